This design comes from an exercise in tuning for small area on the open sky130 flow, not from production work.
The RTL was checked by simulation tests, not by an equivalence proof against the original design.
Order is by start time. A run may have started before the one above it ended, and the first run may already hold edits.
Some runs may be left out. An edit can pass the tests and still lose a function that they never use.

$ cat design/flow/run.sh
#!/bin/bash
# synth_recipe.tcl (not shown) runs the flow's synth.tcl, then flattens the netlist and writes it again
# the make line also repeats each setting of config.mk as NAME=value (left out here)
make -C /OpenROAD-flow-scripts/flow DESIGN_CONFIG=/design/flow/config.mk WORK_HOME=/design/flow/orfs CLKGATE_MAP_FILE= SYNTH_SCRIPT=/design/flow/synth_recipe.tcl finish
$ cat design/flow/config.mk
export PLATFORM = sky130hd
export DESIGN_NAME = my_chip
export DESIGN_NICKNAME = my_chip
export VERILOG_FILES = /design/flow/design.v
export SDC_FILE = /design/flow/constraint.sdc
export NUM_CORES = 4
export LEC_CHECK = 0
export CAP_MARGIN = 20
export CORE_MARGIN = 2
export CORE_UTILIZATION = 40
export SLEW_MARGIN = 20
$ cat design/flow/constraint.sdc
create_clock -name core_clock -period 10.0 [get_ports {clock}]
set_input_delay 2.0000 -clock core_clock [delete_from_list [all_inputs] [get_ports {clock}]]
set_output_delay 2.0000 -clock core_clock [all_outputs]
set_load 0.01 [all_outputs]
$ cat design/flow/design.v
module ChipInterface #(parameter FRE = 25000000, parameter DEBOUNCE = FRE / 100) (
    input logic clock,
    input logic confirm,
    input logic clear,
    input logic algorithm_select_mode,
    input reset,
    input logic enter0, enter1,
    output logic [5:0] led
  );
  logic confirm_sync, clear_sync, enter0_sync, enter1_sync, algorithm_select_mode_sync;
  logic enter0_valid_press, enter1_valid_press, clear_valid_press, confirm_valid_press, algorithm_select_mode_valid_press;
  logic [11:0] password_current, password_next;
  logic [11:0] password_ref;
  logic [5:0] OTP;
  logic change_current, change_next;
  logic [31:0] cnt_current, cnt_next;
  logic [1:0] wrong_password_time_current, wrong_password_time_next;
  logic algorithm_selet_current, algorithm_selet_next;
  logic [2:0] algorithm_mode_current, algorithm_mode_next;
  password_generator password_generator_inst(
    .clock(clock),
    .reset(reset),  
    .algorithm_select(algorithm_mode_current),
    .OTP(OTP), 
    .password(password_ref));
  FF2_Synchronizer confirm_sync_ (
    .clock(clock),
    .button(confirm),
    .sync_button(confirm_sync)
  );
  FF2_Synchronizer clear_sync_ (
    .clock(clock),
    .button(clear),
    .sync_button(clear_sync)
  );
  FF2_Synchronizer enter0_sync_ (
    .clock(clock),
    .button(enter0),
    .sync_button(enter0_sync)
  );
  FF2_Synchronizer enter1_sync_ (
    .clock(clock),
    .button(enter1),
    .sync_button(enter1_sync)
  );
  FF2_Synchronizer algorithm_select_mode_sync_ (
    .clock(clock),
    .button(algorithm_select_mode),
    .sync_button(algorithm_select_mode_sync)
  );
  button_handler #(.COUNT_MAX(DEBOUNCE)) confirm_valid(.clock(clock), .reset(reset), .btn(confirm_sync), .valid_press(confirm_valid_press));
  button_handler #(.COUNT_MAX(DEBOUNCE)) clear_valid(.clock(clock), .reset(reset), .btn(clear_sync), .valid_press(clear_valid_press));
  button_handler #(.COUNT_MAX(DEBOUNCE)) enter0_valid(.clock(clock), .reset(reset), .btn(enter0_sync), .valid_press(enter0_valid_press));
  button_handler #(.COUNT_MAX(DEBOUNCE)) enter1_valid(.clock(clock), .reset(reset), .btn(enter1_sync), .valid_press(enter1_valid_press));
  button_handler #(.COUNT_MAX(DEBOUNCE)) algorithm_select_mode_valid(.clock(clock), .reset(reset), .btn(algorithm_select_mode_sync), .valid_press(algorithm_select_mode_valid_press));
  OTP_generator inst_OTP_generator(.clock(clock), .reset(reset), .change(change_current), .OTP(OTP));
  typedef enum logic [2:0] {IDLE = 3'b000, 
                            TIMEOUT = 3'b001, 
                            INPUT = 3'b010, 
                            VERIFY = 3'b011, 
                            PASS = 3'b100, 
                            FAIL = 3'b101, 
                            LOCK = 3'b110,
                            ALGO_SELECT = 3'b111} state_t;
  state_t current_state, next_state;
  always_ff @(posedge clock or posedge reset) begin 
    if(reset) begin
      current_state <= IDLE;
      password_current <= 0;
      change_current <= 0;
      wrong_password_time_current <= 0;
      algorithm_selet_current <= 0;
      algorithm_mode_current <= 0;
      cnt_current <= 0;
    end
    else begin
      current_state <= next_state;
      password_current <= password_next;
      change_current <= change_next;
      wrong_password_time_current <= wrong_password_time_next;
      algorithm_selet_current <= algorithm_selet_next;
      algorithm_mode_current <= algorithm_mode_next;
      cnt_current <= cnt_next;
    end
  end
  always_comb begin
    case(current_state)
      IDLE: begin
        wrong_password_time_next = wrong_password_time_current;
        algorithm_mode_next = algorithm_mode_current;
        if(cnt_current == 60 * FRE -1) begin
          next_state = TIMEOUT;
          password_next = 0;
          change_next = 1;
          algorithm_selet_next = 0;
          cnt_next = 0;
        end
        else if(algorithm_select_mode_valid_press) begin
            algorithm_selet_next = 1;
            next_state = INPUT;
            change_next = 0;
            password_next = 0;
            cnt_next = 0;
        end
        else if(enter0_valid_press)begin
           cnt_next = 0;
           next_state = INPUT;
           password_next = {password_current[10:0],1'b0};
           change_next = 0;
           algorithm_selet_next = 0;
        end 
        else if(enter1_valid_press)begin
           cnt_next = 0;
           next_state = INPUT;
           password_next = {password_current[10:0],1'b1};
           change_next = 0;
           algorithm_selet_next = 0;
        end 
        else begin
          cnt_next = cnt_current + 1;
          next_state = IDLE;
          password_next = 0;
          change_next = 0;
          algorithm_selet_next = 0;
        end
      end
      TIMEOUT: begin
        next_state = IDLE;
        wrong_password_time_next = wrong_password_time_current;
        cnt_next = cnt_current + 1;
        password_next = 0;
        change_next = 0;
        algorithm_selet_next = 0;
        algorithm_mode_next = algorithm_mode_current;
      end
      INPUT:begin
        wrong_password_time_next = wrong_password_time_current;
        cnt_next = 0;
        change_next = 0;
        algorithm_selet_next = algorithm_selet_current;
        algorithm_mode_next = algorithm_mode_current;
        if(confirm_valid_press) begin
           next_state = VERIFY;
           password_next = password_current;
        end
        else if(clear_valid_press) begin
           next_state = INPUT;
           password_next = 0;
        end
        else if(enter0_valid_press) begin
           next_state = INPUT;
           password_next = {password_current[10:0],1'b0};
        end 
        else if(enter1_valid_press)begin
           next_state = INPUT;
           password_next = {password_current[10:0],1'b1};
        end
        else begin
          next_state = INPUT;
          password_next = password_current;
        end
      end
      VERIFY: begin
        cnt_next = 0;
        password_next = 0;
        change_next = 0;
        algorithm_selet_next = algorithm_selet_current;
        algorithm_mode_next = algorithm_mode_current;
        if(password_current == password_ref) begin
            next_state = PASS;
            wrong_password_time_next = wrong_password_time_current;
        end
        else begin
            next_state = FAIL;
            wrong_password_time_next = wrong_password_time_current + 1;
        end
      end
      PASS: begin
        wrong_password_time_next = wrong_password_time_current;
        password_next = 0;
        algorithm_selet_next = algorithm_selet_current;
        algorithm_mode_next = algorithm_mode_current;
        if(cnt_current == 6 * FRE) begin
          if(algorithm_selet_current == 1) begin
              next_state = ALGO_SELECT;
              change_next = 0;
          end
          else begin
              next_state = IDLE;
              change_next = 1;
          end
          cnt_next = 0;
        end 
        else begin
          cnt_next = cnt_current + 1;
          next_state = PASS;
          change_next = 0;
        end
      end
      ALGO_SELECT : begin
        password_next = 0;
        cnt_next = 0;
        algorithm_selet_next = 0;
        wrong_password_time_next = wrong_password_time_current;
        if(confirm_valid_press) begin
           next_state = IDLE;
           algorithm_mode_next = algorithm_mode_current;
           change_next = 1;
        end
        else if(clear_valid_press) begin
           next_state = ALGO_SELECT;
           algorithm_mode_next = 0;
           change_next = 0;
        end
        else if(enter0_valid_press) begin
           next_state = ALGO_SELECT;
           algorithm_mode_next = {algorithm_mode_current[1:0],1'b0};
           change_next = 0;
        end 
        else if(enter1_valid_press)begin
           next_state = ALGO_SELECT;
           algorithm_mode_next = {algorithm_mode_current[1:0],1'b1};
           change_next = 0;
        end
        else begin
           next_state = ALGO_SELECT;
           algorithm_mode_next = algorithm_mode_current;
           change_next = 0;
        end
      end
      FAIL: begin
        algorithm_mode_next = algorithm_mode_current;
        wrong_password_time_next = wrong_password_time_current;
        password_next = 0;
        algorithm_selet_next = 0;
        if(cnt_current == 6 * FRE) begin
          change_next = 1;
          cnt_next = 0;
          next_state = LOCK;
        end 
        else begin
          cnt_next = cnt_current + 1;
          next_state = FAIL;
          change_next = 0;
        end
      end
      LOCK: begin
         algorithm_mode_next = algorithm_mode_current;
         cnt_next = cnt_current + 1;
         wrong_password_time_next = wrong_password_time_current;
         password_next = 0;
         algorithm_selet_next = 0;
         if(wrong_password_time_current == 1) begin
            if(cnt_current == 15 * FRE) begin
              next_state = IDLE;
              change_next = 1;
              cnt_next = 0;
            end
            else begin
              next_state = LOCK;
              change_next = 0;
            end
         end
         else if (wrong_password_time_current == 2) begin
            if(cnt_current == 30 * FRE) begin
              next_state = IDLE;
              change_next = 1;
              cnt_next = 0;
            end
            else begin
               next_state = LOCK;
              change_next = 0;
            end 
         end
         else begin
            if(cnt_current == 60 * FRE) begin
                 next_state = IDLE;
                 change_next = 1;
                 cnt_next = 0;
            end
            else begin
              next_state = LOCK;
              change_next = 0;
            end
         end
      end
    endcase
  end
  always_ff @(posedge clock or posedge reset) begin
    if(reset) led <= 6'b0;
    else if(current_state == PASS) led <= 6'b111111;
    else if(current_state == ALGO_SELECT) begin
        led <= {4'b0, algorithm_mode_current};
    end
    else if(current_state == FAIL) begin
    if ((cnt_current >= FRE*1 && cnt_current < FRE*2) || 
        (cnt_current >= FRE*3 && cnt_current < FRE*4) || 
        (cnt_current >= FRE*5 && cnt_current < FRE*6))
        led <= 6'b0; 
    else
        led <= 6'b111111; 
    end
    else if(current_state == LOCK) led <= 6'b101010;
    else led <= OTP;
  end
endmodule
module password_generator(
    input logic clock,
    input logic reset,  
    input logic [2:0] algorithm_select,
    input logic [5:0] OTP,
    output logic [11:0] password
);
  always_ff @(posedge clock or posedge reset) begin
      if(reset) begin
          password <= 0;
      end
      else begin
        case(algorithm_select)
            3'd0: password <= OTP * 2 + 1;                    
            3'd1: password <= (OTP << 2) ^ 12'hA3; 
            3'd2: password <= (OTP * 3) + (OTP >> 1);         
            3'd3: password <= ~(OTP * 5) & 12'hFFF;           
            3'd4: password <= (OTP * OTP) % 4096;             
            3'd5: password <= ((OTP << 3) - OTP) ^ 12'h3C3;   
            3'd6: password <= {OTP[2:0], OTP[5:3]} + 12'h55A; 
            3'd7: password <= (OTP * 9) & 12'hFFF;            
        endcase
      end
  end
endmodule
module OTP_generator(
    input logic clock,
    input logic change,
    input reset,
    output logic [5:0] OTP 
);
    logic [5:0] lfsr;
    always_ff @(posedge clock or posedge reset) begin
        if (reset)
            lfsr <= 6'b101101;  
        else if (change)
            lfsr <= {lfsr[4:0], lfsr[5] ^ lfsr[3]};
    end
    assign OTP = lfsr;
endmodule
module button_handler (
    input  logic clock,        
    input  logic reset,
    input  logic btn,         
    output logic valid_press  
);
    parameter COUNT_MAX = 250_000;
    logic btn_pre;
    logic [$clog2(COUNT_MAX):0] count;
    logic armed;
    always_ff @(posedge clock or posedge reset) begin
        if (reset)
            btn_pre <= 0;
        else
            btn_pre <= btn;
    end
    always_ff @(posedge clock or posedge reset) begin
        if (reset) begin
            count <= 0;
            valid_press <= 0;
            armed <= 1;
        end else begin
            valid_press <= 0;  
            if (btn && btn_pre) begin  
                if (armed) begin
                    if (count < COUNT_MAX - 1) begin
                        count <= count + 1;
                    end else begin
                        valid_press <= 1;  
                        armed <= 0;        
                        count <= 0;
                    end
                end
            end else begin
                count <= 0;
                if (!btn) 
                    armed <= 1; 
            end
        end
    end
endmodule
module FF2_Synchronizer(
  input logic clock,
  input logic button,
  output logic sync_button
);
  logic [1:0] button_dff;
  always_ff @(posedge clock) begin
    button_dff[0] <= button;
    button_dff[1] <= button_dff[0];
  end
  assign sync_button = button_dff[1];
endmodule
`default_nettype none
module my_chip (
    input logic [11:0] io_in,  
    output logic [11:0] io_out,  
    input logic clock,
    input logic reset  
);
    ChipInterface #(.FRE(25000)) chipInterface_inst(
        .clock(clock),
        .confirm(io_in[0]),
        .clear(io_in[1]),
        .algorithm_select_mode(io_in[2]),
        .reset(reset),
        .enter0(io_in[3]), 
        .enter1(io_in[4]),
        .led(io_out[5:0])
    );
    assign io_out[11:6] = 6'b0;
endmodule
==> results of run 1 <==
[worst max-delay path, cell delays in order (launching register included)]
cell	delay, ps
dfstp_2	760
inv_1	270
nor2_1	300
fa_1	460
inv_1	120
fa_1	410
inv_1	90
fa_1	400
ha_1	350
a21o_1	200
a21o_1	230
a2111oi_0	400
nor3_1	130
mux2i_1	180
o211ai_1	100
[final cells by class]
type / count / area [sq um] / area share [%]
multi-input combinational: 791 / 5320 / 51.2
sequential: 148 / 3660 / 35.3
clock buffer: 21 / 440 / 4.24
tap: 319 / 399 / 3.84
inverter: 54 / 208 / 2.00
clock inverter: 11 / 204 / 1.96
timing repair buffer: 17 / 158 / 1.52
[worst paths after layout]
check / cells past startpoint / start / to
max: 14 / chipInterface_inst.inst_OTP_generator.lfsr[0] / flop
min: 0 / chipInterface_inst.confirm_sync_.button_dff[0] / chipInterface_inst.confirm_sync_.button_dff[1]
max reg2reg: 14 / chipInterface_inst.inst_OTP_generator.lfsr[0] / flop
min reg2reg: 0 / chipInterface_inst.confirm_sync_.button_dff[0] / chipInterface_inst.confirm_sync_.button_dff[1]
max in group asynchronous: 3 / reset / chipInterface_inst.enter0_valid.valid_press
min in group asynchronous: 2 / reset / chipInterface_inst.confirm_valid.btn_pre
[kinds of logic after synthesis]
logic type / after synthesis
buf+inv: 106
compound gates: 241
fa+ha+maj: 78
xor+xnor: 69
other cells: 1
simple gates: 388
flops: 148
mux: 9
[metrics by stage]
step	setup WS (ps)	cells	hold WS [ps]
floorplan	4320	1045	310
global placement	5470	1329	312
detailed placement	5470	1329	315
CTS	5460	1361	330
global route	5150	1361	331
finish	5480	1361	328
[synthesized netlist by cell type (all sizes together) (8+ instances only)]
library cell | number | share of area (%)
nand2 | 87 | 3.5
inv | 53 | 2.1
and3 | 9 | 0.60
mux2i | 9 | 0.96
nor4 | 14 | 0.93
and2 | 16 | 1.1
dfxtp | 10 | 2.1
o21ai | 83 | 4.4
xor2 | 32 | 3.0
o22ai | 8 | 0.53
nor2 | 106 | 4.2
a21oi | 46 | 2.5
xnor2 | 37 | 3.4
ha | 63 | 8.4
a31oi | 12 | 0.80
nor2b | 17 | 1.1
a22o | 14 | 1.4
nand2b | 17 | 1.1
a21o | 13 | 1.0
dfstp | 9 | 2.5
fa | 15 | 3.2
nor3 | 23 | 1.2
nand3 | 32 | 1.7
clkbuf | 38 | 1.5
or3 | 9 | 0.60
nand4 | 24 | 1.6
buf | 14 | 1.1
dfrtp | 129 | 34
[routing by layer]
metal | global-route usage [%] | wire length (microns) | vias up
met5 | 0 | 0 | -
met4 | 5.41 | 337 | 0
met3 | 3.06 | 742 | 25
met2 | 28.9 | 9880 | 125
met1 | 24.9 | 10100 | 3603
li1 | - | - | 3659
[state kept, by name (all words and copies together) (netlist names), 2 cells and up]
register / count
chipInterface_inst.algorithm_select_mode_valid.count: 9
chipInterface_inst.password_current: 12
chipInterface_inst.wrong_password_time_current: 2
chipInterface_inst.confirm_sync_.button_dff: 2
chipInterface_inst.algorithm_select_mode_sync_.button_dff: 2
chipInterface_inst.led: 6
chipInterface_inst.enter0_valid.count: 9
chipInterface_inst.clear_valid.count: 9
chipInterface_inst.confirm_valid.count: 9
chipInterface_inst.password_generator_inst.password: 12
chipInterface_inst.algorithm_mode_current: 3
chipInterface_inst.inst_OTP_generator.lfsr: 6
chipInterface_inst.enter1_valid.count: 9
chipInterface_inst.cnt_current: 32
chipInterface_inst.current_state: 3
chipInterface_inst.enter1_sync_.button_dff: 2
chipInterface_inst.clear_sync_.button_dff: 2
chipInterface_inst.enter0_sync_.button_dff: 2
==> flow_metrics.env, run 1 <==
export IMPL_cts_tree="yes"
export IMPL_finalClockSkew_ps=18.2
export IMPL_synth_warnings=5
export IMPL_cap_violations=0
export IMPL_synthAdderAreaFrac_pct=11.6
export IMPL_path_clk_slew_ps=60
export IMPL_hold_violations=0
export IMPL_fillers=2324
export IMPL_critPathKind="reg -> reg"
export IMPL_worstSkewPairLatency_ps=440
export IMPL_post_drt_wl_per_cell_microns=15.5
export IMPL_vias=7412
export IMPL_cts_setup_buffers=0
export IMPL_area_growth_syn_to_layout_pct=10.4
export IMPL_setup_tns_ps=0
export IMPL_start_util_pct=40.5
export IMPL_synthMuxAreaShare_pct=0.957
export IMPL_synth_top_family_by_area="simple AND/OR/NAND/NOR gates"
export IMPL_core_area_sq_um=23300
export IMPL_final_area_sq_um=10400
export IMPL_finalMaxSlewViolations=0
export IMPL_drtPass1Iterations=5
export IMPL_ys_seq_area_share_pct=38.9
export IMPL_cts_buffers=17
export IMPL_relSlewSlack_pct=36.6
export IMPL_final_common_cell="dfrtp_1"
export IMPL_crit_arrival_ps=4820
export IMPL_async_reset_ff_share_pct=93.2
export IMPL_synth_compound_area_share_pct=16.6
export IMPL_die_height_microns=157
export IMPL_cts_root_buf="clkbuf_16"
export IMPL_ant_nets=0
export IMPL_place_area_sq_um=9750
export IMPL_synth_edf_count=0
export IMPL_grt_max_degree=76
export IMPL_grtUsageTotal_pct=18.0
export IMPL_htreeDepth=4
export IMPL_cts_hold_fix_buffers=0
export IMPL_syn_area_per_cell_sq_um=9.06
export IMPL_fmaxAchievable_mhz=221
export IMPL_status="finished clean"
export IMPL_synthFlopType="dfrtp_1"
export IMPL_final_cell_mix="dfrtp_1 (129), nor2_1 (106), nand2_1 (87)"
export IMPL_cp_end_kind="flop"
export IMPL_die_w_microns=157
export IMPL_crit_fanout=14
export IMPL_port_buffers=12
export IMPL_gp_congestion=0.850
export IMPL_grt_pass1_vias=7029
export IMPL_cp_start_kind="flop"
export IMPL_ys_seq_elements=148
export IMPL_hp_class="reg -> reg"
export IMPL_dieArea_sq_um=24800
export IMPL_overflow=0
export IMPL_cts_num_sinks=148
export IMPL_period_needed_ps=4520
export IMPL_first_iter_violations=451
export IMPL_hpwl_microns=14700
export IMPL_drc=0
export IMPL_required_ps=10300
export IMPL_syn_area_sq_um=9420
export IMPL_synthDistinctLibCells=75
export IMPL_io_pins=26
export IMPL_rows=56
export IMPL_nets=1121
export IMPL_clock_path_buffers=2
export IMPL_post_route_util_pct=44.7
export IMPL_synth_xor_area_share_pct=6.42
export IMPL_tightest_slew_ps=947
export IMPL_finalWirelength_microns=21100
export IMPL_grt_pass1_wl_microns=35600
export IMPL_rsz0062_at_grt="no"
export IMPL_ff2ff_setup_slack_ps=5480
export IMPL_post_cts_resized=0
export IMPL_diodes=0
export IMPL_vias_per_cell=5.45
export IMPL_finalCritPeriodShare_pct=45.2
export IMPL_synthCells=1040
export IMPL_antenna_found_initial=0
export IMPL_setup_viol_count_final=0
export IMPL_yosys_area_share_simple_pct=20.7
export IMPL_drive_above_1_share_pct=5.28
Power of run 1 is not shown: the default activity estimate is doubtful for this run.
==> run 2: changes to the inputs <==
==> design/flow/design.v (replaced) <==
`default_nettype none
module debounce (
    input  logic clock,
    input  logic reset,
    input  logic btn,
    output logic press
);
  logic s1, s2;
  always_ff @(posedge clock) begin
    s1 <= btn;
    s2 <= s1;
  end
  localparam logic [7:0] Z = 8'hf7;
  logic [7:0] y, x, xn;
  assign x = y ^ Z;
  assign press = (x == 8'h7f);
  assign xn = {x[6:0], ~(x[7] ^ x[5] ^ x[4] ^ x[3]) | press};
  always_ff @(posedge clock or posedge reset) begin
    if (reset) y <= 8'h00;
    else if (s2) y <= xn ^ Z;
    else y <= 8'h00;
  end
endmodule
module ChipInterface (
    input  logic clock,
    input  logic reset,
    input  logic [4:0] btn,
    output logic [5:0] led
);
  logic confirm, clear, asel_p, e0, e1;
  debounce d0 (.clock(clock), .reset(reset), .btn(btn[0]), .press(confirm));
  debounce d1 (.clock(clock), .reset(reset), .btn(btn[1]), .press(clear));
  debounce d2 (.clock(clock), .reset(reset), .btn(btn[2]), .press(asel_p));
  debounce d3 (.clock(clock), .reset(reset), .btn(btn[3]), .press(e0));
  debounce d4 (.clock(clock), .reset(reset), .btn(btn[4]), .press(e1));
  typedef enum logic [2:0] {IDLE = 3'b000, TIMEOUT = 3'b001, INPUT = 3'b010, VERIFY = 3'b011,
                            PASS = 3'b100, FAIL = 3'b101, LOCK = 3'b110, ALGO = 3'b111} state_t;
  state_t st, st_n;
  logic [14:0] p, p_n;
  logic [5:0] s, s_n;
  logic p_end, p_zero, clr;
  assign p_end = (p == 15'h77b9);
  assign p_zero = (p == 15'h0000);
  logic [11:0] pw, pw_n;        
  logic asel, asel_n;           
  logic chg, chg_n;
  logic [1:0] wr, wr_n;
  logic [2:0] alg, alg_n;
  logic [5:0] otp;
  logic [11:0] o, ref_pw;
  assign o = {6'b0, otp};
  always_comb begin
    case (alg)
      3'd0: ref_pw = o * 2 + 1;
      3'd1: ref_pw = (o << 2) ^ 12'hA3;
      3'd2: ref_pw = (o * 3) + (o >> 1);
      3'd3: ref_pw = ~(o * 5);
      3'd4: ref_pw = o * o;
      3'd5: ref_pw = ((o << 3) - o) ^ 12'h3C3;
      3'd6: ref_pw = {6'b0, otp[2:0], otp[5:3]} + 12'h55A;
      default: ref_pw = o * 9;
    endcase
  end
  logic end6, endl, tmo, any_entry;
  assign end6 = s[2] & s[1] & p_zero;            
  assign tmo = s[5] & s[4] & s[3] & s[1] & s[0] & p_end;   
  always_comb begin
    case (wr)
      2'd1: endl = (s[3:0] == 4'hF) & p_zero;     
      2'd2: endl = (s[4:1] == 4'hF) & p_zero;     
      default: endl = (s[5:2] == 4'hF) & p_zero;  
    endcase
  end
  assign any_entry = asel_p | e0 | e1;
  always_comb begin
    st_n = st;
    chg_n = 1'b0;
    clr = 1'b0;
    wr_n = wr;
    alg_n = alg;
    case (st)
      IDLE: begin
        if (tmo) begin st_n = TIMEOUT; chg_n = 1'b1; clr = 1'b1; end
        else if (any_entry) begin st_n = INPUT; clr = 1'b1; end
      end
      TIMEOUT: st_n = IDLE;
      INPUT: begin
        clr = 1'b1;
        if (confirm) st_n = VERIFY;
      end
      VERIFY: begin
        clr = 1'b1;
        if (pw == ref_pw) st_n = PASS;
        else begin st_n = FAIL; wr_n = wr + 2'd1; end
      end
      PASS: if (end6) begin
        clr = 1'b1;
        if (asel) st_n = ALGO;
        else begin st_n = IDLE; chg_n = 1'b1; end
      end
      ALGO: begin
        clr = 1'b1;
        if (confirm) begin st_n = IDLE; chg_n = 1'b1; end
        else if (clear) alg_n = 3'd0;
        else if (e0) alg_n = {alg[1:0], 1'b0};
        else if (e1) alg_n = {alg[1:0], 1'b1};
      end
      FAIL: if (end6) begin st_n = LOCK; chg_n = 1'b1; clr = 1'b1; end
      LOCK: if (endl) begin st_n = IDLE; chg_n = 1'b1; clr = 1'b1; end
    endcase
  end
  always_comb begin
    if (clr) begin
      p_n = 15'h0000;
      s_n = 6'd0;
    end else if (p_end) begin
      p_n = 15'h0000;
      s_n = s + 6'd1;
    end else begin
      p_n = {p[13:0], ~(p[14] ^ p[13])};
      s_n = s;
    end
  end
  always_comb begin
    if (st == IDLE) pw_n = {11'b0, ~asel_p & ~e0};
    else if (confirm) pw_n = pw;
    else if (clear) pw_n = 12'h000;
    else if (e0) pw_n = {pw[10:0], 1'b0};
    else if (e1) pw_n = {pw[10:0], 1'b1};
    else pw_n = pw;
  end
  assign asel_n = (st == IDLE) ? asel_p : asel;
  always_ff @(posedge clock) begin
    pw <= pw_n;
    asel <= asel_n;
  end
  always_ff @(posedge clock or posedge reset) begin
    if (reset) begin
      st <= IDLE;
      chg <= 1'b0;
      wr <= 2'd0;
      alg <= 3'd0;
      p <= 15'h0000;
      s <= 6'd0;
      otp <= 6'b101101;
    end else begin
      st <= st_n;
      chg <= chg_n;
      wr <= wr_n;
      alg <= alg_n;
      p <= p_n;
      s <= s_n;
      if (chg) otp <= {otp[4:0], otp[5] ^ otp[3]};
    end
  end
  always_ff @(posedge clock or posedge reset) begin
    if (reset) led <= 6'b0;
    else case (st)
      PASS: led <= 6'b111111;
      ALGO: led <= {3'b0, alg};
      FAIL: led <= s[0] ? 6'b000000 : 6'b111111;
      LOCK: led <= 6'b101010;
      default: led <= otp;
    endcase
  end
endmodule
`default_nettype none
module my_chip (
    input  logic [11:0] io_in,
    output logic [11:0] io_out,
    input  logic clock,
    input  logic reset
);
  logic [5:0] led;
  ChipInterface chipInterface_inst (
      .clock(clock),
      .reset(reset),
      .btn(io_in[4:0]),
      .led(led)
  );
  assign io_out = {6'b0, led};
endmodule
==> run 2 against run 1 <==
  * Via count shrank 22%
  * Routed wire length shrank 15%
  * Cell area shrank 24%
  * Highest routed layer unchanged
==> flow_metrics.env, run 2 <==
export IMPL_finalCritPeriodShare_pct=58.4
export IMPL_largest_register_ffs=15
export IMPL_synth_warnings=2
export IMPL_die_w_microns=139
export IMPL_io_pins=26
export IMPL_fillers=1727
export IMPL_cp_end_kind="flop"
export IMPL_setup_tns_ps=0
export IMPL_synth_most_common_cell="dfrtp_1"
export IMPL_worstSkewPairLatency_ps=350
export IMPL_crit_arrival_ps=6080
export IMPL_required_ps=10230
export IMPL_place_area_sq_um=7590
export IMPL_area_growth_syn_to_layout_pct=8.34
export IMPL_nets=863
export IMPL_regArea_sq_um=2540
export IMPL_post_route_util_pct=44.1
export IMPL_crit_fanout=19
export IMPL_reg_top3="chipInterface_inst.p (15), chipInterface_inst.pw (12)"
export IMPL_cts_setup_buffers=0
export IMPL_core_area_sq_um=18000
export IMPL_synthFlopType="dfrtp_1"
export IMPL_syn_area_per_cell_sq_um=9.32
export IMPL_synth_edf_count=2
export IMPL_worstPathCellList="ha_1 > inv_1 > fa_1 > fa_1 > inv_1 > fa_1 > ha_1 > a211oi_2 > or4_1 > a21oi_1 > a2111oi_0 > xor2_1 > nand4_1 > nor4_2 > and3_1 > a211oi_2"
export IMPL_setup_viol_count_final=0
export IMPL_overflow=0
export IMPL_async_reset_ff_share_pct=78.1
export IMPL_vias_per_cell=5.73
export IMPL_cap_violations=0
export IMPL_rsz0062_at_grt="no"
export IMPL_first_iter_violations=514
export IMPL_hp_class="reg -> reg"
export IMPL_finalClockSkew_ps=5.60
export IMPL_synthTopCellsByArea="dfrtp_1 (27%), ha_1 (9.4%), dfxtp_1 (5.8%)"
export IMPL_critPathMaxStageDelay_ps=820
export IMPL_yosysTopAreaCell="dfrtp_1"
export IMPL_start_util_pct=40.7
export IMPL_grtUsageTotal_pct=18.9
export IMPL_dp_cells=999
export IMPL_slowest_stage="dfstp_2"
export IMPL_htreeDepth=3
export IMPL_drive_above_1_share_pct=5.98
export IMPL_rows=49
export IMPL_drtPass1Iterations=6
export IMPL_cts_root_buf="clkbuf_16"
export IMPL_cts_tree="yes"
export IMPL_finalWirelength_microns=17900
export IMPL_post_cts_resized=0
export IMPL_dieArea_sq_um=19400
export IMPL_cts_num_sinks=105
export IMPL_die_height_microns=139
export IMPL_multi_input_area_sq_um=4460
export IMPL_status="finished clean"
export IMPL_synthCells=784
export IMPL_path_clk_slew_ps=70
export IMPL_final_area_sq_um=7920
export IMPL_cts_hold_fix_buffers=0
export IMPL_final_common_cell="dfrtp_1"
export IMPL_grt_max_degree=83
export IMPL_ys_seq_elements=105
export IMPL_vias=5813
export IMPL_fin_cells=1015
export IMPL_grt_pass1_wl_microns=29200
export IMPL_finalMaxSlewViolations=0
export IMPL_gp_congestion=0.950
export IMPL_synth_top_area_share_pct=26.7
export IMPL_relSlewSlack_pct=40.1
export IMPL_cts_buffers=9
export IMPL_ant_nets=0
export IMPL_diodes=0
export IMPL_tightest_slew_ps=898
export IMPL_critPathKind="reg -> reg"
export IMPL_syn_area_sq_um=7310
export IMPL_port_buffers=12
export IMPL_synth_common_cells="dfrtp_1 (78), ha_1 (55), nand2_1 (51)"
export IMPL_drc=0
export IMPL_final_cell_mix="dfrtp_1 (78), ha_1 (55), nand2_1 (51)"
export IMPL_fmaxAchievable_mhz=171
export IMPL_period_needed_ps=5840
export IMPL_hold_violations=0
export IMPL_cpMostUsedCell="fa_1"
export IMPL_post_drt_wl_per_cell_microns=17.7
export IMPL_grt_pass1_vias=5290
export IMPL_max_flop_register="chipInterface_inst.p"
export IMPL_antenna_found_initial=0
export IMPL_ys_seq_area_share_pct=34.7
export IMPL_cp_start_kind="flop"
export IMPL_synthDistinctLibCells=85
export IMPL_hpwl_microns=13200
export IMPL_clock_path_buffers=2
## run 2: cell count changes after synthesis, sizes merged, moves of 17 or more
cell    previous run  this run
clkbuf            38        15
and2              16        43
xnor2             37        20
nand2             87        51
o21ai             83        44
nor2             106        50
dfrtp            129        78
## run 2: critical path, delay by kind of cell, from the launching register on
family | cells | cell delay (ps)
AO/OA/AOI/OAI | 4 | 1190
XOR/XNOR | 1 | 280
adder cells (fa/ha/maj) | 5 | 2320
buffers and inverters | 2 | 170
flip-flops | 1 | 820
AND/OR/NAND/NOR | 4 | 930
## run 2: path summary, 6_finish.rpt
| kind | startpoint | endpoint | slack [ps] | depth (start not counted) |
|---|---|---|---|---|
| setup / recovery | chipInterface_inst.otp[2] | chipInterface_inst.wr[1] | 4160 | 16 |
| hold / removal | chipInterface_inst.d4.s1 | chipInterface_inst.d4.s2 | 330 | 0 |
| setup reg to reg | chipInterface_inst.otp[2] | chipInterface_inst.wr[1] | 4160 | 16 |
| hold reg to reg | chipInterface_inst.d4.s1 | chipInterface_inst.d4.s2 | 330 | 0 |
| max in group asynchronous | reset | chipInterface_inst.d2.y[3] | 7330 | 3 |
| min in group asynchronous | reset | chipInterface_inst.led[1] | 2150 | 3 |
## run 2: logic make-up after synthesis
family                   share of synthesized area [%]
other                                           0.0513
multiplexers                                      2.19
XOR/XNOR                                          5.27
buffers and inverters                             4.47
AO/OA/AOI/OAI                                     18.3
AND/OR/NAND/NOR                                   22.0
flip-flops                                        34.7
adder cells (fa/ha/maj)                           13.0
## run 2: layer usage
layer  GRT usage [%]  wire length, microns  up-vias
met5               0                     0        -
met4            6.27                   369        0
met3            3.90                   963       29
met2            25.8                  7390      150
met1            29.4                  9210     2812
li1                -                     -     2822
## run 2: layout make-up
class | count | area share, %
multi-input cells | 609 | 56.4
flip-flops and latches | 105 | 32.0
well taps | 229 | 3.62
clock buffers | 10 | 2.89
repair buffers | 16 | 1.94
inverters | 40 | 1.91
clock inverters | 6 | 1.22
## run 2: stage by stage
stage | setup slack [ps] | hold WS, ps
after detailed placement | 4260 | 320
after global placement | 4260 | 319
after global routing | 3800 | 339
after floorplan | 4980 | 310
after CTS | 4220 | 337
final | 4160 | 335
Power of run 2 is not shown: the default activity estimate is doubtful for this run.
==> run 3: changes to the inputs <==
--- a/design/flow/config.mk
+++ b/design/flow/config.mk
@@ -10,2 +10,5 @@
 export CORE_UTILIZATION = 40
+export CTS_BUF_LIST = sky130_fd_sc_hd__clkbuf_8
+export CTS_CLUSTER_DIAMETER = 100
+export CTS_CLUSTER_SIZE = 30
 export SLEW_MARGIN = 20
==> run 3 against run 2 <==
  * Non-clock buffer count did not move
  * Critical endpoint unchanged
  * Highest routed layer unchanged
  * Via count about the same
  * Register-to-register slack is essentially flat
  * Worst setup slack got worse by 4.5 ps
  * Largest cell class unchanged
==> flow_metrics.env, run 3 <==
export IMPL_first_iter_violations=468
export IMPL_htreeDepth=3
export IMPL_overflow=0
export IMPL_cap_violations=0
export IMPL_cp_start_kind="flop"
export IMPL_setup_viol_count_final=0
export IMPL_cts_buffers=9
export IMPL_reg_top3="chipInterface_inst.p (15), chipInterface_inst.pw (12)"
export IMPL_synthFlopType="dfrtp_1"
export IMPL_cts_hold_fix_buffers=0
export IMPL_rsz0062_at_grt="no"
export IMPL_synthTopCellsByArea="dfrtp_1 (27%), ha_1 (9.4%), dfxtp_1 (5.8%)"
export IMPL_max_flop_register="chipInterface_inst.p"
export IMPL_worstSkewPairLatency_ps=390
export IMPL_grt_pass1_vias=5292
export IMPL_critPathKind="reg -> reg"
export IMPL_drc=0
export IMPL_core_area_sq_um=18000
export IMPL_async_reset_ff_share_pct=78.1
export IMPL_tightest_slew_ps=918
export IMPL_vias_per_cell=5.73
export IMPL_fmaxAchievable_mhz=171
export IMPL_synthDistinctLibCells=85
export IMPL_diodes=0
export IMPL_synth_most_common_cell="dfrtp_1"
export IMPL_setup_tns_ps=0
export IMPL_fin_cells=1015
export IMPL_cp_end_kind="flop"
export IMPL_synth_top_area_share_pct=26.7
export IMPL_area_growth_syn_to_layout_pct=6.95
export IMPL_hold_violations=0
export IMPL_dieArea_sq_um=19400
export IMPL_hpwl_microns=13200
export IMPL_grtUsageTotal_pct=18.9
export IMPL_fillers=1742
export IMPL_clock_path_buffers=2
export IMPL_vias=5812
export IMPL_final_common_cell="dfrtp_1"
export IMPL_syn_area_sq_um=7310
export IMPL_crit_arrival_ps=6120
export IMPL_ant_nets=0
export IMPL_grt_pass1_wl_microns=29100
export IMPL_finalCritPeriodShare_pct=58.5
export IMPL_port_buffers=12
export IMPL_drtPass1Iterations=5
export IMPL_largest_register_ffs=15
export IMPL_synth_warnings=2
export IMPL_final_cell_mix="dfrtp_1 (78), ha_1 (55), nand2_1 (51)"
export IMPL_required_ps=10270
export IMPL_cts_root_buf="clkbuf_8"
export IMPL_antenna_found_initial=0
export IMPL_yosysTopAreaCell="dfrtp_1"
export IMPL_cts_num_sinks=105
export IMPL_reg2reg_depth=16
export IMPL_drive_above_1_share_pct=5.98
export IMPL_ys_seq_elements=105
export IMPL_finalMaxSlewViolations=0
export IMPL_period_needed_ps=5850
export IMPL_synth_edf_count=2
export IMPL_gp_congestion=0.950
export IMPL_dp_cells=999
export IMPL_crit_fanout=19
export IMPL_rows=49
export IMPL_syn_area_per_cell_sq_um=9.32
export IMPL_die_height_microns=139
export IMPL_post_drt_wl_per_cell_microns=17.6
export IMPL_grt_max_degree=83
export IMPL_start_util_pct=40.7
export IMPL_cts_tree="yes"
export IMPL_min_path_cells=0
export IMPL_synthCells=784
export IMPL_ys_seq_area_share_pct=34.7
export IMPL_hp_class="reg -> reg"
export IMPL_nets=863
export IMPL_post_cts_resized=0
export IMPL_die_w_microns=139
export IMPL_path_clk_slew_ps=100
export IMPL_relSlewSlack_pct=38.8
export IMPL_finalWirelength_microns=17900
export IMPL_cts_setup_buffers=0
export IMPL_synth_common_cells="dfrtp_1 (78), ha_1 (55), nand2_1 (51)"
export IMPL_io_pins=26
export IMPL_finalClockSkew_ps=8.60
export IMPL_holdWs_ps=342
export IMPL_status="finished clean"
run 3: path summary, 6_finish.rpt:
check / startpoint / end / slack [ps]
worst max register to register: chipInterface_inst.otp[2] / chipInterface_inst.wr[1] / 4150
worst max-delay path: chipInterface_inst.otp[2] / chipInterface_inst.wr[1] / 4150
max in group asynchronous: reset / chipInterface_inst.d2.y[3] / 7380
worst min-delay path: chipInterface_inst.d4.s1 / chipInterface_inst.d4.s2 / 340
min in group asynchronous: reset / chipInterface_inst.led[1] / 2100
worst min register to register: chipInterface_inst.d4.s1 / chipInterface_inst.d4.s2 / 340
run 3: layer usage:
metal  share of wire [%]  wire length [microns]  global-route usage [%]  vias to the layer above
met3                 5.8                   1040                    3.97                       29
met2                  41                   7330                    25.8                      164
met5                   0                      0                       0                        -
li1                    -                      -                       -                     2815
met1                  51                   9210                    29.3                     2804
met4                 1.8                    329                    6.33                        0
run 3: worst max-delay path, cell delays in order, from the launching register on:
cell and delay, ps:
dfstp_2 820, ha_1 340, inv_1 120, fa_1 550, fa_1 560, inv_1 50, fa_1 480, ha_1 390
a211oi_2 340, or4_1 160, a21oi_1 80, a2111oi_0 710, xor2_1 280, nand4_1 130, nor4_2 360, and3_1 270
a211oi_2 90
run 3: through the flow:
stage	cell area [sq um]	setup WS (ps)	util [%]
2_1_floorplan	7330	4980	-
3_3_place_gp	7590	4260	42.2
3_5_place_dp	7590	4260	42.2
4_1_cts	7810	4220	43.5
5_1_grt	7820	3800	43.5
6_report	7820	4150	43.5
run 3: kinds of logic (layout without fill, tap and decap cells):
family	Yosys count	after routing	share of synthesized area (%)
AOI/OAI and AO/OA	186	186	18.3
xor gates and xnor gates	44	44	5.27
adders and majority gates	68	68	13.0
buffers and inverters	75	72	4.47
DFF	105	105	34.7
muxes	15	15	2.19
other	1	6	0.0513
and+or+nand+nor	290	290	22.0
run 3: final cells by class:
class                   count  area [sq um]  share of cell area (%)
well taps                 229           287                    3.67
multi-input cells         609          4460                    57.1
inverters                  40           151                    1.94
clock inverters             7           100                    1.28
repair buffers             16           154                    1.97
flip-flops and latches    105          2540                    32.5
clock buffers               9           124                    1.58
Power of run 3 is not shown: the default activity estimate is doubtful for this run.
==> run 4: changes to the inputs <==
==> design/flow/flow/run.sh (new file) <==
#!/bin/bash
# Standard ORFS layout (standard.sh), with two changes:
#  - clock tree synthesis without dummy load cells, using clkbuf_8 buffers
#  - port buffers start as buf_1 (the resizer may still upsize them)
export CTS_ARGS="-sink_clustering_enable -repair_clock_nets -dont_use_dummy_load -buf_list sky130_fd_sc_hd__clkbuf_8 -sink_clustering_size 30 -sink_clustering_max_diameter 100"
export BUFFER_PORTS_ARGS="-buffer_cell sky130_fd_sc_hd__buf_1"
bash standard.sh > standard.log 2>&1
==> design/flow/standard.sh (new file) <==
#!/bin/bash
# synth_recipe.tcl (not shown) runs the flow's synth.tcl, then flattens the netlist and writes it again
# the make line also repeats each setting of config.mk as NAME=value (left out here)
make -C /OpenROAD-flow-scripts/flow DESIGN_CONFIG=/design/flow/config.mk WORK_HOME=/design/flow/orfs CLKGATE_MAP_FILE= SYNTH_SCRIPT=/design/flow/synth_recipe.tcl "${@:-finish}"
--- a/design/flow/config.mk
+++ b/design/flow/config.mk
@@ -10,5 +10,2 @@
 export CORE_UTILIZATION = 40
-export CTS_BUF_LIST = sky130_fd_sc_hd__clkbuf_8
-export CTS_CLUSTER_DIAMETER = 100
-export CTS_CLUSTER_SIZE = 30
 export SLEW_MARGIN = 20
removed: design/flow/run.sh
==> run 4 against run 3 <==
  * Still clean on timing, DRC and antenna
  * Routed wire length is 1.6% lower
  * Area after synthesis stayed put
  * Core utilization is 0.98 points lower
  * Clock-buffer cell count stayed put
  * Worst hold slack worse by 15 ps
  * Global-route usage is 0.31 points lower
  * Worst setup slack better by 65 ps
  * Non-clock buffer count stayed put
  * Critical path type unchanged
  * Highest routed layer unchanged
==> flow_metrics.env, run 4 <==
export IMPL_first_iter_violations=464
export IMPL_area_growth_syn_to_layout_pct=4.55
export IMPL_synthDistinctLibCells=85
export IMPL_synth_edf_count=2
export IMPL_drtPass1Iterations=6
export IMPL_relSlewSlack_pct=37.9
export IMPL_finalClockSkew_ps=36.0
export IMPL_cts_num_sinks=105
export IMPL_grt_pass1_wl_microns=29000
export IMPL_final_common_cell="dfrtp_1"
export IMPL_critPathLaunch="chipInterface_inst.otp[4]"
export IMPL_final_cell_mix="dfrtp_1 (78), ha_1 (55), nand2_1 (51)"
export IMPL_syn_area_per_cell_sq_um=9.32
export IMPL_vias_per_cell=5.62
export IMPL_ys_seq_area_share_pct=34.7
export IMPL_clock_path_buffers=2
export IMPL_largest_register_ffs=15
export IMPL_grt_pass1_vias=5352
export IMPL_synth_most_common_cell="dfrtp_1"
export IMPL_syn_area_sq_um=7310
export IMPL_rsz0062_at_grt="no"
export IMPL_ant_nets=0
export IMPL_finalCritPeriodShare_pct=57.8
export IMPL_tightest_slew_ps=929
export IMPL_synth_common_cells="dfrtp_1 (78), ha_1 (55), nand2_1 (51)"
export IMPL_path_clk_slew_ps=80
export IMPL_status="finished clean"
export IMPL_cts_hold_fix_buffers=0
export IMPL_nets=863
export IMPL_setup_viol_count_final=0
export IMPL_crit_fanout=16
export IMPL_finalMaxSlewViolations=0
export IMPL_synth_warnings=2
export IMPL_cp_start_kind="flop"
export IMPL_start_util_pct=40.7
export IMPL_synthCells=784
export IMPL_hpwl_microns=13000
export IMPL_synth_top_area_share_pct=26.7
export IMPL_finalWirelength_microns=17600
export IMPL_die_height_microns=139
export IMPL_cts_root_buf="clkbuf_8"
export IMPL_max_flop_register="chipInterface_inst.p"
export IMPL_crit_arrival_ps=6030
export IMPL_synthFlopType="dfrtp_1"
export IMPL_gp_congestion=0.971
export IMPL_synthTopCellsByArea="dfrtp_1 (27%), ha_1 (9.4%), dfxtp_1 (5.8%)"
export IMPL_antenna_found_initial=0
export IMPL_worstSkewPairLatency_ps=380
export IMPL_post_drt_wl_per_cell_microns=17.5
export IMPL_cts_buffers=9
export IMPL_reg_top3="chipInterface_inst.p (15), chipInterface_inst.pw (12)"
export IMPL_grt_max_degree=83
export IMPL_htreeDepth=3
export IMPL_core_area_sq_um=18000
export IMPL_diodes=0
export IMPL_setup_tns_ps=0
export IMPL_yosysTopAreaCell="dfrtp_1"
export IMPL_holdCritStartpoint="chipInterface_inst.d0.s1"
export IMPL_overflow=0
export IMPL_rows=49
export IMPL_async_reset_ff_share_pct=78.1
export IMPL_critPathKind="reg -> reg"
export IMPL_period_needed_ps=5780
export IMPL_cts_setup_buffers=0
export IMPL_die_w_microns=139
export IMPL_cts_tree="yes"
export IMPL_vias=5661
export IMPL_ys_seq_elements=105
export IMPL_io_pins=26
export IMPL_port_buffers=12
export IMPL_r2r_start="chipInterface_inst.otp[4]"
export IMPL_required_ps=10250
export IMPL_hp_class="reg -> reg"
export IMPL_grtUsageTotal_pct=18.5
export IMPL_fmaxAchievable_mhz=173
export IMPL_drc=0
export IMPL_drive_above_1_share_pct=5.26
export IMPL_dieArea_sq_um=19400
export IMPL_cp_end_kind="flop"
export IMPL_post_cts_resized=0
export IMPL_cap_violations=0
export IMPL_hold_violations=0
run 4: cell types whose count changed in the layout (fill, tap and decap cells not counted):
cell             previous run  this run
clkinv_2                    2         1
inv_6                       1         0
buf_1                       0        12
clkdlybuf4s50_1            12         0
bufinv_16                   2         0
inv_8                       2         0
inv_1                      37        36
run 4: through the flow:
stage,std cells,hold slack [ps],utilization [%],area [sq um],setup WS (ps)
after floorplan,789,310,-,7330,4980
after detailed placement,999,312,41.8,7510,4340
after global routing,1008,351,42.5,7640,3840
after CTS,1008,328,42.5,7640,4290
final,1008,327,42.5,7640,4220
after global placement,999,311,41.8,7510,4320
run 4: cell families after synthesis:
family / share of synthesized area (%)
muxes: 2.19
DFF: 34.7
other: 0.0513
buffers and inverters: 4.47
AOI/OAI and AO/OA: 18.3
xor gates and xnor gates: 5.27
and+or+nand+nor: 22.0
adders and majority gates: 13.0
run 4: worst max-delay path, cell delays in order, from the launching register on:
cell       delay, ps
dfrtp_1          800
inv_1            460
nor2_1           470
ha_1             220
inv_1             50
fa_1             490
inv_1             50
fa_1             490
ha_1             390
a211oi_2         370
o21bai_1         150
a2111oi_2        530
o211ai_1         190
a21boi_0         230
o211ai_1         140
a211oi_1         400
a21o_1           160
nand3_1           50
run 4: worst paths after layout:
path | cells after the start | endpoint | slack (ps)
max in group asynchronous | 3 | chipInterface_inst.st[0] | 7690
min in group asynchronous | 3 | chipInterface_inst.s[1] | 1790
hold / removal | 0 | chipInterface_inst.d0.s2 | 330
setup reg to reg | 17 | chipInterface_inst.wr[0] | 4220
hold reg to reg | 0 | chipInterface_inst.d0.s2 | 330
setup / recovery | 17 | chipInterface_inst.wr[0] | 4220
run 4: cell type report:
| type | instances | area, sq um |
|---|---|---|
| multi-input cells | 609 | 4460 |
| clock buffers | 9 | 124 |
| flip-flops and latches | 105 | 2540 |
| fillers | 1771 | 10300 |
| well taps | 229 | 287 |
| inverters | 40 | 151 |
| repair buffers | 16 | 78.8 |
run 4: per-layer routing:
layer / global-route usage (%) / share of wire (%) / wire length (microns) / up-vias
li1: - / - / - / 2798
met1: 27.5 / 50 / 8770 / 2684
met2: 27.9 / 43 / 7510 / 158
met3: 3.35 / 5.7 / 998 / 21
met4: 5.00 / 2.0 / 348 / 0
met5: 0 / 0 / 0 / -
Power of run 4 is not shown: the default activity estimate is doubtful for this run.
==> run 5: changes to the inputs <==
--- a/design/flow/design.v
+++ b/design/flow/design.v
@@ -43,3 +43,2 @@
   assign p_zero = (p == 15'h0000);
-  logic [11:0] pw, pw_n;        
   logic asel, asel_n;           
@@ -49,14 +48,119 @@
   logic [5:0] otp;
-  logic [11:0] o, ref_pw;
-  assign o = {6'b0, otp};
+  logic [11:0] ref_pw;
+  logic [5:0] o;
+  assign o = otp;
   always_comb begin
     case (alg)
-      3'd0: ref_pw = o * 2 + 1;
-      3'd1: ref_pw = (o << 2) ^ 12'hA3;
-      3'd2: ref_pw = (o * 3) + (o >> 1);
-      3'd3: ref_pw = ~(o * 5);
-      3'd4: ref_pw = o * o;
-      3'd5: ref_pw = ((o << 3) - o) ^ 12'h3C3;
-      3'd6: ref_pw = {6'b0, otp[2:0], otp[5:3]} + 12'h55A;
-      default: ref_pw = o * 9;
+      3'd0: begin
+        ref_pw[0] = 1'b1;
+        ref_pw[1] = (o[0]);
+        ref_pw[2] = (o[1]);
+        ref_pw[3] = (o[2]);
+        ref_pw[4] = (o[3]);
+        ref_pw[5] = (o[4]);
+        ref_pw[6] = (o[5]);
+        ref_pw[7] = 1'b0;
+        ref_pw[8] = 1'b0;
+        ref_pw[9] = 1'b0;
+        ref_pw[10] = 1'b0;
+        ref_pw[11] = 1'b0;
+      end
+      3'd1: begin
+        ref_pw[0] = 1'b1;
+        ref_pw[1] = 1'b1;
+        ref_pw[2] = (o[0]);
+        ref_pw[3] = (o[1]);
+        ref_pw[4] = (o[2]);
+        ref_pw[5] = (~o[3]);
+        ref_pw[6] = (o[4]);
+        ref_pw[7] = (~o[5]);
+        ref_pw[8] = 1'b0;
+        ref_pw[9] = 1'b0;
+        ref_pw[10] = 1'b0;
+        ref_pw[11] = 1'b0;
+      end
+      3'd2: begin
+        ref_pw[0] = (o[0] & ~o[1]) | (~o[0] & o[1]);
+        ref_pw[1] = (o[0] & ~o[2]) | (o[1] & ~o[2]) | (~o[0] & ~o[4] & o[5]);
+        ref_pw[2] = (o[0] & o[3]) | (~o[0] & ~o[3]) | (~o[1] & ~o[5]);
+        ref_pw[3] = (~o[3]) | (o[2] & o[5]) | (o[1] & o[4]);
+        ref_pw[4] = (~o[4]) | (o[2] & o[5]) | (~o[0] & ~o[2]);
+        ref_pw[5] = (~o[3] & o[5]) | (o[2] & o[3] & ~o[5]);
+        ref_pw[6] = (o[3] & o[4]) | (o[4] & ~o[5]) | (o[1] & ~o[2] & ~o[3]);
+        ref_pw[7] = (o[4] & o[5]) | (o[3] & o[5]);
+        ref_pw[8] = 1'b0;
+        ref_pw[9] = 1'b0;
+        ref_pw[10] = 1'b0;
+        ref_pw[11] = 1'b0;
+      end
+      3'd3: begin
+        ref_pw[0] = (~o[0]);
+        ref_pw[1] = (~o[1]);
+        ref_pw[2] = (o[0] & o[2]) | (~o[0] & ~o[2]);
+        ref_pw[3] = (o[0] & o[3]) | (o[1] & o[3]) | (o[0] & ~o[5]) | (~o[2] & ~o[3] & o[4]);
+        ref_pw[4] = (~o[0] & o[1]) | (~o[3] & ~o[4]) | (o[0] & o[2] & o[5]) | (o[1] & o[4]);
+        ref_pw[5] = (~o[0] & o[5]) | (o[1] & o[3] & ~o[4]) | (~o[1] & o[2] & o[4]) | (~o[0] & o[1] & o[3]);
+        ref_pw[6] = (~o[3] & ~o[4]) | (o[0] & o[3] & o[4]) | (o[2] & ~o[3] & o[5]) | (o[1] & ~o[2] & o[4]);
+        ref_pw[7] = (o[1] & o[2]) | (o[2] & ~o[3]) | (~o[1] & ~o[2] & o[3]) | (o[3] & o[4] & o[5]);
+        ref_pw[8] = (~o[4]) | (~o[5]) | (~o[2] & ~o[3]);
+        ref_pw[9] = 1'b1;
+        ref_pw[10] = 1'b1;
+        ref_pw[11] = 1'b1;
+      end
+      3'd4: begin
+        ref_pw[0] = (o[0]);
+        ref_pw[1] = 1'b0;
+        ref_pw[2] = (~o[0] & o[1]);
+        ref_pw[3] = (o[0] & o[3]) | (~o[2] & ~o[4]) | (~o[1] & o[2] & ~o[3]);
+        ref_pw[4] = (o[0] & o[2] & ~o[3]) | (~o[2] & o[3] & o[5]) | (~o[0] & o[3] & o[5]);
+        ref_pw[5] = (~o[3] & o[4]) | (o[0] & o[2] & ~o[4]) | (~o[0] & o[1] & o[4]) | (~o[2] & o[3] & ~o[4]);
+        ref_pw[6] = (o[0] & ~o[1]) | (~o[0] & o[1] & o[2]) | (~o[3] & o[5]) | (~o[1] & ~o[2]);
+        ref_pw[7] = (~o[1] & o[2] & o[5]) | (~o[0] & o[1] & ~o[5]) | (o[3] & o[4] & o[5]) | (~o[2] & ~o[3] & ~o[4]);
+        ref_pw[8] = (o[3] & o[5]) | (~o[0] & ~o[3]) | (o[0] & o[3]) | (~o[2] & ~o[3] & o[4]);
+        ref_pw[9] = (o[2] & o[5]) | (o[3] & o[4] & ~o[5]) | (~o[2] & o[3] & ~o[4]);
+        ref_pw[10] = (o[3] & o[5]) | (~o[2] & ~o[4]);
+        ref_pw[11] = (o[4] & o[5]);
+      end
+      3'd5: begin
+        ref_pw[0] = (~o[0]);
+        ref_pw[1] = (o[0] & o[1]) | (~o[0] & ~o[1]);
+        ref_pw[2] = (o[0] & ~o[2]) | (o[1] & ~o[2]) | (~o[0] & ~o[4] & o[5]);
+        ref_pw[3] = (o[0] & o[3]) | (~o[0] & ~o[3]) | (~o[1] & ~o[5]);
+        ref_pw[4] = (~o[3]) | (o[2] & o[5]) | (o[1] & o[4]);
+        ref_pw[5] = (~o[4]) | (o[2] & o[5]) | (~o[0] & ~o[2]);
+        ref_pw[6] = (o[3] & o[5]) | (~o[0] & o[4] & ~o[5]) | (~o[3] & ~o[5]);
+        ref_pw[7] = (o[2] & o[5]) | (o[3] & ~o[4]) | (~o[1] & o[5]) | (~o[4] & ~o[5]);
+        ref_pw[8] = (~o[5]) | (~o[3] & ~o[4]);
+        ref_pw[9] = 1'b1;
+        ref_pw[10] = 1'b0;
+        ref_pw[11] = 1'b0;
+      end
+      3'd6: begin
+        ref_pw[0] = (o[3]);
+        ref_pw[1] = (~o[4]);
+        ref_pw[2] = (o[4] & ~o[5]) | (~o[4] & o[5]);
+        ref_pw[3] = (~o[0] & ~o[5]) | (o[0] & o[4] & o[5]) | (~o[0] & ~o[1]);
+        ref_pw[4] = (o[0] & o[1]) | (~o[0] & ~o[1]) | (~o[0] & o[5]);
+        ref_pw[5] = (o[0] & ~o[2]) | (o[1] & ~o[2]) | (~o[0] & ~o[4] & o[5]);
+        ref_pw[6] = (~o[2]) | (~o[0] & ~o[1]);
+        ref_pw[7] = (o[2] & o[4]) | (o[2] & ~o[5]) | (o[0] & o[2]);
+        ref_pw[8] = 1'b1;
+        ref_pw[9] = 1'b0;
+        ref_pw[10] = 1'b1;
+        ref_pw[11] = 1'b0;
+      end
+      3'd7: begin
+        ref_pw[0] = (o[0]);
+        ref_pw[1] = (o[1]);
+        ref_pw[2] = (o[2]);
+        ref_pw[3] = (o[0] & ~o[3]) | (~o[0] & o[3]);
+        ref_pw[4] = (o[0] & ~o[3]) | (~o[1] & ~o[2]) | (~o[4] & ~o[5]) | (o[0] & o[2] & o[5]) | (o[3] & o[4] & o[5]);
+        ref_pw[5] = (~o[3] & ~o[4]) | (~o[0] & o[1] & o[3]) | (~o[2] & ~o[3]) | (~o[0] & o[1] & o[5]);
+        ref_pw[6] = (~o[0] & ~o[5]) | (o[2] & ~o[3] & o[4]);
+        ref_pw[7] = (o[2] & o[5]) | (~o[0] & o[4]) | (~o[1] & ~o[2]) | (~o[2] & o[3] & ~o[4]);
+        ref_pw[8] = (o[0] & ~o[1]) | (~o[4] & o[5]) | (o[2] & o[5]);
+        ref_pw[9] = (o[3] & o[4] & o[5]);
+        ref_pw[10] = 1'b0;
+        ref_pw[11] = 1'b0;
+      end
     endcase
@@ -92,3 +196,3 @@
         clr = 1'b1;
-        if (pw == ref_pw) st_n = PASS;
+        if (p[11:0] == ref_pw) st_n = PASS;
         else begin st_n = FAIL; wr_n = wr + 2'd1; end
@@ -112,26 +216,21 @@
   always_comb begin
-    if (clr) begin
+    s_n = s;
+    if (clr) s_n = 6'd0;
+    else if (p_end) s_n = s + 6'd1;
+    if (st == INPUT) begin
+      if (confirm) p_n = p;
+      else if (clear) p_n = 15'h0000;
+      else if (e0) p_n = {p[13:0], 1'b0};
+      else if (e1) p_n = {p[13:0], 1'b1};
+      else p_n = p;
+    end else if (st == IDLE && !tmo && any_entry) begin
+      p_n = {14'b0, ~asel_p & ~e0};
+    end else if (clr | p_end) begin
       p_n = 15'h0000;
-      s_n = 6'd0;
-    end else if (p_end) begin
-      p_n = 15'h0000;
-      s_n = s + 6'd1;
     end else begin
       p_n = {p[13:0], ~(p[14] ^ p[13])};
-      s_n = s;
     end
   end
-  always_comb begin
-    if (st == IDLE) pw_n = {11'b0, ~asel_p & ~e0};
-    else if (confirm) pw_n = pw;
-    else if (clear) pw_n = 12'h000;
-    else if (e0) pw_n = {pw[10:0], 1'b0};
-    else if (e1) pw_n = {pw[10:0], 1'b1};
-    else pw_n = pw;
-  end
   assign asel_n = (st == IDLE) ? asel_p : asel;
-  always_ff @(posedge clock) begin
-    pw <= pw_n;
-    asel <= asel_n;
-  end
+  always_ff @(posedge clock) asel <= asel_n;
   always_ff @(posedge clock or posedge reset) begin
==> design/flow/flow/run.sh (replaced) <==
#!/bin/bash
# Layout flow: the standard ORFS flow (standard.sh) with three changes:
#  - synthesis maps logic with an area-oriented ABC script (flow/abc.script) in
#    place of ORFS's abc_speed.script; everything else in ORFS's scripts is unchanged
#  - clock tree synthesis without dummy load cells, using clkbuf_8 buffers
#  - port buffers are inserted as buf_1
set -euo pipefail
rm -rf scripts_mod
cp -r "$FLOW_HOME/scripts" scripts_mod
cp flow/abc.script scripts_mod/abc_speed.script
export SCRIPTS_DIR="$PWD/scripts_mod"
export CTS_ARGS="-sink_clustering_enable -repair_clock_nets -dont_use_dummy_load -buf_list sky130_fd_sc_hd__clkbuf_8 -sink_clustering_size 30 -sink_clustering_max_diameter 100"
export BUFFER_PORTS_ARGS="-buffer_cell sky130_fd_sc_hd__buf_1"
bash standard.sh > standard.log 2>&1
==> design/flow/flow/abc.script (new file) <==
strash
dc2
balance; rewrite; refactor; balance; rewrite; rewrite -z; balance; refactor -z; rewrite -z; balance
&get -n
&deepsyn -T 60
&put
dch -f
map -a
topo
==> run 5 against run 4 <==
  * Still clean
  * Global-route usage rose by 0.062 points
  * Register-to-register slack gained 1800 ps
  * Die area decreased by 32%
  * Fmax increased by 44%
  * Clock-buffer cell count unchanged
  * Routed wire length is 35% lower
  * Sequential share of layout area rose by 10 points
  * Critical path type unchanged
==> flow_metrics.env, run 5 <==
export IMPL_cp_end_kind="flop"
export IMPL_io_pins=26
export IMPL_synth_top_area_share_pct=39.9
export IMPL_critPathMaxStageDelay_ps=830
export IMPL_hpwl_microns=8380
export IMPL_cts_root_buf="clkbuf_8"
export IMPL_crit_arrival_ps=4240
export IMPL_final_cell_mix="clkinv_1 (102), nor2_1 (93), dfrtp_1 (78)"
export IMPL_overflow=0
export IMPL_rows=40
export IMPL_dieArea_sq_um=13100
export IMPL_post_cts_resized=0
export IMPL_ys_seq_area_share_pct=46.8
export IMPL_cts_num_sinks=93
export IMPL_setup_viol_count_final=0
export IMPL_synth_common_cells="clkinv_1 (103), nor2_1 (93), dfrtp_1 (78)"
export IMPL_hp_class="reg -> reg"
export IMPL_synthCells=589
export IMPL_holdPathEnd="chipInterface_inst.d3.s2"
export IMPL_tightest_slew_ps=800
export IMPL_cts_buffers=9
export IMPL_critPathKind="reg -> reg"
export IMPL_cpMostUsedCell="a2111oi_0"
export IMPL_syn_area_sq_um=4890
export IMPL_setup_tns_ps=0
export IMPL_critPathBufInv=1
export IMPL_period_needed_ps=4010
export IMPL_syn_area_per_cell_sq_um=8.30
export IMPL_worst_r2r_endpoint="chipInterface_inst.st[0]"
export IMPL_min_path_cells=0
export IMPL_cap_violations=0
export IMPL_final_common_cell="clkinv_1"
export IMPL_post_route_util_pct=43.9
export IMPL_cts_setup_buffers=0
export IMPL_cts_hold_fix_buffers=0
export IMPL_worstPathCellList="clkinv_1 > ha_1 > nor2_1 > a31oi_1 > a2111oi_0 > nand3_1 > o21ai_0 > xor2_1 > a2111oi_0 > nand4_1 > nand2_1 > o311ai_0 > a22o_2"
export IMPL_r2r_start="chipInterface_inst.otp[3]"
export IMPL_cp_start_kind="flop"
export IMPL_area_growth_syn_to_layout_pct=7.40
export IMPL_finalWirelength_microns=11500
export IMPL_die_w_microns=115
export IMPL_gp_congestion=0.897
export IMPL_ant_nets=0
export IMPL_yosysTopAreaCell="dfrtp_1"
export IMPL_required_ps=10220
export IMPL_fmaxAchievable_mhz=249
export IMPL_drc=0
export IMPL_ff2ff_setup_slack_ps=5990
export IMPL_synth_most_common_cell="clkinv_1"
export IMPL_holdCritStartpoint="chipInterface_inst.d3.s1"
export IMPL_worstSkewPairLatency_ps=350
export IMPL_antenna_found_initial=0
export IMPL_async_reset_ff_share_pct=88.2
export IMPL_drtPass1Iterations=5
export IMPL_synthFlopType="dfrtp_1"
export IMPL_start_util_pct=40.9
export IMPL_status="finished clean"
export IMPL_vias_per_cell=5.52
export IMPL_cts_tree="yes"
export IMPL_port_buffers=12
export IMPL_synth_edf_count=1
export IMPL_fillers=1206
export IMPL_htreeDepth=3
export IMPL_finalMaxSlewViolations=0
export IMPL_grt_pass1_wl_microns=19400
export IMPL_nets=650
export IMPL_crit_family="compound AO/OA/AOI/OAI gates"
export IMPL_grt_max_degree=83
export IMPL_hold_violations=0
export IMPL_synthTopCellsByArea="dfrtp_1 (40%), clkinv_1 (7.9%), nor2_1 (7.1%)"
export IMPL_post_drt_wl_per_cell_microns=15.1
export IMPL_rsz0062_at_grt="no"
export IMPL_relSlewSlack_pct=46.2
export IMPL_largest_register_ffs=15
export IMPL_grt_pass1_vias=4067
export IMPL_final_area_sq_um=5250
export IMPL_reg2reg_depth=13
export IMPL_crit_fanout=23
export IMPL_die_height_microns=115
export IMPL_path_clk_slew_ps=90
export IMPL_finalCritPeriodShare_pct=40.1
export IMPL_ys_seq_elements=93
export IMPL_place_area_sq_um=5120
export IMPL_grtUsageTotal_pct=18.6
export IMPL_synth_warnings=2
export IMPL_max_flop_register="chipInterface_inst.p"
export IMPL_drive_above_1_share_pct=3.26
export IMPL_holdWs_ps=331
export IMPL_first_iter_violations=301
export IMPL_slowest_stage="dfstp_2"
export IMPL_synthDistinctLibCells=35
export IMPL_core_area_sq_um=12000
export IMPL_finalClockSkew_ps=22.2
export IMPL_clock_path_buffers=2
export IMPL_diodes=0
export IMPL_vias=4192
run 5: metal layers:
metal	up-vias	global-route usage (%)	share of wire, %
li1	2055	-	-
met1	1969	24.5	45
met2	141	30.0	47
met3	27	2.96	5.0
met4	0	8.86	3.0
met5	-	0	0
run 5: how the worst max path moves through the flow:
stage / start / to / slack (ps) / cells past startpoint
finish: chipInterface_inst.otp[3] / chipInterface_inst.st[0] / 5990 / 13
global placement: chipInterface_inst.otp[4] / chipInterface_inst.st[0] / 6160 / 11
CTS: chipInterface_inst.otp[4] / chipInterface_inst.st[0] / 6140 / 11
floorplan: reset / chipInterface_inst.alg[0] / 6650 / 1
global route: chipInterface_inst.otp[3] / chipInterface_inst.st[0] / 5640 / 13
detailed placement: chipInterface_inst.otp[2] / chipInterface_inst.st[0] / 6230 / 13
run 5: cell type report:
type / instances / area, sq um / area share (%)
clock buffers: 9 / 124 / 2.36
inverters: 103 / 388 / 7.39
multi-input cells: 392 / 2190 / 41.7
flip-flops and latches: 93 / 2290 / 43.6
well taps: 147 / 184 / 3.50
repair buffers: 16 / 78.8 / 1.50
run 5: through the flow:
stage	std cells	worst slack, ps
finish	760	5990
global route	760	5640
CTS	760	6140
detailed placement	751	6230
global placement	751	6160
floorplan	594	6650
run 5: kinds of logic (layout without fill, tap and decap cells):
group                      count (synthesis)  in the layout  synth area share (%)
AOI/OAI and AO/OA                        134            134                  16.6
other                                      1              6                0.0767
DFF                                       93             93                  46.8
and+or+nand+nor                          209            209                  18.4
buffers and inverters                    109            128                  8.83
xor gates and xnor gates                  22             22                  3.94
adders and majority gates                 21             21                  5.38
Power of run 5 is not shown: the default activity estimate is doubtful for this run.
==> run 6: changes to the inputs <==
==> design/flow/flow/abc.script (replaced) <==
strash
dc2
balance; rewrite; refactor; balance; rewrite; rewrite -z; balance; refactor -z; rewrite -z; balance
dc2
balance; rewrite; refactor; balance; rewrite; rewrite -z; balance; refactor -z; rewrite -z; balance
dch -f
map -a
topo
==> run 6 against run 5 <==
  * First-iteration DRC count grew 18%
  * Critical path depth shrank 1
  * Fmax grew 9.4%
  * Non-clock buffer count shrank 2
  * Area after synthesis grew 1.2%
  * Cell area grew 1.3%
  * Core utilization grew 0.20 points
  * Synthesized cell count grew 2.0%
  * Via count grew 1.1%
  * Critical path type unchanged
  * Critical endpoint unchanged
==> flow_metrics.env, run 6 <==
export IMPL_required_ps=10240
export IMPL_clock_path_buffers=2
export IMPL_relSlewSlack_pct=52.4
export IMPL_diodes=0
export IMPL_fmaxAchievable_mhz=273
export IMPL_vias=4238
export IMPL_async_reset_ff_share_pct=88.2
export IMPL_cts_tree="yes"
export IMPL_vias_per_cell=5.36
export IMPL_ys_seq_area_share_pct=46.3
export IMPL_synth_most_common_cell="nor2_1"
export IMPL_crit_arrival_ps=3900
export IMPL_dieArea_sq_um=13300
export IMPL_post_drt_wl_per_cell_microns=14.7
export IMPL_drive_above_1_share_pct=2.89
export IMPL_ys_seq_elements=93
export IMPL_hpwl_microns=8460
export IMPL_top_layer="met4"
export IMPL_final_common_cell="nor2_1"
export IMPL_critPathKind="reg -> reg"
export IMPL_synth_common_cells="nor2_1 (104), clkinv_1 (103), dfrtp_1 (78)"
export IMPL_die_height_microns=115
export IMPL_syn_area_per_cell_sq_um=8.23
export IMPL_rsz0062_at_grt="no"
export IMPL_nets=660
export IMPL_fin_cells=791
export IMPL_status="finished clean"
export IMPL_path_clk_slew_ps=90
export IMPL_synthTopCellsByArea="dfrtp_1 (39%), nor2_1 (7.9%), clkinv_1 (7.8%)"
export IMPL_syn_area_sq_um=4940
export IMPL_cap_violations=0
export IMPL_largest_register_ffs=15
export IMPL_setup_tns_ps=0
export IMPL_grt_pass1_vias=4094
export IMPL_max_flop_register="chipInterface_inst.p"
export IMPL_synthDistinctLibCells=37
export IMPL_cp_end_kind="flop"
export IMPL_hp_class="reg -> reg"
export IMPL_htreeDepth=3
export IMPL_ant_nets=0
export IMPL_grt_max_degree=83
export IMPL_die_w_microns=115
export IMPL_period_needed_ps=3670
export IMPL_tightest_slew_ps=708
export IMPL_wl_met2_microns=5450
export IMPL_cp_start_kind="flop"
export IMPL_post_cts_resized=0
export IMPL_routedLengthMet1_microns=5190
export IMPL_finalClockSkew_ps=19.7
export IMPL_antenna_found_initial=0
export IMPL_yosysTopAreaCell="dfrtp_1"
export IMPL_dp_cells=782
export IMPL_cts_buffers=9
export IMPL_final_cell_mix="nor2_1 (104), clkinv_1 (102), dfrtp_1 (78)"
export IMPL_fillers=1208
export IMPL_setup_viol_count_final=0
export IMPL_drc=0
export IMPL_crit_fanout=14
export IMPL_grtUsageTotal_pct=18.9
export IMPL_worstSkewPairLatency_ps=360
export IMPL_finalCritPeriodShare_pct=36.7
export IMPL_cts_hold_fix_buffers=0
export IMPL_start_util_pct=41.0
export IMPL_synthFlopType="dfrtp_1"
export IMPL_synth_edf_count=1
export IMPL_finalMaxSlewViolations=0
export IMPL_synth_top_area_share_pct=39.5
export IMPL_drtPass1Iterations=5
export IMPL_core_area_sq_um=12100
export IMPL_synth_warnings=2
export IMPL_synthCells=601
export IMPL_cts_setup_buffers=0
export IMPL_grt_pass1_wl_microns=19900
export IMPL_finalWirelength_microns=11600
export IMPL_gp_congestion=0.899
export IMPL_first_iter_violations=354
export IMPL_wl_met3_microns=556
export IMPL_area_growth_syn_to_layout_pct=7.54
export IMPL_cts_root_buf="clkbuf_8"
export IMPL_regArea_sq_um=2290
export IMPL_cts_num_sinks=93
export IMPL_io_pins=26
export IMPL_overflow=0
export IMPL_hold_violations=0
export IMPL_rows=40
export IMPL_port_buffers=12
export IMPL_multi_input_area_sq_um=2240
## run 6: layout make-up
| cell class | instances | share of cell area [%] |
|---|---|---|
| Clock buffer | 9 | 2.33 |
| Sequential cell | 93 | 43.0 |
| Timing Repair Buffer | 14 | 1.20 |
| Tap cell | 168 | 3.95 |
| Inverter | 103 | 7.30 |
| Multi-Input combinational cell | 404 | 42.2 |
## run 6: cells by family after synthesis
logic type                 count (synthesis)  synth area share (%)
AOI/OAI and AO/OA                        131                  16.2
DFF                                       93                  46.3
xor gates and xnor gates                  22                  3.90
and+or+nand+nor                          224                  19.5
other                                      1                0.0759
buffers and inverters                    109                  8.73
adders and majority gates                 21                  5.32
## run 6: per-layer routing
| layer | up-vias | track usage, % |
|---|---|---|
| li1 | 2082 | - |
| met1 | 1997 | 25.2 |
| met2 | 126 | 30.4 |
| met3 | 33 | 2.53 |
| met4 | 0 | 9.72 |
| met5 | - | 0 |
## run 6: worst max-delay path, cell delays in order (launching register included)
cell and delay, ps:
dfrtp_1 690, clkinv_1 590, ha_1 420, nor3_1 180
nor2_1 70, nor4_1 520, xor2_1 190, nand2_1 70
nor3_1 220, nand4_1 170, nand2_1 170, o211ai_1 120
o2bb2ai_1 140
## run 6: through the flow
| step | hold slack (ps) | cell area [sq um] | setup slack, ps | utilization [%] |
|---|---|---|---|---|
| floorplan | 310 | 4960 | 6650 | - |
| global placement | 311 | 5190 | 6330 | 43.0 |
| detailed placement | 312 | 5190 | 6390 | 43.0 |
| CTS | 332 | 5310 | 6360 | 44.0 |
| global route | 340 | 5320 | 6040 | 44.1 |
| finish | 331 | 5320 | 6330 | 44.1 |
## run 6: path summary, 6_finish.rpt
path | start | end | slack (ps) | cells past startpoint
max in group asynchronous | reset | chipInterface_inst.p[5] | 7700 | 3
max | chipInterface_inst.otp[4] | chipInterface_inst.st[0] | 6330 | 12
min | chipInterface_inst.d2.s1 | chipInterface_inst.d2.s2 | 330 | 0
min in group asynchronous | reset | chipInterface_inst.d1.y[3] | 1820 | 3
max reg2reg | chipInterface_inst.otp[4] | chipInterface_inst.st[0] | 6330 | 12
min reg2reg | chipInterface_inst.d2.s1 | chipInterface_inst.d2.s2 | 330 | 0
Power of run 6 is not shown: the default activity estimate is doubtful for this run.
==> run 7: changes to the inputs <==
--- a/design/flow/design.v
+++ b/design/flow/design.v
@@ -43,3 +43,2 @@
   assign p_zero = (p == 15'h0000);
-  logic asel, asel_n;           
   logic chg, chg_n;
@@ -201,3 +200,3 @@
         clr = 1'b1;
-        if (asel) st_n = ALGO;
+        if (s[5]) st_n = ALGO;
         else begin st_n = IDLE; chg_n = 1'b1; end
@@ -216,5 +215,7 @@
   always_comb begin
-    s_n = s;
-    if (clr) s_n = 6'd0;
+    if (st == IDLE && !tmo && any_entry) s_n = {asel_p, 5'd0};
+    else if (st == INPUT || st == VERIFY) s_n = {s[5], 5'd0};
+    else if (clr) s_n = 6'd0;
     else if (p_end) s_n = s + 6'd1;
+    else s_n = s;
     if (st == INPUT) begin
@@ -233,4 +234,2 @@
   end
-  assign asel_n = (st == IDLE) ? asel_p : asel;
-  always_ff @(posedge clock) asel <= asel_n;
   always_ff @(posedge clock or posedge reset) begin
--- a/design/flow/flow/abc.script
+++ b/design/flow/flow/abc.script
@@ -5,4 +5,6 @@
 balance; rewrite; refactor; balance; rewrite; rewrite -z; balance; refactor -z; rewrite -z; balance
-dch -f
-map -a
+&get -n
+&dch -f
+&nf -R 1000 -p -E 50
+&put
 topo
==> run 7 against run 6 <==
  * Clock-buffer cell count did not move
  * Core utilization fell by 0.59 points
  * Worst hold slack got worse by 18 ps
  * Critical path depth rose by 1
  * Flip-flop and latch count fell by 1
  * Clock skew rose by 5.5 ps
  * Synthesized cell count fell by 17%
  * Non-clock buffer count did not move
  * Global-route usage fell by 0.72 points
  * Critical path type unchanged
==> flow_metrics.env, run 7 <==
export IMPL_ys_seq_area_share_pct=46.9
export IMPL_gp_congestion=0.960
export IMPL_fmaxAchievable_mhz=268
export IMPL_grtUsageTotal_pct=18.2
export IMPL_crit_fanout=19
export IMPL_worstSkewPairLatency_ps=360
export IMPL_overflow=0
export IMPL_critPathKind="reg -> reg"
export IMPL_async_reset_ff_share_pct=89.1
export IMPL_final_common_cell="dfrtp_1"
export IMPL_post_drt_wl_per_cell_microns=16.3
export IMPL_worst_r2r_endpoint="chipInterface_inst.st[0]"
export IMPL_ff2ff_setup_slack_ps=6270
export IMPL_max_flop_register="chipInterface_inst.p"
export IMPL_required_ps=10240
export IMPL_core_area_sq_um=11900
export IMPL_post_cts_resized=0
export IMPL_rsz0062_at_grt="no"
export IMPL_first_iter_violations=299
export IMPL_ys_seq_elements=92
export IMPL_synth_warnings=2
export IMPL_holdPathEnd="chipInterface_inst.d3.s2"
export IMPL_worst_slack_ps=6270
export IMPL_grt_max_degree=83
export IMPL_cp_end_kind="flop"
export IMPL_port_buffers=12
export IMPL_syn_area_sq_um=4810
export IMPL_final_cell_mix="dfrtp_1 (78), nand2_1 (53), o21ai_0 (42)"
export IMPL_drc=0
export IMPL_diodes=0
export IMPL_status="finished clean"
export IMPL_setup_viol_count_final=0
export IMPL_die_height_microns=114
export IMPL_rows=40
export IMPL_synthFlopType="dfrtp_1"
export IMPL_hold_violations=0
export IMPL_vias_per_cell=5.80
export IMPL_dieArea_sq_um=12900
export IMPL_holdCritStartpoint="chipInterface_inst.d3.s1"
export IMPL_htreeDepth=3
export IMPL_finalCritPeriodShare_pct=37.3
export IMPL_clock_path_buffers=2
export IMPL_crit_arrival_ps=3970
export IMPL_hp_class="reg -> reg"
export IMPL_tightest_slew_ps=971
export IMPL_synth_common_cells="dfrtp_1 (78), nand2_1 (53), o21ai_0 (42)"
export IMPL_grt_pass1_vias=3901
export IMPL_antenna_found_initial=0
export IMPL_nets=559
export IMPL_area_growth_syn_to_layout_pct=7.20
export IMPL_vias=3879
export IMPL_cts_hold_fix_buffers=0
export IMPL_start_util_pct=40.6
export IMPL_synth_top_area_share_pct=40.6
export IMPL_r2r_start="chipInterface_inst.otp[4]"
export IMPL_largest_register_ffs=15
export IMPL_finalClockSkew_ps=25.1
export IMPL_reg2reg_depth=13
export IMPL_cts_setup_buffers=0
export IMPL_dpl_worst_slack_ps=6290
export IMPL_synthCells=500
export IMPL_relSlewSlack_pct=34.8
export IMPL_cts_buffers=9
export IMPL_syn_area_per_cell_sq_um=9.62
export IMPL_ant_nets=0
export IMPL_min_path_cells=0
export IMPL_yosysTopAreaCell="dfrtp_1"
export IMPL_cp_start_kind="flop"
export IMPL_drive_above_1_share_pct=3.07
export IMPL_drtPass1Iterations=5
export IMPL_cap_violations=0
export IMPL_die_w_microns=114
export IMPL_finalWirelength_microns=10900
export IMPL_cts_num_sinks=92
export IMPL_path_clk_slew_ps=80
export IMPL_cts_root_buf="clkbuf_8"
export IMPL_hpwl_microns=7600
export IMPL_synth_edf_count=0
export IMPL_period_needed_ps=3730
export IMPL_synthTopCellsByArea="dfrtp_1 (41%), ha_1 (5.5%), o21ai_0 (4.4%)"
export IMPL_io_pins=26
export IMPL_synthDistinctLibCells=51
export IMPL_finalMaxSlewViolations=0
export IMPL_synth_most_common_cell="dfrtp_1"
export IMPL_setup_tns_ps=0
export IMPL_cts_tree="yes"
export IMPL_grt_pass1_wl_microns=19000
[run 7: cell types whose count changed in the layout (fill, tap and decap cells not counted), moves of 12 or more]
cell / previous run / this run
o22ai_1: 22 / 6
nor2b_1: 0 / 16
a21oi_1: 41 / 27
a22o_1: 0 / 14
nor3_1: 27 / 8
xnor2_1: 9 / 22
nor2_1: 104 / 38
o21ai_0: 30 / 42
and2_0: 0 / 26
and3_1: 0 / 12
clkinv_1: 102 / 13
[run 7: kinds of logic after synthesis]
group / count (synthesis) / synth area share [%]
adders and majority gates: 21 / 5.46
muxes: 1 / 0.234
AOI/OAI and AO/OA: 139 / 18.8
other: 1 / 0.0779
and+or+nand+nor: 196 / 21.0
buffers and inverters: 20 / 2.03
xor gates and xnor gates: 30 / 5.46
DFF: 92 / 46.9
[run 7: cell type report]
class | instances | area (sq um)
multi-input cells | 393 | 2480
fillers | 1169 | 6700
clock buffers | 9 | 124
well taps | 147 | 184
flip-flops and latches | 92 | 2260
inverters | 14 | 53.8
repair buffers | 14 | 63.8
[run 7: layer usage]
metal,vias to the layer above,wire [microns],track usage [%]
met2,118,5010,28.3
met3,27,566,3.67
met5,-,0,0
met4,0,303,8.21
met1,1875,5020,24.7
li1,1859,-,-
[run 7: worst max-delay path by stage]
stage                              start                        end  slack (ps)
6_report       chipInterface_inst.otp[4]   chipInterface_inst.st[0]        6270
5_1_grt          chipInterface_inst.p[1]    chipInterface_inst.p[3]        5880
4_1_cts          chipInterface_inst.p[1]    chipInterface_inst.p[3]        6290
3_5_place_dp     chipInterface_inst.p[1]    chipInterface_inst.p[3]        6290
3_3_place_gp   chipInterface_inst.otp[4]   chipInterface_inst.st[0]        6300
2_1_floorplan                      reset  chipInterface_inst.alg[0]        6650
[run 7: through the flow]
| step | hold WS [ps] | util (%) | cell area (sq um) | std cells |
|---|---|---|---|---|
| finish | 313 | 43.5 | 5160 | 669 |
| global route | 322 | 43.5 | 5160 | 669 |
| CTS | 321 | 43.5 | 5150 | 669 |
| detailed placement | 316 | 42.4 | 5030 | 660 |
| global placement | 310 | 42.4 | 5030 | 660 |
| floorplan | 310 | - | 4830 | 505 |
[run 7: critical path, cell delays in order, from the launching register on]
cell      delay [ps]
dfrtp_1          780
clkinv_1         500
ha_1             420
a22oi_1          170
o211ai_1         130
a211oi_1         230
o21ai_0          110
o21ai_0          170
xor2_1           180
nand3_1           90
nor4_1           190
a31oi_1          280
nor3_1           270
o21ai_0          110
Power of run 7 is not shown: the default activity estimate is doubtful for this run.
==> run 8: changes to the inputs <==
--- a/design/flow/flow/abc.script
+++ b/design/flow/flow/abc.script
@@ -7,3 +7,3 @@
 &dch -f
-&nf -R 1000 -p -E 50
+&nf -R 1000 -p
 &put
==> run 8 against run 7 <==
  * Cell area is 0.27% lower
  * Critical path type unchanged
  * Worst hold slack better by 18 ps
  * Still clean
  * Clock skew up 0.58 ps
  * Critical endpoint unchanged
==> flow_metrics.env, run 8 <==
export IMPL_overflow=0
export IMPL_syn_area_sq_um=4790
export IMPL_vias_per_cell=5.86
export IMPL_async_reset_ff_share_pct=89.1
export IMPL_cts_num_sinks=92
export IMPL_port_buffers=12
export IMPL_clock_path_buffers=2
export IMPL_largest_register_ffs=15
export IMPL_holdPathEnd="chipInterface_inst.d2.s2"
export IMPL_antenna_found_initial=0
export IMPL_io_pins=26
export IMPL_critPathMaxStageDelay_ps=830
export IMPL_path_clk_slew_ps=80
export IMPL_post_drt_wl_per_cell_microns=16.5
export IMPL_yosysTopAreaCell="dfrtp_1"
export IMPL_synthTopCellsByArea="dfrtp_1 (41%), ha_1 (5.5%), o21ai_0 (4.4%)"
export IMPL_synth_compound_area_share_pct=19.4
export IMPL_drive_above_1_share_pct=3.28
export IMPL_status="finished clean"
export IMPL_hpwl_microns=7570
export IMPL_rows=39
export IMPL_r2r_start="chipInterface_inst.otp[4]"
export IMPL_required_ps=10230
export IMPL_die_height_microns=113
export IMPL_cts_setup_buffers=0
export IMPL_min_path_cells=0
export IMPL_fmaxAchievable_mhz=234
export IMPL_die_w_microns=113
export IMPL_finalMaxSlewViolations=0
export IMPL_synthMuxAreaShare_pct=0.470
export IMPL_worst_slack_ps=5730
export IMPL_synthAdderAreaFrac_pct=5.48
export IMPL_gp_congestion=0.944
export IMPL_dieArea_sq_um=12900
export IMPL_cts_root_buf="clkbuf_8"
export IMPL_cap_violations=0
export IMPL_final_common_cell="dfrtp_1"
export IMPL_finalCritPeriodShare_pct=42.7
export IMPL_max_flop_register="chipInterface_inst.p"
export IMPL_synth_top_area_share_pct=40.7
export IMPL_grtUsageTotal_pct=17.4
export IMPL_post_route_util_pct=44.5
export IMPL_worstPathCellList="clkinv_1 > ha_1 > a221o_1 > a21oi_1 > o21ai_0 > o31ai_1 > xnor2_1 > nor4_1 > nand3_1 > o31ai_1 > o221ai_1 > a22o_1"
export IMPL_holdCritStartpoint="chipInterface_inst.d2.s1"
export IMPL_nets=555
export IMPL_synth_xor_area_share_pct=5.66
export IMPL_rsz0062_at_grt="no"
export IMPL_slowest_stage="dfrtp_1"
export IMPL_grt_pass1_vias=3729
export IMPL_tightest_slew_ps=999
export IMPL_final_cell_mix="dfrtp_1 (78), nand2_1 (50), o21ai_0 (42)"
export IMPL_post_cts_resized=0
export IMPL_start_util_pct=41.5
export IMPL_cts_tree="yes"
export IMPL_ff2ff_setup_slack_ps=5730
export IMPL_crit_arrival_ps=4500
export IMPL_yosys_area_share_simple_pct=19.7
export IMPL_synth_common_cells="dfrtp_1 (78), nand2_1 (50), o21ai_0 (42)"
export IMPL_relSlewSlack_pct=33.1
export IMPL_cpMostUsedCell="o31ai_1"
export IMPL_multi_input_area_sq_um=2450
export IMPL_vias=3876
export IMPL_dpl_worst_slack_ps=5810
export IMPL_hp_class="reg -> reg"
export IMPL_fillers=1127
export IMPL_finalWirelength_microns=10900
export IMPL_synthDistinctLibCells=48
export IMPL_cp_end_kind="flop"
export IMPL_period_needed_ps=4270
export IMPL_setup_viol_count_final=0
export IMPL_regArea_sq_um=2260
export IMPL_holdWs_ps=331
export IMPL_synth_top_family_by_area="simple AND/OR/NAND/NOR gates"
export IMPL_ys_seq_area_share_pct=47.1
export IMPL_worstSkewPairLatency_ps=350
export IMPL_cts_buffers=9
export IMPL_htreeDepth=3
export IMPL_drc=0
export IMPL_synth_edf_count=0
export IMPL_area_growth_syn_to_layout_pct=7.31
export IMPL_hold_violations=0
export IMPL_grt_pass1_wl_microns=18000
export IMPL_reg2reg_depth=12
export IMPL_drtPass1Iterations=5
export IMPL_worst_r2r_endpoint="chipInterface_inst.st[0]"
export IMPL_synth_warnings=2
export IMPL_syn_area_per_cell_sq_um=9.69
export IMPL_finalClockSkew_ps=25.7
export IMPL_grt_max_degree=83
export IMPL_critPathKind="reg -> reg"
export IMPL_synthFlopType="dfrtp_1"
export IMPL_cts_hold_fix_buffers=0
export IMPL_cp_start_kind="flop"
export IMPL_ant_nets=0
export IMPL_crit_fanout=22
export IMPL_core_area_sq_um=11600
export IMPL_setup_tns_ps=0
export IMPL_first_iter_violations=350
export IMPL_diodes=0
export IMPL_synthCells=495
export IMPL_synth_most_common_cell="dfrtp_1"
export IMPL_ys_seq_elements=92
## run 8: cell types whose count changed in the layout (fill, tap and decap cells not counted), sizes merged, moves of 4 or more
cell and delta:
and2 +4, o2111ai -4, nand3 -4, o211ai +5
nor2b -4, and3 -4
## run 8: worst max-delay path by stage
stage | startpoint | to | slack (ps) | depth (start not counted)
global placement | chipInterface_inst.otp[4] | chipInterface_inst.st[0] | 5770 | 12
floorplan | reset | chipInterface_inst.alg[0] | 6650 | 1
CTS | chipInterface_inst.otp[4] | chipInterface_inst.st[0] | 5770 | 12
detailed placement | chipInterface_inst.otp[4] | chipInterface_inst.st[0] | 5810 | 12
global route | chipInterface_inst.otp[4] | chipInterface_inst.st[0] | 5400 | 12
finish | chipInterface_inst.otp[4] | chipInterface_inst.st[0] | 5730 | 12
## run 8: layer usage
layer | track usage (%) | wire length [microns]
met1 | 23.9 | 5020
met2 | 27.0 | 4970
met3 | 2.66 | 522
met4 | 8.29 | 368
met5 | 0 | 0
## run 8: logic make-up after synthesis
logic type                 Yosys count
xor gates and xnor gates            31
AOI/OAI and AO/OA                  143
and+or+nand+nor                    183
adders and majority gates           21
buffers and inverters               22
other                                1
muxes                                2
DFF                                 92
## run 8: worst max-delay path, delay by kind of cell, from the launching register on
| kind | cells | cell delay (ps) |
|---|---|---|
| AO/OA/AOI/OAI | 7 | 1990 |
| AND/OR/NAND/NOR | 2 | 390 |
| buffers and inverters | 1 | 480 |
| XOR/XNOR | 1 | 110 |
| flip-flops | 1 | 830 |
| adder cells (fa/ha/maj) | 1 | 350 |
## run 8: final cells by class
type | count | area share (%)
well taps | 143 | 3.48
clock buffers | 9 | 2.41
repair buffers | 15 | 1.39
inverters | 16 | 1.19
flip-flops and latches | 92 | 43.9
multi-input cells | 386 | 47.7
## run 8: stage by stage
step / cell area, sq um / instances
2_1_floorplan: 4810 / 500
3_3_place_gp: 5020 / 652
3_5_place_dp: 5020 / 652
4_1_cts: 5140 / 661
5_1_grt: 5140 / 661
6_report: 5140 / 661
Power of run 8 is not shown: the default activity estimate is doubtful for this run.
==> run 9: changes to the inputs <==
--- a/design/flow/design.v
+++ b/design/flow/design.v
@@ -12,3 +12,3 @@
   end
-  localparam logic [7:0] Z = 8'hf7;
+  localparam logic [7:0] Z = 8'hf0;
   logic [7:0] y, x, xn;
@@ -16,3 +16,3 @@
   assign press = (x == 8'h7f);
-  assign xn = {x[6:0], ~(x[7] ^ x[5] ^ x[4] ^ x[3]) | press};
+  assign xn = {x[6:0], ~(x[7] ^ (x[0] & x[4])) | press};
   always_ff @(posedge clock or posedge reset) begin
--- a/design/flow/flow/run.sh
+++ b/design/flow/flow/run.sh
@@ -4,2 +4,3 @@
 #    place of ORFS's abc_speed.script; everything else in ORFS's scripts is unchanged
+#  - no half/full adder extraction before ABC (ADDER_MAP_FILE empty)
 #  - clock tree synthesis without dummy load cells, using clkbuf_8 buffers
@@ -11,2 +12,3 @@
 export SCRIPTS_DIR="$PWD/scripts_mod"
+export ADDER_MAP_FILE=
 export CTS_ARGS="-sink_clustering_enable -repair_clock_nets -dont_use_dummy_load -buf_list sky130_fd_sc_hd__clkbuf_8 -sink_clustering_size 30 -sink_clustering_max_diameter 100"
==> run 9 against run 8 <==
  * First-iteration DRC count down 18%
  * Routed wire length down 3.5%
  * Core utilization down 0.094 points
  * Largest cell class is now sequential cells
  * Non-clock buffer count down 2
  * Cell area down 5.6%
  * Still clean
  * Synthesized cell count down 4.0%
  * Worst hold slack about the same
  * Critical endpoint unchanged
==> flow_metrics.env, run 9 <==
export IMPL_cts_tree="yes"
export IMPL_max_flop_register="chipInterface_inst.p"
export IMPL_io_pins=26
export IMPL_tightest_slew_ps=1060
export IMPL_antenna_found_initial=0
export IMPL_yosysTopAreaCell="dfrtp_1"
export IMPL_critPathBufInv=1
export IMPL_period_needed_ps=3580
export IMPL_final_cell_mix="dfrtp_1 (78), nand2_1 (56), and2_0 (37), o21ai_0 (37), nor2_1 (35)"
export IMPL_cts_num_sinks=92
export IMPL_setup_viol_count_final=0
export IMPL_ff2ff_setup_slack_ps=6420
export IMPL_dieArea_sq_um=12100
export IMPL_nets=512
export IMPL_overflow=0
export IMPL_post_cts_resized=0
export IMPL_grtUsageTotal_pct=18.6
export IMPL_synthDistinctLibCells=48
export IMPL_finalMaxSlewViolations=0
export IMPL_cts_root_buf="clkbuf_8"
export IMPL_drtPass1Iterations=5
export IMPL_grt_pass1_wl_microns=17600
export IMPL_largest_register_ffs=15
export IMPL_worstSkewPairLatency_ps=350
export IMPL_synthTopCellsByArea="dfrtp_1 (43%), and2_0 (5.1%), nand2_1 (4.7%)"
export IMPL_slowest_stage="dfrtp_1"
export IMPL_syn_area_per_cell_sq_um=9.50
export IMPL_port_buffers=12
export IMPL_setup_tns_ps=0
export IMPL_synth_most_common_cell="dfrtp_1"
export IMPL_crit_fanout=23
export IMPL_post_drt_wl_per_cell_microns=16.5
export IMPL_required_ps=10230
export IMPL_grt_max_degree=83
export IMPL_die_w_microns=110
export IMPL_holdWs_ps=331
export IMPL_vias_per_cell=5.86
export IMPL_drc=0
export IMPL_critPathMaxStageDelay_ps=820
export IMPL_fillers=1043
export IMPL_hpwl_microns=7060
export IMPL_htreeDepth=3
export IMPL_drive_above_1_share_pct=3.43
export IMPL_hp_class="reg -> reg"
export IMPL_async_reset_ff_share_pct=89.1
export IMPL_final_common_cell="dfrtp_1"
export IMPL_cp_end_kind="flop"
export IMPL_first_iter_violations=287
export IMPL_fmaxAchievable_mhz=279
export IMPL_multi_input_area_sq_um=2210
export IMPL_regArea_sq_um=2260
export IMPL_die_height_microns=110
export IMPL_worstPathCellList="clkinv_1 > a21oi_1 > o22ai_1 > a211oi_1 > o21ai_0 > o32ai_1 > xor2_1 > nand4_1 > o21a_1 > o21ai_0 > nand2_1"
export IMPL_start_util_pct=41.3
export IMPL_cp_start_kind="flop"
export IMPL_synth_warnings=2
export IMPL_rsz0062_at_grt="no"
export IMPL_diodes=0
export IMPL_syn_area_sq_um=4510
export IMPL_cts_hold_fix_buffers=0
export IMPL_cts_setup_buffers=0
export IMPL_core_area_sq_um=10900
export IMPL_synth_edf_count=0
export IMPL_ys_seq_area_share_pct=50.0
export IMPL_synthFlopType="dfrtp_1"
export IMPL_cpMostUsedCell="o21ai_0"
export IMPL_worst_slack_ps=6420
export IMPL_vias=3726
export IMPL_cts_buffers=9
export IMPL_critPathKind="reg -> reg"
export IMPL_ant_nets=0
export IMPL_rows=38
export IMPL_synthCells=475
export IMPL_gp_congestion=0.903
export IMPL_grt_pass1_vias=3565
export IMPL_hold_violations=0
export IMPL_clock_path_buffers=2
export IMPL_path_clk_slew_ps=80
export IMPL_place_area_sq_um=4710
export IMPL_cap_violations=0
export IMPL_status="finished clean"
export IMPL_area_growth_syn_to_layout_pct=7.60
export IMPL_relSlewSlack_pct=29.1
export IMPL_synth_common_cells="dfrtp_1 (78), nand2_1 (56), and2_0 (37), o21ai_0 (37), nor2_1 (35)"
export IMPL_finalClockSkew_ps=20.2
export IMPL_final_area_sq_um=4850
export IMPL_crit_family="compound AO/OA/AOI/OAI gates"
export IMPL_crit_arrival_ps=3820
export IMPL_ys_seq_elements=92
export IMPL_finalWirelength_microns=10500
export IMPL_dpl_worst_slack_ps=6560
export IMPL_finalCritPeriodShare_pct=35.8
export IMPL_synth_top_area_share_pct=43.3
run 9: changes by cell type after synthesis, moves of 6 or more:
cell and delta:
and2_0 +7, nand3_1 +6, ha_1 -21, nor2b_1 +6
nand2_1 +6, xnor2_1 -9, a21boi_0 +8, a21oi_1 -6
clkinv_1 -7, nand2b_1 +6, o211ai_1 -11
run 9: routing by layer:
layer | track usage [%] | share of wire, % | routed length, microns | vias up
met3 | 3.41 | 6.8 | 718 | 32
met1 | 26.5 | 45 | 4750 | 1772
met4 | 8.57 | 2.8 | 297 | 0
li1 | - | - | - | 1760
met2 | 27.6 | 45 | 4730 | 162
met5 | 0 | 0 | 0 | -
run 9: cell families (layout without fill, tap and decap cells):
family / count (synthesis) / in the layout / synth area share, %
compound gates: 137 / 137 / 20.2
xor+xnor: 22 / 22 / 4.27
buf+inv: 15 / 31 / 1.75
flops: 92 / 92 / 50.0
mux: 2 / 2 / 0.499
other cells: 1 / 6 / 0.0831
simple gates: 206 / 206 / 23.2
run 9: path summary, 6_finish.rpt:
kind | startpoint | cells past startpoint | endpoint
max in group asynchronous | reset | 3 | chipInterface_inst.p[14]
max reg2reg | chipInterface_inst.otp[4] | 11 | chipInterface_inst.st[0]
min in group asynchronous | reset | 3 | chipInterface_inst.d3.y[1]
min | chipInterface_inst.d0.s1 | 0 | chipInterface_inst.d0.s2
min reg2reg | chipInterface_inst.d0.s1 | 0 | chipInterface_inst.d0.s2
max | chipInterface_inst.otp[4] | 11 | chipInterface_inst.st[0]
run 9: layout make-up:
class	count	share of cell area (%)
inverter	9	0.722
tap	140	3.61
multi-input combinational	373	45.5
timing repair buffer	13	1.16
clock buffer	9	2.55
sequential	92	46.5
run 9: through the flow:
stage,instances,util [%]
final,636,44.4
after global placement,627,43.1
after detailed placement,627,43.1
after floorplan,480,-
after global routing,636,44.4
after CTS,636,44.2
Power of run 9 is not shown: the default activity estimate is doubtful for this run.
==> run 10: changes to the inputs <==
--- a/design/flow/design.v
+++ b/design/flow/design.v
@@ -38,2 +38,7 @@
   state_t st, st_n;
+  logic rst_pending;
+  always_ff @(posedge clock or posedge reset) begin
+    if (reset) rst_pending <= 1'b1;
+    else rst_pending <= 1'b0;
+  end
   logic [14:0] p, p_n;
@@ -41,2 +46,6 @@
   logic p_end, p_zero, clr;
+  always_ff @(posedge clock) begin
+    p <= p_n;
+    s <= s_n;
+  end
   assign p_end = (p == 15'h77b9);
@@ -168,3 +177,3 @@
   assign end6 = s[2] & s[1] & p_zero;            
-  assign tmo = s[5] & s[4] & s[3] & s[1] & s[0] & p_end;   
+  assign tmo = ~rst_pending & s[5] & s[4] & s[3] & s[1] & s[0] & p_end;   
   always_comb begin
@@ -215,3 +224,4 @@
   always_comb begin
-    if (st == IDLE && !tmo && any_entry) s_n = {asel_p, 5'd0};
+    if (rst_pending) s_n = 6'd0;
+    else if (st == IDLE && !tmo && any_entry) s_n = {asel_p, 5'd0};
     else if (st == INPUT || st == VERIFY) s_n = {s[5], 5'd0};
@@ -220,3 +230,5 @@
     else s_n = s;
-    if (st == INPUT) begin
+    if (rst_pending) begin
+      p_n = 15'h0001;   
+    end else if (st == INPUT) begin
       if (confirm) p_n = p;
@@ -240,4 +252,2 @@
       alg <= 3'd0;
-      p <= 15'h0000;
-      s <= 6'd0;
       otp <= 6'b101101;
@@ -248,4 +258,2 @@
       alg <= alg_n;
-      p <= p_n;
-      s <= s_n;
       if (chg) otp <= {otp[4:0], otp[5] ^ otp[3]};
==> run 10 against run 9 <==
  * Via count grew 2.7%
  * Global-route usage is 0.25 points higher
  * Sequential share of layout area shrank 1.3 points
  * Worst setup slack got worse by 130 ps
==> flow_metrics.env, run 10 <==
export IMPL_die_height_microns=110
export IMPL_nets=527
export IMPL_grtUsageTotal_pct=18.9
export IMPL_crit_fanout=15
export IMPL_syn_area_sq_um=4480
export IMPL_area_growth_syn_to_layout_pct=7.51
export IMPL_cts_num_sinks=93
export IMPL_first_iter_violations=338
export IMPL_htreeDepth=3
export IMPL_max_flop_register="chipInterface_inst.p"
export IMPL_cts_hold_fix_buffers=0
export IMPL_synth_warnings=2
export IMPL_synth_edf_count=0
export IMPL_hp_class="reg -> reg"
export IMPL_setup_viol_count_final=0
export IMPL_drc=0
export IMPL_tightest_slew_ps=1060
export IMPL_cts_buffers=9
export IMPL_grt_pass1_vias=3520
export IMPL_port_buffers=12
export IMPL_syn_area_per_cell_sq_um=9.19
export IMPL_setup_tns_ps=0
export IMPL_relSlewSlack_pct=29.1
export IMPL_path_clk_slew_ps=80
export IMPL_async_reset_ff_share_pct=66.7
export IMPL_reg2reg_depth=11
export IMPL_clock_path_buffers=2
export IMPL_min_path_cells=0
export IMPL_finalMaxSlewViolations=0
export IMPL_synthCells=488
export IMPL_final_common_cell="dfrtp_1"
export IMPL_finalClockSkew_ps=27.5
export IMPL_overflow=0
export IMPL_drive_above_1_share_pct=3.33
export IMPL_status="finished clean"
export IMPL_cap_violations=0
export IMPL_diodes=0
export IMPL_grt_pass1_wl_microns=17700
export IMPL_worstSkewPairLatency_ps=360
export IMPL_synth_common_cells="dfrtp_1 (57), nor2_1 (52), nand2_1 (48)"
export IMPL_drtPass1Iterations=6
export IMPL_finalWirelength_microns=10300
export IMPL_ys_seq_area_share_pct=48.6
export IMPL_finalCritPeriodShare_pct=37.1
export IMPL_core_area_sq_um=10900
export IMPL_ys_seq_elements=93
export IMPL_io_pins=26
export IMPL_cts_root_buf="clkbuf_8"
export IMPL_cts_setup_buffers=0
export IMPL_vias_per_cell=5.88
export IMPL_start_util_pct=41.2
export IMPL_largest_register_ffs=15
export IMPL_required_ps=10250
export IMPL_hpwl_microns=7150
export IMPL_period_needed_ps=3710
export IMPL_grt_max_degree=63
export IMPL_yosysTopAreaCell="dfrtp_1"
export IMPL_synthDistinctLibCells=49
export IMPL_gp_congestion=0.921
export IMPL_synth_top_area_share_pct=31.8
export IMPL_dieArea_sq_um=12100
export IMPL_hold_violations=0
export IMPL_rows=38
export IMPL_crit_arrival_ps=3960
export IMPL_synthFlopType="dfrtp_1"
export IMPL_critPathKind="reg -> reg"
export IMPL_die_w_microns=110
export IMPL_synthTopCellsByArea="dfrtp_1 (32%), dfxtp_1 (14%), and2_0 (4.6%)"
export IMPL_ant_nets=0
export IMPL_rsz0062_at_grt="no"
export IMPL_fmaxAchievable_mhz=270
export IMPL_cp_end_kind="flop"
export IMPL_post_cts_resized=0
export IMPL_synth_most_common_cell="dfrtp_1"
export IMPL_cp_start_kind="flop"
export IMPL_antenna_found_initial=0
export IMPL_fillers=1069
export IMPL_vias=3826
export IMPL_post_drt_wl_per_cell_microns=15.9
export IMPL_final_cell_mix="dfrtp_1 (57), nor2_1 (52), nand2_1 (48)"
export IMPL_cts_tree="yes"
## run 10: changes by cell type after synthesis, moves of 5 or more
cell	previous run	this run
a22o_1	15	3
dfrtp_1	78	57
a22oi_1	1	15
xor2_1	9	15
dfxtp_1	10	31
a31oi_1	8	13
nor2_1	35	52
nand2_1	56	48
nand2b_1	8	14
o21ai_0	37	32
## run 10: per-layer routing
metal  global-route usage (%)  wire length (microns)  up-vias
met5                        0                      0        -
met4                     8.50                    271        0
met3                     4.68                    649       28
met2                     28.3                   4540      153
met1                     25.7                   4860     1833
li1                         -                      -     1812
## run 10: stage by stage
stage	setup slack, ps	hold slack (ps)	utilization (%)	instance area, sq um	std cells
after floorplan	7040	310	-	4510	494
after global placement	6270	310	43.1	4700	642
after detailed placement	6260	312	43.1	4700	642
after CTS	6260	332	44.3	4820	651
after global routing	6030	337	44.3	4820	651
final	6290	330	44.3	4820	651
## run 10: path summary, 6_finish.rpt
path	endpoint	start	slack, ps
setup reg to reg	chipInterface_inst.st[0]	chipInterface_inst.otp[3]	6290
min in group asynchronous	chipInterface_inst.d3.y[2]	reset	1820
hold / removal	chipInterface_inst.d4.s2	chipInterface_inst.d4.s1	330
max in group asynchronous	chipInterface_inst.led[3]	reset	7650
setup / recovery	chipInterface_inst.st[0]	chipInterface_inst.otp[3]	6290
hold reg to reg	chipInterface_inst.d4.s2	chipInterface_inst.d4.s1	330
## run 10: logic make-up (layout without fill, tap and decap cells)
| family | after synthesis | after routing | synth area share (%) |
|---|---|---|---|
| other | 1 | 7 | 0.0836 |
| AND/OR/NAND/NOR | 224 | 224 | 25.7 |
| multiplexers | 3 | 3 | 0.754 |
| AO/OA/AOI/OAI | 129 | 129 | 18.4 |
| XOR/XNOR | 25 | 25 | 4.88 |
| flip-flops | 93 | 93 | 48.6 |
| buffers and inverters | 13 | 30 | 1.59 |
## run 10: layout make-up
class | count | area [sq um] | area share (%)
clock buffer | 9 | 124 | 2.57
inverter | 7 | 26.3 | 0.545
multi-input combinational | 388 | 2260 | 46.8
sequential | 93 | 2180 | 45.2
tap | 140 | 175 | 3.63
timing repair buffer | 14 | 60.1 | 1.25
## run 10: critical path: stages, from the launching register on
cell and delay (ps):
dfstp_2 720, clkinv_1 430, nor2_1 340, o21ai_0 140, a32oi_1 200, o31ai_1 90
o32ai_1 410, xor2_1 180, nand4_1 110, o31ai_1 530, o221ai_1 240, a22o_1 220
Power of run 10 is not shown: the default activity estimate is doubtful for this run.
==> run 11: changes to the inputs <==
--- a/design/flow/design.v
+++ b/design/flow/design.v
@@ -3,3 +3,3 @@
     input  logic clock,
-    input  logic reset,
+    input  logic rst_pending,   
     input  logic btn,
@@ -13,9 +13,12 @@
   localparam logic [7:0] Z = 8'hf0;
+  localparam logic [7:0] K = 8'h10;
   logic [7:0] y, x, xn;
+  logic fresh;
   assign x = y ^ Z;
-  assign press = (x == 8'h7f);
-  assign xn = {x[6:0], ~(x[7] ^ (x[0] & x[4])) | press};
-  always_ff @(posedge clock or posedge reset) begin
-    if (reset) y <= 8'h00;
-    else if (s2) y <= xn ^ Z;
+  assign fresh = (x == 8'h7f);
+  assign press = fresh & ~rst_pending;
+  assign xn = {x[6:0], ~(x[7] ^ (x[0] & x[4])) | fresh};
+  always_ff @(posedge clock) begin
+    if (s2 & ~rst_pending) y <= xn ^ Z;
+    else if (s2) y <= K;
     else y <= 8'h00;
@@ -29,11 +32,2 @@
 );
-  logic confirm, clear, asel_p, e0, e1;
-  debounce d0 (.clock(clock), .reset(reset), .btn(btn[0]), .press(confirm));
-  debounce d1 (.clock(clock), .reset(reset), .btn(btn[1]), .press(clear));
-  debounce d2 (.clock(clock), .reset(reset), .btn(btn[2]), .press(asel_p));
-  debounce d3 (.clock(clock), .reset(reset), .btn(btn[3]), .press(e0));
-  debounce d4 (.clock(clock), .reset(reset), .btn(btn[4]), .press(e1));
-  typedef enum logic [2:0] {IDLE = 3'b000, TIMEOUT = 3'b001, INPUT = 3'b010, VERIFY = 3'b011,
-                            PASS = 3'b100, FAIL = 3'b101, LOCK = 3'b110, ALGO = 3'b111} state_t;
-  state_t st, st_n;
   logic rst_pending;
@@ -43,2 +37,11 @@
   end
+  logic confirm, clear, asel_p, e0, e1;
+  debounce d0 (.clock(clock), .rst_pending(rst_pending), .btn(btn[0]), .press(confirm));
+  debounce d1 (.clock(clock), .rst_pending(rst_pending), .btn(btn[1]), .press(clear));
+  debounce d2 (.clock(clock), .rst_pending(rst_pending), .btn(btn[2]), .press(asel_p));
+  debounce d3 (.clock(clock), .rst_pending(rst_pending), .btn(btn[3]), .press(e0));
+  debounce d4 (.clock(clock), .rst_pending(rst_pending), .btn(btn[4]), .press(e1));
+  typedef enum logic [2:0] {IDLE = 3'b000, TIMEOUT = 3'b001, INPUT = 3'b010, VERIFY = 3'b011,
+                            PASS = 3'b100, FAIL = 3'b101, LOCK = 3'b110, ALGO = 3'b111} state_t;
+  state_t st, st_n;
   logic [14:0] p, p_n;
==> run 11 against run 10 <==
  * Die area decreased by 3.1%
  * Clock skew decreased by 7.1 ps
  * Register-to-register slack got worse by 260 ps
  * Cell area decreased by 3.2%
  * Critical path type unchanged
  * Global-route usage increased by 0.17 points
  * Critical endpoint unchanged
  * Via count increased by 1.3%
  * Non-clock buffer count decreased by 1
  * Final cell count increased by 2.6%
  * Clock-buffer cell count unchanged
  * Still clean on timing, DRC and antenna
  * Core utilization decreased by 0.65 points
==> flow_metrics.env, run 11 <==
export IMPL_vias_per_cell=5.80
export IMPL_port_buffers=12
export IMPL_synth_most_common_cell="dfxtp_1"
export IMPL_ys_seq_elements=93
export IMPL_finalWirelength_microns=10200
export IMPL_overflow=0
export IMPL_dieArea_sq_um=11700
export IMPL_htreeDepth=3
export IMPL_crit_fanout=14
export IMPL_finalMaxSlewViolations=0
export IMPL_synthDistinctLibCells=52
export IMPL_cts_buffers=9
export IMPL_die_height_microns=108
export IMPL_tightest_slew_ps=1010
export IMPL_cap_violations=0
export IMPL_crit_family="compound AO/OA/AOI/OAI gates"
export IMPL_first_iter_violations=275
export IMPL_finalCritPeriodShare_pct=39.7
export IMPL_hpwl_microns=7200
export IMPL_post_cts_resized=0
export IMPL_synth_edf_count=0
export IMPL_final_common_cell="dfxtp_1"
export IMPL_hp_class="reg -> reg"
export IMPL_core_area_sq_um=10700
export IMPL_crit_arrival_ps=4200
export IMPL_reg2reg_depth=11
export IMPL_path_clk_slew_ps=80
export IMPL_synth_warnings=2
export IMPL_final_cell_mix="dfxtp_1 (71), nor2_1 (57), nand2_1 (52)"
export IMPL_cts_num_sinks=93
export IMPL_fillers=1097
export IMPL_critPathBufInv=1
export IMPL_rows=38
export IMPL_synthFlopType="dfxtp_1"
export IMPL_rsz0062_at_grt="no"
export IMPL_drive_above_1_share_pct=2.84
export IMPL_drc=0
export IMPL_min_path_cells=0
export IMPL_fin_cells=668
export IMPL_largest_register_ffs=15
export IMPL_status="finished clean"
export IMPL_die_w_microns=108
export IMPL_cts_setup_buffers=0
export IMPL_ant_nets=0
export IMPL_start_util_pct=40.5
export IMPL_worstSkewPairLatency_ps=350
export IMPL_diodes=0
export IMPL_synth_common_cells="dfxtp_1 (71), nor2_1 (57), nand2_1 (52)"
export IMPL_antenna_found_initial=0
export IMPL_r2r_start="chipInterface_inst.alg[0]"
export IMPL_worst_r2r_endpoint="chipInterface_inst.st[0]"
export IMPL_setup_viol_count_final=0
export IMPL_grt_max_degree=28
export IMPL_required_ps=10230
export IMPL_io_pins=26
export IMPL_ys_seq_area_share_pct=45.6
export IMPL_grtUsageTotal_pct=19.1
export IMPL_finalClockSkew_ps=20.4
export IMPL_slowest_stage="dfrtp_1"
export IMPL_dp_cells=659
export IMPL_period_needed_ps=3970
export IMPL_hold_violations=0
export IMPL_grt_pass1_vias=3600
export IMPL_cpMostUsedCell="o21ai_0"
export IMPL_max_flop_register="chipInterface_inst.p"
export IMPL_worstPathCellList="clkinv_1 > nand3b_1 > o21ai_0 > a2111oi_0 > o21ai_0 > xor2_1 > a21oi_1 > o2111ai_1 > o21ai_0 > nand2_1 > a32o_1"
export IMPL_synthCells=506
export IMPL_yosysTopAreaCell="dfxtp_1"
export IMPL_holdPathEnd="chipInterface_inst.d4.s2"
export IMPL_cts_root_buf="clkbuf_8"
export IMPL_fmaxAchievable_mhz=252
export IMPL_cts_tree="yes"
export IMPL_cp_end_kind="flop"
export IMPL_synth_top_area_share_pct=32.8
export IMPL_critPathKind="reg -> reg"
export IMPL_synthTopCellsByArea="dfxtp_1 (33%), dfrtp_1 (9.8%), nor2_1 (4.9%)"
export IMPL_cts_hold_fix_buffers=0
export IMPL_critPathMaxStageDelay_ps=670
export IMPL_drtPass1Iterations=5
export IMPL_post_drt_wl_per_cell_microns=15.3
export IMPL_grt_pass1_wl_microns=17800
export IMPL_ff2ff_setup_slack_ps=6030
export IMPL_syn_area_per_cell_sq_um=8.57
export IMPL_syn_area_sq_um=4340
export IMPL_holdCritStartpoint="chipInterface_inst.d4.s1"
export IMPL_area_growth_syn_to_layout_pct=7.59
export IMPL_gp_congestion=1.01
export IMPL_clock_path_buffers=2
export IMPL_cp_start_kind="flop"
export IMPL_async_reset_ff_share_pct=23.7
export IMPL_nets=544
export IMPL_relSlewSlack_pct=32.6
export IMPL_vias=3877
export IMPL_setup_tns_ps=0
==> run 11: cell types whose count changed in the layout (fill, tap and decap cells not counted), moves of 5 or more <==
cell,before,now
dfrtp_1,57,17
dfxtp_1,31,71
a32oi_1,3,15
clkinv_1,6,17
a22oi_1,15,5
xor2_1,15,5
o21ai_0,32,41
a21boi_0,4,11
nand2b_1,14,7
a21oi_1,25,31
nor2_1,52,57
nor2b_1,16,11
==> run 11: through the flow <==
step | hold WS, ps | instance area, sq um | util [%] | setup WS [ps]
global placement | 310 | 4540 | 42.5 | 6160
finish | 332 | 4670 | 43.6 | 6030
global route | 339 | 4670 | 43.6 | 5730
CTS | 335 | 4670 | 43.6 | 6150
detailed placement | 315 | 4540 | 42.5 | 6160
floorplan | 310 | 4360 | - | 6750
==> run 11: kinds of logic (layout without fill, tap and decap cells) <==
logic type / after synthesis / in the layout / synth area share (%)
compound gates: 153 / 153 / 23.1
other cells: 1 / 7 / 0.0865
buf+inv: 23 / 39 / 2.51
flops: 93 / 93 / 45.6
mux: 1 / 1 / 0.260
xor+xnor: 19 / 19 / 3.84
simple gates: 216 / 216 / 24.6
==> run 11: cell type report <==
cell class | instances | area, sq um | area share, %
Clock buffer | 9 | 124 | 2.65
Multi-Input combinational cell | 396 | 2270 | 48.7
Sequential cell | 93 | 1980 | 42.4
Timing Repair Buffer | 13 | 52.6 | 1.13
Tap cell | 140 | 175 | 3.75
Inverter | 17 | 63.8 | 1.37
==> run 11: routing by layer <==
layer / wire [microns] / vias to the layer above / global-route usage [%]
met4: 211 / 0 / 8.52
li1: - / 1892 / -
met1: 4590 / 1794 / 25.9
met2: 4700 / 172 / 28.8
met5: 0 / - / 0
met3: 732 / 19 / 4.58
==> run 11: worst max-delay path by stage <==
stage                                          from                       end  slack [ps]  cells after the start
final                     chipInterface_inst.alg[0]  chipInterface_inst.st[0]        6030                     11
after global routing      chipInterface_inst.otp[4]  chipInterface_inst.st[0]        5730                     12
after CTS                  chipInterface_inst.p[13]   chipInterface_inst.p[4]        6150                     14
after detailed placement  chipInterface_inst.otp[4]  chipInterface_inst.st[0]        6160                     12
after global placement    chipInterface_inst.otp[4]  chipInterface_inst.st[0]        6160                     11
after floorplan            chipInterface_inst.p[11]  chipInterface_inst.p[10]        6750                     13
Power of run 11 is not shown: the default activity estimate is doubtful for this run.
==> run 12: changes to the inputs <==
--- a/design/flow/design.v
+++ b/design/flow/design.v
@@ -13,6 +13,7 @@
   localparam logic [7:0] Z = 8'hf0;
-  localparam logic [7:0] K = 8'h10;
+  localparam logic [7:0] C = 8'haa;
+  localparam logic [7:0] SZ = 8'he0;   
   logic [7:0] y, x, xn;
   logic fresh;
-  assign x = y ^ Z;
+  assign x = y ^ C;
   assign fresh = (x == 8'h7f);
@@ -21,5 +22,5 @@
   always_ff @(posedge clock) begin
-    if (s2 & ~rst_pending) y <= xn ^ Z;
-    else if (s2) y <= K;
-    else y <= 8'h00;
+    if (s2 & ~rst_pending) y <= xn ^ C;
+    else if (s2) y <= SZ ^ C;
+    else y <= Z ^ C;
   end
--- a/design/flow/flow/run.sh
+++ b/design/flow/flow/run.sh
@@ -1,5 +1,6 @@
 #!/bin/bash
-# Layout flow: the standard ORFS flow (standard.sh) with three changes:
-#  - synthesis maps logic with an area-oriented ABC script (flow/abc.script) in
-#    place of ORFS's abc_speed.script; everything else in ORFS's scripts is unchanged
+# Layout flow: the standard ORFS flow (standard.sh) with these changes:
+#  - synthesis maps logic with an area-oriented ABC script (flow/abc.script,
+#    which includes a time-limited &deepsyn) in place of ORFS's abc_speed.script;
+#    everything else in ORFS's scripts is unchanged
 #  - no half/full adder extraction before ABC (ADDER_MAP_FILE empty)
@@ -7,2 +8,3 @@
 #  - port buffers are inserted as buf_1
+# Each tool's output is in standard.log and in ORFS's logs under orfs/logs.
 set -euo pipefail
==> design/flow/flow/abc.script (replaced) <==
strash
dc2
balance; rewrite; refactor; balance; rewrite; rewrite -z; balance; refactor -z; rewrite -z; balance
&get -n
&deepsyn -T 200
&dch -f
&nf -R 1000 -p
&put
topo
==> run 12 against run 11 <==
  * Still clean on timing, DRC and antenna
  * Flip-flop and latch count unchanged
  * Sequential share of layout area grew 1.6 points
  * Fmax down 2.4%
==> flow_metrics.env, run 12 <==
export IMPL_status="finished clean"
export IMPL_diodes=0
export IMPL_ys_seq_area_share_pct=47.5
export IMPL_critPathKind="reg -> reg"
export IMPL_final_area_sq_um=4490
export IMPL_final_cell_mix="nand2_1 (79), dfxtp_1 (71), nor2_1 (63)"
export IMPL_io_pins=26
export IMPL_cts_hold_fix_buffers=0
export IMPL_nets=531
export IMPL_synthTopCellsByArea="dfxtp_1 (34%), dfrtp_1 (10%), nand2_1 (7.1%)"
export IMPL_fillers=1035
export IMPL_hpwl_microns=7160
export IMPL_area_growth_syn_to_layout_pct=7.97
export IMPL_cts_root_buf="clkbuf_8"
export IMPL_rows=37
export IMPL_core_area_sq_um=10200
export IMPL_final_common_cell="nand2_1"
export IMPL_grt_pass1_vias=3620
export IMPL_cts_setup_buffers=0
export IMPL_grt_pass1_wl_microns=17100
export IMPL_cp_end_kind="flop"
export IMPL_relSlewSlack_pct=49.1
export IMPL_slowest_stage="dfrtp_1"
export IMPL_htreeDepth=3
export IMPL_grtUsageTotal_pct=18.9
export IMPL_syn_area_per_cell_sq_um=8.46
export IMPL_hp_class="reg -> reg"
export IMPL_synthFlopType="dfxtp_1"
export IMPL_max_flop_register="chipInterface_inst.p"
export IMPL_finalWirelength_microns=9990
export IMPL_drc=0
export IMPL_overflow=0
export IMPL_synth_common_cells="nand2_1 (79), dfxtp_1 (71), nor2_1 (63)"
export IMPL_busiest_layer="met2"
export IMPL_vias=3759
export IMPL_syn_area_sq_um=4160
export IMPL_ant_nets=0
export IMPL_hold_violations=0
export IMPL_setup_tns_ps=0
export IMPL_tightest_slew_ps=759
export IMPL_synth_edf_count=0
export IMPL_setup_viol_count_final=0
export IMPL_synth_top_area_share_pct=34.2
export IMPL_path_clk_slew_ps=80
export IMPL_port_buffers=12
export IMPL_synth_warnings=2
export IMPL_drtPass1Iterations=5
export IMPL_start_util_pct=40.7
export IMPL_fin_cells=651
export IMPL_async_reset_ff_share_pct=23.7
export IMPL_synthDistinctLibCells=46
export IMPL_finalMaxSlewViolations=0
export IMPL_cts_num_sinks=93
export IMPL_dieArea_sq_um=11200
export IMPL_grt_use_met1_pct=24.0
export IMPL_cts_tree="yes"
export IMPL_use_met2_pct=29.7
export IMPL_finalClockSkew_ps=20.9
export IMPL_place_area_sq_um=4370
export IMPL_grt_max_degree=24
export IMPL_cpMostUsedCell="nor3_1"
export IMPL_post_cts_resized=0
export IMPL_first_iter_violations=246
export IMPL_cts_buffers=9
export IMPL_synthCells=492
export IMPL_die_height_microns=106
export IMPL_clock_path_buffers=2
export IMPL_fmaxAchievable_mhz=246
export IMPL_gr_usage_met3_pct=3.49
export IMPL_worstPathCellList="clkinv_1 > nand2_1 > a21oi_1 > a221oi_1 > nor3_1 > a2111oi_0 > xnor2_1 > nor4_1 > nand4_1 > nor3_1 > nor3_1 > nor4_1 > nor2_1"
export IMPL_period_needed_ps=4070
export IMPL_post_drt_wl_per_cell_microns=15.3
export IMPL_finalCritPeriodShare_pct=40.7
export IMPL_dp_cells=642
export IMPL_cap_violations=0
export IMPL_gp_congestion=0.927
export IMPL_critPathMaxStageDelay_ps=760
export IMPL_cp_start_kind="flop"
export IMPL_crit_fanout=19
export IMPL_die_w_microns=106
export IMPL_worstSkewPairLatency_ps=360
export IMPL_synth_most_common_cell="nand2_1"
export IMPL_rsz0062_at_grt="no"
export IMPL_crit_arrival_ps=4310
export IMPL_ys_seq_elements=93
export IMPL_vias_per_cell=5.77
export IMPL_antenna_found_initial=0
export IMPL_yosysTopAreaCell="dfxtp_1"
export IMPL_largest_register_ffs=15
export IMPL_required_ps=10230
export IMPL_drive_above_1_share_pct=3.11
run 12: final timing paths:
| check | startpoint | end | slack [ps] | depth (start not counted) |
|---|---|---|---|---|
| worst max-delay path | chipInterface_inst.alg[2] | chipInterface_inst.st[0] | 5930 | 13 |
| worst min-delay path | chipInterface_inst.d4.s1 | chipInterface_inst.d4.s2 | 330 | 0 |
| worst max register to register | chipInterface_inst.alg[2] | chipInterface_inst.st[0] | 5930 | 13 |
| worst min register to register | chipInterface_inst.d4.s1 | chipInterface_inst.d4.s2 | 330 | 0 |
| max in group asynchronous | reset | chipInterface_inst.alg[1] | 7960 | 2 |
| min in group asynchronous | reset | chipInterface_inst.led[3] | 1650 | 2 |
run 12: metal layers:
metal	wire, microns	part of all wire [%]
met4	380	3.8
met1	4410	44
met5	0	0
met2	4580	46
met3	620	6.2
run 12: layout make-up:
type	count	area (sq um)	area share, %
clock buffers	9	124	2.76
inverters	12	45.0	1.00
multi-input cells	387	2120	47.1
flip-flops and latches	93	1980	44.0
well taps	136	170	3.79
repair buffers	14	60.1	1.34
run 12: critical path, delay by kind of cell, from the launching register on:
kind	cells	cell delay, ps
buffers and inverters	1	460
AO/OA/AOI/OAI	3	920
AND/OR/NAND/NOR	8	1690
XOR/XNOR	1	130
flip-flops	1	760
run 12: through the flow:
step / util, % / setup WS, ps / hold WS, ps
final: 43.9 / 5930 / 330
after detailed placement: 42.7 / 5990 / 312
after global routing: 43.9 / 5620 / 340
after global placement: 42.7 / 5930 / 311
after floorplan: - / 7130 / 310
after CTS: 43.9 / 5980 / 332
run 12: logic make-up after synthesis:
logic type / after synthesis / synth area share [%]
and+or+nand+nor: 216 / 23.6
AOI/OAI and AO/OA: 148 / 23.3
DFF: 93 / 47.5
buffers and inverters: 18 / 2.16
xor gates and xnor gates: 16 / 3.37
other: 1 / 0.0901
Power of run 12 is not shown: the default activity estimate is doubtful for this run.
==> run 13: changes to the inputs <==
--- a/design/flow/config.mk
+++ b/design/flow/config.mk
@@ -9,3 +9,4 @@
 export CORE_MARGIN = 2
-export CORE_UTILIZATION = 40
+export CORE_UTILIZATION = 70
+export PLACE_DENSITY = 0.8
 export SLEW_MARGIN = 20
==> run 13 against run 12 <==
  * Cell area fell by 1.7%
  * Worst hold slack better by 5.6 ps
  * Die area decreased by 41%
  * Sequential share of layout area up 0.76 points
  * Largest cell class unchanged
  * First-iteration DRC count rose by 57%
  * Fmax increased by 3.8%
  * Non-clock buffer count is the same
  * Synthesized cell count is the same
  * Critical path type unchanged
  * Area after synthesis did not move
  * Routed wire length decreased by 4.2%
  * Register-to-register slack better by 150 ps
==> flow_metrics.env, run 13 <==
export IMPL_status="finished clean"
export IMPL_worst_slack_ps=6080
export IMPL_fmaxAchievable_mhz=255
export IMPL_die_w_microns=81.1
export IMPL_grt_pass1_wl_microns=15800
export IMPL_cts_num_sinks=93
export IMPL_holdWs_ps=335
export IMPL_post_route_util_pct=75.9
export IMPL_cts_hold_fix_buffers=0
export IMPL_finalClockSkew_ps=23.9
export IMPL_synth_most_common_cell="nand2_1"
export IMPL_period_needed_ps=3920
export IMPL_regArea_sq_um=1980
export IMPL_multi_input_area_sq_um=2120
export IMPL_post_cts_resized=0
export IMPL_async_reset_ff_share_pct=23.7
export IMPL_critPathMaxStageDelay_ps=830
export IMPL_dieArea_sq_um=6580
export IMPL_relSlewSlack_pct=46.8
export IMPL_cts_setup_buffers=0
export IMPL_syn_area_sq_um=4160
export IMPL_cpMostUsedCell="nor3_1"
export IMPL_ys_seq_area_share_pct=47.5
export IMPL_synthCells=492
export IMPL_cts_tree="yes"
export IMPL_rows=28
export IMPL_core_area_sq_um=5820
export IMPL_overflow=0
export IMPL_worstPathCellList="clkinv_1 > nor2_1 > nand2_1 > o21ai_0 > nor3_1 > a2111oi_0 > xnor2_1 > nor4_1 > nand4_1 > nor3_1 > nor3_1 > nor4_1 > nor2_1"
export IMPL_io_pins=26
export IMPL_grt_max_degree=24
export IMPL_drive_above_1_share_pct=3.11
export IMPL_syn_area_per_cell_sq_um=8.46
export IMPL_setup_tns_ps=0
export IMPL_cp_end_kind="flop"
export IMPL_synth_top_area_share_pct=34.2
export IMPL_required_ps=10240
export IMPL_hold_violations=0
export IMPL_synth_common_cells="nand2_1 (79), dfxtp_1 (71), nor2_1 (63)"
export IMPL_finalWirelength_microns=9570
export IMPL_clock_path_buffers=2
export IMPL_finalMaxSlewViolations=0
export IMPL_post_drt_wl_per_cell_microns=16.2
export IMPL_crit_fanout=23
export IMPL_tightest_slew_ps=793
export IMPL_worstSkewPairLatency_ps=340
export IMPL_slowest_stage="dfrtp_1"
export IMPL_start_util_pct=71.6
export IMPL_dpl_worst_slack_ps=6180
export IMPL_synth_warnings=2
export IMPL_crit_arrival_ps=4160
export IMPL_cp_start_kind="flop"
export IMPL_rsz0062_at_grt="no"
export IMPL_setup_viol_count_final=0
export IMPL_vias_per_cell=6.46
export IMPL_hp_class="reg -> reg"
export IMPL_htreeDepth=3
export IMPL_finalCritPeriodShare_pct=39.2
export IMPL_ant_nets=0
export IMPL_vias=3814
export IMPL_drc=0
export IMPL_die_height_microns=81.1
export IMPL_ys_seq_elements=93
export IMPL_antenna_found_initial=0
export IMPL_area_growth_syn_to_layout_pct=6.13
export IMPL_path_clk_slew_ps=90
export IMPL_gp_congestion=1.02
export IMPL_max_flop_register="chipInterface_inst.p"
export IMPL_grtUsageTotal_pct=31.2
export IMPL_first_iter_violations=386
export IMPL_nets=531
export IMPL_yosysTopAreaCell="dfxtp_1"
export IMPL_synthDistinctLibCells=46
export IMPL_diodes=0
export IMPL_critPathKind="reg -> reg"
export IMPL_cts_root_buf="clkbuf_8"
export IMPL_drtPass1Iterations=8
export IMPL_port_buffers=12
export IMPL_cap_violations=0
export IMPL_synthTopCellsByArea="dfxtp_1 (34%), dfrtp_1 (10%), nand2_1 (7.1%)"
export IMPL_fillers=417
export IMPL_synthFlopType="dfxtp_1"
export IMPL_final_cell_mix="nand2_1 (79), dfxtp_1 (71), nor2_1 (63)"
export IMPL_largest_register_ffs=15
export IMPL_hpwl_microns=6750
export IMPL_grt_pass1_vias=3490
export IMPL_synth_edf_count=0
export IMPL_final_common_cell="nand2_1"
export IMPL_cts_buffers=9
## run 13: cells by family (layout without fill, tap and decap cells)
group                     count (synthesis)  after routing  synth area share [%]
DFF                                      93             93                  47.5
and+or+nand+nor                         216            216                  23.6
other                                     1              7                0.0901
AOI/OAI and AO/OA                       148            148                  23.3
buffers and inverters                    18             35                  2.16
xor gates and xnor gates                 16             16                  3.37
## run 13: final cells by class
class | instances | area share (%)
Timing Repair Buffer | 14 | 1.36
Inverter | 12 | 1.02
Multi-Input combinational cell | 387 | 47.9
Clock buffer | 9 | 2.80
Tap cell | 75 | 2.12
Sequential cell | 93 | 44.8
## run 13: worst paths after layout
kind / from / to / slack, ps / depth (start not counted)
setup reg to reg: chipInterface_inst.alg[0] / chipInterface_inst.st[0] / 6080 / 13
setup / recovery: chipInterface_inst.alg[0] / chipInterface_inst.st[0] / 6080 / 13
min in group asynchronous: reset / chipInterface_inst.st[0] / 1680 / 2
hold reg to reg: chipInterface_inst.d1.s1 / chipInterface_inst.d1.s2 / 340 / 0
max in group asynchronous: reset / chipInterface_inst.led[3] / 7920 / 2
hold / removal: chipInterface_inst.d1.s1 / chipInterface_inst.d1.s2 / 340 / 0
## run 13: metrics by stage
| stage | area (sq um) | instances |
|---|---|---|
| after floorplan | 4180 | 498 |
| after global placement | 4290 | 581 |
| after detailed placement | 4290 | 581 |
| after CTS | 4420 | 590 |
| after global routing | 4420 | 590 |
| final | 4420 | 590 |
## run 13: worst max-delay path: cells and delay by family (launching register included)
family	cells	cell delay, ps
AND/OR/NAND/NOR	9	1800
AO/OA/AOI/OAI	2	670
XOR/XNOR	1	120
buffers and inverters	1	390
flip-flops	1	830
## run 13: routing by layer
metal / track usage, % / up-vias / wire (microns) / part of all wire (%)
met2: 51.0 / 185 / 4560 / 48
met4: 12.0 / 0 / 311 / 3.2
li1: - / 1834 / - / -
met3: 9.22 / 38 / 713 / 7.4
met5: 0 / - / 0 / 0
met1: 39.0 / 1757 / 3990 / 42
Power of run 13 is not shown: the default activity estimate is doubtful for this run.
==> run 14: changes to the inputs <==
--- a/design/flow/design.v
+++ b/design/flow/design.v
@@ -55,3 +55,3 @@
   assign p_end = (p == 15'h77b9);
-  assign p_zero = (p == 15'h0000);
+  always_ff @(posedge clock) p_zero <= p_end;   
   logic chg, chg_n;
--- a/design/flow/flow/run.sh
+++ b/design/flow/flow/run.sh
@@ -8,2 +8,3 @@
 #  - port buffers are inserted as buf_1
+#  - one tie cell drives all constant outputs (SKIP_REPAIR_TIE_FANOUT)
 # Each tool's output is in standard.log and in ORFS's logs under orfs/logs.
@@ -16,2 +17,3 @@
 export CTS_ARGS="-sink_clustering_enable -repair_clock_nets -dont_use_dummy_load -buf_list sky130_fd_sc_hd__clkbuf_8 -sink_clustering_size 30 -sink_clustering_max_diameter 100"
+export SKIP_REPAIR_TIE_FANOUT=1
 export BUFFER_PORTS_ARGS="-buffer_cell sky130_fd_sc_hd__buf_1"
--- a/design/flow/config.mk
+++ b/design/flow/config.mk
@@ -9,4 +9,3 @@
 export CORE_MARGIN = 2
-export CORE_UTILIZATION = 70
-export PLACE_DENSITY = 0.8
+export CORE_UTILIZATION = 40
 export SLEW_MARGIN = 20
==> run 14 against run 13 <==
  * Largest cell class unchanged
  * Critical endpoint unchanged
  * Synthesized cell count down 2.4%
  * Area after synthesis up 0.21%
  * Die area rose by 71%
  * Sequential share of layout area decreased by 0.10 points
  * Worst setup slack got worse by 55 ps
  * Still clean
==> flow_metrics.env, run 14 <==
export IMPL_setup_viol_count_final=0
export IMPL_start_util_pct=40.8
export IMPL_cap_violations=0
export IMPL_post_drt_wl_per_cell_microns=15.2
export IMPL_synthTopCellsByArea="dfxtp_1 (35%), dfrtp_1 (10%), nand2_1 (5.9%)"
export IMPL_io_pins=26
export IMPL_clock_path_buffers=2
export IMPL_area_growth_syn_to_layout_pct=7.23
export IMPL_async_reset_ff_share_pct=23.4
export IMPL_max_flop_register="chipInterface_inst.p"
export IMPL_cp_start_kind="flop"
export IMPL_antenna_found_initial=0
export IMPL_hp_class="reg -> reg"
export IMPL_yosysTopAreaCell="dfxtp_1"
export IMPL_finalWirelength_microns=9600
export IMPL_largest_register_ffs=15
export IMPL_final_cell_mix="dfxtp_1 (72), nand2_1 (65), nor2_1 (53)"
export IMPL_setup_tns_ps=0
export IMPL_required_ps=10210
export IMPL_grt_max_degree=27
export IMPL_use_met2_pct=26.0
export IMPL_vias_per_cell=5.73
export IMPL_core_area_sq_um=10200
export IMPL_overflow=0
export IMPL_die_height_microns=106
export IMPL_final_common_cell="dfxtp_1"
export IMPL_grt_pass1_wl_microns=16000
export IMPL_diodes=0
export IMPL_crit_arrival_ps=4190
export IMPL_synth_edf_count=0
export IMPL_finalMaxSlewViolations=0
export IMPL_synth_most_common_cell="dfxtp_1"
export IMPL_vias=3620
export IMPL_gr_usage_met3_pct=4.23
export IMPL_synth_top_area_share_pct=34.6
export IMPL_rows=37
export IMPL_dp_cells=623
export IMPL_hpwl_microns=6590
export IMPL_first_iter_violations=184
export IMPL_fin_cells=632
export IMPL_fmaxAchievable_mhz=252
export IMPL_worstSkewPairLatency_ps=350
export IMPL_hold_violations=0
export IMPL_tightest_slew_ps=947
export IMPL_critPathKind="reg -> reg"
export IMPL_synthDistinctLibCells=51
export IMPL_drtPass1Iterations=6
export IMPL_cp_end_kind="flop"
export IMPL_relSlewSlack_pct=36.7
export IMPL_synthCells=480
export IMPL_ant_nets=0
export IMPL_nets=512
export IMPL_busiest_layer="met2"
export IMPL_gp_congestion=0.961
export IMPL_grt_use_met1_pct=24.5
export IMPL_path_clk_slew_ps=80
export IMPL_synth_warnings=2
export IMPL_cts_root_buf="clkbuf_8"
export IMPL_htreeDepth=3
export IMPL_cts_buffers=9
export IMPL_die_w_microns=106
export IMPL_port_buffers=12
export IMPL_drc=0
export IMPL_crit_fanout=19
export IMPL_cts_hold_fix_buffers=0
export IMPL_cts_num_sinks=94
export IMPL_grtUsageTotal_pct=17.7
export IMPL_dieArea_sq_um=11300
export IMPL_cts_tree="yes"
export IMPL_syn_area_sq_um=4170
export IMPL_status="finished clean"
export IMPL_post_cts_resized=0
export IMPL_ys_seq_area_share_pct=47.9
export IMPL_drive_above_1_share_pct=3.02
export IMPL_cts_setup_buffers=0
export IMPL_period_needed_ps=3980
export IMPL_finalClockSkew_ps=21.5
export IMPL_ys_seq_elements=94
export IMPL_syn_area_per_cell_sq_um=8.69
export IMPL_finalCritPeriodShare_pct=39.8
export IMPL_synth_common_cells="dfxtp_1 (72), nand2_1 (65), nor2_1 (53)"
export IMPL_grt_pass1_vias=3313
export IMPL_rsz0062_at_grt="no"
export IMPL_synthFlopType="dfxtp_1"
run 14: cell type report:
class	instances	area, sq um
fillers	1025	5760
well taps	136	170
clock buffers	9	124
repair buffers	13	52.6
flip-flops and latches	94	2000
multi-input cells	374	2100
inverters	6	22.5
run 14: critical path: stages, from the launching register on:
cell and delay [ps]:
dfstp_2 760, clkinv_1 400, a21oi_1 470, nand3_1 130
a32oi_1 240, a21oi_1 70, nor4_1 430, o2111ai_1 160
o21ai_0 130, xor2_1 100, nor4_1 390, nor3_1 170
or3_1 410
run 14: through the flow:
step                hold slack (ps)  utilization [%]  setup WS, ps  instance area [sq um]
detailed placement              312             42.5          6080                   4350
CTS                             331             43.7          6040                   4470
finish                          329             43.7          6020                   4470
global route                    336             43.7          5650                   4470
global placement                311             42.5          6090                   4350
floorplan                       310                -          6960                   4170
run 14: path summary, 6_finish.rpt:
| kind | endpoint | slack, ps | cells past startpoint | start |
|---|---|---|---|---|
| worst max-delay path | chipInterface_inst.st[0] | 6020 | 12 | chipInterface_inst.otp[2] |
| worst min-delay path | chipInterface_inst.d1.s2 | 330 | 0 | chipInterface_inst.d1.s1 |
| worst max register to register | chipInterface_inst.st[0] | 6020 | 12 | chipInterface_inst.otp[2] |
| worst min register to register | chipInterface_inst.d1.s2 | 330 | 0 | chipInterface_inst.d1.s1 |
| max in group asynchronous | chipInterface_inst.alg[1] | 7950 | 2 | reset |
| min in group asynchronous | chipInterface_inst.wr[0] | 1660 | 2 | reset |
run 14: metal layers:
layer	vias up	part of all wire [%]
met2	133	44
li1	1793	-
met3	19	6.4
met5	-	0
met4	0	2.5
met1	1675	47
run 14: cells by family after synthesis:
kind of cell / share of synthesized area (%)
buf+inv: 1.62
xor+xnor: 3.57
compound gates: 20.6
simple gates: 25.9
flops: 47.9
mux: 0.270
other cells: 0.0899
Power of run 14 is not shown: the default activity estimate is doubtful for this run.
==> run 15: changes to the inputs <==
--- a/design/flow/design.v
+++ b/design/flow/design.v
@@ -95,9 +95,9 @@
         ref_pw[0] = (o[0] & ~o[1]) | (~o[0] & o[1]);
-        ref_pw[1] = (o[0] & ~o[2]) | (o[1] & ~o[2]) | (~o[0] & ~o[4] & o[5]);
-        ref_pw[2] = (o[0] & o[3]) | (~o[0] & ~o[3]) | (~o[1] & ~o[5]);
-        ref_pw[3] = (~o[3]) | (o[2] & o[5]) | (o[1] & o[4]);
-        ref_pw[4] = (~o[4]) | (o[2] & o[5]) | (~o[0] & ~o[2]);
-        ref_pw[5] = (~o[3] & o[5]) | (o[2] & o[3] & ~o[5]);
-        ref_pw[6] = (o[3] & o[4]) | (o[4] & ~o[5]) | (o[1] & ~o[2] & ~o[3]);
-        ref_pw[7] = (o[4] & o[5]) | (o[3] & o[5]);
+        ref_pw[1] = (o[1] & ~o[2]) | (~o[2] & o[5]) | (~o[0] & o[3] & o[5]);
+        ref_pw[2] = (~o[1] & ~o[5]) | (~o[0] & ~o[3]) | (o[0] & o[3]);
+        ref_pw[3] = (~o[3]) | (o[1] & o[4]) | (o[2] & o[5]);
+        ref_pw[4] = (~o[4]) | (~o[0] & o[3]) | (o[2] & o[5]);
+        ref_pw[5] = (o[3] & ~o[4] & ~o[5]) | (o[0] & o[4] & ~o[5]) | (~o[3] & o[5]);
+        ref_pw[6] = (o[4] & ~o[5]) | (o[3] & o[4]) | (~o[3] & ~o[4] & o[5]);
+        ref_pw[7] = (o[3] & o[5]) | (o[4] & o[5]);
         ref_pw[8] = 1'b0;
@@ -110,9 +110,9 @@
         ref_pw[1] = (~o[1]);
-        ref_pw[2] = (o[0] & o[2]) | (~o[0] & ~o[2]);
-        ref_pw[3] = (o[0] & o[3]) | (o[1] & o[3]) | (o[0] & ~o[5]) | (~o[2] & ~o[3] & o[4]);
-        ref_pw[4] = (~o[0] & o[1]) | (~o[3] & ~o[4]) | (o[0] & o[2] & o[5]) | (o[1] & o[4]);
-        ref_pw[5] = (~o[0] & o[5]) | (o[1] & o[3] & ~o[4]) | (~o[1] & o[2] & o[4]) | (~o[0] & o[1] & o[3]);
-        ref_pw[6] = (~o[3] & ~o[4]) | (o[0] & o[3] & o[4]) | (o[2] & ~o[3] & o[5]) | (o[1] & ~o[2] & o[4]);
-        ref_pw[7] = (o[1] & o[2]) | (o[2] & ~o[3]) | (~o[1] & ~o[2] & o[3]) | (o[3] & o[4] & o[5]);
-        ref_pw[8] = (~o[4]) | (~o[5]) | (~o[2] & ~o[3]);
+        ref_pw[2] = (o[0] & o[2]) | (~o[0] & o[3] & o[4]);
+        ref_pw[3] = (o[0] & ~o[5]) | (o[0] & o[3]) | (o[1] & o[3]) | (~o[2] & o[4] & o[5]);
+        ref_pw[4] = (o[1] & ~o[3]) | (o[1] & o[2]) | (o[1] & o[4]) | (o[0] & o[2] & o[5]);
+        ref_pw[5] = (o[1] & o[3] & ~o[4]) | (~o[0] & o[1] & o[3]) | (o[0] & o[2] & o[4]) | (~o[0] & o[5]);
+        ref_pw[6] = (~o[3] & ~o[4]) | (o[0] & ~o[5]) | (o[1] & o[3] & o[4]) | (o[2] & o[4] & o[5]);
+        ref_pw[7] = (o[2] & ~o[3]) | (o[1] & o[2]) | (~o[0] & ~o[1] & o[4]) | (o[3] & o[4] & o[5]);
+        ref_pw[8] = (~o[5]) | (~o[4]) | (~o[1] & ~o[2]);
         ref_pw[9] = 1'b1;
@@ -125,10 +125,10 @@
         ref_pw[2] = (~o[0] & o[1]);
-        ref_pw[3] = (o[0] & o[3]) | (~o[2] & ~o[4]) | (~o[1] & o[2] & ~o[3]);
-        ref_pw[4] = (o[0] & o[2] & ~o[3]) | (~o[2] & o[3] & o[5]) | (~o[0] & o[3] & o[5]);
-        ref_pw[5] = (~o[3] & o[4]) | (o[0] & o[2] & ~o[4]) | (~o[0] & o[1] & o[4]) | (~o[2] & o[3] & ~o[4]);
-        ref_pw[6] = (o[0] & ~o[1]) | (~o[0] & o[1] & o[2]) | (~o[3] & o[5]) | (~o[1] & ~o[2]);
-        ref_pw[7] = (~o[1] & o[2] & o[5]) | (~o[0] & o[1] & ~o[5]) | (o[3] & o[4] & o[5]) | (~o[2] & ~o[3] & ~o[4]);
-        ref_pw[8] = (o[3] & o[5]) | (~o[0] & ~o[3]) | (o[0] & o[3]) | (~o[2] & ~o[3] & o[4]);
-        ref_pw[9] = (o[2] & o[5]) | (o[3] & o[4] & ~o[5]) | (~o[2] & o[3] & ~o[4]);
-        ref_pw[10] = (o[3] & o[5]) | (~o[2] & ~o[4]);
+        ref_pw[3] = (~o[2] & ~o[4]) | (o[0] & o[3]) | (o[0] & o[2] & o[5]);
+        ref_pw[4] = (o[0] & o[2] & ~o[3]) | (~o[0] & o[3] & o[5]) | (o[1] & o[3] & o[5]);
+        ref_pw[5] = (o[2] & ~o[3]) | (o[0] & o[3] & ~o[4]) | (~o[3] & o[4]) | (~o[0] & o[1] & o[4]);
+        ref_pw[6] = (~o[2] & ~o[3]) | (~o[1] & ~o[2]) | (o[0] & ~o[1]) | (~o[0] & o[1] & o[2]) | (o[0] & o[3] & ~o[5]) | (~o[1] & o[4]) | (o[2] & o[4]);
+        ref_pw[7] = (~o[0] & o[1] & ~o[5]) | (~o[3] & ~o[4] & o[5]) | (~o[1] & o[2] & o[5]) | (o[3] & o[4] & o[5]);
+        ref_pw[8] = (~o[0] & ~o[3]) | (o[0] & o[3]) | (o[3] & o[5]) | (~o[2] & o[4] & o[5]);
+        ref_pw[9] = (~o[0] & ~o[2]) | (~o[1] & o[2]) | (~o[0] & o[5]) | (o[3] & ~o[4] & o[5]);
+        ref_pw[10] = (~o[4] & o[5]) | (o[3] & o[5]);
         ref_pw[11] = (o[4] & o[5]);
@@ -137,9 +137,9 @@
         ref_pw[0] = (~o[0]);
-        ref_pw[1] = (o[0] & o[1]) | (~o[0] & ~o[1]);
-        ref_pw[2] = (o[0] & ~o[2]) | (o[1] & ~o[2]) | (~o[0] & ~o[4] & o[5]);
-        ref_pw[3] = (o[0] & o[3]) | (~o[0] & ~o[3]) | (~o[1] & ~o[5]);
-        ref_pw[4] = (~o[3]) | (o[2] & o[5]) | (o[1] & o[4]);
-        ref_pw[5] = (~o[4]) | (o[2] & o[5]) | (~o[0] & ~o[2]);
-        ref_pw[6] = (o[3] & o[5]) | (~o[0] & o[4] & ~o[5]) | (~o[3] & ~o[5]);
-        ref_pw[7] = (o[2] & o[5]) | (o[3] & ~o[4]) | (~o[1] & o[5]) | (~o[4] & ~o[5]);
+        ref_pw[1] = (~o[0] & ~o[1]) | (o[0] & o[1]);
+        ref_pw[2] = (o[1] & ~o[2]) | (~o[2] & o[5]) | (~o[0] & o[3] & o[5]);
+        ref_pw[3] = (~o[1] & ~o[5]) | (~o[0] & ~o[3]) | (o[0] & o[3]);
+        ref_pw[4] = (~o[3]) | (o[1] & o[4]) | (o[2] & o[5]);
+        ref_pw[5] = (~o[4]) | (~o[0] & o[3]) | (o[2] & o[5]);
+        ref_pw[6] = (~o[3] & ~o[5]) | (~o[0] & o[4] & ~o[5]) | (o[3] & o[5]);
+        ref_pw[7] = (o[2] & ~o[4]) | (o[3] & ~o[4]) | (~o[1] & o[5]) | (o[2] & o[5]);
         ref_pw[8] = (~o[5]) | (~o[3] & ~o[4]);
@@ -153,7 +153,7 @@
         ref_pw[2] = (o[4] & ~o[5]) | (~o[4] & o[5]);
-        ref_pw[3] = (~o[0] & ~o[5]) | (o[0] & o[4] & o[5]) | (~o[0] & ~o[1]);
-        ref_pw[4] = (o[0] & o[1]) | (~o[0] & ~o[1]) | (~o[0] & o[5]);
-        ref_pw[5] = (o[0] & ~o[2]) | (o[1] & ~o[2]) | (~o[0] & ~o[4] & o[5]);
+        ref_pw[3] = (~o[0] & ~o[5]) | (~o[1] & ~o[3]) | (~o[0] & o[3]) | (~o[2] & o[4]);
+        ref_pw[4] = (~o[0] & ~o[1]) | (o[0] & o[1]) | (o[1] & o[5]);
+        ref_pw[5] = (o[1] & ~o[2]) | (~o[2] & o[5]) | (~o[0] & o[3] & o[5]);
         ref_pw[6] = (~o[2]) | (~o[0] & ~o[1]);
-        ref_pw[7] = (o[2] & o[4]) | (o[2] & ~o[5]) | (o[0] & o[2]);
+        ref_pw[7] = (o[0] & o[2]) | (o[1] & o[2]) | (o[2] & o[4]);
         ref_pw[8] = 1'b1;
@@ -168,8 +168,8 @@
         ref_pw[3] = (o[0] & ~o[3]) | (~o[0] & o[3]);
-        ref_pw[4] = (o[0] & ~o[3]) | (~o[1] & ~o[2]) | (~o[4] & ~o[5]) | (o[0] & o[2] & o[5]) | (o[3] & o[4] & o[5]);
-        ref_pw[5] = (~o[3] & ~o[4]) | (~o[0] & o[1] & o[3]) | (~o[2] & ~o[3]) | (~o[0] & o[1] & o[5]);
-        ref_pw[6] = (~o[0] & ~o[5]) | (o[2] & ~o[3] & o[4]);
-        ref_pw[7] = (o[2] & o[5]) | (~o[0] & o[4]) | (~o[1] & ~o[2]) | (~o[2] & o[3] & ~o[4]);
-        ref_pw[8] = (o[0] & ~o[1]) | (~o[4] & o[5]) | (o[2] & o[5]);
-        ref_pw[9] = (o[3] & o[4] & o[5]);
+        ref_pw[4] = (~o[4] & ~o[5]) | (~o[1] & ~o[2]) | (o[0] & ~o[3]) | (o[0] & o[2] & o[5]) | (o[3] & o[4] & o[5]);
+        ref_pw[5] = (~o[4] & ~o[5]) | (~o[2] & ~o[3]) | (~o[0] & o[1] & o[3]) | (~o[0] & o[4] & o[5]);
+        ref_pw[6] = (~o[0] & o[1]) | (~o[0] & o[4]) | (o[2] & o[4] & o[5]);
+        ref_pw[7] = (~o[1] & ~o[2]) | (o[0] & o[3] & ~o[4]) | (~o[0] & o[4]) | (o[2] & o[5]);
+        ref_pw[8] = (~o[1] & o[2]) | (~o[4] & o[5]) | (~o[3] & o[5]) | (o[2] & o[5]);
+        ref_pw[9] = (o[0] & o[1] & o[4]);
         ref_pw[10] = 1'b0;
==> run 15 against run 14 <==
  * Still clean on timing, DRC and antenna
  * Core utilization is 0.49 points higher
  * Clock-buffer cell count stayed put
  * Die area is 0.46% higher
  * First-iteration DRC count is 33% higher
  * Worst setup slack better by 210 ps
  * Synthesized cell count is 1.9% higher
  * Flip-flop and latch count stayed put
  * Register-to-register slack better by 210 ps
  * Final cell count is 1.7% higher
  * Critical path depth is 1 higher
  * Area after synthesis is 0.48% higher
  * Routed wire length is 5.8% higher
  * Critical endpoint is now chipInterface_inst.wr[1]
  * Highest routed layer unchanged
==> flow_metrics.env, run 15 <==
export IMPL_synth_edf_count=0
export IMPL_drtPass1Iterations=5
export IMPL_cts_root_buf="clkbuf_8"
export IMPL_finalClockSkew_ps=31.8
export IMPL_path_clk_slew_ps=100
export IMPL_ant_nets=0
export IMPL_vias=3721
export IMPL_grtUsageTotal_pct=18.6
export IMPL_worstPathCellList="clkinv_1 > nor2_1 > nand2_1 > o21ai_0 > o2bb2ai_1 > or3_1 > a31oi_1 > xnor2_1 > a2111oi_0 > nand4_1 > nand4_1 > nand2b_1 > xnor2_1"
export IMPL_antenna_found_initial=0
export IMPL_first_iter_violations=245
export IMPL_worstSkewPairLatency_ps=350
export IMPL_final_common_cell="dfxtp_1"
export IMPL_die_w_microns=106
export IMPL_synth_common_cells="dfxtp_1 (72), nand2_1 (69), nor2_1 (60)"
export IMPL_slowest_stage="dfstp_2"
export IMPL_post_route_util_pct=44.2
export IMPL_rows=37
export IMPL_place_area_sq_um=4380
export IMPL_gp_congestion=0.932
export IMPL_fillers=1045
export IMPL_hpwl_microns=7110
export IMPL_rsz0062_at_grt="no"
export IMPL_nets=523
export IMPL_cts_tree="yes"
export IMPL_overflow=0
export IMPL_async_reset_ff_share_pct=23.4
export IMPL_syn_area_sq_um=4190
export IMPL_synthTopCellsByArea="dfxtp_1 (34%), dfrtp_1 (10%), nand2_1 (6.2%)"
export IMPL_drive_above_1_share_pct=3.55
export IMPL_post_drt_wl_per_cell_microns=15.8
export IMPL_setup_tns_ps=0
export IMPL_crit_fanout=17
export IMPL_grt_pass1_vias=3509
export IMPL_grt_pass1_wl_microns=16900
export IMPL_hold_violations=0
export IMPL_synth_most_common_cell="dfxtp_1"
export IMPL_htreeDepth=3
export IMPL_dpl_worst_slack_ps=6330
export IMPL_cap_violations=0
export IMPL_cp_start_kind="flop"
export IMPL_critPathKind="reg -> reg"
export IMPL_hp_class="reg -> reg"
export IMPL_cts_buffers=9
export IMPL_worst_slack_ps=6230
export IMPL_synthDistinctLibCells=53
export IMPL_cts_setup_buffers=0
export IMPL_finalWirelength_microns=10200
export IMPL_ys_seq_area_share_pct=47.7
export IMPL_diodes=0
export IMPL_drc=0
export IMPL_finalCritPeriodShare_pct=37.7
export IMPL_synth_warnings=2
export IMPL_relSlewSlack_pct=32.1
export IMPL_crit_arrival_ps=4030
export IMPL_port_buffers=12
export IMPL_setup_viol_count_final=0
export IMPL_largest_register_ffs=15
export IMPL_vias_per_cell=5.79
export IMPL_yosysTopAreaCell="dfxtp_1"
export IMPL_start_util_pct=41.0
export IMPL_period_needed_ps=3770
export IMPL_core_area_sq_um=10200
export IMPL_cts_num_sinks=94
export IMPL_fmaxAchievable_mhz=266
export IMPL_area_growth_syn_to_layout_pct=7.91
export IMPL_cp_end_kind="flop"
export IMPL_status="finished clean"
export IMPL_tightest_slew_ps=1020
export IMPL_synthCells=489
export IMPL_synth_top_area_share_pct=34.4
export IMPL_required_ps=10270
export IMPL_clock_path_buffers=2
export IMPL_synthFlopType="dfxtp_1"
export IMPL_ys_seq_elements=94
export IMPL_critPathMaxStageDelay_ps=770
export IMPL_final_cell_mix="dfxtp_1 (72), nand2_1 (69), nor2_1 (60)"
export IMPL_dieArea_sq_um=11300
export IMPL_final_area_sq_um=4520
export IMPL_die_height_microns=106
export IMPL_post_cts_resized=0
export IMPL_finalMaxSlewViolations=0
export IMPL_grt_max_degree=34
export IMPL_io_pins=26
export IMPL_cts_hold_fix_buffers=0
export IMPL_max_flop_register="chipInterface_inst.p"
export IMPL_syn_area_per_cell_sq_um=8.57
==> run 15: cell count changes after synthesis, moves of 4 or more <==
cell,delta
o21ai_0,+6
nand4_1,-5
clkinv_1,+7
nand2_1,+4
nor2_1,+7
nand2b_1,-9
==> run 15: logic make-up (layout without fill, tap and decap cells) <==
group | count (synthesis) | in the layout | share of synthesized area (%)
flops | 94 | 94 | 47.7
xor+xnor | 17 | 17 | 3.55
compound gates | 148 | 148 | 23.2
other cells | 1 | 1 | 0.0895
simple gates | 209 | 209 | 23.0
mux | 1 | 1 | 0.239
buf+inv | 19 | 37 | 2.24
==> run 15: stage by stage <==
step,hold slack [ps],instances
6_report,335,643
5_1_grt,342,643
4_1_cts,336,642
3_5_place_dp,312,633
3_3_place_gp,311,633
2_1_floorplan,310,489
==> run 15: worst max-delay path, delay by kind of cell, from the launching register on <==
family	cells	cell delay, ps
flip-flops	1	770
AND/OR/NAND/NOR	6	1240
XOR/XNOR	2	210
AO/OA/AOI/OAI	4	1100
buffers and inverters	1	370
==> run 15: worst paths after layout <==
| path | cells after the start | slack [ps] | from | to |
|---|---|---|---|---|
| setup / recovery | 13 | 6230 | chipInterface_inst.otp[3] | chipInterface_inst.wr[1] |
| hold / removal | 0 | 330 | chipInterface_inst.d2.s1 | chipInterface_inst.d2.s2 |
| setup reg to reg | 13 | 6230 | chipInterface_inst.otp[3] | chipInterface_inst.wr[1] |
| hold reg to reg | 0 | 330 | chipInterface_inst.d2.s1 | chipInterface_inst.d2.s2 |
| max in group asynchronous | 2 | 7940 | reset | chipInterface_inst.otp[2] |
| min in group asynchronous | 2 | 1670 | reset | chipInterface_inst.led[3] |
==> run 15: final cells by class <==
type                    count  area, sq um  area share [%]
multi-input cells         376         2110            46.7
well taps                 136          170            3.76
inverters                  13         48.8            1.08
repair buffers             15         67.6            1.49
flip-flops and latches     94         2000            44.2
clock buffers               9          124            2.74
==> run 15: layer usage <==
layer	up-vias	GRT usage, %	wire length [microns]
met3	27	3.68	520
li1	1822	-	-
met5	-	0	0
met2	129	30.1	4690
met4	0	7.89	257
met1	1743	24.3	4680
Power of run 15 is not shown: the default activity estimate is doubtful for this run.
==> run 16: changes to the inputs <==
--- a/design/flow/design.v
+++ b/design/flow/design.v
@@ -227,24 +227,14 @@
   end
-  always_comb begin
-    if (rst_pending) s_n = 6'd0;
-    else if (st == IDLE && !tmo && any_entry) s_n = {asel_p, 5'd0};
-    else if (st == INPUT || st == VERIFY) s_n = {s[5], 5'd0};
-    else if (clr) s_n = 6'd0;
-    else if (p_end) s_n = s + 6'd1;
-    else s_n = s;
-    if (rst_pending) begin
-      p_n = 15'h0001;   
-    end else if (st == INPUT) begin
-      if (confirm) p_n = p;
-      else if (clear) p_n = 15'h0000;
-      else if (e0) p_n = {p[13:0], 1'b0};
-      else if (e1) p_n = {p[13:0], 1'b1};
-      else p_n = p;
-    end else if (st == IDLE && !tmo && any_entry) begin
-      p_n = {14'b0, ~asel_p & ~e0};
-    end else if (clr | p_end) begin
-      p_n = 15'h0000;
-    end else begin
-      p_n = {p[13:0], ~(p[14] ^ p[13])};
-    end
+  logic t_load, t_shin, t_hold, t_cnt;
+  assign t_load = (st == IDLE) & ~tmo & any_entry;               
+  assign t_shin = (st == INPUT) & ~confirm & ~clear & (e0 | e1);   
+  assign t_hold = (st == INPUT) & (confirm | ~(clear | e0 | e1));
+  assign t_cnt = ~rst_pending & ~clr & ~p_end;                    
+  always_comb begin
+    s_n[4:0] = (~rst_pending & ~clr) ? s[4:0] + {4'd0, p_end} : 5'd0;
+    s_n[5] = (~rst_pending & ~clr) ? s[5] ^ (p_end & (&s[4:0]))
+             : (t_load & asel_p) | (~rst_pending & (st == INPUT || st == VERIFY) & s[5]);
+    p_n[14:1] = ({14{t_shin | t_cnt}} & p[13:0]) | ({14{t_hold}} & p[14:1]);
+    p_n[0] = (t_shin & ~e0) | (t_cnt & ~(p[14] ^ p[13])) | (t_hold & p[0]) | rst_pending
+             | (t_load & ~asel_p & ~e0);
   end
==> run 16 against run 15 <==
  * Routed wire length is 2.6% lower
  * Register-to-register slack hardly changed
  * Die area is 0.55% higher
  * Cell area is 0.14% lower
  * Synthesized cell count is 0.41% lower
  * Area after synthesis is 0.57% higher
==> flow_metrics.env, run 16 <==
export IMPL_diodes=0
export IMPL_dpl_worst_slack_ps=6350
export IMPL_period_needed_ps=3750
export IMPL_die_w_microns=107
export IMPL_synthTopCellsByArea="dfxtp_1 (34%), dfrtp_1 (10%), nand2_1 (6.6%)"
export IMPL_vias=3663
export IMPL_max_flop_register="chipInterface_inst.p"
export IMPL_vias_per_cell=5.73
export IMPL_overflow=0
export IMPL_core_area_sq_um=10300
export IMPL_async_reset_ff_share_pct=23.4
export IMPL_path_clk_slew_ps=80
export IMPL_first_iter_violations=206
export IMPL_ys_seq_area_share_pct=47.4
export IMPL_grt_max_degree=32
export IMPL_ff2ff_setup_slack_ps=6250
export IMPL_cts_setup_buffers=0
export IMPL_post_cts_resized=0
export IMPL_routedLengthMet1_microns=4480
export IMPL_largest_register_ffs=15
export IMPL_critPathKind="reg -> reg"
export IMPL_ys_seq_elements=94
export IMPL_die_height_microns=107
export IMPL_grt_pass1_vias=3450
export IMPL_synth_common_cells="nand2_1 (74), dfxtp_1 (72), nor2_1 (49)"
export IMPL_crit_fanout=22
export IMPL_synth_most_common_cell="nand2_1"
export IMPL_area_growth_syn_to_layout_pct=7.16
export IMPL_grtUsageTotal_pct=18.2
export IMPL_syn_area_per_cell_sq_um=8.65
export IMPL_syn_area_sq_um=4210
export IMPL_cts_tree="yes"
export IMPL_final_common_cell="nand2_1"
export IMPL_nets=519
export IMPL_setup_tns_ps=0
export IMPL_hp_class="reg -> reg"
export IMPL_yosysTopAreaCell="dfxtp_1"
export IMPL_synth_top_area_share_pct=34.2
export IMPL_holdWs_ps=331
export IMPL_finalWirelength_microns=9890
export IMPL_required_ps=10240
export IMPL_hold_violations=0
export IMPL_status="finished clean"
export IMPL_finalCritPeriodShare_pct=37.5
export IMPL_synthCells=487
export IMPL_reg2reg_depth=11
export IMPL_post_drt_wl_per_cell_microns=15.5
export IMPL_top_layer="met4"
export IMPL_cts_buffers=9
export IMPL_holdCritStartpoint="chipInterface_inst.d2.s1"
export IMPL_rows=37
export IMPL_grt_pass1_wl_microns=16500
export IMPL_final_cell_mix="nand2_1 (74), dfxtp_1 (72), nor2_1 (49)"
export IMPL_relSlewSlack_pct=36.1
export IMPL_crit_arrival_ps=3990
export IMPL_antenna_found_initial=0
export IMPL_drc=0
export IMPL_cp_end_kind="flop"
export IMPL_start_util_pct=41.0
export IMPL_cap_violations=0
export IMPL_wl_met2_microns=4540
export IMPL_io_pins=26
export IMPL_r2r_start="chipInterface_inst.alg[1]"
export IMPL_synth_edf_count=0
export IMPL_worstSkewPairLatency_ps=350
export IMPL_wl_met3_microns=592
export IMPL_post_route_util_pct=43.9
export IMPL_rsz0062_at_grt="no"
export IMPL_fmaxAchievable_mhz=266
export IMPL_hpwl_microns=6720
export IMPL_drtPass1Iterations=7
export IMPL_min_path_cells=0
export IMPL_synthFlopType="dfxtp_1"
export IMPL_tightest_slew_ps=959
export IMPL_cts_num_sinks=94
export IMPL_htreeDepth=3
export IMPL_worst_slack_ps=6250
export IMPL_gp_congestion=0.899
export IMPL_finalMaxSlewViolations=0
export IMPL_drive_above_1_share_pct=2.98
export IMPL_dieArea_sq_um=11400
export IMPL_cts_root_buf="clkbuf_8"
export IMPL_holdPathEnd="chipInterface_inst.d2.s2"
export IMPL_cp_start_kind="flop"
export IMPL_ant_nets=0
export IMPL_clock_path_buffers=2
export IMPL_synth_warnings=2
export IMPL_setup_viol_count_final=0
export IMPL_synthDistinctLibCells=50
export IMPL_worst_r2r_endpoint="chipInterface_inst.st[0]"
export IMPL_port_buffers=12
export IMPL_cts_hold_fix_buffers=0
export IMPL_finalClockSkew_ps=23.3
-- run 16: critical path: stages (launching register included) --
cell and delay (ps):
dfrtp_1 790, clkinv_1 500, nor2_1 430, o21ai_0 190, a31oi_1 180, a31oi_1 50
nand3_1 120, o21ai_0 130, xor2_1 180, a2111oi_0 430, a21oi_1 230, or3_1 410
-- run 16: stage by stage --
stage,instance area (sq um),cells
after floorplan,4210,487
after global placement,4390,630
after detailed placement,4390,630
after CTS,4520,639
after global routing,4520,639
final,4520,639
-- run 16: area by class of cell --
cell class	count	area [sq um]
Timing Repair Buffer	13	52.6
Tap cell	136	170
Fill cell	1054	5760
Multi-Input combinational cell	379	2140
Inverter	8	30.0
Clock buffer	9	124
Sequential cell	94	2000
-- run 16: cell families (layout without fill, tap and decap cells) --
family | after synthesis | in the layout | synth area share (%)
other | 1 | 1 | 0.0890
XOR/XNOR | 19 | 19 | 3.95
AO/OA/AOI/OAI | 149 | 149 | 22.7
buffers and inverters | 14 | 30 | 1.78
multiplexers | 4 | 4 | 1.07
AND/OR/NAND/NOR | 206 | 206 | 23.0
flip-flops | 94 | 94 | 47.4
-- run 16: worst max path at each step --
stage	start	to	slack (ps)	cells past startpoint
global placement	chipInterface_inst.alg[1]	chipInterface_inst.st[0]	6310	11
finish	chipInterface_inst.alg[1]	chipInterface_inst.st[0]	6250	11
CTS	chipInterface_inst.p[0]	chipInterface_inst.p[2]	6290	12
detailed placement	chipInterface_inst.p[0]	chipInterface_inst.p[2]	6350	12
global route	chipInterface_inst.alg[1]	chipInterface_inst.st[0]	5960	11
floorplan	chipInterface_inst.p[1]	chipInterface_inst.p[10]	7090	12
-- run 16: per-layer routing --
layer | global-route usage (%) | vias to the layer above
li1 | - | 1812
met1 | 24.0 | 1707
met2 | 28.2 | 125
met3 | 3.83 | 19
met4 | 9.74 | 0
met5 | 0 | -
Power of run 16 is not shown: the default activity estimate is doubtful for this run.
==> run 17: changes to the inputs <==
==> design/flow/design.v (replaced) <==
`default_nettype none
module debounce (
    input  logic clock,
    input  logic rst_pending,   
    input  logic btn,
    output logic press
);
  logic s1, s2;
  always_ff @(posedge clock) begin
    s1 <= btn;
    s2 <= s1;
  end
  localparam logic [7:0] Z = 8'hf0;
  localparam logic [7:0] C = 8'haa;
  localparam logic [7:0] SZ = 8'he0;   
  logic [7:0] y, x, xn;
  logic fresh;
  assign x = y ^ C;
  assign fresh = (x == 8'h7f);
  assign press = fresh & ~rst_pending;
  assign xn = {x[6:0], ~(x[7] ^ (x[0] & x[4])) | fresh};
  always_ff @(posedge clock) begin
    if (s2 & ~rst_pending) y <= xn ^ C;
    else if (s2) y <= SZ ^ C;
    else y <= Z ^ C;
  end
endmodule
module ChipInterface (
    input  logic clock,
    input  logic reset,
    input  logic [4:0] btn,
    output logic [5:0] led
);
  logic rst_pending;
  always_ff @(posedge clock or posedge reset) begin
    if (reset) rst_pending <= 1'b1;
    else rst_pending <= 1'b0;
  end
  logic confirm, clear, asel_p, e0, e1;
  debounce d0 (.clock(clock), .rst_pending(rst_pending), .btn(btn[0]), .press(confirm));
  debounce d1 (.clock(clock), .rst_pending(rst_pending), .btn(btn[1]), .press(clear));
  debounce d2 (.clock(clock), .rst_pending(rst_pending), .btn(btn[2]), .press(asel_p));
  debounce d3 (.clock(clock), .rst_pending(rst_pending), .btn(btn[3]), .press(e0));
  debounce d4 (.clock(clock), .rst_pending(rst_pending), .btn(btn[4]), .press(e1));
  typedef enum logic [2:0] {IDLE = 3'b000, TIMEOUT = 3'b001, INPUT = 3'b010, VERIFY = 3'b011,
                            PASS = 3'b100, FAIL = 3'b101, LOCK = 3'b110, ALGO = 3'b111} state_t;
  state_t st, st_n;
  logic [14:0] p, p_n;
  logic [5:0] s, s_n;
  logic p_end, pz, pz_n, clr;
  always_ff @(posedge clock) begin
    p <= p_n;
    s <= s_n;
    pz <= pz_n;
  end
  assign p_end = (p == 15'h77b9);
  logic chg, chg_n;
  logic [1:0] wr, wr_n;
  logic [2:0] alg, alg_n;
  logic [5:0] otp;
  logic [3:0] vi;
  logic [2:0] vj;
  assign vi = s[3:0];
  assign vj = p[14:12];
  logic v_last_bit, v_done;
  assign v_last_bit = (vi == 4'd11);
  assign v_done = v_last_bit & (vj == 3'd7);
  logic [3:0] vidx;
  assign vidx = vi - {1'b0, vj};
  logic osel;   
  always_comb begin
    case (vidx)
      4'd0: osel = otp[0];
      4'd1: osel = otp[1];
      4'd2: osel = otp[2];
      4'd3: osel = otp[3];
      4'd4: osel = otp[4];
      4'd5: osel = otp[5];
      default: osel = 1'b0;
    endcase
  end
  localparam logic [11:0] C6 = 12'h55A;
  localparam logic [11:0] X1 = 12'hA3;
  localparam logic [11:0] X5 = 12'h3C3;
  logic tb, xb;   
  always_comb begin
    tb = 1'b0;
    if (vj <= 3'd5) begin
      case (alg)
        3'd0: tb = (vj == 3'd1) & osel;
        3'd1: tb = (vj == 3'd2) & osel;
        3'd2: tb = (vj <= 3'd1) & osel;
        3'd3: tb = ((vj == 3'd0) | (vj == 3'd2)) & osel;
        3'd4: tb = otp[vj] & osel;
        3'd5: tb = (vj <= 3'd2) & osel;
        3'd6: tb = 1'b0;
        default: tb = ((vj == 3'd0) | (vj == 3'd3)) & osel;
      endcase
    end else if (vj == 3'd6) begin
      case (vi)
        4'd0: tb = (alg == 3'd2) ? otp[1] : (alg == 3'd6) & otp[3];
        4'd1: tb = (alg == 3'd2) ? otp[2] : (alg == 3'd6) & otp[4];
        4'd2: tb = (alg == 3'd2) ? otp[3] : (alg == 3'd6) & otp[5];
        4'd3: tb = (alg == 3'd2) ? otp[4] : (alg == 3'd6) & otp[0];
        4'd4: tb = (alg == 3'd2) ? otp[5] : (alg == 3'd6) & otp[1];
        4'd5: tb = (alg == 3'd6) & otp[2];
        default: tb = 1'b0;
      endcase
    end else begin
      tb = ((alg == 3'd0) & (vi == 4'd0)) | ((alg == 3'd6) & C6[vi]);
    end
    case (alg)
      3'd1: xb = (vj == 3'd0) & X1[vi];
      3'd3: xb = (vj == 3'd0);
      3'd5: xb = (vj == 3'd0) & X5[vi];
      default: xb = 1'b0;
    endcase
  end
  logic mb, vd, bo_n, mism_n;
  assign mb = p[0] ^ xb;
  assign vd = mb ^ tb ^ pz;
  assign bo_n = ~v_last_bit & ((~mb & tb) | (~mb & pz) | (tb & pz));
  assign mism_n = s[4] | ((vj == 3'd7) & vd);
  logic end6, endl, tmo, any_entry;
  assign end6 = s[2] & s[1] & pz;            
  assign tmo = ~rst_pending & s[5] & s[4] & s[3] & s[1] & s[0] & p_end;   
  always_comb begin
    case (wr)
      2'd1: endl = (s[3:0] == 4'hF) & pz;     
      2'd2: endl = (s[4:1] == 4'hF) & pz;     
      default: endl = (s[5:2] == 4'hF) & pz;  
    endcase
  end
  assign any_entry = asel_p | e0 | e1;
  always_comb begin
    st_n = st;
    chg_n = 1'b0;
    clr = 1'b0;
    wr_n = wr;
    alg_n = alg;
    case (st)
      IDLE: begin
        if (tmo) begin st_n = TIMEOUT; chg_n = 1'b1; clr = 1'b1; end
        else if (any_entry) begin st_n = INPUT; clr = 1'b1; end
      end
      TIMEOUT: st_n = IDLE;
      INPUT: begin
        clr = 1'b1;
        if (confirm) st_n = VERIFY;
      end
      VERIFY: begin
        clr = 1'b1;
        if (v_done) begin
          if (mism_n) begin st_n = FAIL; wr_n = wr + 2'd1; end
          else st_n = PASS;
        end
      end
      PASS: if (end6) begin
        clr = 1'b1;
        if (s[5]) st_n = ALGO;
        else begin st_n = IDLE; chg_n = 1'b1; end
      end
      ALGO: begin
        clr = 1'b1;
        if (confirm) begin st_n = IDLE; chg_n = 1'b1; end
        else if (clear) alg_n = 3'd0;
        else if (e0) alg_n = {alg[1:0], 1'b0};
        else if (e1) alg_n = {alg[1:0], 1'b1};
      end
      FAIL: if (end6) begin st_n = LOCK; chg_n = 1'b1; clr = 1'b1; end
      LOCK: if (endl) begin st_n = IDLE; chg_n = 1'b1; clr = 1'b1; end
    endcase
  end
  logic t_load, t_shin, t_hold, t_cnt;
  assign t_load = (st == IDLE) & ~tmo & any_entry;               
  assign t_shin = (st == INPUT) & ~confirm & ~clear & (e0 | e1);   
  assign t_hold = (st == INPUT) & (confirm | ~(clear | e0 | e1));
  assign t_cnt = ~rst_pending & ~clr & ~p_end;                    
  always_comb begin
    if (st == VERIFY & ~rst_pending) begin
      if (v_done) begin
        s_n = {s[5], 5'd0};
        p_n = 15'h799f;   
      end else begin
        s_n = {s[5], mism_n, v_last_bit ? 4'd0 : vi + 4'd1};
        p_n = {v_last_bit ? vj + 3'd1 : vj, vd, p[11:1]};
      end
      pz_n = bo_n;
    end else begin
      s_n[4:0] = (~rst_pending & ~clr) ? s[4:0] + {4'd0, p_end} : 5'd0;
      s_n[5] = (~rst_pending & ~clr) ? s[5] ^ (p_end & (&s[4:0]))
               : (t_load & asel_p) | (~rst_pending & (st == INPUT) & s[5]);
      p_n[14:12] = {3{t_cnt}} & p[13:11];
      p_n[11:1] = ({11{t_shin | t_cnt}} & p[10:0]) | ({11{t_hold}} & p[11:1]);
      p_n[0] = (t_shin & ~e0) | (t_cnt & ~(p[14] ^ p[13])) | (t_hold & p[0]) | rst_pending
               | (t_load & ~asel_p & ~e0);
      pz_n = p_end & (st != INPUT);
    end
  end
  always_ff @(posedge clock or posedge reset) begin
    if (reset) begin
      st <= IDLE;
      chg <= 1'b0;
      wr <= 2'd0;
      alg <= 3'd0;
      otp <= 6'b101101;
    end else begin
      st <= st_n;
      chg <= chg_n;
      wr <= wr_n;
      alg <= alg_n;
      if (chg) otp <= {otp[4:0], otp[5] ^ otp[3]};
    end
  end
  always_ff @(posedge clock or posedge reset) begin
    if (reset) led <= 6'b0;
    else case (st)
      PASS: led <= 6'b111111;
      ALGO: led <= {3'b0, alg};
      FAIL: led <= s[0] ? 6'b000000 : 6'b111111;
      LOCK: led <= 6'b101010;
      VERIFY: led <= (vi == 4'd0 && vj == 3'd0) ? otp : 6'b111111;
      default: led <= otp;
    endcase
  end
endmodule
`default_nettype none
module my_chip (
    input  logic [11:0] io_in,
    output logic [11:0] io_out,
    input  logic clock,
    input  logic reset
);
  logic [5:0] led;
  ChipInterface chipInterface_inst (
      .clock(clock),
      .reset(reset),
      .btn(io_in[4:0]),
      .led(led)
  );
  assign io_out = {6'b0, led};
endmodule
==> run 17 against run 16 <==
  * Critical path type unchanged
  * Global-route usage down 1.4 points
  * Register-to-register slack worse by 180 ps
  * Worst hold slack better by 1.7 ps
==> flow_metrics.env, run 17 <==
export IMPL_post_drt_wl_per_cell_microns=14.1
export IMPL_crit_arrival_ps=4220
export IMPL_regArea_sq_um=2040
export IMPL_overflow=0
export IMPL_tightest_slew_ps=795
export IMPL_ant_nets=0
export IMPL_cts_root_buf="clkbuf_8"
export IMPL_fin_cells=577
export IMPL_period_needed_ps=3940
export IMPL_setup_tns_ps=0
export IMPL_crit_fanout=16
export IMPL_cts_num_sinks=94
export IMPL_rsz0062_at_grt="no"
export IMPL_rows=36
export IMPL_ys_seq_elements=94
export IMPL_cpMostUsedCell="nor2_1"
export IMPL_final_cell_mix="dfxtp_1 (68), nor2_1 (59), nand2_1 (55)"
export IMPL_status="finished clean"
export IMPL_htreeDepth=3
export IMPL_grt_pass1_wl_microns=14200
export IMPL_worstPathCellList="nand3_1 > nor2_1 > nand4_1 > nor2_1 > nand3_1 > nor2_1 > or4_1 > nor2_1 > a32oi_1 > a21oi_1 > nand2_1 > o21ai_1 > a221oi_1 > a21oi_1"
export IMPL_async_reset_ff_share_pct=23.4
export IMPL_cap_violations=0
export IMPL_nets=460
export IMPL_drc=0
export IMPL_post_route_util_pct=43.7
export IMPL_cts_buffers=9
export IMPL_finalClockSkew_ps=35.5
export IMPL_max_flop_register="chipInterface_inst.p"
export IMPL_dp_cells=568
export IMPL_path_clk_slew_ps=80
export IMPL_cp_end_kind="flop"
export IMPL_final_common_cell="dfxtp_1"
export IMPL_area_growth_syn_to_layout_pct=7.54
export IMPL_largest_register_ffs=15
export IMPL_cts_hold_fix_buffers=0
export IMPL_synth_top_area_share_pct=34.8
export IMPL_fmaxAchievable_mhz=254
export IMPL_min_path_cells=0
export IMPL_die_height_microns=103
export IMPL_synthTopCellsByArea="dfxtp_1 (35%), dfrtp_1 (11%), nor2_1 (5.7%)"
export IMPL_grt_pass1_vias=3075
export IMPL_vias=3183
export IMPL_finalMaxSlewViolations=0
export IMPL_hold_violations=0
export IMPL_hpwl_microns=5740
export IMPL_ys_seq_area_share_pct=52.1
export IMPL_synth_edf_count=4
export IMPL_syn_area_sq_um=3920
export IMPL_relSlewSlack_pct=46.8
export IMPL_synth_most_common_cell="dfxtp_1"
export IMPL_yosysTopAreaCell="dfxtp_1"
export IMPL_busiest_layer="met2"
export IMPL_synth_warnings=2
export IMPL_setup_viol_count_final=0
export IMPL_grtUsageTotal_pct=16.9
export IMPL_start_util_pct=40.6
export IMPL_multi_input_area_sq_um=1790
export IMPL_reg2reg_depth=14
export IMPL_cts_tree="yes"
export IMPL_synthCells=429
export IMPL_slowest_stage="edfxtp_1"
export IMPL_required_ps=10280
export IMPL_syn_area_per_cell_sq_um=9.13
export IMPL_first_iter_violations=160
export IMPL_synthFlopType="dfxtp_1"
export IMPL_critPathKind="reg -> reg"
export IMPL_post_cts_resized=0
export IMPL_port_buffers=12
export IMPL_grt_use_met1_pct=22.0
export IMPL_fillers=1006
export IMPL_hp_class="reg -> reg"
export IMPL_vias_per_cell=5.52
export IMPL_finalCritPeriodShare_pct=39.4
export IMPL_finalWirelength_microns=8120
export IMPL_drive_above_1_share_pct=3.38
export IMPL_core_area_sq_um=9640
export IMPL_synth_common_cells="dfxtp_1 (68), nor2_1 (59), nand2_1 (55)"
export IMPL_drtPass1Iterations=5
export IMPL_cp_start_kind="flop"
export IMPL_clock_path_buffers=2
export IMPL_critPathMaxStageDelay_ps=630
export IMPL_cts_setup_buffers=0
export IMPL_worstSkewPairLatency_ps=370
export IMPL_antenna_found_initial=0
export IMPL_diodes=0
export IMPL_synthDistinctLibCells=51
export IMPL_io_pins=26
export IMPL_dieArea_sq_um=10600
export IMPL_gp_congestion=0.849
export IMPL_die_w_microns=103
export IMPL_use_met2_pct=28.0
export IMPL_gr_usage_met3_pct=3.32
export IMPL_grt_max_degree=26
==> run 17: cell count changes after synthesis, moves of 5 or more <==
cell	delta
xnor2_1	-5
and3_1	-5
a221oi_1	+7
a22o_1	-14
a222oi_1	+5
a21oi_1	-9
nand3_1	-6
nor2_1	+10
o21ai_0	-17
nand2b_1	+5
clkinv_1	+5
nand2_1	-19
==> run 17: routing by layer <==
metal  vias to the layer above  part of all wire, %
met1                      1555                   48
met3                         9                  3.1
met2                        51                   48
li1                       1568                    -
met5                         -                    0
met4                         0                  1.3
==> run 17: logic make-up (layout without fill, tap and decap cells) <==
group	after synthesis	after routing	synth area share [%]
AND/OR/NAND/NOR	194	194	23.7
AO/OA/AOI/OAI	103	103	17.3
flip-flops	94	94	52.1
buffers and inverters	19	34	2.40
XOR/XNOR	11	11	2.46
multiplexers	7	7	1.95
other	1	1	0.0958
==> run 17: per-stage QoR <==
step	cell area [sq um]	worst slack, ps	hold WS (ps)
global placement	4080	6090	312
global route	4210	5720	342
detailed placement	4080	6050	317
finish	4210	6060	333
floorplan	3920	6960	310
CTS	4210	6030	338
==> run 17: area by class of cell <==
cell class	instances	area share [%]
tap	133	3.95
clock buffer	9	2.94
inverter	13	1.16
multi-input combinational	316	42.5
timing repair buffer	12	1.07
sequential	94	48.4
==> run 17: final timing paths <==
check | start | end | slack, ps
worst max-delay path | chipInterface_inst.p[12] | chipInterface_inst.p[11] | 6060
worst min-delay path | chipInterface_inst.d0.s1 | chipInterface_inst.d0.s2 | 330
worst max register to register | chipInterface_inst.p[12] | chipInterface_inst.p[11] | 6060
worst min register to register | chipInterface_inst.d0.s1 | chipInterface_inst.d0.s2 | 330
max in group asynchronous | reset | chipInterface_inst.st[0] | 7960
min in group asynchronous | reset | chipInterface_inst.wr[0] | 1650
==> run 17: critical path: cells and delay by family, from the launching register on <==
kind | cells | cell delay, ps
AO/OA/AOI/OAI | 5 | 1470
AND/OR/NAND/NOR | 9 | 1760
flip-flops | 1 | 630
Power of run 17 is not shown: the default activity estimate is doubtful for this run.
==> run 18: changes to the inputs <==
--- a/design/flow/design.v
+++ b/design/flow/design.v
@@ -67,4 +67,5 @@
   assign v_done = v_last_bit & (vj == 3'd7);
-  logic [3:0] vidx;
-  assign vidx = vi - {1'b0, vj};
+  logic [3:0] vsh, vidx;
+  assign vsh = (vj <= 3'd5) ? {1'b0, vj} : (alg == 3'd2) ? 4'hF : 4'hD;   
+  assign vidx = vi - vsh;
   logic osel;   
@@ -95,3 +96,3 @@
         3'd5: tb = (vj <= 3'd2) & osel;
-        3'd6: tb = 1'b0;
+        3'd6: tb = (vj == 3'd3) & (vidx <= 4'd2) & osel;   
         default: tb = ((vj == 3'd0) | (vj == 3'd3)) & osel;
@@ -99,11 +100,3 @@
     end else if (vj == 3'd6) begin
-      case (vi)
-        4'd0: tb = (alg == 3'd2) ? otp[1] : (alg == 3'd6) & otp[3];
-        4'd1: tb = (alg == 3'd2) ? otp[2] : (alg == 3'd6) & otp[4];
-        4'd2: tb = (alg == 3'd2) ? otp[3] : (alg == 3'd6) & otp[5];
-        4'd3: tb = (alg == 3'd2) ? otp[4] : (alg == 3'd6) & otp[0];
-        4'd4: tb = (alg == 3'd2) ? otp[5] : (alg == 3'd6) & otp[1];
-        4'd5: tb = (alg == 3'd6) & otp[2];
-        default: tb = 1'b0;
-      endcase
+      tb = ((alg == 3'd2) | (alg == 3'd6)) & osel;
     end else begin
==> run 18 against run 17 <==
  * Fmax rose by 13%
  * Flip-flop and latch count did not move
  * Still clean
  * First-iteration DRC count shrank 11%
  * Sequential share of layout area rose by 0.95 points
  * Register-to-register slack better by 460 ps
  * Die area down 1.9%
  * Worst hold slack lost 7.0 ps
  * Clock skew decreased by 1.3 ps
  * Cell area down 1.9%
==> flow_metrics.env, run 18 <==
export IMPL_status="finished clean"
export IMPL_finalMaxSlewViolations=0
export IMPL_cts_tree="yes"
export IMPL_grtUsageTotal_pct=16.8
export IMPL_crit_fanout=14
export IMPL_setup_viol_count_final=0
export IMPL_grt_pass1_vias=3028
export IMPL_drtPass1Iterations=5
export IMPL_setup_tns_ps=0
export IMPL_cts_num_sinks=94
export IMPL_clock_path_buffers=2
export IMPL_cts_root_buf="clkbuf_8"
export IMPL_vias_per_cell=5.39
export IMPL_period_needed_ps=3470
export IMPL_synth_warnings=2
export IMPL_die_height_microns=102
export IMPL_hp_class="reg -> reg"
export IMPL_fillers=917
export IMPL_syn_area_sq_um=3840
export IMPL_ant_nets=0
export IMPL_diodes=0
export IMPL_cts_setup_buffers=0
export IMPL_critPathLaunch="chipInterface_inst.st[1]"
export IMPL_synth_most_common_cell="dfxtp_1"
export IMPL_io_pins=26
export IMPL_start_util_pct=41.3
export IMPL_port_buffers=12
export IMPL_overflow=0
export IMPL_hold_violations=0
export IMPL_relSlewSlack_pct=44.4
export IMPL_regArea_sq_um=2040
export IMPL_htreeDepth=3
export IMPL_cp_end_kind="flop"
export IMPL_die_w_microns=102
export IMPL_rsz0062_at_grt="no"
export IMPL_largest_register_ffs=15
export IMPL_finalWirelength_microns=7900
export IMPL_area_growth_syn_to_layout_pct=7.63
export IMPL_final_cell_mix="dfxtp_1 (68), nor2_1 (60), nand2_1 (57)"
export IMPL_synth_edf_count=4
export IMPL_yosysTopAreaCell="dfxtp_1"
export IMPL_async_reset_ff_share_pct=23.4
export IMPL_multi_input_area_sq_um=1700
export IMPL_first_iter_violations=143
export IMPL_vias=3057
export IMPL_critPathKind="reg -> reg"
export IMPL_finalClockSkew_ps=34.1
export IMPL_fmaxAchievable_mhz=288
export IMPL_cp_start_kind="flop"
export IMPL_post_drt_wl_per_cell_microns=13.9
export IMPL_synthCells=422
export IMPL_synthFlopType="dfxtp_1"
export IMPL_dieArea_sq_um=10400
export IMPL_antenna_found_initial=0
export IMPL_synth_top_area_share_pct=35.5
export IMPL_holdCritStartpoint="chipInterface_inst.d0.s1"
export IMPL_grt_max_degree=23
export IMPL_drive_above_1_share_pct=3.42
export IMPL_max_flop_register="chipInterface_inst.p"
export IMPL_path_clk_slew_ps=80
export IMPL_nets=454
export IMPL_synthTopCellsByArea="dfxtp_1 (35%), dfrtp_1 (11%), nor2_1 (5.9%)"
export IMPL_r2r_start="chipInterface_inst.st[1]"
export IMPL_post_cts_resized=0
export IMPL_ys_seq_area_share_pct=53.1
export IMPL_cts_buffers=9
export IMPL_required_ps=10280
export IMPL_grt_pass1_wl_microns=14000
export IMPL_gp_congestion=0.849
export IMPL_tightest_slew_ps=828
export IMPL_drc=0
export IMPL_ys_seq_elements=94
export IMPL_finalCritPeriodShare_pct=34.7
export IMPL_rows=35
export IMPL_hpwl_microns=5540
export IMPL_syn_area_per_cell_sq_um=9.09
export IMPL_crit_arrival_ps=3750
export IMPL_final_common_cell="dfxtp_1"
export IMPL_cts_hold_fix_buffers=0
export IMPL_synth_common_cells="dfxtp_1 (68), nor2_1 (60), nand2_1 (57)"
export IMPL_synthDistinctLibCells=49
export IMPL_core_area_sq_um=9280
export IMPL_worstSkewPairLatency_ps=360
export IMPL_cap_violations=0
## run 18: metrics by stage
stage	hold WS [ps]	cell area [sq um]	setup slack, ps	util, %	std cells
after global routing	331	4130	6220	44.5	567
after floorplan	310	3840	7270	-	422
final	326	4130	6530	44.5	567
after global placement	310	4010	6600	43.1	558
after detailed placement	313	4010	6560	43.1	558
after CTS	330	4130	6580	44.5	567
## run 18: final timing paths
kind | to | slack (ps) | cells past startpoint
max in group asynchronous | chipInterface_inst.wr[0] | 7910 | 2
setup / recovery | chipInterface_inst.p[11] | 6530 | 11
min in group asynchronous | chipInterface_inst.alg[2] | 1670 | 2
hold / removal | chipInterface_inst.d0.s2 | 330 | 0
setup reg to reg | chipInterface_inst.p[11] | 6530 | 11
hold reg to reg | chipInterface_inst.d0.s2 | 330 | 0
## run 18: final cells by class
class | instances | share of cell area [%]
sequential | 94 | 49.4
multi-input combinational | 307 | 41.1
tap | 129 | 3.91
clock buffer | 9 | 3.00
inverter | 15 | 1.36
timing repair buffer | 13 | 1.27
## run 18: cells by family after synthesis
kind of cell | Yosys count | share of synthesized area (%)
AND/OR/NAND/NOR | 189 | 22.7
AO/OA/AOI/OAI | 98 | 16.7
flip-flops | 94 | 53.1
buffers and inverters | 21 | 2.64
XOR/XNOR | 13 | 2.97
multiplexers | 6 | 1.70
other | 1 | 0.0978
## run 18: worst max-delay path, cell delays in order (launching register included)
cell and delay, ps:
dfrtp_1 620, clkinv_1 230, nor2_1 180, a22o_1 140, o21ai_0 70, nor3b_1 160, o32ai_1 380, nor2b_1 480
and2_0 300, or2_0 510, a221oi_1 190, a21oi_1 150
## run 18: layer usage
layer / up-vias / wire length [microns] / track usage [%]
met5: - / 0 / 0
met4: 0 / 59 / 7.08
met3: 4 / 259 / 2.74
met2: 57 / 3640 / 26.5
met1: 1463 / 3940 / 22.9
li1: 1533 / - / -
Power of run 18 is not shown: the default activity estimate is doubtful for this run.

## static timing again, ports no longer ideal
The results above use ideal ports. As a check the final layouts listed here were re-extracted and re-timed, cells and wires unchanged.
Step 1 assumes that a clkbuf_16 drives the clock port and a buf_2 every other input.
Step 2 adds t to the input delays and takes it off the output delays; t is the mean of the earliest and latest rising clock arrival at the registers after step 1. Input paths then give back, and output paths get back, about the clock's delay inside the block.
Slacks: ideal ports / drivers / drivers and shift; pairs: ideal ports / drivers.
| run | t, ns | setup WS [ns] | worst setup path after step 2 | worst register clock-pin slew, ns |
|---|---|---|---|---|
| run 1 | 0.470 | 5.482 / 5.482 / 5.482 | register to register | 0.07 / 0.07 |
| run 2 | 0.394 | 4.157 / 4.157 / 4.157 | register to register | 0.07 / 0.07 |
| run 3 | 0.425 | 4.153 / 4.153 / 4.153 | register to register | 0.10 / 0.10 |
| run 4 | 0.400 | 4.218 / 4.218 / 4.218 | register to register | 0.11 / 0.11 |
| run 5 | 0.377 | 5.985 / 5.985 / 5.985 | register to register | 0.09 / 0.09 |
| run 6 | 0.381 | 6.331 / 6.331 / 6.331 | register to register | 0.09 / 0.09 |
| run 7 | 0.377 | 6.267 / 6.267 / 6.267 | register to register | 0.09 / 0.09 |
| run 8 | 0.372 | 5.731 / 5.731 / 5.731 | register to register | 0.09 / 0.09 |
| run 9 | 0.367 | 6.416 / 6.416 / 6.416 | register to register | 0.08 / 0.08 |
| run 10 | 0.386 | 6.290 / 6.290 / 6.290 | register to register | 0.09 / 0.09 |
| run 11 | 0.371 | 6.027 / 6.027 / 6.027 | register to register | 0.09 / 0.09 |
| run 12 | 0.379 | 5.929 / 5.929 / 5.929 | register to register | 0.09 / 0.09 |
| run 13 | 0.364 | 6.079 / 6.079 / 6.079 | register to register | 0.09 / 0.09 |
| run 14 | 0.376 | 6.024 / 6.024 / 6.024 | register to register | 0.09 / 0.09 |
| run 15 | 0.370 | 6.234 / 6.234 / 6.234 | register to register | 0.10 / 0.10 |
| run 16 | 0.376 | 6.246 / 6.246 / 6.246 | register to register | 0.09 / 0.09 |
| run 17 | 0.380 | 6.061 / 6.061 / 6.061 | register to register | 0.10 / 0.10 |
| run 18 | 0.369 | 6.526 / 6.526 / 6.526 | register to register | 0.10 / 0.10 |
After both steps every run listed still meets setup and hold.
